Context: an optimization exercise on an open-source flow, tuned for small area. The choices shown serve that exercise and are no tape-out recipe. RTL that was checked went through simulation tests only; none was proved equivalent to the original. Order is by start time. A run may have started before the one above it ended, and the first run may already hold edits. Some runs may be left out. An edit can pass the tests and still lose a function that they never use. Only the layout flow was run in runs 2 to 4, 14 and 22; the RTL was not checked for function there. The flow treats the clock pin as an ideal source. Dropping or thinning the clock tree relies on that and would not hold on a real chip. Power figures rest on the tool's default switching activity, not on a simulated workload.

$ cat design.v
module recursive_ma_fir(
	input logic clk, input logic reset_n,
	input  logic signed [15:0] d,
	output logic signed [15:0] q_8tap,
	output logic signed [15:0] q_rma
	);
	logic signed [15:0] del [7:0];
	integer i;
	always_ff@(posedge clk) begin
		del[0] <= d;
		for (i = 1; i <= 7; i = i+1)
			del[i] <= del[i-1];
	end
	logic [2:0] cnt;
	logic       v7;
	always_ff@(posedge clk)
		if (reset_n == 1'b0) begin
			cnt <= 3'd0;
			v7  <= 1'b0;
		end else begin
			if (cnt != 3'd7) cnt <= cnt + 3'd1;
			v7 <= (cnt == 3'd7);
		end
	logic signed [15:0] x6, x7;
	assign x6 = (cnt == 3'd7) ? del[6] : 16'sd0;
	assign x7 = v7 ? del[7] : 16'sd0;
	logic signed [18:0] sum;
	logic signed [15:0] y;
	logic signed [16:0] diff6;
	assign diff6 = d - x6;
	always_ff@(posedge clk)
		if (reset_n == 1'b0) begin
			sum <= 19'sd0;
			y   <= 16'sd0;
		end else begin
			sum <= sum + d - x7;
			y   <= y + 16'($signed(diff6[16:3]));
		end
	assign q_8tap = sum[18:3];
	assign q_rma  = y;
endmodule
$ cat run.sh
#!/bin/bash
# synth_recipe.tcl (not shown) runs the flow's synth.tcl, then flattens the netlist and writes it again
# the make line also repeats each setting of config.mk as NAME=value (left out here)
make -C /OpenROAD-flow-scripts/flow DESIGN_CONFIG=/design/flow/config.mk WORK_HOME=/design/flow/orfs CLKGATE_MAP_FILE= SYNTH_SCRIPT=/design/flow/synth_recipe.tcl finish
$ cat config.mk
export PLATFORM = sky130hd
export DESIGN_NAME = recursive_ma_fir
export DESIGN_NICKNAME = recursive_ma_fir
export VERILOG_FILES = /design/flow/design.v
export SDC_FILE = /design/flow/constraint.sdc
export NUM_CORES = 4
export LEC_CHECK = 0
export CAP_MARGIN = 20
export CORE_MARGIN = 2
export CORE_UTILIZATION = 40
export SLEW_MARGIN = 20
$ cat constraint.sdc
create_clock -name core_clock -period 7.0 [get_ports {clk}]
set_input_delay 1.4000 -clock core_clock [delete_from_list [all_inputs] [get_ports {clk}]]
set_output_delay 1.4000 -clock core_clock [all_outputs]
set_load 0.01 [all_outputs]
==> results.py, run 1 <==
metrics = {
    "outcome": {
        "status": "no timing/DRC/antenna violations",
    },
    "synth": {
        "syn_inst": 659,
        "synth_ff_type": "dfxtp_1",
        "synth_edf_count": 0,
        "async_flop_share_pct": 0,
        "ys_seq_area_share_pct": 49.3,
        "synthesis.area_mm2": 0.00678,
        "synth.ff_latch_count": 167,
        "yosysUniqueCellTypes": 52,
        "syn_avg_cell_area_um2": 10.3,
        "ys_warn_count": 2,
    },
    "setup_path": {
        "crit_arrival_ns": 4.85,
        "cp-end-kind": "register",
        "path_class": "input port to register",
        "crit_cells": 15,
        "crit_buf_inv": 1,
        "path_delay_family": "compound AO/OA/AOI/OAI gates",
        "cp_cell_sequence": "clkdlybuf4s50_1 > ha_1 > a21oi_1 > o211ai_1 > and2_1 > a21o_1 > a21oi_1 > xnor2_1 > ha_1 > or2_2 > a31oi_1 > a21oi_1 > a31oi_1 > xor2_1 > nor2_1",
        "cpMaxStageDelayCell": "clkdlybuf4s50_1",
        "path_max_fanout": 4,
        "reg2reg_slack_ns": 2.64,
        "r2r-start": "cnt[0]",
        "startpoint_type": "input port",
        "crit_top_cell": "a21oi_1",
        "r2r-end": "y[13]",
        "r2r_cells": 17,
        "crit_path_max_incr_delay_ns": 0.47,
        "cp.required_ns": 7.29,
    },
    "power_and_ir_drop": {
        "power_frac_seq_pct": 34.8,
        "irDropWorstVdd_v": 0.000190,
        "p_sw_share_pct": 33.7,
        "clkPwrFrac_pct": 28.5,
        "p_per_area_mw_per_mm2": 411,
        "p_total_w": 0.00328,
        "p_comb_share_pct": 36.7,
        "p_switching_w": 0.00111,
        "leakagePower_nw": 3.53,
        "internal_power_w": 0.00218,
    },
    "timing": {
        "fin_tns_setup_ns": 0,
        "period_minus_slack_ns": 4.55,
        "rsz0062_at_grt": "false",
        "fin_crit_sh_pct": 65.1,
        "worst_pin_slew_ns": 0.724,
        "slew_headroom_pct": 51.7,
        "finalClockSkew_ns": 0.00744,
        "clock.fmax_mhz": 220,
        "drv_slew": 0,
        "hold_viol": 0,
        "fin_hold_ws_ns": 0.323,
        "finalSetupViolCount": 0,
    },
    "layout": {
        "area_delta_synth_final_pct": 17.9,
        "nets": 795,
        "n_fill_cell": 1549,
        "num_antenna_cells": 0,
        "multiInputGateArea_mm2": 0.00298,
        "layout-drive-gt1-share_pct": 7.11,
        "ff_latch_area_mm2": 0.00334,
    },
    "hold_path": {
        "hold_depth": 0,
        "hold_start": "del[1][9]",
        "hold_end": "del[2][9]",
        "min_path_type": "register to register",
    },
    "grt": {
        "track_usage_pct": 16.0,
        "grt_pass1_wl_um": 22300,
        "grt_pass1_vias": 4660,
        "antenna_found_initial": 0,
        "overflow": 0,
        "grt_max_degree": 34,
    },
    "floorplanning": {
        "num_rows": 47,
        "die_height_um": 134,
        "initial_core_util_pct": 40.9,
        "coreArea_mm2": 0.0166,
        "die_area_mm2": 0.0180,
        "chipWidth_um": 134,
        "ioPinCount": 50,
    },
    "cts": {
        "worstSkewPairLatency_ns": 0.43,
        "cts_setup_buffers": 0,
        "numCtsBuffers": 17,
        "clockBufferDepth": 2,
        "cts_tree": "built",
        "cts_sinks": 167,
        "htree_levels": 4,
        "postCtsHoldBufs": 0,
        "post_cts_resized": 0,
        "ctsRootBufferMaster": "clkbuf_16",
        "path_clk_slew_ns": 0.07,
    },
    "job": {
        "maxCapViolCount": 0,
    },
    "route": {
        "wirelength_um": 13300,
        "dr.pass1.iters": 5,
        "drtIter0Drc": 310,
        "drcViolationCount": 0,
        "drtAntennaViolNets": 0,
        "num_vias": 4543,
        "vias_per_cell": 4.85,
        "wl_per_cell_um": 14.2,
    },
    "placement": {
        "portBuffers": 49,
        "globalplace.congestion": 0.980,
        "dp_hpwl_um": 9860,
    },
}
[how the worst max path moves through the flow]
stage               from     to  slack [ns]
global placement    d[2]  y[13]        2.12
detailed placement  d[2]  y[13]        2.04
CTS                 d[2]  y[13]        2.49
global route        d[2]  y[15]        2.17
floorplan           d[2]  y[14]        2.92
finish              d[2]  y[13]        2.45
[power by group through the flow]
stage	Combinational, W	Sequential, W	Clock [W]
global route	0.00135	0.00116	0.00100
finish	0.00121	0.00114	0.000935
global placement	0.00117	0.00116	0
detailed placement	0.00120	0.00116	0
CTS	0.00121	0.00115	0.000958
floorplan	0.000896	0.00116	0
[worst register-to-register path: cells and delay by family (launching register included)]
kind	cells	cell delay [ns]
AOI/OAI and AO/OA	7	1.51
adders and majority gates	4	1.39
and+or+nand+nor	4	0.67
DFF	1	0.36
xor gates and xnor gates	2	0.31
[state kept, by name (all words and copies together) (netlist names)]
signal and cells:
cnt 3, del 128, sum 19, v7 1, y 16
[metal layers]
layer  share of wire, %  vias up  GRT usage, %
li1                   -     2253             -
met1                 47     2139          20.0
met2                 46      120          26.1
met3                4.8       31          4.65
met4                2.2        0          6.37
met5                  0        -             0
[placed cells by master, fill, tap and decap left out, drive strengths merged, types with 3 or more instances in the layout]
cell	instances
a211oi	9
a21boi	3
a21o	17
a21oi	45
a31oi	5
and2	22
and3	4
clkbuf	18
clkdlybuf4s50	49
clkinv	4
dfxtp	167
fa	19
ha	54
inv	88
nand2	39
nand2b	6
nand3	8
nor2	47
nor3	8
nor4	4
o211ai	8
o21a	4
o21ai	18
o21bai	6
o31ai	3
or2	4
xnor2	18
xor2	16
[kinds of logic after synthesis]
group           after synthesis  synth area share (%)
xor+xnor                     34                  4.40
buf+inv                     105                  6.70
flops                       167                  49.3
simple gates                149                  10.5
compound gates              128                  12.9
fa+ha+maj                    73                  15.6
mux                           3                 0.517
[stage by stage]
stage / cell area, µm² / setup slack [ns] / utilization [%] / instances
after global placement: 7390 / 2.12 / 44.6 / 905
after global routing: 7990 / 2.17 / 48.2 / 937
after floorplan: 6780 / 2.92 / - / 659
final: 7990 / 2.45 / 48.2 / 937
after CTS: 7990 / 2.49 / 48.2 / 937
after detailed placement: 7390 / 2.04 / 44.6 / 905
[cell usage after synthesis (all sizes together), types with 4 or more instances]
cell,n,area [µm²]
dfxtp,167,3340
o211ai,8,65.1
nand2,39,149
nor3,8,40.0
fa,19,380
o21a,4,30.0
clkbuf,6,22.5
and3,4,25.0
o21ai,18,93.8
nand3,8,40.0
or2,4,25.0
xor2,16,140
o21bai,6,45.0
a21oi,45,240
inv,82,308
nand2b,6,37.5
nor2,47,176
a21o,17,128
a31oi,5,31.3
buf,17,124
nor4,4,31.3
ha,54,676
xnor2,18,158
and2,22,138
a211oi,9,82.6
[cell type report]
class / instances / area share (%)
well taps: 220 / 3.45
repair buffers: 49 / 6.14
clock buffers: 18 / 5.37
multi-input cells: 387 / 37.3
flip-flops and latches: 167 / 41.9
inverters: 82 / 3.85
clock inverters: 14 / 2.05
==> inputs of run 2 (changes only) <==
==> design.v (replaced) <==
module recursive_ma_fir(
	input logic clk, input logic reset_n,
	input  logic signed [15:0] d,
	output logic signed [15:0] q_8tap,
	output logic signed [15:0] q_rma
	);
	logic signed [15:0] del [7:0];
	integer i;
	always_ff@(posedge clk)
		if(reset_n == 1'b0)
			for (i = 0; i <= 7; i = i+1) begin : clear_fir
				del[i] <= 0;
			end
		else
			for (i = 0; i <= 7; i = i+1) begin : shift
				if(i == 0)
					del[i] <= d;
				else
					del[i] <= del[i-1];
			end
	logic signed [18:0] sum; assign sum =  del[0] + del[1] + del[2] + del[3] + del[4] + del[5] + del[6] + del[7];
	assign q_8tap = $signed(sum[18:3]); 
	logic signed [15:0] y_n_1;
	logic signed [15:0] x_n;
	assign x_n = del[0];
	logic signed [15:0] x_n_N;
	assign x_n_N = del[7];
	logic signed [18:0] diff;
	assign diff = x_n - x_n_N;
	logic signed [15:0] Navg;
	assign Navg = $signed(diff[18:3]);
	assign q_rma = y_n_1 + Navg;
	always_ff@(posedge clk)
	if(reset_n == 1'b0)
		 y_n_1 <= 15'd0;
	else
       y_n_1 <= q_rma;	
endmodule 
==> run 2 against run 1 <==
Maximum frequency fell by 32%. Power decreased by 18%. Non-clock buffer count increased by 4. Sequential power down 22%. Sequential cell count fell by 23. First-iteration DRC count down 25%. Setup slack got worse by 2.2 ns. Worst hold slack improved by 0.13 ns. Sequential share of layout area down 14 points. Synthesized cell count grew 39%. Register-to-register slack gained 0.29 ns. Highest routed layer unchanged.
==> results.py, run 2 <==
metrics = {
    "outcome": {
        "status": "no timing/DRC/antenna violations",
    },
    "floorplanning": {
        "die_height_um": 152,
        "coreArea_mm2": 0.0216,
        "initial_core_util_pct": 40.4,
        "chipWidth_um": 152,
        "die_area_mm2": 0.0231,
        "ioPinCount": 50,
        "num_rows": 54,
    },
    "cts": {
        "path_clk_slew_ns": 0.06,
        "htree_levels": 4,
        "cts_tree": "built",
        "postCtsHoldBufs": 0,
        "numCtsBuffers": 17,
        "ctsRootBufferMaster": "clkbuf_16",
        "worstSkewPairLatency_ns": 0.42,
        "clockBufferDepth": 2,
        "cts_sinks": 144,
    },
    "setup_path": {
        "r2r-end": "y_n_1[15]",
        "path_class": "register to output port",
        "cp-end-kind": "output port",
        "crit_path_start": "del[0][3]",
        "r2r_cells": 16,
        "crit_arrival_ns": 5.32,
        "startpoint_type": "register",
        "crit_path_max_incr_delay_ns": 0.59,
        "cp.required_ns": 5.60,
        "reg2reg_slack_ns": 2.93,
        "cpMaxStageDelayCell": "clkdlybuf4s50_1",
        "cp_cell_sequence": "inv_1 > fa_1 > inv_1 > fa_1 > fa_1 > inv_1 > fa_1 > inv_1 > ha_1 > a31o_1 > a21o_1 > a221o_1 > a21o_1 > a21oi_1 > xnor2_1 > clkdlybuf4s50_1",
        "crit_path_end": "q_8tap[8]",
        "r2r-start": "del[7][2]",
        "path_max_fanout": 3,
    },
    "timing": {
        "hold_viol": 0,
        "fin_hold_ws_ns": 0.448,
        "worst_pin_slew_ns": 0.569,
        "fin_crit_sh_pct": 95.9,
        "clock.fmax_mhz": 149,
        "rsz0062_at_grt": "false",
        "drv_slew": 0,
        "fin_tns_setup_ns": 0,
        "finalSetupViolCount": 0,
        "finalClockSkew_ns": 0.00826,
        "period_minus_slack_ns": 6.72,
        "slew_headroom_pct": 61.1,
    },
    "power_and_ir_drop": {
        "clkPwrFrac_pct": 35.1,
        "p_per_area_mw_per_mm2": 265,
        "p_total_w": 0.00270,
        "irDropWorstVdd_v": 0.000220,
        "p_switching_w": 0.000822,
        "leakagePower_nw": 4.76,
        "internal_power_w": 0.00188,
        "p_comb_share_pct": 31.9,
        "p_sw_share_pct": 30.4,
        "power_frac_seq_pct": 33.0,
    },
    "layout": {
        "top_regs": "del x128, y_n_1 x16",
        "num_antenna_cells": 0,
        "top_register": "del",
        "largest_register_ffs": 128,
        "layout-drive-gt1-share_pct": 4.66,
        "n_fill_cell": 2091,
        "area_delta_synth_final_pct": 16.7,
        "mostFrequentLayoutCells": "250 x inv_1, 145 x and2_1, 144 x dfxtp_1",
        "utilization_pct": 47.2,
        "multiInputGateArea_mm2": 0.00488,
        "nets": 1139,
        "ff_latch_area_mm2": 0.00288,
        "final_common_cell": "inv_1",
    },
    "grt": {
        "overflow": 0,
        "grt_pass1_wl_um": 26200,
        "busiest_layer": "met2",
        "grt_pass1_vias": 5801,
        "grt_max_degree": 74,
        "grt_use_met1_pct": 18.7,
        "antenna_found_initial": 0,
        "track_usage_pct": 13.9,
        "gr-usage-met3_pct": 3.88,
        "grtUsageMet2_pct": 22.1,
    },
    "synth": {
        "synthTopCellsByArea": "dfxtp_1 33%, fa_1 23%, inv_1 11%",
        "async_flop_share_pct": 0,
        "yosysUniqueCellTypes": 46,
        "synthesis.area_mm2": 0.00874,
        "synth_ff_type": "dfxtp_1",
        "yosysTopAreaCellShare_pct": 33.0,
        "ys_warn_count": 2,
        "ys_seq_area_share_pct": 33.0,
        "syn_inst": 918,
        "syn_avg_cell_area_um2": 9.52,
        "synth.ff_latch_count": 144,
        "yosysTopAreaCell": "dfxtp_1",
        "yosys-top-cells-count": "250 x inv_1, 145 x and2_1, 144 x dfxtp_1",
        "synth_most_common_cell": "inv_1",
        "synth_edf_count": 0,
    },
    "placement": {
        "portBuffers": 49,
        "dp_hpwl_um": 11400,
        "globalplace.congestion": 0.777,
    },
    "route": {
        "num_vias": 5527,
        "dr.pass1.iters": 4,
        "wl_per_cell_um": 11.6,
        "wirelength_um": 14700,
        "vias_per_cell": 4.36,
        "drtAntennaViolNets": 0,
        "drtIter0Drc": 232,
        "drcViolationCount": 0,
    },
    "job": {
        "maxCapViolCount": 0,
    },
    "hold_path": {
        "min_path_type": "register to register",
    },
}
## run 2: cell types whose count changed in the layout (fill, tap and decap cells not counted), sizes merged, moves of 6 or more
| cell | change |
|---|---|
| dfxtp | -23 |
| fa | +80 |
| a21oi | -16 |
| clkdlybuf4s50 | -6 |
| o211ai | -6 |
| nor2 | -23 |
| inv | +167 |
| ha | -6 |
| and2 | +123 |
| xor2 | -8 |
| nand2 | -25 |
## run 2: area by class of cell
cell class / instances / share of cell area, %
clock buffers: 19 / 4.34
flip-flops and latches: 144 / 28.2
inverters: 250 / 9.20
clock inverters: 13 / 1.72
repair buffers: 53 / 5.20
well taps: 280 / 3.43
multi-input cells: 508 / 47.9
## run 2: power groups by stage
stage          Clock [W]  Sequential, W  Combinational (W)
2_1_floorplan          0       0.000904           0.000553
3_3_place_gp           0       0.000910           0.000864
3_5_place_dp           0       0.000910           0.000866
4_1_cts         0.000979       0.000892           0.000877
5_1_grt          0.00101       0.000897           0.000971
6_report        0.000950       0.000891           0.000862
## run 2: critical path, delay by kind of cell, from the launching register on
kind	cells	cell delay [ns]
flops	1	0.36
xor+xnor	1	0.13
fa+ha+maj	5	2.43
compound gates	5	1.14
buf+inv	5	0.85
## run 2: layer usage
metal,up-vias,part of all wire [%]
met2,73,44
met4,0,0.95
met5,-,0
li1,2864,-
met1,2579,51
met3,11,3.7
## run 2: worst min path at each step
stage               cells past startpoint         end  slack [ns]  startpoint
floorplan                               1  del[2][10]        0.43  del[1][10]
global placement                        1  del[3][10]        0.43  del[2][10]
detailed placement                      1   del[3][7]        0.44   del[2][7]
CTS                                     1   del[5][2]        0.45   del[4][2]
global route                            1   del[5][7]        0.46   del[4][7]
finish                                  1   del[5][2]        0.45   del[4][2]
## run 2: kinds of logic after synthesis
logic type,count (synthesis),synth area share (%)
AOI/OAI and AO/OA,107,8.16
xor gates and xnor gates,30,3.01
adders and majority gates,147,29.5
buffers and inverters,266,11.4
DFF,144,33.0
muxes,2,0.229
and+or+nand+nor,222,14.7
## run 2: per-stage QoR
stage	setup WS [ns]	std cells	instance area, µm²
after floorplan	1.23	918	8740
after global placement	0.438	1233	9530
after detailed placement	0.358	1233	9530
after CTS	0.0437	1265	10200
after global routing	0.0469	1267	10200
final	0.284	1267	10200
## run 2: repair_timing
action	4_1_cts	5_1_grt
setup endpoints to repair	3	4
buffers inserted	0	2
gates resized for setup	3	7
pin swaps	0	4
==> inputs of run 3 (changes only) <==
==> design.v (replaced) <==
module recursive_ma_fir(
	input logic clk, input logic reset_n,
	input  logic signed [15:0] d,
	output logic signed [15:0] q_8tap,
	output logic signed [15:0] q_rma
	);
	logic [15:0] del [6:0];
	logic [15:0] n7;     
	integer i;
	logic [2:0] cnt;
	always_ff@(posedge clk)
		if (reset_n == 1'b0)
			cnt <= 3'd0;
		else if (cnt != 3'd7)
			cnt <= cnt + 3'd1;
	logic m;
	assign m = reset_n & (cnt == 3'd7);
	logic [15:0] n6;     
	assign n6 = ~({16{m}} & del[6]);
	always_ff@(posedge clk) begin
		del[0] <= d;
		for (i = 1; i <= 6; i = i+1)
			del[i] <= del[i-1];
		n7 <= n6;
	end
	logic [18:0] sum;
	logic [15:0] y;
	genvar g;
	logic [18:0] sa, sb, sc, ss, sk, so;
	logic [19:0] sr;
	assign sa = sum;
	assign sb = {{3{d[15]}}, d};
	assign sc = {{3{n7[15]}}, n7};
	generate for (g = 0; g < 19; g = g + 1) begin : s_csa
		rma_fa u (.a(sa[g]), .b(sb[g]), .c(sc[g]), .s(ss[g]), .co(sk[g]));
	end endgenerate
	assign sr[0] = 1'b0;
	generate for (g = 0; g < 19; g = g + 1) begin : s_cpa
		logic p, q;
		assign p = ss[g];
		assign q = (g == 0) ? 1'b1 : sk[g-1];
		rma_fa u (.a(p), .b(q), .c(sr[g]), .s(so[g]), .co(sr[g+1]));
	end endgenerate
	logic [3:0] lc;
	assign lc[0] = 1'b1;
	generate for (g = 0; g < 3; g = g + 1) begin : y_low
		assign lc[g+1] = (d[g] & n6[g]) | (d[g] & lc[g]) | (n6[g] & lc[g]);
	end endgenerate
	logic [15:0] ya, yb, yc, ys, yk, yo;
	logic [16:0] yr;
	assign ya = y;
	assign yb = {{3{d[15]}}, d[15:3]};
	assign yc = {{3{n6[15]}}, n6[15:3]};
	generate for (g = 0; g < 16; g = g + 1) begin : y_csa
		rma_fa u (.a(ya[g]), .b(yb[g]), .c(yc[g]), .s(ys[g]), .co(yk[g]));
	end endgenerate
	assign yr[0] = 1'b0;
	generate for (g = 0; g < 16; g = g + 1) begin : y_cpa
		logic p, q;
		assign p = ys[g];
		assign q = (g == 0) ? lc[3] : yk[g-1];
		rma_fa u (.a(p), .b(q), .c(yr[g]), .s(yo[g]), .co(yr[g+1]));
	end endgenerate
	always_ff@(posedge clk)
		if (reset_n == 1'b0) begin
			sum <= 19'd0;
			y   <= 16'd0;
		end else begin
			sum <= so;
			y   <= yo;
		end
	assign q_8tap = sum[18:3];
	assign q_rma  = y;
endmodule
module rma_fa(input logic a, input logic b, input logic c, output logic s, output logic co);
	assign s  = a ^ b ^ c;
	assign co = (a & b) | (a & c) | (b & c);
endmodule
--- a/config.mk
+++ b/config.mk
@@ -9,3 +9,5 @@
 export CORE_MARGIN = 2
 export CORE_UTILIZATION = 40
 export SLEW_MARGIN = 20
+export SYNTH_HIERARCHICAL = 1
+export SYNTH_MINIMUM_KEEP_SIZE = 0
==> run 3 against run 2 <==
The layout now fails its checks (negative setup slack). Register-to-register slack lost 3.7 ns. Via count shrank 59%. Global-route usage fell by 1.1 points. Wire length is 49% lower. Setup slack got worse by 1.8 ns. Critical path depth increased by 6. Combinational power fell by 18%. Die area fell by 39%. First-iteration DRC count is 50% lower. Synthesized cell count down 65%. Critical path type is now input port to register.
==> results.py, run 3 <==
metrics = {
    "grt": {
        "track_usage_pct": 12.8,
        "antenna_found_initial": 0,
        "overflow": 0,
        "grt_pass1_wl_um": 13200,
        "grt_max_degree": 39,
        "grt_pass1_vias": 2666,
    },
    "synth": {
        "yosys-top-cells-count": "166 x dfxtp_1, 70 x fa_1, 37 x and2_1",
        "syn_avg_cell_area_um2": 16.3,
        "async_flop_share_pct": 0,
        "yosysTopAreaCell": "dfxtp_1",
        "yosysUniqueCellTypes": 19,
        "synth.ff_latch_count": 166,
        "synth_ff_type": "dfxtp_1",
        "synth_most_common_cell": "dfxtp_1",
        "yosysTopAreaCellShare_pct": 62.8,
        "ys_warn_count": 8,
        "synth_edf_count": 0,
        "ys_seq_area_share_pct": 62.8,
        "synthTopCellsByArea": "dfxtp_1 63%, fa_1 27%, and2_1 4.4%",
        "synthesis.area_mm2": 0.00529,
        "syn_inst": 325,
    },
    "power_and_ir_drop": {
        "p_per_area_mw_per_mm2": 419,
        "internal_power_w": 0.00201,
        "power_frac_seq_pct": 41.5,
        "clkPwrFrac_pct": 33.1,
        "irDropWorstVdd_v": 0.000266,
        "p_switching_w": 0.000761,
        "p_sw_share_pct": 27.5,
        "p_comb_share_pct": 25.4,
        "p_total_w": 0.00277,
        "leakagePower_nw": 2.52,
    },
    "floorplanning": {
        "ioPinCount": 50,
        "chipWidth_um": 119,
        "num_rows": 42,
        "coreArea_mm2": 0.0131,
        "die_height_um": 119,
        "initial_core_util_pct": 40.4,
        "die_area_mm2": 0.0142,
    },
    "timing": {
        "worst_pin_slew_ns": 0.613,
        "slew_headroom_pct": 59.0,
        "finalSetupViolCount": 8,
        "period_minus_slack_ns": 8.54,
        "hold_viol": 0,
        "setup_slack_ns": -1.54,
        "rsz0062_at_grt": "true",
        "fin_crit_sh_pct": 122,
        "drv_slew": 0,
        "finalClockSkew_ns": 0.00844,
        "clock.fmax_mhz": 117,
    },
    "setup_path": {
        "reg2reg_slack_ns": -0.81,
        "cp.required_ns": 7.31,
        "startpoint_type": "input port",
        "path_max_fanout": 2,
        "crit_arrival_ns": 8.86,
        "path_class": "input port to register",
        "cp-end-kind": "register",
        "r2r_cells": 21,
    },
    "outcome": {
        "violations": "negative setup slack",
        "status": "finished with violations",
    },
    "cts": {
        "ctsRootBufferMaster": "clkbuf_16",
        "htree_levels": 4,
        "clockBufferDepth": 2,
        "postCtsHoldBufs": 0,
        "numCtsBuffers": 17,
        "cts_tree": "built",
        "worstSkewPairLatency_ns": 0.42,
        "path_clk_slew_ns": 0.06,
        "cts_sinks": 166,
    },
    "layout": {
        "nets": 471,
        "num_antenna_cells": 0,
        "top_register": "del",
        "area_delta_synth_final_pct": 25.1,
        "design_area_mm2": 0.00662,
        "largest_register_ffs": 112,
        "top_regs": "del x112, sum x19",
        "layout-drive-gt1-share_pct": 21.3,
        "mostFrequentLayoutCells": "166 x dfxtp_1, 44 x clkdlybuf4s50_1, 37 x fa_1",
        "final_common_cell": "dfxtp_1",
        "utilization_pct": 50.6,
    },
    "route": {
        "drcViolationCount": 0,
        "dr.pass1.iters": 4,
        "wl_per_cell_um": 13.3,
        "drtAntennaViolNets": 0,
        "num_vias": 2281,
        "wirelength_um": 7570,
        "drtIter0Drc": 115,
        "vias_per_cell": 4.00,
    },
    "hold_path": {
        "min_path_type": "register to register",
        "hold_depth": 0,
    },
    "placement": {
        "place_area_mm2": 0.00599,
        "pre_cts_ws_ns": -2.39,
        "portBuffers": 49,
        "globalplace.congestion": 0.717,
        "dp_hpwl_um": 5360,
    },
    "job": {
        "maxCapViolCount": 0,
    },
}
==> run 3: cell count changes after synthesis, sizes merged, moves of 13 or more <==
cell / previous run / this run
fa: 99 / 70
xnor2: 22 / 1
and2: 145 / 37
nor2: 24 / 0
clkbuf: 16 / 3
buf: 0 / 19
o21ai: 19 / 0
a21o: 15 / 0
ha: 48 / 2
dfxtp: 144 / 166
inv: 250 / 1
a21oi: 29 / 0
==> run 3: cell families after synthesis <==
logic type,share of synthesized area (%)
simple gates,5.87
other cells,0.142
compound gates,0.473
flops,62.8
fa+ha+maj,27.0
xor+xnor,0.166
mux,0.379
buf+inv,3.15
==> run 3: path summary, 6_finish.rpt <==
path             start   endpoint
max               d[0]    sum[18]
min          del[3][6]  del[4][6]
max reg2reg     sum[0]    sum[18]
min reg2reg  del[3][6]  del[4][6]
==> run 3: metal layers <==
| layer | GRT usage [%] | routed length, µm |
|---|---|---|
| met5 | 0 | 0 |
| met4 | 6.92 | 187 |
| met3 | 4.79 | 317 |
| met2 | 19.5 | 3660 |
| met1 | 15.7 | 3400 |
==> run 3: modules after synthesis (local to each module, per instance) <==
module	cells	cell area (µm²)	flops+latches
recursive_ma_fir	255	3890	166
rma_fa	1	20.0	0
==> run 3: cell type report <==
class                      count  area (µm²)
sequential                   166        3320
clock buffer                  18         439
inverter                       1        3.75
timing repair buffer          58         558
fill                        1119        6470
tap                          176         220
multi-input combinational    137        1920
clock inverter                14         151
==> run 3: repair_timing <==
| item | CTS | global route |
|---|---|---|
| pin swaps | 6 | 6 |
| hold endpoints to repair | 0 | 0 |
| gates resized for setup | 17 | 5 |
| cloned | 0 | 0 |
| buffers inserted | 0 | 1 |
| endpoints found under the setup margin | 10 | 8 |
==> run 3: power groups by stage <==
stage	Combinational (W)	Clock (W)	Sequential [W]
after floorplan	0.000475	0	0.00117
after global placement	0.000684	0	0.00117
after detailed placement	0.000710	0	0.00117
after CTS	0.000720	0.000944	0.00116
after global routing	0.000828	0.000981	0.00117
final	0.000703	0.000919	0.00115
==> run 3: worst max-delay path, stage by stage <==
cell and delay (ns):
buf_6 0.10, fa_1 0.47, fa_2 0.36, fa_2 0.39, fa_2 0.35, fa_2 0.36, fa_2 0.35, fa_2 0.35
fa_2 0.35, fa_2 0.35, fa_2 0.34, fa_2 0.35, fa_2 0.34, fa_2 0.34, fa_2 0.35, fa_2 0.35
fa_2 0.35, fa_2 0.35, fa_2 0.35, fa_2 0.34, fa_1 0.42, and2_1 0.16
==> run 3: per-stage QoR <==
stage	hold WS, ns	TNS, ns	std cells
CTS	0.327	-5.83	569
detailed placement	0.312	-14.34	537
global placement	0.310	-13.80	537
finish	0.325	-5.37	570
floorplan	0.310	-4.10	326
global route	0.331	-6.57	570
==> inputs of run 4 (changes only) <==
==> design.v (replaced) <==
module recursive_ma_fir(
	input logic clk, input logic reset_n,
	input  logic signed [15:0] d,
	output logic signed [15:0] q_8tap,
	output logic signed [15:0] q_rma
	);
	localparam int SK = 14;
	logic [15:0] del [6:0];
	logic [15:0] n7;     
	integer i;
	logic [2:0] cnt;
	always_ff@(posedge clk)
		if (reset_n == 1'b0)
			cnt <= 3'd0;
		else if (cnt != 3'd7)
			cnt <= cnt + 3'd1;
	logic m;
	assign m = reset_n & (cnt == 3'd7);
	logic [15:0] n6;     
	assign n6 = ~({16{m}} & del[6]);
	always_ff@(posedge clk) begin
		del[0] <= d;
		for (i = 1; i <= 6; i = i+1)
			del[i] <= del[i-1];
		n7 <= n6;
	end
	genvar g;
	logic [SK-1:0]  s_lo;      
	logic [18:SK]   s_hi;      
	logic           s_c;       
	logic [18:0]    s;         
	logic [19:SK] ic;
	assign ic[SK] = s_c;
	generate for (g = SK; g < 18; g = g + 1) begin : s_inc
		rma_ha u (.a(s_hi[g]), .b(ic[g]), .s(s[g]), .co(ic[g+1]));
	end endgenerate
	assign s[18] = s_hi[18] ^ ic[18];
	assign s[SK-1:0] = s_lo;
	logic [15:0] db, nb;
	assign db = {~d[15], d[14:0]};
	assign nb = {~n7[15], n7[14:0]};
	logic [15:0] ss, sk;
	generate for (g = 0; g < 16; g = g + 1) begin : s_csa
		rma_fa u (.a(s[g]), .b(db[g]), .c(nb[g]), .s(ss[g]), .co(sk[g]));
	end endgenerate
	logic [SK:0]   lc;
	logic [SK-1:0] lo_n;
	assign lo_n[0] = ~ss[0];
	assign lc[1]   = ss[0];
	generate for (g = 1; g < SK; g = g + 1) begin : s_lo_cpa
		rma_fa u (.a(ss[g]), .b(sk[g-1]), .c(lc[g]), .s(lo_n[g]), .co(lc[g+1]));
	end endgenerate
	logic [16:SK]  hc;
	logic [18:SK]  hi_n;
	rma_ha h0 (.a(ss[SK]), .b(sk[SK-1]), .s(hi_n[SK]), .co(hc[SK+1]));
	generate for (g = SK + 1; g < 16; g = g + 1) begin : s_hi_cpa
		rma_fa u (.a(ss[g]), .b(sk[g-1]), .c(hc[g]), .s(hi_n[g]), .co(hc[g+1]));
	end endgenerate
	assign hi_n[18:16] = s[18:16] + {2'b00, sk[15]} + {2'b00, hc[16]} + 3'b111;
	always_ff@(posedge clk)
		if (reset_n == 1'b0) begin
			s_lo <= '0;
			s_hi <= '0;
			s_c  <= 1'b0;
		end else begin
			s_lo <= lo_n;
			s_hi <= hi_n;
			s_c  <= lc[SK];
		end
	assign q_8tap = s[18:3];
	logic [15:0] y;
	logic c1, c2, c3;
	assign c1 = d[0] | n6[0];
	assign c2 = (d[1] & n6[1]) | (d[1] & c1) | (n6[1] & c1);
	assign c3 = (d[2] & n6[2]) | (d[2] & c2) | (n6[2] & c2);
	logic [12:0] ya, yb, ys, yk;
	assign ya = {~d[15], d[14:3]};
	assign yb = {~n6[15], n6[14:3]};
	generate for (g = 0; g < 13; g = g + 1) begin : y_csa
		rma_fa u (.a(y[g]), .b(ya[g]), .c(yb[g]), .s(ys[g]), .co(yk[g]));
	end endgenerate
	logic [13:0] yc;
	logic [15:0] y_n;
	rma_ha y0 (.a(ys[0]), .b(c3), .s(y_n[0]), .co(yc[1]));
	generate for (g = 1; g < 13; g = g + 1) begin : y_cpa
		rma_fa u (.a(ys[g]), .b(yk[g-1]), .c(yc[g]), .s(y_n[g]), .co(yc[g+1]));
	end endgenerate
	assign y_n[15:13] = y[15:13] + {2'b00, yk[12]} + {2'b00, yc[13]} + 3'b111;
	always_ff@(posedge clk)
		if (reset_n == 1'b0)
			y <= '0;
		else
			y <= y_n;
	assign q_rma = y;
endmodule
module rma_fa(input logic a, input logic b, input logic c, output logic s, output logic co);
	assign s  = a ^ b ^ c;
	assign co = (a & b) | (a & c) | (b & c);
endmodule
module rma_ha(input logic a, input logic b, output logic s, output logic co);
	assign s  = a ^ b;
	assign co = a & b;
endmodule
==> run 4 against run 3 <==
The layout still fails its checks (negative setup slack). Via count is 4.0% higher. Worst hold slack hardly changed. Clock power shrank 5.0%. Power is 0.62% higher. Cell area is the same. Maximum frequency grew 15%. Sequential share of layout area is 0.30 points higher. Register-to-register slack improved by 0.78 ns.
==> results.py, run 4 <==
metrics = {
    "route": {
        "drcViolationCount": 0,
        "num_vias": 2372,
        "wl_per_cell_um": 13.1,
        "drtIter0Drc": 101,
        "wirelength_um": 7650,
        "vias_per_cell": 4.06,
        "dr.pass1.iters": 4,
        "drtAntennaViolNets": 0,
    },
    "cts": {
        "cts_sinks": 167,
        "htree_levels": 4,
        "ctsRootBufferMaster": "clkbuf_16",
        "numCtsBuffers": 17,
        "cts_tree": "built",
        "clockBufferDepth": 2,
        "worstSkewPairLatency_ns": 0.42,
        "path_clk_slew_ns": 0.06,
    },
    "placement": {
        "globalplace.congestion": 0.787,
        "portBuffers": 49,
        "dp_hpwl_um": 5300,
        "place_area_mm2": 0.00596,
    },
    "synth": {
        "synth_most_common_cell": "dfxtp_1",
        "yosys-top-cells-count": "167 x dfxtp_1, 57 x fa_1, 34 x and2_1",
        "yosysTopAreaCellShare_pct": 63.5,
        "syn_inst": 338,
        "async_flop_share_pct": 0,
        "synth_ff_type": "dfxtp_1",
        "synth.ff_latch_count": 167,
        "synthesis.area_mm2": 0.00526,
        "synthTopCellsByArea": "dfxtp_1 64%, fa_1 22%, and2_1 4.0%",
        "ys_warn_count": 8,
        "ys_seq_area_share_pct": 63.5,
        "syn_avg_cell_area_um2": 15.6,
        "yosysUniqueCellTypes": 20,
        "yosysTopAreaCell": "dfxtp_1",
        "synth_edf_count": 0,
    },
    "layout": {
        "layout-drive-gt1-share_pct": 21.8,
        "top_register": "del",
        "area_delta_synth_final_pct": 25.7,
        "n_fill_cell": 1107,
        "num_antenna_cells": 0,
        "design_area_mm2": 0.00662,
        "mostFrequentLayoutCells": "167 x dfxtp_1, 44 x clkdlybuf4s50_1, 33 x and2_1",
        "top_regs": "del x112, n7 x16, y x16",
        "largest_register_ffs": 112,
        "final_common_cell": "dfxtp_1",
        "nets": 487,
    },
    "grt": {
        "grt_pass1_vias": 2706,
        "grt_max_degree": 40,
        "grt_pass1_wl_um": 13300,
        "antenna_found_initial": 0,
        "grt_use_met1_pct": 16.5,
        "busiest_layer": "met2",
        "track_usage_pct": 12.7,
        "overflow": 0,
        "gr-usage-met3_pct": 4.73,
        "grtUsageMet2_pct": 18.9,
    },
    "timing": {
        "setup_slack_ns": -0.417,
        "finalSetupViolCount": 2,
        "fin_crit_sh_pct": 106,
        "slew_headroom_pct": 76.5,
        "drv_slew": 0,
        "finalClockSkew_ns": 0.00706,
        "clock.fmax_mhz": 135,
        "rsz0062_at_grt": "true",
        "fin_tns_setup_ns": -0.648,
        "period_minus_slack_ns": 7.42,
        "worst_pin_slew_ns": 0.353,
        "hold_viol": 0,
    },
    "setup_path": {
        "r2r-end": "y[15]",
        "cp-end-kind": "register",
        "crit_arrival_ns": 7.73,
        "crit_top_cell": "fa_2",
        "path_max_fanout": 3,
        "r2r_cells": 27,
        "startpoint_type": "input port",
        "path_class": "input port to register",
        "reg2reg_slack_ns": -0.03,
        "cp.required_ns": 7.31,
        "cpMaxStageDelayCell": "fa_1",
        "r2r-start": "cnt[0]",
        "crit_path_max_incr_delay_ns": 0.50,
    },
    "outcome": {
        "status": "finished with violations",
        "violations": "negative setup slack",
    },
    "floorplanning": {
        "die_area_mm2": 0.0141,
        "coreArea_mm2": 0.0127,
        "ioPinCount": 50,
        "initial_core_util_pct": 41.4,
        "die_height_um": 119,
        "chipWidth_um": 119,
        "num_rows": 41,
    },
    "power_and_ir_drop": {
        "p_per_area_mw_per_mm2": 422,
        "leakagePower_nw": 2.60,
        "irDropWorstVdd_v": 0.000196,
    },
    "hold_path": {
        "hold_end": "del[6][12]",
        "min_path_type": "register to register",
        "hold_depth": 0,
        "hold_start": "del[5][12]",
    },
    "job": {
        "maxCapViolCount": 0,
    },
}
## run 4: power by group
part           internal [W]  leakage [nW]  switching, W  total (W)
logic              0.000436         0.954      0.000332   0.000768
clock network      0.000500         0.250      0.000373   0.000873
registers           0.00107          1.40     0.0000750    0.00115
total               0.00201          2.60      0.000780    0.00279
## run 4: cells by family after synthesis
logic type	count (synthesis)	synth area share, %
flip-flops	167	63.5
XOR/XNOR	6	1.14
AND/OR/NAND/NOR	57	6.02
AO/OA/AOI/OAI	3	0.476
adder cells (fa/ha/maj)	69	24.5
buffers and inverters	34	3.90
multiplexers	2	0.381
## run 4: per-module statistics from Yosys (local to each module, per instance)
module            times used  cell area (µm²)  cells inside
recursive_ma_fir           1             4090           277
rma_fa                    55             20.0             1
rma_ha                     6             12.5             1
## run 4: cell type report
class                   count  area, µm²  share of cell area [%]
repair buffers             65        603                    9.12
well taps                 172        215                    3.25
clock inverters            13        125                    1.89
multi-input cells         137       1840                    27.8
flip-flops and latches    167       3340                    50.5
inverters                  12       47.5                   0.719
clock buffers              18        439                    6.64
## run 4: worst max path at each step
stage                     startpoint  slack (ns)  cells after the start     to
final                        reset_n       -0.42                     26  y[15]
after floorplan              reset_n       -0.73                     26  y[15]
after global placement       reset_n       -1.31                     26  y[15]
after global routing         reset_n       -0.57                     26  y[15]
after detailed placement     reset_n       -1.37                     26  y[15]
after CTS                    reset_n       -0.47                     26  y[15]
## run 4: what timing repair did
| item | CTS | global route |
|---|---|---|
| hold buffers | 0 | 0 |
| gates resized for setup | 24 | 11 |
| hold endpoints to repair | 0 | 0 |
| buffers inserted | 1 | 2 |
| endpoints found under the setup margin | 6 | 5 |
| pin swaps | 6 | 2 |
## run 4: through the flow
stage	setup WS [ns]	std cells	hold slack [ns]	power [W]	util, %
floorplan	-0.733	338	0.310	0.00167	-
global placement	-1.31	550	0.310	0.00188	46.8
detailed placement	-1.37	550	0.312	0.00192	46.8
CTS	-0.472	582	0.326	0.00282	51.7
global route	-0.569	584	0.329	0.00300	52.0
finish	-0.417	584	0.326	0.00279	52.0
## run 4: routing by layer
layer  share of wire, %  routed length (µm)
met1                 47                3610
met2                 47                3570
met3                4.4                 336
met4                1.7                 130
met5                  0                   0
## run 4: critical path: cells and delay by family
kind	cells	cell delay (ns)
adders and majority gates	17	5.49
and+or+nand+nor	3	0.34
xor gates and xnor gates	2	0.26
buffers and inverters	4	0.22
==> inputs of run 5 (changes only) <==
--- a/design.v
+++ b/design.v
@@ -5,6 +5,7 @@
 	output logic signed [15:0] q_rma
 	);
 	localparam int SK = 14;
+	localparam int YK = 11;
 	logic [15:0] del [6:0];
 	logic [15:0] n7;     
 	integer i;
@@ -68,7 +69,17 @@
 			s_c  <= lc[SK];
 		end
 	assign q_8tap = s[18:3];
-	logic [15:0] y;
+	logic [YK-1:0] y_lo;      
+	logic [15:YK]  y_hi;      
+	logic          y_c;       
+	logic [15:0]   y;         
+	logic [16:YK] jc;
+	assign jc[YK] = y_c;
+	generate for (g = YK; g < 15; g = g + 1) begin : y_inc
+		rma_ha u (.a(y_hi[g]), .b(jc[g]), .s(y[g]), .co(jc[g+1]));
+	end endgenerate
+	assign y[15] = y_hi[15] ^ jc[15];
+	assign y[YK-1:0] = y_lo;
 	logic c1, c2, c3;
 	assign c1 = d[0] | n6[0];
 	assign c2 = (d[1] & n6[1]) | (d[1] & c1) | (n6[1] & c1);
@@ -79,18 +90,29 @@
 	generate for (g = 0; g < 13; g = g + 1) begin : y_csa
 		rma_fa u (.a(y[g]), .b(ya[g]), .c(yb[g]), .s(ys[g]), .co(yk[g]));
 	end endgenerate
-	logic [13:0] yc;
-	logic [15:0] y_n;
-	rma_ha y0 (.a(ys[0]), .b(c3), .s(y_n[0]), .co(yc[1]));
-	generate for (g = 1; g < 13; g = g + 1) begin : y_cpa
-		rma_fa u (.a(ys[g]), .b(yk[g-1]), .c(yc[g]), .s(y_n[g]), .co(yc[g+1]));
+	logic [YK:1]   yc;
+	logic [YK-1:0] ylo_n;
+	rma_ha y0 (.a(ys[0]), .b(c3), .s(ylo_n[0]), .co(yc[1]));
+	generate for (g = 1; g < YK; g = g + 1) begin : y_lo_cpa
+		rma_fa u (.a(ys[g]), .b(yk[g-1]), .c(yc[g]), .s(ylo_n[g]), .co(yc[g+1]));
 	end endgenerate
-	assign y_n[15:13] = y[15:13] + {2'b00, yk[12]} + {2'b00, yc[13]} + 3'b111;
+	logic [13:YK]  yh;
+	logic [15:YK]  yhi_n;
+	rma_ha y1 (.a(ys[YK]), .b(yk[YK-1]), .s(yhi_n[YK]), .co(yh[YK+1]));
+	generate for (g = YK + 1; g < 13; g = g + 1) begin : y_hi_cpa
+		rma_fa u (.a(ys[g]), .b(yk[g-1]), .c(yh[g]), .s(yhi_n[g]), .co(yh[g+1]));
+	end endgenerate
+	assign yhi_n[15:13] = y[15:13] + {2'b00, yk[12]} + {2'b00, yh[13]} + 3'b111;
 	always_ff@(posedge clk)
-		if (reset_n == 1'b0)
-			y <= '0;
-		else
-			y <= y_n;
+		if (reset_n == 1'b0) begin
+			y_lo <= '0;
+			y_hi <= '0;
+			y_c  <= 1'b0;
+		end else begin
+			y_lo <= ylo_n;
+			y_hi <= yhi_n;
+			y_c  <= yc[YK];
+		end
 	assign q_rma = y;
 endmodule
 module rma_fa(input logic a, input logic b, input logic c, output logic s, output logic co);
==> run 5 against run 4 <==
The run now finishes clean. Wire length is 1.3% lower. Global-route usage down 0.51 points. Cell area down 0.83%. Cell count is 0.51% higher. Setup slack gained 0.55 ns. Clock-buffer cell count down 1. Sequential share of layout area rose by 0.73 points. First-iteration DRC count up 19%. Core utilization shrank 2.1 points. Non-clock buffer count fell by 9. Clock skew decreased by 0.00088 ns.
==> results.py, run 5 <==
metrics = {
    "layout": {
        "layout-drive-gt1-share_pct": 12.4,
        "top_regs": "del x112, n7 x16, s_lo x14",
        "mostFrequentLayoutCells": "168 x dfxtp_1, 48 x clkdlybuf4s50_1, 46 x fa_1",
        "final_common_cell": "dfxtp_1",
        "num_antenna_cells": 0,
        "largest_register_ffs": 112,
        "design_area_mm2": 0.00656,
        "n_fill_cell": 1128,
        "nets": 489,
        "top_register": "del",
        "area_delta_synth_final_pct": 22.8,
    },
    "setup_path": {
        "cp-end-kind": "register",
        "cp.required_ns": 7.31,
        "crit_top_cell": "fa_2",
        "crit_path_max_incr_delay_ns": 0.49,
        "crit_arrival_ns": 7.18,
        "cpMaxStageDelayCell": "clkdlybuf4s50_1",
        "cp_cell_sequence": "clkdlybuf4s50_1 > fa_1 > fa_2 > fa_2 > fa_2 > fa_2 > fa_2 > fa_2 > fa_1 > fa_1 > fa_2 > fa_2 > fa_2 > fa_2 > fa_1 > and2_1",
        "path_class": "input port to register",
        "startpoint_type": "input port",
        "path_max_fanout": 2,
    },
    "synth": {
        "synth_ff_type": "dfxtp_1",
        "async_flop_share_pct": 0,
        "synthesis.area_mm2": 0.00534,
        "syn_inst": 345,
        "synthTopCellsByArea": "dfxtp_1 63%, fa_1 21%, and2_1 4.0%",
        "synth_edf_count": 0,
        "ys_seq_area_share_pct": 62.9,
        "yosysUniqueCellTypes": 18,
        "syn_avg_cell_area_um2": 15.5,
        "yosysTopAreaCell": "dfxtp_1",
        "yosys-top-cells-count": "168 x dfxtp_1, 56 x fa_1, 34 x and2_1",
        "synth.ff_latch_count": 168,
        "synth_most_common_cell": "dfxtp_1",
        "ys_warn_count": 8,
        "yosysTopAreaCellShare_pct": 62.9,
    },
    "placement": {
        "dp_hpwl_um": 5330,
        "globalplace.congestion": 0.717,
        "portBuffers": 49,
        "pre_cts_ws_ns": -0.714,
        "place_area_mm2": 0.00596,
    },
    "route": {
        "dr.pass1.iters": 4,
        "num_vias": 2407,
        "wl_per_cell_um": 12.9,
        "drtIter0Drc": 120,
        "vias_per_cell": 4.10,
        "drcViolationCount": 0,
        "drtAntennaViolNets": 0,
        "wirelength_um": 7550,
    },
    "floorplanning": {
        "coreArea_mm2": 0.0131,
        "num_rows": 42,
        "ioPinCount": 50,
        "initial_core_util_pct": 40.7,
        "chipWidth_um": 120,
        "die_area_mm2": 0.0143,
        "die_height_um": 120,
    },
    "cts": {
        "numCtsBuffers": 17,
        "cts_sinks": 168,
        "ctsRootBufferMaster": "clkbuf_16",
        "worstSkewPairLatency_ns": 0.42,
        "cts_tree": "built",
        "clockBufferDepth": 2,
        "postCtsHoldBufs": 0,
        "path_clk_slew_ns": 0.07,
        "htree_levels": 4,
    },
    "timing": {
        "finalClockSkew_ns": 0.00618,
        "clock.fmax_mhz": 146,
        "slew_headroom_pct": 75.1,
        "rsz0062_at_grt": "false",
        "period_minus_slack_ns": 6.86,
        "hold_viol": 0,
        "worst_pin_slew_ns": 0.374,
        "setup_slack_ns": 0.137,
        "drv_slew": 0,
        "fin_crit_sh_pct": 98.0,
        "finalSetupViolCount": 0,
    },
    "power_and_ir_drop": {
        "irDropWorstVdd_v": 0.000208,
        "p_per_area_mw_per_mm2": 430,
        "leakagePower_nw": 2.65,
    },
    "job": {
        "maxCapViolCount": 0,
    },
    "grt": {
        "overflow": 0,
        "grt_pass1_wl_um": 12800,
        "antenna_found_initial": 0,
        "track_usage_pct": 12.1,
        "grt_max_degree": 41,
        "grt_pass1_vias": 2590,
    },
    "hold_path": {
        "min_path_type": "register to register",
    },
    "outcome": {
        "status": "no timing/DRC/antenna violations",
    },
}
-- run 5: metrics by stage --
step / hold slack, ns / TNS [ns] / util (%) / total power (W) / cells
CTS: 0.327 / 0 / 49.9 / 0.00287 / 587
global placement: 0.310 / -1.80 / 45.4 / 0.00191 / 555
detailed placement: 0.312 / -2.10 / 45.4 / 0.00194 / 555
finish: 0.325 / 0 / 49.9 / 0.00282 / 587
global route: 0.329 / 0 / 49.9 / 0.00302 / 587
floorplan: 0.310 / 0 / - / 0.00169 / 345
-- run 5: per-module statistics from Yosys (local to each module, per instance) --
module | cell area [µm²] | flops+latches | cells inside | copies in the design
rma_ha | 12.5 | 0 | 1 | 11
recursive_ma_fir | 4130 | 168 | 280 | 1
rma_fa | 20.0 | 0 | 1 | 54
-- run 5: worst paths after layout --
| check | endpoint | slack, ns | cells after the start | from |
|---|---|---|---|---|
| setup / recovery | s_lo[13] | 0.14 | 16 | d[1] |
| hold / removal | del[5][4] | 0.32 | 0 | del[4][4] |
| setup reg to reg | y_lo[10] | 1.04 | 17 | cnt[0] |
| hold reg to reg | del[5][4] | 0.32 | 0 | del[4][4] |
-- run 5: layer usage --
metal / global-route usage (%) / wire [µm]
met3: 4.33 / 332
met5: 0 / 0
met4: 7.35 / 181
met2: 17.5 / 3470
met1: 15.6 / 3570
-- run 5: what timing repair did --
item | in CTS | in global routing
pin swaps | 2 | 1
setup buffers | 0 | 0
gates resized for setup | 5 | 2
setup endpoints to repair | 2 | 2
-- run 5: logic make-up (layout without fill, tap and decap cells) --
logic type | count (synthesis) | in the layout | synth area share, %
flip-flops | 168 | 168 | 62.9
buffers and inverters | 34 | 100 | 3.79
multiplexers | 2 | 2 | 0.375
XOR/XNOR | 7 | 7 | 1.43
AND/OR/NAND/NOR | 58 | 58 | 6.04
AO/OA/AOI/OAI | 3 | 3 | 0.468
adder cells (fa/ha/maj) | 73 | 73 | 25.0
-- run 5: where the power goes --
group	internal, W	switching [W]	total (W)
clock	0.000506	0.000404	0.000910
combinational	0.000424	0.000332	0.000756
sequential	0.00108	0.0000712	0.00115
total	0.00201	0.000807	0.00282
-- run 5: worst max-delay path: cells and delay by family --
family	cells	cell delay, ns
buf+inv	1	0.49
simple gates	1	0.16
fa+ha+maj	14	5.13
-- run 5: cell type report --
cell class,instances,area [µm²],area share [%]
sequential,168,3360,51.3
multi-input combinational,143,1800,27.5
timing repair buffer,56,542,8.26
clock buffer,17,425,6.48
tap,176,220,3.36
clock inverter,15,161,2.46
inverter,12,45.0,0.687
==> inputs of run 6 (changes only) <==
==> flow/run.sh (new file) <==
#!/bin/bash
# The standard layout (standard.sh, standard synthesis unchanged) with
# two changes: the port buffers are buf_1 instead of the flow's default
# delay buffer, and clock tree synthesis inserts no dummy loads and uses a
# smaller clock buffer. The full make output goes to flow.log here.
set -euo pipefail
bash standard.sh \
  "BUFFER_PORTS_ARGS=-buffer_cell sky130_fd_sc_hd__buf_1" \
  "CTS_ARGS=-sink_clustering_enable -repair_clock_nets -dont_use_dummy_load -buf_list sky130_fd_sc_hd__clkbuf_8" \
  finish > flow.log 2>&1
==> standard.sh (new file) <==
#!/bin/bash
# synth_recipe.tcl (not shown) runs the flow's synth.tcl, then flattens the netlist and writes it again
# the make line also repeats each setting of config.mk as NAME=value (left out here)
make -C /OpenROAD-flow-scripts/flow DESIGN_CONFIG=/design/flow/config.mk WORK_HOME=/design/flow/orfs CLKGATE_MAP_FILE= SYNTH_SCRIPT=/design/flow/synth_recipe.tcl "${@:-finish}"
removed: run.sh
==> run 6 against run 5 <==
Wire length shrank 2.4%. Critical path depth did not move. Cell count shrank 2.9%. Clock power down 46%. First-iteration DRC count shrank 29%. Sequential power about the same. Clock skew grew 0.014 ns.
==> results.py, run 6 <==
metrics = {
    "timing": {
        "fin_crit_sh_pct": 97.5,
        "slew_headroom_pct": 76.2,
        "clock.fmax_mhz": 147,
        "fin_hold_ws_ns": 0.312,
        "worst_pin_slew_ns": 0.358,
        "drv_slew": 0,
        "hold_viol": 0,
        "period_minus_slack_ns": 6.82,
        "rsz0062_at_grt": "false",
        "finalClockSkew_ns": 0.0201,
        "finalSetupViolCount": 0,
        "setup_slack_ns": 0.177,
    },
    "cts": {
        "worstSkewPairLatency_ns": 0.44,
        "htree_levels": 4,
        "clockBufferDepth": 2,
        "path_clk_slew_ns": 0.07,
        "numCtsBuffers": 17,
        "cts_sinks": 168,
        "ctsRootBufferMaster": "clkbuf_8",
        "cts_tree": "built",
        "cts_setup_buffers": 0,
    },
    "synth": {
        "ys_seq_area_share_pct": 62.9,
        "synth_edf_count": 0,
        "synthTopCellsByArea": "dfxtp_1 63%, fa_1 21%, and2_1 4.0%",
        "yosysTopAreaCellShare_pct": 62.9,
        "synth_ff_type": "dfxtp_1",
        "synth_most_common_cell": "dfxtp_1",
        "synthesis.area_mm2": 0.00534,
        "async_flop_share_pct": 0,
        "yosysTopAreaCell": "dfxtp_1",
        "ys_warn_count": 8,
        "yosys-top-cells-count": "168 x dfxtp_1, 56 x fa_1, 34 x and2_1",
        "syn_inst": 345,
        "yosysUniqueCellTypes": 18,
        "synth.ff_latch_count": 168,
        "syn_avg_cell_area_um2": 15.5,
    },
    "floorplanning": {
        "initial_core_util_pct": 40.7,
        "die_height_um": 120,
        "coreArea_mm2": 0.0131,
        "ioPinCount": 50,
        "die_area_mm2": 0.0143,
        "num_rows": 42,
        "chipWidth_um": 120,
    },
    "grt": {
        "antenna_found_initial": 0,
        "grt_pass1_vias": 2636,
        "grt_max_degree": 41,
        "grt_pass1_wl_um": 13000,
        "track_usage_pct": 12.3,
        "overflow": 0,
    },
    "layout": {
        "final_common_cell": "dfxtp_1",
        "top_regs": "del x112, n7 x16, s_lo x14",
        "largest_register_ffs": 112,
        "nets": 487,
        "n_fill_cell": 1214,
        "top_register": "del",
        "num_antenna_cells": 0,
        "multiInputGateArea_mm2": 0.00179,
        "area_delta_synth_final_pct": 9.95,
        "layout-drive-gt1-share_pct": 7.61,
        "ff_latch_area_mm2": 0.00336,
        "mostFrequentLayoutCells": "168 x dfxtp_1, 51 x fa_1, 48 x buf_1",
        "design_area_mm2": 0.00588,
    },
    "setup_path": {
        "path_class": "input port to register",
        "r2r_cells": 15,
        "crit_arrival_ns": 7.14,
        "startpoint_type": "input port",
        "cp.required_ns": 7.32,
        "path_max_fanout": 2,
        "cp-end-kind": "register",
    },
    "placement": {
        "portBuffers": 49,
        "dp_hpwl_um": 5430,
        "place_area_mm2": 0.00564,
        "globalplace.congestion": 0.716,
        "pre_cts_ws_ns": -0.381,
    },
    "route": {
        "wl_per_cell_um": 12.9,
        "drtIter0Drc": 85,
        "dr.pass1.iters": 4,
        "wirelength_um": 7360,
        "num_vias": 2332,
        "drtAntennaViolNets": 0,
        "drcViolationCount": 0,
        "vias_per_cell": 4.09,
    },
    "power_and_ir_drop": {
        "leakagePower_nw": 2.35,
        "irDropWorstVdd_v": 0.000162,
        "p_per_area_mw_per_mm2": 390,
    },
    "job": {
        "maxCapViolCount": 0,
    },
    "hold_path": {
        "min_path_type": "register to register",
        "hold_depth": 0,
    },
    "outcome": {
        "status": "no timing/DRC/antenna violations",
    },
}
## run 6: cell types whose count changed in the layout (fill, tap and decap cells not counted), moves of 4 or more
cell / previous run / this run
inv_6: 4 / 0
clkbuf_8: 0 / 17
clkinv_4: 5 / 0
clkbuf_16: 17 / 0
fa_1: 46 / 51
clkdlybuf4s50_1: 48 / 0
fa_2: 10 / 5
buf_1: 0 / 48
inv_8: 4 / 0
## run 6: logic make-up after synthesis
logic type               Yosys count  share of synthesized area [%]
buffers and inverters             34                           3.79
multiplexers                       2                          0.375
flip-flops                       168                           62.9
AND/OR/NAND/NOR                   58                           6.04
adder cells (fa/ha/maj)           73                           25.0
AO/OA/AOI/OAI                      3                          0.468
XOR/XNOR                           7                           1.43
## run 6: modules after synthesis (local to each module, per instance)
module	copies in the design	flip-flops and latches	cells inside	area [µm²]
recursive_ma_fir	1	168	280	4130
rma_fa	54	0	1	20.0
rma_ha	11	0	1	12.5
## run 6: what timing repair did
action	4_1_cts	5_1_grt
gates resized for setup	0	2
hold buffers	0	0
setup endpoints to repair	0	1
## run 6: final cells by class
class | instances | share of cell area (%)
clock buffers | 17 | 3.98
inverters | 12 | 0.767
multi-input cells | 143 | 30.5
flip-flops and latches | 168 | 57.2
well taps | 176 | 3.75
repair buffers | 54 | 3.79
## run 6: per-layer routing
metal / track usage, % / routed length, µm / share of wire (%) / vias up
met5: 0 / 0 / 0 / -
met3: 5.18 / 408 / 5.5 / 12
met4: 5.96 / 157 / 2.1 / 0
met1: 14.9 / 3290 / 45 / 1146
met2: 18.9 / 3510 / 48 / 48
li1: - / - / - / 1126
## run 6: power breakdown
part / switching [W] / total [W] / internal [W]
combinational: 0.000332 / 0.000652 / 0.000320
clock: 0.000275 / 0.000489 / 0.000214
sequential: 0.0000709 / 0.00115 / 0.00108
total: 0.000678 / 0.00229 / 0.00161
## run 6: worst max-delay path, stage by stage
cell    delay [ns]
buf_1         0.10
fa_1          0.51
fa_2          0.41
fa_2          0.36
fa_1          0.39
fa_1          0.40
fa_1          0.40
fa_1          0.39
fa_1          0.39
fa_1          0.38
fa_1          0.39
fa_2          0.35
fa_2          0.34
fa_2          0.34
fa_1          0.43
and2_1        0.16
## run 6: final timing paths
path	from	endpoint	slack [ns]
worst max-delay path	d[1]	s_lo[13]	0.18
worst min-delay path	del[3][12]	del[4][12]	0.31
worst min register to register	del[3][12]	del[4][12]	0.31
worst max register to register	s_lo[1]	s_lo[13]	0.90
## run 6: per-stage QoR
| stage | TNS (ns) | util [%] | std cells | total power, W |
|---|---|---|---|---|
| global placement | -0.508 | 42.9 | 553 | 0.00181 |
| CTS | 0 | 44.7 | 570 | 0.00235 |
| global route | 0 | 44.7 | 570 | 0.00251 |
| floorplan | 0 | - | 345 | 0.00169 |
| detailed placement | -0.698 | 42.9 | 553 | 0.00185 |
| finish | 0 | 44.7 | 570 | 0.00229 |
==> inputs of run 7 (changes only) <==
--- a/flow/run.sh
+++ b/flow/run.sh
@@ -6,5 +6,5 @@
 set -euo pipefail
 bash standard.sh \
   "BUFFER_PORTS_ARGS=-buffer_cell sky130_fd_sc_hd__buf_1" \
-  "CTS_ARGS=-sink_clustering_enable -repair_clock_nets -dont_use_dummy_load -buf_list sky130_fd_sc_hd__clkbuf_8" \
+  "CTS_ARGS=-sink_clustering_enable -repair_clock_nets -dont_use_dummy_load -buf_list sky130_fd_sc_hd__clkbuf_8 -sink_clustering_size 40 -sink_clustering_max_diameter 150" \
   finish > flow.log 2>&1
--- a/config.mk
+++ b/config.mk
@@ -7,7 +7,8 @@
 export LEC_CHECK = 0
 export CAP_MARGIN = 20
 export CORE_MARGIN = 2
-export CORE_UTILIZATION = 40
+export CORE_UTILIZATION = 65
+export PLACE_DENSITY = 0.75
 export SLEW_MARGIN = 20
 export SYNTH_HIERARCHICAL = 1
 export SYNTH_MINIMUM_KEEP_SIZE = 0
==> run 7 against run 6 <==
First-iteration DRC count shrank 69%. Cell count shrank 13%. Clock-buffer cell count is the same. Critical path type unchanged. Highest routed layer unchanged.
==> results.py, run 7 <==
metrics = {
    "cts": {
        "cts_sinks": 168,
        "htree_levels": 4,
        "path_clk_slew_ns": 0.08,
        "ctsRootBufferMaster": "clkbuf_8",
        "numCtsBuffers": 17,
        "clockBufferDepth": 2,
        "worstSkewPairLatency_ns": 0.42,
        "cts_setup_buffers": 0,
        "cts_tree": "built",
    },
    "grt": {
        "grt_pass1_wl_um": 11900,
        "grt_max_degree": 41,
        "overflow": 0,
        "grt_pass1_vias": 2578,
        "antenna_found_initial": 0,
        "track_usage_pct": 18.3,
    },
    "timing": {
        "finalSetupViolCount": 0,
        "worst_pin_slew_ns": 0.352,
        "slew_headroom_pct": 76.6,
        "drv_slew": 0,
        "fin_crit_sh_pct": 97.4,
        "period_minus_slack_ns": 6.82,
        "hold_viol": 0,
        "finalClockSkew_ns": 0.0340,
        "rsz0062_at_grt": "false",
        "clock.fmax_mhz": 147,
    },
    "synth": {
        "synth_compound_gate_area_share_pct": 0.468,
        "ys_seq_area_share_pct": 62.9,
        "yosysTopAreaCell": "dfxtp_1",
        "synthMuxAreaShare_pct": 0.375,
        "synth_fa_ha_area_share_pct": 25.0,
        "synthTopCellsByArea": "dfxtp_1 63%, fa_1 21%, and2_1 4.0%",
        "syn_inst": 345,
        "yosysTopAreaCellShare_pct": 62.9,
        "yosysUniqueCellTypes": 18,
        "synth_edf_count": 0,
        "ys_warn_count": 8,
        "synth_top_family_by_area": "adder cells",
        "synth_most_common_cell": "dfxtp_1",
        "synth.ff_latch_count": 168,
        "synthXorXnorAreaFrac_pct": 1.43,
        "syn_avg_cell_area_um2": 15.5,
        "async_flop_share_pct": 0,
        "synth_ff_type": "dfxtp_1",
        "synth-simple-area-share_pct": 6.04,
        "yosys-top-cells-count": "168 x dfxtp_1, 56 x fa_1, 34 x and2_1",
        "synthesis.area_mm2": 0.00534,
    },
    "power_and_ir_drop": {
        "leakagePower_nw": 2.35,
        "irDropWorstVdd_v": 0.000332,
        "p_per_area_mw_per_mm2": 394,
    },
    "placement": {
        "dp_hpwl_um": 5220,
        "portBuffers": 49,
        "place_area_mm2": 0.00554,
        "post-place-cells": 481,
        "globalplace.congestion": 0.714,
    },
    "floorplanning": {
        "die_area_mm2": 0.00896,
        "num_rows": 33,
        "initial_core_util_pct": 66.0,
        "ioPinCount": 50,
        "coreArea_mm2": 0.00809,
        "chipWidth_um": 94.7,
        "die_height_um": 94.7,
    },
    "outcome": {
        "status": "no timing/DRC/antenna violations",
    },
    "route": {
        "dr.pass1.iters": 3,
        "drcViolationCount": 0,
        "drtIter0Drc": 26,
        "wl_per_cell_um": 13.9,
        "num_vias": 2328,
        "wirelength_um": 6920,
        "drtAntennaViolNets": 0,
        "vias_per_cell": 4.67,
    },
    "layout": {
        "area_delta_synth_final_pct": 8.10,
        "num_antenna_cells": 0,
        "top_register": "del",
        "n_fill_cell": 584,
        "design_area_mm2": 0.00578,
        "layout-drive-gt1-share_pct": 7.12,
        "largest_register_ffs": 112,
        "mostFrequentLayoutCells": "168 x dfxtp_1, 52 x fa_1, 48 x buf_1",
        "top_regs": "del x112, n7 x16, s_lo x14",
        "final_cells": 498,
        "final_common_cell": "dfxtp_1",
        "nets": 486,
    },
    "job": {
        "maxCapViolCount": 0,
    },
    "setup_path": {
        "path_class": "input port to register",
        "startpoint_type": "input port",
        "cp.required_ns": 7.29,
        "cp-end-kind": "register",
        "crit_arrival_ns": 7.11,
        "path_max_fanout": 3,
    },
    "hold_path": {
        "min_path_type": "register to register",
    },
}
[run 7: cell types whose count changed in the layout (fill, tap and decap cells not counted), sizes merged]
cell | previous run | this run
buf | 53 | 52
[run 7: Yosys stat by module, one instance, submodules excluded]
module / area (µm²) / cells
recursive_ma_fir: 4130 / 280
rma_fa: 20.0 / 1
rma_ha: 12.5 / 1
[run 7: final cells by class]
class	count	area [µm²]	area share, %
flip-flops and latches	168	3360	58.2
clock buffers	17	234	4.05
repair buffers	53	215	3.73
well taps	105	131	2.27
inverters	12	45.0	0.780
multi-input cells	143	1790	31.0
[run 7: per-layer routing]
layer	GRT usage (%)	wire, µm	vias to the layer above
li1	-	-	1124
met1	23.3	3090	1158
met4	6.16	64	0
met3	6.23	273	7
met5	0	0	-
met2	29.6	3490	39
[run 7: stage by stage]
step / utilization [%] / TNS [ns] / setup slack [ns] / total power [W] / hold slack (ns)
after floorplan: - / 0 / 0.00189 / 0.00169 / 0.310
after global placement: 68.5 / -0.429 / -0.251 / 0.00180 / 0.310
after detailed placement: 68.5 / -0.549 / -0.309 / 0.00184 / 0.312
after CTS: 71.4 / 0 / 0.136 / 0.00232 / 0.303
after global routing: 71.4 / 0 / 0.00426 / 0.00248 / 0.309
final: 71.4 / 0 / 0.181 / 0.00228 / 0.301
[run 7: cells by family after synthesis]
kind of cell | after synthesis
adders and majority gates | 73
and+or+nand+nor | 58
muxes | 2
DFF | 168
buffers and inverters | 34
AOI/OAI and AO/OA | 3
xor gates and xnor gates | 7
[run 7: worst max-delay path, stage by stage]
cell,delay (ns)
clkbuf_2,0.12
fa_1,0.50
fa_2,0.36
fa_1,0.39
fa_1,0.40
fa_1,0.40
fa_1,0.39
fa_1,0.39
fa_1,0.39
fa_1,0.38
fa_1,0.39
fa_2,0.35
fa_2,0.34
fa_2,0.34
fa_1,0.42
and2_1,0.15
[run 7: path summary, 6_finish.rpt]
kind	start	end	slack [ns]	cells past startpoint
setup reg to reg	s_lo[1]	s_lo[13]	0.91	15
hold reg to reg	del[0][6]	del[1][6]	0.30	0
hold / removal	del[0][6]	del[1][6]	0.30	0
setup / recovery	d[0]	s_lo[13]	0.18	16
[run 7: timing repair]
item,4_1_cts,5_1_grt
endpoints found under the hold margin,0,0
hold buffers,0,0
endpoints found under the setup margin,0,2
resized for setup,0,1
[run 7: report_power, final]
part           total, W  switching [W]  internal (W)
logic          0.000645       0.000326      0.000318
clock network  0.000481       0.000266      0.000215
registers       0.00115      0.0000693       0.00108
total           0.00228       0.000662       0.00161
==> inputs of run 8 (changes only) <==
--- a/flow/run.sh
+++ b/flow/run.sh
@@ -6,5 +6,5 @@
 set -euo pipefail
 bash standard.sh \
   "BUFFER_PORTS_ARGS=-buffer_cell sky130_fd_sc_hd__buf_1" \
-  "CTS_ARGS=-sink_clustering_enable -repair_clock_nets -dont_use_dummy_load -buf_list sky130_fd_sc_hd__clkbuf_8 -sink_clustering_size 40 -sink_clustering_max_diameter 150" \
+  "CTS_ARGS=-sink_clustering_enable -repair_clock_nets -dont_use_dummy_load -buf_list sky130_fd_sc_hd__clkbuf_8" \
   finish > flow.log 2>&1
==> run 8 against run 7 <==
Still clean on timing, DRC and antenna. Sequential cell count did not move. Die area stayed put. Power is the same. Critical path depth unchanged. Wire length did not move. Core utilization is the same. Area after synthesis did not move. Critical path type unchanged.
==> results.py, run 8 <==
metrics = {
    "outcome": {
        "status": "no timing/DRC/antenna violations",
    },
    "synth": {
        "ys_seq_area_share_pct": 62.9,
        "synth_ff_type": "dfxtp_1",
        "syn_inst": 345,
        "yosys-top-cells-count": "168 x dfxtp_1, 56 x fa_1, 34 x and2_1",
        "async_flop_share_pct": 0,
        "synth.ff_latch_count": 168,
        "yosysUniqueCellTypes": 18,
        "yosysTopAreaCell": "dfxtp_1",
        "yosysTopAreaCellShare_pct": 62.9,
        "synth_most_common_cell": "dfxtp_1",
        "synthesis.area_mm2": 0.00534,
        "ys_warn_count": 8,
        "syn_avg_cell_area_um2": 15.5,
        "synth_edf_count": 0,
        "synthTopCellsByArea": "dfxtp_1 63%, fa_1 21%, and2_1 4.0%",
    },
    "cts": {
        "numCtsBuffers": 17,
        "cts_tree": "built",
        "worstSkewPairLatency_ns": 0.42,
        "postCtsHoldBufs": 0,
        "path_clk_slew_ns": 0.08,
        "clockBufferDepth": 2,
        "htree_levels": 4,
        "cts_sinks": 168,
        "cts_setup_buffers": 0,
        "ctsRootBufferMaster": "clkbuf_8",
    },
    "setup_path": {
        "path_max_fanout": 3,
        "r2r-start": "s_lo[1]",
        "path_class": "input port to register",
        "cpMaxStageDelayCell": "fa_1",
        "crit_path_max_incr_delay_ns": 0.50,
        "r2r_cells": 15,
        "crit_arrival_ns": 7.11,
        "cp_cell_sequence": "clkbuf_2 > fa_1 > fa_2 > fa_1 > fa_1 > fa_1 > fa_1 > fa_1 > fa_1 > fa_1 > fa_1 > fa_2 > fa_2 > fa_2 > fa_1 > and2_1",
        "r2r-end": "s_lo[13]",
        "crit_path_end": "s_lo[13]",
        "crit_path_start": "d[0]",
        "reg2reg_slack_ns": 0.91,
        "crit_top_cell": "fa_1",
        "cp-end-kind": "register",
        "cp.required_ns": 7.29,
        "startpoint_type": "input port",
    },
    "timing": {
        "slew_headroom_pct": 76.6,
        "finalClockSkew_ns": 0.0340,
        "clock.fmax_mhz": 147,
        "rsz0062_at_grt": "false",
        "hold_viol": 0,
        "finalSetupViolCount": 0,
        "fin_crit_sh_pct": 97.4,
        "worst_pin_slew_ns": 0.352,
        "period_minus_slack_ns": 6.82,
        "drv_slew": 0,
        "setup_slack_ns": 0.181,
    },
    "floorplanning": {
        "die_area_mm2": 0.00896,
        "ioPinCount": 50,
        "chipWidth_um": 94.7,
        "initial_core_util_pct": 66.0,
        "num_rows": 33,
        "coreArea_mm2": 0.00809,
        "die_height_um": 94.7,
    },
    "job": {
        "maxCapViolCount": 0,
    },
    "hold_path": {
        "hold_start": "del[0][6]",
        "min_path_type": "register to register",
    },
    "layout": {
        "design_area_mm2": 0.00578,
        "top_regs": "del x112, n7 x16, s_lo x14",
        "mostFrequentLayoutCells": "168 x dfxtp_1, 52 x fa_1, 48 x buf_1",
        "final_common_cell": "dfxtp_1",
        "largest_register_ffs": 112,
        "nets": 486,
        "n_fill_cell": 584,
        "num_antenna_cells": 0,
        "final_cells": 498,
        "area_delta_synth_final_pct": 8.10,
        "multiInputGateArea_mm2": 0.00179,
        "layout-drive-gt1-share_pct": 7.12,
        "top_register": "del",
        "ff_latch_area_mm2": 0.00336,
    },
    "placement": {
        "portBuffers": 49,
        "post-place-cells": 481,
        "dp_hpwl_um": 5220,
        "globalplace.congestion": 0.714,
        "place_area_mm2": 0.00554,
        "pre_cts_ws_ns": -0.309,
    },
    "grt": {
        "track_usage_pct": 18.3,
        "overflow": 0,
        "grt_max_degree": 41,
        "grt_pass1_wl_um": 11900,
        "grt_pass1_vias": 2578,
        "antenna_found_initial": 0,
    },
    "route": {
        "vias_per_cell": 4.67,
        "drcViolationCount": 0,
        "wl_per_cell_um": 13.9,
        "num_vias": 2328,
        "drtAntennaViolNets": 0,
        "drtIter0Drc": 26,
        "dr.pass1.iters": 3,
        "wirelength_um": 6920,
    },
    "power_and_ir_drop": {
        "leakagePower_nw": 2.35,
        "p_per_area_mw_per_mm2": 394,
        "irDropWorstVdd_v": 0.000332,
    },
}
## run 8: cell counts after synthesis
Identical to the previous run, type by type.
## run 8: cell type report
type,instances,share of cell area (%)
Clock buffer,17,4.05
Sequential cell,168,58.2
Timing Repair Buffer,53,3.73
Tap cell,105,2.27
Inverter,12,0.780
Multi-Input combinational cell,143,31.0
## run 8: critical path: cells and delay by family
family	cells	cell delay [ns]
and+or+nand+nor	1	0.15
adders and majority gates	14	5.44
buffers and inverters	1	0.12
## run 8: routing by layer
layer	global-route usage [%]	wire [µm]	share of wire [%]	vias up
met4	6.16	64	0.92	0
met1	23.3	3090	45	1158
met2	29.6	3490	50	39
li1	-	-	-	1124
met5	0	0	0	-
met3	6.23	273	3.9	7
## run 8: worst min path at each step
stage            endpoint  slack [ns]  cells past startpoint
4_1_cts         del[1][6]        0.30                      0
3_3_place_gp   del[2][13]        0.31                      0
6_report        del[1][6]        0.30                      0
3_5_place_dp    del[1][6]        0.31                      0
2_1_floorplan   del[1][0]        0.31                      0
5_1_grt         del[1][6]        0.31                      0
## run 8: repair_timing
action                                  CTS  global route
endpoints found under the setup margin    0             2
endpoints found under the hold margin     0             0
resized for setup                         0             1
## run 8: kinds of logic (layout without fill, tap and decap cells)
family	Yosys count	in the layout	share of synthesized area [%]
DFF	168	168	62.9
and+or+nand+nor	58	58	6.04
AOI/OAI and AO/OA	3	3	0.468
xor gates and xnor gates	7	7	1.43
muxes	2	2	0.375
buffers and inverters	34	82	3.79
adders and majority gates	73	73	25.0
## run 8: where the power goes
| part | total, W | internal, W | switching, W |
|---|---|---|---|
| registers | 0.00115 | 0.00108 | 0.0000693 |
| clock network | 0.000481 | 0.000215 | 0.000266 |
| logic | 0.000645 | 0.000318 | 0.000326 |
## run 8: Yosys stat by module, one instance, submodules excluded
module | flops+latches | area, µm² | cells inside | copies in the design
recursive_ma_fir | 168 | 4130 | 280 | 1
rma_fa | 0 | 20.0 | 1 | 54
rma_ha | 0 | 12.5 | 1 | 11
## run 8: stage by stage
stage                     TNS, ns  power [W]  hold slack [ns]  utilization [%]
after floorplan                 0    0.00169            0.310                -
after global placement     -0.429    0.00180            0.310             68.5
after detailed placement   -0.549    0.00184            0.312             68.5
after CTS                       0    0.00232            0.303             71.4
after global routing            0    0.00248            0.309             71.4
final                           0    0.00228            0.301             71.4
==> inputs of run 9 (changes only) <==
--- a/flow/run.sh
+++ b/flow/run.sh
@@ -6,5 +6,5 @@
 set -euo pipefail
 bash standard.sh \
   "BUFFER_PORTS_ARGS=-buffer_cell sky130_fd_sc_hd__buf_1" \
-  "CTS_ARGS=-sink_clustering_enable -repair_clock_nets -dont_use_dummy_load -buf_list sky130_fd_sc_hd__clkbuf_8" \
+  "CTS_ARGS=-sink_clustering_enable -repair_clock_nets -dont_use_dummy_load -buf_list {sky130_fd_sc_hd__clkbuf_4 sky130_fd_sc_hd__clkbuf_8}" \
   finish > flow.log 2>&1
==> run 9 against run 8 <==
Clock power is essentially flat. Power unchanged. Critical path depth unchanged. Non-clock buffer count is the same. Setup slack stayed put. Critical path type unchanged. Largest power group unchanged.
==> results.py, run 9 <==
metrics = {
    "placement": {
        "globalplace.congestion": 0.714,
        "place_area_mm2": 0.00554,
        "portBuffers": 49,
        "pre_cts_ws_ns": -0.309,
        "dp_hpwl_um": 5220,
    },
    "setup_path": {
        "startpoint_type": "input port",
        "path_delay_family": "adder cells",
        "cp-end-kind": "register",
        "crit_arrival_ns": 7.11,
        "path_max_fanout": 3,
        "crit_buf_inv": 1,
        "r2r-end": "s_lo[13]",
        "cp_cell_sequence": "clkbuf_2 > fa_1 > fa_2 > fa_1 > fa_1 > fa_1 > fa_1 > fa_1 > fa_1 > fa_1 > fa_1 > fa_2 > fa_2 > fa_2 > fa_1 > and2_1",
        "r2r_cells": 15,
        "crit_path_max_incr_delay_ns": 0.50,
        "path_class": "input port to register",
        "crit_top_cell": "fa_1",
        "cpMaxStageDelayCell": "fa_1",
        "reg2reg_slack_ns": 0.91,
        "r2r-start": "s_lo[1]",
        "cp.required_ns": 7.29,
    },
    "layout": {
        "layout-drive-gt1-share_pct": 7.12,
        "top_regs": "del x112, n7 x16, s_lo x14",
        "final_common_cell": "dfxtp_1",
        "largest_register_ffs": 112,
        "area_delta_synth_final_pct": 8.10,
        "top_register": "del",
        "design_area_mm2": 0.00578,
        "mostFrequentLayoutCells": "168 x dfxtp_1, 52 x fa_1, 48 x buf_1",
        "nets": 486,
        "num_antenna_cells": 0,
    },
    "grt": {
        "grt_pass1_wl_um": 11900,
        "antenna_found_initial": 0,
        "grt_max_degree": 41,
        "track_usage_pct": 18.3,
        "overflow": 0,
        "grt_pass1_vias": 2578,
    },
    "timing": {
        "setup_slack_ns": 0.181,
        "period_minus_slack_ns": 6.82,
        "finalSetupViolCount": 0,
        "worst_pin_slew_ns": 0.352,
        "fin_crit_sh_pct": 97.4,
        "drv_slew": 0,
        "clock.fmax_mhz": 147,
        "hold_viol": 0,
        "rsz0062_at_grt": "false",
        "slew_headroom_pct": 76.6,
        "finalClockSkew_ns": 0.0340,
    },
    "cts": {
        "htree_levels": 4,
        "cts_sinks": 168,
        "clockBufferDepth": 2,
        "ctsRootBufferMaster": "clkbuf_8",
        "path_clk_slew_ns": 0.08,
        "postCtsHoldBufs": 0,
        "worstSkewPairLatency_ns": 0.42,
        "cts_tree": "built",
        "numCtsBuffers": 17,
    },
    "floorplanning": {
        "coreArea_mm2": 0.00809,
        "ioPinCount": 50,
        "die_area_mm2": 0.00896,
        "chipWidth_um": 94.7,
        "num_rows": 33,
        "die_height_um": 94.7,
        "initial_core_util_pct": 66.0,
    },
    "route": {
        "drcViolationCount": 0,
        "drtIter0Drc": 26,
        "dr.pass1.iters": 3,
        "drtAntennaViolNets": 0,
        "wirelength_um": 6920,
        "wl_per_cell_um": 13.9,
        "vias_per_cell": 4.67,
        "num_vias": 2328,
    },
    "power_and_ir_drop": {
        "p_per_area_mw_per_mm2": 394,
        "leakagePower_nw": 2.35,
        "irDropWorstVdd_v": 0.000332,
    },
    "synth": {
        "yosysTopAreaCell": "dfxtp_1",
        "synthTopCellsByArea": "dfxtp_1 63%, fa_1 21%, and2_1 4.0%",
        "syn_avg_cell_area_um2": 15.5,
        "yosysUniqueCellTypes": 18,
        "synth_edf_count": 0,
        "synth.ff_latch_count": 168,
        "ys_seq_area_share_pct": 62.9,
        "synth_ff_type": "dfxtp_1",
        "ys_warn_count": 8,
        "async_flop_share_pct": 0,
        "yosys-top-cells-count": "168 x dfxtp_1, 56 x fa_1, 34 x and2_1",
        "syn_inst": 345,
        "synth_most_common_cell": "dfxtp_1",
        "synthesis.area_mm2": 0.00534,
        "yosysTopAreaCellShare_pct": 62.9,
    },
    "hold_path": {
        "hold_start": "del[0][6]",
        "hold_depth": 0,
        "hold_end": "del[1][6]",
        "min_path_type": "register to register",
    },
    "job": {
        "maxCapViolCount": 0,
    },
    "outcome": {
        "status": "no timing/DRC/antenna violations",
    },
}
## run 9: worst max-delay path by stage
| stage | startpoint | end | slack [ns] | depth (start not counted) |
|---|---|---|---|---|
| final | d[0] | s_lo[13] | 0.18 | 16 |
| after floorplan | d[1] | s_lo[13] | 0.002 | 15 |
| after global placement | d[0] | s_lo[13] | -0.25 | 16 |
| after detailed placement | d[0] | s_lo[13] | -0.31 | 16 |
| after CTS | d[0] | s_lo[13] | 0.14 | 16 |
| after global routing | d[0] | s_lo[13] | 0.004 | 16 |
## run 9: modules after synthesis (local to each module, per instance)
| module | flip-flops and latches | times used | cell area [µm²] | cells inside |
|---|---|---|---|---|
| rma_ha | 0 | 11 | 12.5 | 1 |
| recursive_ma_fir | 168 | 1 | 4130 | 280 |
| rma_fa | 0 | 54 | 20.0 | 1 |
## run 9: logic make-up after synthesis
logic type                 synth area share, %
xor gates and xnor gates                  1.43
buffers and inverters                     3.79
muxes                                    0.375
AOI/OAI and AO/OA                        0.468
and+or+nand+nor                           6.04
adders and majority gates                 25.0
DFF                                       62.9
## run 9: cell type report
type / instances / area [µm²]
Inverter: 12 / 45.0
Multi-Input combinational cell: 143 / 1790
Sequential cell: 168 / 3360
Timing Repair Buffer: 53 / 215
Tap cell: 105 / 131
Clock buffer: 17 / 234
Fill cell: 584 / 2320
## run 9: where the power goes
part | total, W | internal [W] | switching, W | leakage [nW]
Sequential | 0.00115 | 0.00108 | 0.0000693 | 1.41
Clock | 0.000481 | 0.000215 | 0.000266 | 0.122
Combinational | 0.000645 | 0.000318 | 0.000326 | 0.818
## run 9: worst reg2reg max path, stage by stage, from the launching register on
cell and delay (ns):
dfxtp_1 0.32, fa_1 0.52, fa_2 0.41, fa_1 0.39, fa_1 0.40, fa_1 0.40
fa_1 0.39, fa_1 0.39, fa_1 0.39, fa_1 0.38, fa_1 0.39, fa_2 0.35
fa_2 0.34, fa_2 0.34, fa_1 0.42, and2_1 0.15
## run 9: repair_timing
item                       4_1_cts  5_1_grt
setup endpoints to repair        0        2
gates resized for setup          0        1
hold endpoints to repair         0        0
setup buffers                    0        0
## run 9: metrics by stage
| step | total power [W] | std cells | TNS, ns | hold slack, ns | util [%] |
|---|---|---|---|---|---|
| floorplan | 0.00169 | 345 | 0 | 0.310 | - |
| global placement | 0.00180 | 481 | -0.429 | 0.310 | 68.5 |
| detailed placement | 0.00184 | 481 | -0.549 | 0.312 | 68.5 |
| CTS | 0.00232 | 498 | 0 | 0.303 | 71.4 |
| global route | 0.00248 | 498 | 0 | 0.309 | 71.4 |
| finish | 0.00228 | 498 | 0 | 0.301 | 71.4 |
## run 9: routing by layer
metal	part of all wire (%)	GRT usage, %	vias to the layer above
li1	-	-	1124
met1	45	23.3	1158
met2	50	29.6	39
met3	3.9	6.23	7
met4	0.92	6.16	0
met5	0	0	-
==> inputs of run 10 (changes only) <==
--- a/flow/run.sh
+++ b/flow/run.sh
@@ -6,5 +6,5 @@
 set -euo pipefail
 bash standard.sh \
   "BUFFER_PORTS_ARGS=-buffer_cell sky130_fd_sc_hd__buf_1" \
-  "CTS_ARGS=-sink_clustering_enable -repair_clock_nets -dont_use_dummy_load -buf_list {sky130_fd_sc_hd__clkbuf_4 sky130_fd_sc_hd__clkbuf_8}" \
+  "CTS_ARGS=-sink_clustering_enable -repair_clock_nets -dont_use_dummy_load -buf_list sky130_fd_sc_hd__clkbuf_8 -sink_clustering_levels 1 -sink_clustering_size 30 -sink_clustering_max_diameter 300" \
   finish > flow.log 2>&1
==> run 10 against run 9 <==
Sequential power is essentially flat. Power did not move. Largest cell class unchanged. Register-to-register slack about the same. Critical path type unchanged. Clock power is essentially flat. Clock-buffer cell count stayed put. Maximum frequency unchanged. Cell count unchanged.
==> results.py, run 10 <==
metrics = {
    "layout": {
        "num_antenna_cells": 0,
        "mostFrequentLayoutCells": "168 x dfxtp_1, 52 x fa_1, 48 x buf_1",
        "largest_register_ffs": 112,
        "n_fill_cell": 584,
        "top_regs": "del x112, n7 x16, s_lo x14",
        "final_cells": 498,
        "top_register": "del",
        "multiInputGateArea_mm2": 0.00179,
        "area_delta_synth_final_pct": 8.10,
        "layout-drive-gt1-share_pct": 7.12,
        "final_common_cell": "dfxtp_1",
        "nets": 486,
        "ff_latch_area_mm2": 0.00336,
    },
    "synth": {
        "yosysTopAreaCellShare_pct": 62.9,
        "yosys-top-cells-count": "168 x dfxtp_1, 56 x fa_1, 34 x and2_1",
        "synth_edf_count": 0,
        "synthesis.area_mm2": 0.00534,
        "syn_avg_cell_area_um2": 15.5,
        "ys_seq_area_share_pct": 62.9,
        "synth_compound_gate_area_share_pct": 0.468,
        "synth-simple-area-share_pct": 6.04,
        "synth_fa_ha_area_share_pct": 25.0,
        "synth_most_common_cell": "dfxtp_1",
        "syn_inst": 345,
        "synth_ff_type": "dfxtp_1",
        "synthMuxAreaShare_pct": 0.375,
        "async_flop_share_pct": 0,
        "synthTopCellsByArea": "dfxtp_1 63%, fa_1 21%, and2_1 4.0%",
        "synthXorXnorAreaFrac_pct": 1.43,
        "synth_top_family_by_area": "adder cells",
        "ys_warn_count": 8,
        "synth.ff_latch_count": 168,
        "yosysTopAreaCell": "dfxtp_1",
        "yosysUniqueCellTypes": 18,
    },
    "grt": {
        "track_usage_pct": 18.3,
        "overflow": 0,
        "busiest_layer": "met2",
        "grt_max_degree": 41,
        "grtUsageMet2_pct": 29.6,
        "gr-usage-met3_pct": 6.23,
        "grt_pass1_wl_um": 11900,
        "antenna_found_initial": 0,
        "grt_pass1_vias": 2578,
        "grt_use_met1_pct": 23.3,
    },
    "route": {
        "dr.pass1.iters": 3,
        "wirelength_um": 6920,
        "drtAntennaViolNets": 0,
        "vias_per_cell": 4.67,
        "drcViolationCount": 0,
        "num_vias": 2328,
        "wl_per_cell_um": 13.9,
        "drtIter0Drc": 26,
    },
    "cts": {
        "cts_sinks": 168,
        "ctsRootBufferMaster": "clkbuf_8",
        "numCtsBuffers": 17,
        "path_clk_slew_ns": 0.08,
        "clockBufferDepth": 2,
        "cts_tree": "built",
        "worstSkewPairLatency_ns": 0.42,
        "htree_levels": 4,
    },
    "setup_path": {
        "cpMaxStageDelayCell": "fa_1",
        "crit_path_max_incr_delay_ns": 0.50,
        "cp.required_ns": 7.29,
        "path_delay_family": "adder cells",
        "cp_cell_sequence": "clkbuf_2 > fa_1 > fa_2 > fa_1 > fa_1 > fa_1 > fa_1 > fa_1 > fa_1 > fa_1 > fa_1 > fa_2 > fa_2 > fa_2 > fa_1 > and2_1",
        "crit_buf_inv": 1,
        "crit_arrival_ns": 7.11,
        "crit_top_cell": "fa_1",
        "path_max_fanout": 3,
        "r2r_cells": 15,
        "r2r-start": "s_lo[1]",
        "startpoint_type": "input port",
        "cp-end-kind": "register",
        "path_class": "input port to register",
        "reg2reg_slack_ns": 0.91,
        "r2r-end": "s_lo[13]",
    },
    "hold_path": {
        "hold_start": "del[0][6]",
        "hold_end": "del[1][6]",
        "hold_depth": 0,
        "min_path_type": "register to register",
    },
    "placement": {
        "globalplace.congestion": 0.714,
        "post-place-cells": 481,
        "pre_cts_ws_ns": -0.309,
        "portBuffers": 49,
        "dp_hpwl_um": 5220,
    },
    "timing": {
        "finalSetupViolCount": 0,
        "clock.fmax_mhz": 147,
        "worst_pin_slew_ns": 0.352,
        "period_minus_slack_ns": 6.82,
        "setup_slack_ns": 0.181,
        "fin_hold_ws_ns": 0.301,
        "fin_crit_sh_pct": 97.4,
        "drv_slew": 0,
        "hold_viol": 0,
        "rsz0062_at_grt": "false",
        "finalClockSkew_ns": 0.0340,
        "slew_headroom_pct": 76.6,
        "fin_tns_setup_ns": 0,
    },
    "floorplanning": {
        "die_area_mm2": 0.00896,
        "num_rows": 33,
        "initial_core_util_pct": 66.0,
        "chipWidth_um": 94.7,
        "die_height_um": 94.7,
        "coreArea_mm2": 0.00809,
        "ioPinCount": 50,
    },
    "power_and_ir_drop": {
        "leakagePower_nw": 2.35,
        "irDropWorstVdd_v": 0.000332,
        "p_per_area_mw_per_mm2": 394,
    },
    "job": {
        "maxCapViolCount": 0,
    },
    "outcome": {
        "status": "no timing/DRC/antenna violations",
    },
}
-- run 10: cell counts after synthesis --
No cell type changed its count.
-- run 10: stage by stage --
stage	total power [W]	cell area, µm²	utilization (%)
global placement	0.00180	5540	68.5
detailed placement	0.00184	5540	68.5
CTS	0.00232	5780	71.4
floorplan	0.00169	5350	-
finish	0.00228	5780	71.4
global route	0.00248	5780	71.4
-- run 10: modules after synthesis, one instance, submodules excluded --
module            cells inside  area, µm²
recursive_ma_fir           280       4130
rma_fa                       1       20.0
rma_ha                       1       12.5
-- run 10: routing by layer --
| layer | wire, µm | vias up |
|---|---|---|
| met1 | 3090 | 1158 |
| met5 | 0 | - |
| li1 | - | 1124 |
| met2 | 3490 | 39 |
| met4 | 64 | 0 |
| met3 | 273 | 7 |
-- run 10: final cells by class --
cell class	count	share of cell area, %
flip-flops and latches	168	58.2
multi-input cells	143	31.0
clock buffers	17	4.05
repair buffers	53	3.73
well taps	105	2.27
inverters	12	0.780
-- run 10: cells by family after synthesis --
group,Yosys count
compound gates,3
xor+xnor,7
fa+ha+maj,73
buf+inv,34
flops,168
mux,2
simple gates,58
-- run 10: how the worst max path moves through the flow --
| stage | from | end | slack, ns | depth (start not counted) |
|---|---|---|---|---|
| CTS | d[0] | s_lo[13] | 0.14 | 16 |
| floorplan | d[1] | s_lo[13] | 0.002 | 15 |
| global placement | d[0] | s_lo[13] | -0.25 | 16 |
| detailed placement | d[0] | s_lo[13] | -0.31 | 16 |
| global route | d[0] | s_lo[13] | 0.004 | 16 |
| finish | d[0] | s_lo[13] | 0.18 | 16 |
-- run 10: timing repair --
item | 4_1_cts | 5_1_grt
hold buffers | 0 | 0
buffers inserted | 0 | 0
setup endpoints to repair | 0 | 2
endpoints found under the hold margin | 0 | 0
resized for setup | 0 | 1
-- run 10: power breakdown --
part,switching [W],total [W],internal [W]
combinational,0.000326,0.000645,0.000318
sequential,0.0000693,0.00115,0.00108
clock,0.000266,0.000481,0.000215
==> inputs of run 11 (changes only) <==
==> flow/run.sh (replaced) <==
#!/bin/bash
# The standard layout (standard.sh, with the standard synthesis unchanged)
# with three changes:
# * the port buffers are buf_1 instead of the flow's default delay buffer;
# * clock tree synthesis inserts no dummy loads and builds with clkbuf_8;
# * after CTS, flow/clock_trim.tcl merges and downsizes leaf clock buffers
#   while every flip-flop clock pin keeps its slew well under the limit.
# The full make output goes to flow.log in the work folder; ORFS keeps each
# step's own log under orfs/logs.
set -euo pipefail
here=$(pwd)
bash standard.sh \
  "BUFFER_PORTS_ARGS=-buffer_cell sky130_fd_sc_hd__buf_1" \
  "CTS_ARGS=-sink_clustering_enable -repair_clock_nets -dont_use_dummy_load -buf_list sky130_fd_sc_hd__clkbuf_8" \
  "POST_CTS_TCL=$here/flow/clock_trim.tcl" \
  finish > flow.log 2>&1
==> flow/clock_trim.tcl (new file) <==
set block [ord::get_db_block]
set max_sinks 24
set slew_limit 0.110
if {[info exists ::env(CLK_MERGE_MAX_SINKS)]} { set max_sinks $::env(CLK_MERGE_MAX_SINKS) }
if {[info exists ::env(CLK_SLEW_LIMIT)]} { set slew_limit $::env(CLK_SLEW_LIMIT) }

proc leaf_sinks {inst} {
  set out {}
  foreach it [[[$inst findITerm X] getNet] getITerms] {
    if {[$it isInputSignal]} { lappend out $it }
  }
  return $out
}
proc sink_centre {sinks} {
  set x 0; set y 0
  foreach it $sinks {
    set b [[$it getInst] getBBox]
    set x [expr {$x + ([$b xMin] + [$b xMax]) / 2}]
    set y [expr {$y + ([$b yMin] + [$b yMax]) / 2}]
  }
  set n [llength $sinks]
  return [list [expr {$x / $n}] [expr {$y / $n}]]
}
proc worst_sink_slew {inst} {
  set w 0
  foreach it [leaf_sinks $inst] {
    set s [get_property [get_pins [[$it getInst] getName]/[[$it getMTerm] getName]] slew_max]
    if {$s > $w} { set w $s }
  }
  return $w
}
proc move_to_centre {inst} {
  lassign [sink_centre [leaf_sinks $inst]] cx cy
  $inst setLocation [expr {int($cx)}] [expr {int($cy)}]
  $inst setPlacementStatus PLACED
}

# leaf buffers: clock buffers that drive flip-flop clock pins
set leaves {}
foreach inst [$block getInsts] {
  if {![string match sky130_fd_sc_hd__clkbuf_* [[$inst getMaster] getName]]} { continue }
  set ff 0
  foreach it [leaf_sinks $inst] { if {[[$it getMTerm] getName] eq "CLK"} { set ff 1 } }
  if {$ff} { lappend leaves $inst }
}
puts "clock trim: [llength $leaves] leaf buffers"
estimate_parasitics -placement

# candidate pairs, nearest first
set pairs {}
foreach a $leaves {
  lassign [sink_centre [leaf_sinks $a]] ax ay
  foreach b $leaves {
    if {[$a getId] >= [$b getId]} { continue }
    lassign [sink_centre [leaf_sinks $b]] bx by
    lappend pairs [list [expr {abs($ax - $bx) + abs($ay - $by)}] $a $b]
  }
}
set pairs [lsort -real -index 0 $pairs]
set used {}
foreach p $pairs {
  lassign $p dd a b
  if {[lsearch -exact $used $a] >= 0 || [lsearch -exact $used $b] >= 0} { continue }
  set sa [leaf_sinks $a]
  set sb [leaf_sinks $b]
  if {[llength $sa] + [llength $sb] > $max_sinks} { continue }
  set anet [[$a findITerm X] getNet]
  set bnet [[$b findITerm X] getNet]
  set aloc [$a getLocation]
  foreach it $sb { $it disconnect; $it connect $anet }
  move_to_centre $a
  estimate_parasitics -placement
  set w [worst_sink_slew $a]
  if {$w > $slew_limit} {
    foreach it $sb { $it disconnect; $it connect $bnet }
    $a setLocation [lindex $aloc 0] [lindex $aloc 1]
    estimate_parasitics -placement
    continue
  }
  lappend used $a $b
  set bname [$b getName]
  [$b findITerm A] disconnect
  [$b findITerm X] disconnect
  odb::dbInst_destroy $b
  odb::dbNet_destroy $bnet
  puts "clock trim: merged $bname into [$a getName] ([llength [leaf_sinks $a]] sinks, slew $w)"
}
detailed_placement
estimate_parasitics -placement

foreach inst [$block getInsts] {
  if {![string match sky130_fd_sc_hd__clkbuf_* [[$inst getMaster] getName]]} { continue }
  set ff 0
  foreach it [leaf_sinks $inst] { if {[[$it getMTerm] getName] eq "CLK"} { set ff 1 } }
  if {!$ff} { continue }
  set keep [[$inst getMaster] getName]
  foreach cand {sky130_fd_sc_hd__clkbuf_4 sky130_fd_sc_hd__clkbuf_2} {
    replace_cell [$inst getName] $cand
    estimate_parasitics -placement
    if {[worst_sink_slew $inst] <= $slew_limit} { set keep $cand } else { break }
  }
  replace_cell [$inst getName] $keep
  estimate_parasitics -placement
  puts "clock trim: [$inst getName] $keep [llength [leaf_sinks $inst]] sinks, worst slew [worst_sink_slew $inst]"
}
detailed_placement
estimate_parasitics -placement
==> run 11 against run 10 <==
Cell area shrank 1.2%. Critical path depth is the same. Largest cell class unchanged. Clock skew shrank 0.0018 ns. Die area is the same. Cell count shrank 0.80%. Sequential power is essentially flat. Clock-buffer cell count shrank 4. Setup slack gained 0.012 ns. Synthesized cell count is the same. Critical endpoint unchanged. Area after synthesis is the same. Global-route usage shrank 0.23 points. Register-to-register slack gained 0.04 ns.
==> results.py, run 11 <==
metrics = {
    "floorplanning": {
        "die_area_mm2": 0.00896,
        "ioPinCount": 50,
        "initial_core_util_pct": 66.0,
        "num_rows": 33,
        "die_height_um": 94.7,
        "chipWidth_um": 94.7,
        "coreArea_mm2": 0.00809,
    },
    "setup_path": {
        "path_max_fanout": 3,
        "cp-end-kind": "register",
        "r2r_cells": 15,
        "crit_path_end": "s_lo[13]",
        "startpoint_type": "input port",
        "r2r-end": "s_lo[13]",
        "path_class": "input port to register",
        "r2r-start": "n7[1]",
        "crit_path_start": "d[0]",
        "crit_arrival_ns": 7.11,
        "reg2reg_slack_ns": 0.95,
        "cp.required_ns": 7.30,
    },
    "power_and_ir_drop": {
        "irDropWorstVdd_v": 0.000265,
        "p_per_area_mw_per_mm2": 387,
        "leakagePower_nw": 2.31,
    },
    "placement": {
        "globalplace.congestion": 0.714,
        "portBuffers": 49,
        "place_area_mm2": 0.00554,
        "pre_cts_ws_ns": -0.309,
        "dp_hpwl_um": 5220,
    },
    "route": {
        "wirelength_um": 6930,
        "dr.pass1.iters": 4,
        "drcViolationCount": 0,
        "num_vias": 2315,
        "wl_per_cell_um": 14.0,
        "drtAntennaViolNets": 0,
        "vias_per_cell": 4.69,
        "drtIter0Drc": 30,
    },
    "synth": {
        "synth_ff_type": "dfxtp_1",
        "synth_most_common_cell": "dfxtp_1",
        "syn_avg_cell_area_um2": 15.5,
        "synthesis.area_mm2": 0.00534,
        "yosysTopAreaCell": "dfxtp_1",
        "async_flop_share_pct": 0,
        "synth.ff_latch_count": 168,
        "yosysTopAreaCellShare_pct": 62.9,
        "synthTopCellsByArea": "dfxtp_1 63%, fa_1 21%, and2_1 4.0%",
        "yosys-top-cells-count": "168 x dfxtp_1, 56 x fa_1, 34 x and2_1",
        "ys_seq_area_share_pct": 62.9,
        "ys_warn_count": 8,
        "syn_inst": 345,
        "yosysUniqueCellTypes": 18,
        "synth_edf_count": 0,
    },
    "job": {
        "maxCapViolCount": 0,
    },
    "grt": {
        "grt_pass1_wl_um": 11800,
        "grt_max_degree": 41,
        "overflow": 0,
        "grt_pass1_vias": 2537,
        "track_usage_pct": 18.1,
        "antenna_found_initial": 0,
    },
    "layout": {
        "area_delta_synth_final_pct": 6.84,
        "top_regs": "del x112, n7 x16, s_lo x14",
        "nets": 482,
        "utilization_pct": 70.5,
        "largest_register_ffs": 112,
        "top_register": "del",
        "mostFrequentLayoutCells": "168 x dfxtp_1, 52 x fa_1, 48 x buf_1",
        "design_area_mm2": 0.00571,
        "num_antenna_cells": 0,
        "final_common_cell": "dfxtp_1",
        "layout-drive-gt1-share_pct": 6.17,
    },
    "timing": {
        "drv_slew": 0,
        "period_minus_slack_ns": 6.81,
        "rsz0062_at_grt": "false",
        "clock.fmax_mhz": 147,
        "finalSetupViolCount": 0,
        "worst_pin_slew_ns": 0.356,
        "hold_viol": 0,
        "finalClockSkew_ns": 0.0322,
        "fin_crit_sh_pct": 97.2,
        "setup_slack_ns": 0.193,
        "slew_headroom_pct": 76.3,
    },
    "cts": {
        "cts_sinks": 168,
        "path_clk_slew_ns": 0.11,
        "worstSkewPairLatency_ns": 0.39,
    },
    "hold_path": {
        "min_path_type": "register to register",
    },
    "outcome": {
        "status": "no timing/DRC/antenna violations",
    },
}
==> run 11: changes by cell type in the layout (fill, tap and decap cells not counted) <==
cell      before  now
clkbuf_8      17   11
clkbuf_4       0    2
==> run 11: critical path, cell delays in order <==
cell and delay, ns:
clkbuf_2 0.12, fa_1 0.50, fa_2 0.36, fa_1 0.39, fa_1 0.40, fa_1 0.40, fa_1 0.39, fa_1 0.39
fa_1 0.39, fa_1 0.38, fa_1 0.39, fa_2 0.35, fa_2 0.34, fa_2 0.34, fa_1 0.42, and2_1 0.16
==> run 11: cell type report <==
cell class / instances / area, µm²
clock buffer: 13 / 166
fill: 593 / 2380
inverter: 12 / 45.0
multi-input combinational: 143 / 1790
sequential: 168 / 3360
tap: 105 / 131
timing repair buffer: 53 / 215
==> run 11: cells by family (layout without fill, tap and decap cells) <==
kind of cell	count (synthesis)	count (layout)	share of synthesized area, %
fa+ha+maj	73	73	25.0
buf+inv	34	78	3.79
compound gates	3	3	0.468
mux	2	2	0.375
xor+xnor	7	7	1.43
flops	168	168	62.9
simple gates	58	58	6.04
==> run 11: per-module statistics from Yosys, one instance, submodules excluded <==
module / flip-flops and latches / times used
rma_fa: 0 / 54
recursive_ma_fir: 168 / 1
rma_ha: 0 / 11
==> run 11: worst min path at each step <==
stage,from,endpoint,slack (ns),cells past startpoint
global route,del[0][8],del[1][8],0.30,0
finish,del[4][0],del[5][0],0.30,0
floorplan,del[0][0],del[1][0],0.31,0
detailed placement,del[0][6],del[1][6],0.31,0
global placement,del[1][13],del[2][13],0.31,0
==> run 11: per-layer routing <==
metal | track usage [%] | routed length, µm | part of all wire [%] | vias up
li1 | - | - | - | 1118
met1 | 23.6 | 3150 | 45 | 1155
met2 | 29.1 | 3470 | 50 | 35
met3 | 5.99 | 258 | 3.7 | 7
met4 | 5.43 | 53 | 0.76 | 0
met5 | 0 | 0 | 0 | -
==> run 11: metrics by stage <==
step | std cells | power, W | hold WS (ns) | setup TNS, ns
after floorplan | 345 | 0.00169 | 0.310 | 0
after global placement | 481 | 0.00180 | 0.310 | -0.429
after detailed placement | 481 | 0.00184 | 0.312 | -0.549
after global routing | 494 | 0.00241 | 0.300 | 0
final | 494 | 0.00221 | 0.298 | 0
==> run 11: where the power goes <==
group          total, W  switching [W]  leakage [nW]  internal, W
logic          0.000646       0.000327         0.818     0.000319
clock network  0.000413       0.000258        0.0883     0.000155
registers       0.00115      0.0000689          1.41      0.00108
total           0.00221       0.000654          2.31      0.00155
==> inputs of run 12 (changes only) <==
--- a/design.v
+++ b/design.v
@@ -5,7 +5,7 @@
 	output logic signed [15:0] q_rma
 	);
 	localparam int SK = 14;
-	localparam int YK = 11;
+	localparam int YK = 12;
 	logic [15:0] del [6:0];
 	logic [15:0] n7;     
 	integer i;
==> run 12 against run 11 <==
Power is essentially flat. Clock-buffer cell count is the same. Setup slack lost 0.083 ns. Highest routed layer unchanged. Still clean on timing, DRC and antenna. Sequential power is essentially flat.
==> results.py, run 12 <==
metrics = {
    "timing": {
        "drv_slew": 0,
        "clock.fmax_mhz": 145,
        "hold_viol": 0,
        "finalSetupViolCount": 0,
        "period_minus_slack_ns": 6.89,
        "finalClockSkew_ns": 0.0323,
        "slew_headroom_pct": 76.2,
        "fin_crit_sh_pct": 98.4,
        "worst_pin_slew_ns": 0.357,
        "setup_slack_ns": 0.110,
        "fin_hold_ws_ns": 0.308,
        "rsz0062_at_grt": "false",
    },
    "setup_path": {
        "r2r-start": "cnt[0]",
        "path_class": "input port to register",
        "cpMaxStageDelayCell": "fa_1",
        "cp-end-kind": "register",
        "path_max_fanout": 4,
        "crit_path_max_incr_delay_ns": 0.47,
        "r2r_cells": 18,
        "r2r-end": "y_lo[11]",
        "cp_cell_sequence": "buf_1 > and2_1 > nand2_1 > fa_1 > ha_1 > fa_1 > fa_1 > fa_1 > fa_1 > fa_1 > fa_1 > fa_1 > fa_1 > fa_1 > fa_1 > fa_1 > and2_1",
        "startpoint_type": "input port",
        "crit_arrival_ns": 7.20,
        "cp.required_ns": 7.31,
        "crit_top_cell": "fa_1",
        "reg2reg_slack_ns": 0.40,
    },
    "layout": {
        "ff_latch_area_mm2": 0.00336,
        "design_area_mm2": 0.00570,
        "nets": 482,
        "n_fill_cell": 582,
        "top_regs": "del x112, n7 x16, s_lo x14",
        "mostFrequentLayoutCells": "168 x dfxtp_1, 52 x fa_1, 48 x buf_1",
        "num_antenna_cells": 0,
        "area_delta_synth_final_pct": 6.90,
        "multiInputGateArea_mm2": 0.00178,
        "top_register": "del",
        "largest_register_ffs": 112,
        "final_common_cell": "dfxtp_1",
        "layout-drive-gt1-share_pct": 6.67,
    },
    "placement": {
        "pre_cts_ws_ns": -0.324,
        "portBuffers": 49,
        "dp_hpwl_um": 5250,
        "place_area_mm2": 0.00554,
        "globalplace.congestion": 0.735,
    },
    "synth": {
        "synthesis.area_mm2": 0.00533,
        "async_flop_share_pct": 0,
        "syn_avg_cell_area_um2": 15.5,
        "synth.ff_latch_count": 168,
        "yosysUniqueCellTypes": 18,
        "synth_most_common_cell": "dfxtp_1",
        "synth_edf_count": 0,
        "ys_warn_count": 8,
        "syn_inst": 344,
        "synth_ff_type": "dfxtp_1",
        "yosysTopAreaCellShare_pct": 63.1,
        "yosysTopAreaCell": "dfxtp_1",
        "yosys-top-cells-count": "168 x dfxtp_1, 56 x fa_1, 34 x and2_1",
        "ys_seq_area_share_pct": 63.1,
        "synthTopCellsByArea": "dfxtp_1 63%, fa_1 21%, and2_1 4.0%",
    },
    "route": {
        "dr.pass1.iters": 4,
        "vias_per_cell": 4.76,
        "m1WireLength_um": 3270,
        "num_vias": 2355,
        "drcViolationCount": 0,
        "routed.top_layer": "met4",
        "wl_met2_um": 3290,
        "wirelength_um": 7130,
        "drtAntennaViolNets": 0,
        "wl_met3_um": 314,
        "wl_per_cell_um": 14.4,
        "drtIter0Drc": 49,
    },
    "floorplanning": {
        "die_area_mm2": 0.00894,
        "num_rows": 33,
        "initial_core_util_pct": 65.9,
        "coreArea_mm2": 0.00809,
        "die_height_um": 94.6,
        "ioPinCount": 50,
        "chipWidth_um": 94.6,
    },
    "hold_path": {
        "hold_start": "del[0][4]",
        "hold_end": "del[1][4]",
        "hold_depth": 0,
        "min_path_type": "register to register",
    },
    "job": {
        "maxCapViolCount": 0,
    },
    "power_and_ir_drop": {
        "irDropWorstVdd_v": 0.000225,
        "p_per_area_mw_per_mm2": 387,
        "leakagePower_nw": 2.30,
        "p_total_w": 0.00221,
    },
    "grt": {
        "track_usage_pct": 19.1,
        "overflow": 0,
        "grt_pass1_wl_um": 12200,
        "grt_pass1_vias": 2586,
        "grt_max_degree": 41,
        "antenna_found_initial": 0,
    },
    "outcome": {
        "status": "no timing/DRC/antenna violations",
    },
    "cts": {
        "worstSkewPairLatency_ns": 0.41,
        "cts_sinks": 168,
        "path_clk_slew_ns": 0.11,
    },
}
## run 12: cell count changes after synthesis, sizes merged
cell  before  now
ha        17   16
## run 12: cells by family (layout without fill, tap and decap cells)
family / Yosys count / count (layout) / synth area share, %
flip-flops: 168 / 168 / 63.1
adder cells (fa/ha/maj): 72 / 72 / 24.8
AND/OR/NAND/NOR: 58 / 58 / 6.05
buffers and inverters: 34 / 80 / 3.80
XOR/XNOR: 7 / 7 / 1.43
AO/OA/AOI/OAI: 3 / 3 / 0.469
multiplexers: 2 / 2 / 0.376
## run 12: metal layers
layer / up-vias / global-route usage [%]
li1: 1117 / -
met1: 1157 / 25.3
met2: 55 / 27.9
met3: 26 / 5.83
met4: 0 / 11.6
met5: - / 0
## run 12: area by class of cell
class | count | area share, %
Sequential cell | 168 | 59.0
Multi-Input combinational cell | 142 | 31.2
Timing Repair Buffer | 55 | 4.04
Inverter | 12 | 0.790
Tap cell | 105 | 2.31
Clock buffer | 13 | 2.70
## run 12: worst max-delay path, delay by kind of cell
family / cells / cell delay (ns)
adder cells (fa/ha/maj): 13 / 5.18
buffers and inverters: 1 / 0.10
AND/OR/NAND/NOR: 3 / 0.52
## run 12: how the worst max path moves through the flow
stage | from | to
2_1_floorplan | d[1] | s_lo[13]
3_3_place_gp | d[0] | s_lo[13]
3_5_place_dp | d[0] | s_lo[13]
5_1_grt | d[0] | s_lo[13]
6_report | reset_n | y_lo[11]
## run 12: metrics by stage
step                      utilization, %  setup TNS (ns)  cells
after global routing                70.4               0    495
after global placement              68.5          -0.516    482
after detailed placement            68.5           -1.11    482
after floorplan                        -               0    344
final                               70.4               0    495
## run 12: Yosys stat by module, one instance, submodules excluded
| module | copies in the design | cell area [µm²] |
|---|---|---|
| rma_ha | 10 | 12.5 |
| recursive_ma_fir | 1 | 4130 |
| rma_fa | 54 | 20.0 |
## run 12: power by group
group,switching [W],internal (W)
Sequential,0.0000714,0.00108
Clock,0.000261,0.000143
Combinational,0.000330,0.000321
Total,0.000662,0.00154
==> inputs of run 13 (changes only) <==
--- a/flow/clock_trim.tcl
+++ b/flow/clock_trim.tcl
@@ -1,6 +1,6 @@
 set block [ord::get_db_block]
 set max_sinks 24
-set slew_limit 0.110
+set slew_limit 0.115
 if {[info exists ::env(CLK_MERGE_MAX_SINKS)]} { set max_sinks $::env(CLK_MERGE_MAX_SINKS) }
 if {[info exists ::env(CLK_SLEW_LIMIT)]} { set slew_limit $::env(CLK_SLEW_LIMIT) }
 
@@ -46,44 +46,63 @@
 puts "clock trim: [llength $leaves] leaf buffers"
 estimate_parasitics -placement
 
-# candidate pairs, nearest first
-set pairs {}
-foreach a $leaves {
-  lassign [sink_centre [leaf_sinks $a]] ax ay
-  foreach b $leaves {
-    if {[$a getId] >= [$b getId]} { continue }
-    lassign [sink_centre [leaf_sinks $b]] bx by
-    lappend pairs [list [expr {abs($ax - $bx) + abs($ay - $by)}] $a $b]
+proc current_leaves {block} {
+  set out {}
+  foreach inst [$block getInsts] {
+    if {![string match sky130_fd_sc_hd__clkbuf_* [[$inst getMaster] getName]]} { continue }
+    set ff 0
+    foreach it [leaf_sinks $inst] { if {[[$it getMTerm] getName] eq "CLK"} { set ff 1 } }
+    if {$ff} { lappend out $inst }
   }
+  return $out
 }
-set pairs [lsort -real -index 0 $pairs]
-set used {}
-foreach p $pairs {
-  lassign $p dd a b
-  if {[lsearch -exact $used $a] >= 0 || [lsearch -exact $used $b] >= 0} { continue }
-  set sa [leaf_sinks $a]
-  set sb [leaf_sinks $b]
-  if {[llength $sa] + [llength $sb] > $max_sinks} { continue }
-  set anet [[$a findITerm X] getNet]
-  set bnet [[$b findITerm X] getNet]
-  set aloc [$a getLocation]
-  foreach it $sb { $it disconnect; $it connect $anet }
-  move_to_centre $a
-  estimate_parasitics -placement
-  set w [worst_sink_slew $a]
-  if {$w > $slew_limit} {
-    foreach it $sb { $it disconnect; $it connect $bnet }
-    $a setLocation [lindex $aloc 0] [lindex $aloc 1]
+
+# merge rounds: in each round, candidate pairs are tried nearest first
+set merged_any 1
+while {$merged_any} {
+  set merged_any 0
+  set leaves [current_leaves $block]
+  # candidate pairs, nearest first
+  set pairs {}
+  foreach a $leaves {
+    lassign [sink_centre [leaf_sinks $a]] ax ay
+    foreach b $leaves {
+      if {[$a getId] >= [$b getId]} { continue }
+      lassign [sink_centre [leaf_sinks $b]] bx by
+      lappend pairs [list [expr {abs($ax - $bx) + abs($ay - $by)}] $a $b]
+    }
+  }
+  set pairs [lsort -real -index 0 $pairs]
+  set used {}
+  foreach p $pairs {
+    lassign $p dd a b
+    if {[lsearch -exact $used $a] >= 0 || [lsearch -exact $used $b] >= 0} { continue }
+    set sa [leaf_sinks $a]
+    set sb [leaf_sinks $b]
+    if {[llength $sa] + [llength $sb] > $max_sinks} { continue }
+    set anet [[$a findITerm X] getNet]
+    set bnet [[$b findITerm X] getNet]
+    set aloc [$a getLocation]
+    foreach it $sb { $it disconnect; $it connect $anet }
+    move_to_centre $a
     estimate_parasitics -placement
-    continue
+    set w [worst_sink_slew $a]
+    if {$w > $slew_limit} {
+      foreach it $sb { $it disconnect; $it connect $bnet }
+      $a setLocation [lindex $aloc 0] [lindex $aloc 1]
+      estimate_parasitics -placement
+      continue
+    }
+    lappend used $a $b
+    set merged_any 1
+    set bname [$b getName]
+    [$b findITerm A] disconnect
+    [$b findITerm X] disconnect
+    odb::dbInst_destroy $b
+    odb::dbNet_destroy $bnet
+    puts "clock trim: merged $bname into [$a getName] ([llength [leaf_sinks $a]] sinks, slew $w)"
   }
-  lappend used $a $b
-  set bname [$b getName]
-  [$b findITerm A] disconnect
-  [$b findITerm X] disconnect
-  odb::dbInst_destroy $b
-  odb::dbNet_destroy $bnet
-  puts "clock trim: merged $bname into [$a getName] ([llength [leaf_sinks $a]] sinks, slew $w)"
+
 }
 detailed_placement
 estimate_parasitics -placement
==> run 13 against run 12 <==
Still clean. Setup slack worse by 0.0046 ns. Area after synthesis stayed put. Clock-buffer cell count shrank 1. Wire length up 0.15%. First-iteration DRC count decreased by 2.0%. Largest power group unchanged. Highest routed layer unchanged.
==> results.py, run 13 <==
metrics = {
    "placement": {
        "portBuffers": 49,
        "pre_cts_ws_ns": -0.324,
        "post-place-cells": 482,
        "dp_hpwl_um": 5250,
        "globalplace.congestion": 0.735,
        "place_area_mm2": 0.00554,
    },
    "floorplanning": {
        "chipWidth_um": 94.6,
        "num_rows": 33,
        "coreArea_mm2": 0.00809,
        "die_area_mm2": 0.00894,
        "initial_core_util_pct": 65.9,
        "ioPinCount": 50,
        "die_height_um": 94.6,
    },
    "synth": {
        "synth_most_common_cell": "dfxtp_1",
        "async_flop_share_pct": 0,
        "synthesis.area_mm2": 0.00533,
        "synthTopCellsByArea": "dfxtp_1 63%, fa_1 21%, and2_1 4.0%",
        "synth.ff_latch_count": 168,
        "syn_inst": 344,
        "synth_ff_type": "dfxtp_1",
        "yosysTopAreaCellShare_pct": 63.1,
        "ys_seq_area_share_pct": 63.1,
        "syn_avg_cell_area_um2": 15.5,
        "synth_edf_count": 0,
        "ys_warn_count": 8,
        "yosys-top-cells-count": "168 x dfxtp_1, 56 x fa_1, 34 x and2_1",
        "yosysUniqueCellTypes": 18,
        "yosysTopAreaCell": "dfxtp_1",
    },
    "grt": {
        "track_usage_pct": 19.0,
        "grt_pass1_wl_um": 12200,
        "antenna_found_initial": 0,
        "grt_max_degree": 41,
        "overflow": 0,
        "grt_pass1_vias": 2573,
    },
    "outcome": {
        "status": "no timing/DRC/antenna violations",
    },
    "layout": {
        "top_register": "del",
        "final_cells": 494,
        "final_common_cell": "dfxtp_1",
        "area_delta_synth_final_pct": 6.88,
        "largest_register_ffs": 112,
        "design_area_mm2": 0.00570,
        "num_antenna_cells": 0,
        "top_regs": "del x112, n7 x16, s_lo x14",
        "layout-drive-gt1-share_pct": 6.43,
        "mostFrequentLayoutCells": "168 x dfxtp_1, 52 x fa_1, 48 x buf_1",
        "nets": 481,
    },
    "power_and_ir_drop": {
        "leakagePower_nw": 2.30,
        "internal_power_w": 0.00154,
        "irDropWorstVdd_v": 0.000223,
        "p_total_w": 0.00220,
        "power_frac_seq_pct": 52.2,
        "clkPwrFrac_pct": 18.2,
        "p_per_area_mw_per_mm2": 387,
        "p_switching_w": 0.000660,
        "p_sw_share_pct": 30.0,
        "p_comb_share_pct": 29.6,
    },
    "timing": {
        "drv_slew": 0,
        "setup_slack_ns": 0.105,
        "hold_viol": 0,
        "fin_crit_sh_pct": 98.5,
        "slew_headroom_pct": 75.9,
        "period_minus_slack_ns": 6.89,
        "finalClockSkew_ns": 0.0352,
        "rsz0062_at_grt": "false",
        "finalSetupViolCount": 0,
        "clock.fmax_mhz": 145,
        "worst_pin_slew_ns": 0.361,
    },
    "cts": {
        "path_clk_slew_ns": 0.11,
        "worstSkewPairLatency_ns": 0.41,
        "cts_sinks": 168,
    },
    "setup_path": {
        "crit_path_max_incr_delay_ns": 0.48,
        "cpMaxStageDelayCell": "fa_1",
        "path_max_fanout": 4,
        "cp_cell_sequence": "buf_1 > and2_1 > nand2_1 > fa_1 > ha_1 > fa_1 > fa_1 > fa_1 > fa_1 > fa_1 > fa_1 > fa_1 > fa_1 > fa_1 > fa_1 > fa_1 > and2_1",
        "crit_arrival_ns": 7.20,
        "cp-end-kind": "register",
        "crit_top_cell": "fa_1",
        "path_class": "input port to register",
        "startpoint_type": "input port",
        "cp.required_ns": 7.31,
    },
    "route": {
        "vias_per_cell": 4.75,
        "wl_per_cell_um": 14.5,
        "wirelength_um": 7140,
        "drcViolationCount": 0,
        "drtIter0Drc": 48,
        "dr.pass1.iters": 4,
        "drtAntennaViolNets": 0,
        "num_vias": 2348,
    },
    "job": {
        "maxCapViolCount": 0,
    },
    "hold_path": {
        "min_path_type": "register to register",
    },
}
[run 13: area by class of cell]
type,count,area [µm²]
well taps,105,131
flip-flops and latches,168,3360
repair buffers,55,230
inverters,12,45.0
multi-input cells,142,1780
fillers,581,2390
clock buffers,12,153
[run 13: worst max-delay path: cells and delay by family]
kind	cells	cell delay, ns
fa+ha+maj	13	5.19
buf+inv	1	0.10
simple gates	3	0.52
[run 13: logic make-up (layout without fill, tap and decap cells)]
family / Yosys count / in the layout / share of synthesized area [%]
AND/OR/NAND/NOR: 58 / 58 / 6.05
multiplexers: 2 / 2 / 0.376
buffers and inverters: 34 / 79 / 3.80
adder cells (fa/ha/maj): 72 / 72 / 24.8
XOR/XNOR: 7 / 7 / 1.43
flip-flops: 168 / 168 / 63.1
AO/OA/AOI/OAI: 3 / 3 / 0.469
[run 13: Yosys stat by module (local to each module, per instance)]
| module | times used | flops+latches | cells inside | cell area (µm²) |
|---|---|---|---|---|
| recursive_ma_fir | 1 | 168 | 280 | 4130 |
| rma_ha | 10 | 0 | 1 | 12.5 |
| rma_fa | 54 | 0 | 1 | 20.0 |
[run 13: power by group through the flow]
stage / combinational (W) / clock [W] / sequential (W)
3_5_place_dp: 0.000666 / 0 / 0.00118
6_report: 0.000652 / 0.000401 / 0.00115
2_1_floorplan: 0.000521 / 0 / 0.00117
5_1_grt: 0.000778 / 0.000456 / 0.00117
3_3_place_gp: 0.000623 / 0 / 0.00117
[run 13: worst paths after layout]
check	from	to	slack [ns]	cells after the start
max	reset_n	y_lo[11]	0.11	17
max reg2reg	cnt[0]	y_lo[11]	0.40	18
min reg2reg	del[0][4]	del[1][4]	0.31	0
min	del[0][4]	del[1][4]	0.31	0
[run 13: stage by stage]
stage               utilization, %  TNS, ns  hold WS (ns)
floorplan                        -        0         0.310
global placement              68.5   -0.516         0.310
detailed placement            68.5    -1.11         0.312
global route                  70.4        0         0.314
finish                        70.4        0         0.305
[run 13: per-layer routing]
layer	vias up	wire length, µm	global-route usage, %
met1	1170	3250	25.3
met5	-	0	0
met2	45	3390	28.2
li1	1113	-	-
met3	20	280	5.35
met4	0	224	11.1
==> inputs of run 14 (changes only) <==
--- a/design.v
+++ b/design.v
@@ -9,14 +9,25 @@
 	logic [15:0] del [6:0];
 	logic [15:0] n7;     
 	integer i;
-	logic [2:0] cnt;
+	logic [2:0] st, st_n;
+	always_comb
+		case (st)
+			3'b000:  st_n = 3'b111;
+			3'b111:  st_n = 3'b001;
+			3'b001:  st_n = 3'b101;
+			3'b101:  st_n = 3'b100;
+			3'b100:  st_n = 3'b110;
+			3'b110:  st_n = 3'b010;
+			3'b010:  st_n = 3'b011;
+			default: st_n = 3'b011;
+		endcase
 	always_ff@(posedge clk)
 		if (reset_n == 1'b0)
-			cnt <= 3'd0;
-		else if (cnt != 3'd7)
-			cnt <= cnt + 3'd1;
+			st <= 3'd0;
+		else
+			st <= st_n;
 	logic m;
-	assign m = reset_n & (cnt == 3'd7);
+	assign m = reset_n & (st == 3'b011);
 	logic [15:0] n6;     
 	assign n6 = ~({16{m}} & del[6]);
 	always_ff@(posedge clk) begin
==> run 14 against run 13 <==
Still clean on timing, DRC and antenna. Non-clock buffer count stayed put. Global-route usage is 0.082 points higher. Synthesized cell count is 0.87% lower. Sequential cell count stayed put. Clock-buffer cell count stayed put. Register-to-register slack better by 0.55 ns. Largest cell class unchanged. Highest routed layer unchanged.
==> results.py, run 14 <==
metrics = {
    "setup_path": {
        "crit_path_max_incr_delay_ns": 0.50,
        "path_class": "input port to register",
        "cp.required_ns": 7.30,
        "cpMaxStageDelayCell": "fa_1",
        "crit_arrival_ns": 7.13,
        "cp_cell_sequence": "buf_1 > fa_1 > fa_2 > fa_1 > fa_2 > fa_1 > fa_1 > fa_1 > fa_1 > fa_1 > fa_1 > fa_2 > fa_2 > fa_2 > fa_1 > and2_1",
        "crit_top_cell": "fa_1",
        "path_delay_family": "adder cells",
        "startpoint_type": "input port",
        "path_max_fanout": 2,
        "cp-end-kind": "register",
        "crit_buf_inv": 1,
    },
    "route": {
        "num_vias": 2297,
        "wl_per_cell_um": 14.7,
        "vias_per_cell": 4.70,
        "dr.pass1.iters": 4,
        "drtAntennaViolNets": 0,
        "drcViolationCount": 0,
        "wirelength_um": 7200,
        "drtIter0Drc": 51,
    },
    "placement": {
        "portBuffers": 49,
        "pre_cts_ws_ns": -0.339,
        "place_area_mm2": 0.00552,
        "globalplace.congestion": 0.779,
        "dp_hpwl_um": 5280,
    },
    "layout": {
        "num_antenna_cells": 0,
        "design_area_mm2": 0.00567,
        "area_delta_synth_final_pct": 7.09,
        "nets": 477,
        "mostFrequentLayoutCells": "168 x dfxtp_1, 51 x fa_1, 49 x buf_1",
        "final_common_cell": "dfxtp_1",
        "top_register": "del",
        "largest_register_ffs": 112,
        "top_regs": "del x112, n7 x16, s_lo x14",
        "layout-drive-gt1-share_pct": 6.98,
    },
    "synth": {
        "syn_inst": 341,
        "ys_seq_area_share_pct": 63.5,
        "yosysTopAreaCellShare_pct": 63.5,
        "synthTopCellsByArea": "dfxtp_1 63%, fa_1 21%, and2_1 3.9%",
        "yosysUniqueCellTypes": 19,
        "synth.ff_latch_count": 168,
        "syn_avg_cell_area_um2": 15.5,
        "ys_warn_count": 8,
        "synthesis.area_mm2": 0.00530,
        "yosys-top-cells-count": "168 x dfxtp_1, 56 x fa_1, 33 x and2_1",
        "yosysTopAreaCell": "dfxtp_1",
        "async_flop_share_pct": 0,
        "synth_edf_count": 0,
        "synth_most_common_cell": "dfxtp_1",
        "synth_ff_type": "dfxtp_1",
    },
    "grt": {
        "busiest_layer": "met2",
        "grt_max_degree": 41,
        "gr-usage-met3_pct": 5.62,
        "grt_pass1_vias": 2538,
        "overflow": 0,
        "track_usage_pct": 19.1,
        "grt_pass1_wl_um": 12200,
        "grtUsageMet2_pct": 30.5,
        "grt_use_met1_pct": 25.5,
        "antenna_found_initial": 0,
    },
    "timing": {
        "hold_viol": 0,
        "setup_slack_ns": 0.169,
        "finalSetupViolCount": 0,
        "fin_hold_ws_ns": 0.307,
        "finalClockSkew_ns": 0.0262,
        "drv_slew": 0,
        "fin_crit_sh_pct": 97.6,
        "period_minus_slack_ns": 6.83,
        "rsz0062_at_grt": "false",
        "clock.fmax_mhz": 146,
        "worst_pin_slew_ns": 0.357,
        "slew_headroom_pct": 76.2,
    },
    "floorplanning": {
        "coreArea_mm2": 0.00781,
        "initial_core_util_pct": 67.9,
        "ioPinCount": 50,
        "die_area_mm2": 0.00889,
        "die_height_um": 94.3,
        "num_rows": 32,
        "chipWidth_um": 94.3,
    },
    "hold_path": {
        "min_path_type": "register to register",
    },
    "job": {
        "maxCapViolCount": 0,
    },
    "cts": {
        "path_clk_slew_ns": 0.11,
        "cts_sinks": 168,
        "worstSkewPairLatency_ns": 0.39,
    },
    "outcome": {
        "status": "no timing/DRC/antenna violations",
    },
    "power_and_ir_drop": {
        "p_per_area_mw_per_mm2": 396,
        "leakagePower_nw": 2.28,
        "irDropWorstVdd_v": 0.000291,
    },
}
-- run 14: cell count changes in the layout (fill, tap and decap cells not counted), sizes merged, moves of 2 or more --
| cell | before | now |
|---|---|---|
| nand2 | 16 | 18 |
| a21boi | 1 | 3 |
| mux2i | 2 | 0 |
| ha | 16 | 14 |
-- run 14: worst paths after layout --
check,startpoint,slack (ns),endpoint,cells past startpoint
setup / recovery,d[1],0.17,s_lo[13],16
hold / removal,del[1][14],0.31,del[2][14],0
setup reg to reg,s_lo[1],0.95,s_lo[13],15
hold reg to reg,del[1][14],0.31,del[2][14],0
-- run 14: area by class of cell --
type / count / area [µm²]
Clock buffer: 12 / 153
Fill cell: 534 / 2130
Inverter: 11 / 41.3
Multi-Input combinational cell: 141 / 1760
Sequential cell: 168 / 3360
Tap cell: 102 / 128
Timing Repair Buffer: 55 / 229
-- run 14: kinds of logic (layout without fill, tap and decap cells) --
logic type      after synthesis  after routing  share of synthesized area [%]
buf+inv                      32             78                           3.54
xor+xnor                      6              6                           1.28
fa+ha+maj                    70             70                           24.5
flops                       168            168                           63.5
compound gates                5              5                          0.756
simple gates                 60             60                           6.47
-- run 14: worst reg2reg max path, stage by stage (launching register included) --
cell     delay (ns)
dfxtp_1        0.33
fa_1           0.51
fa_2           0.41
fa_1           0.40
fa_2           0.36
fa_1           0.38
fa_1           0.38
fa_1           0.40
fa_1           0.40
fa_1           0.38
fa_1           0.39
fa_2           0.35
fa_2           0.34
fa_2           0.34
fa_1           0.43
and2_1         0.17
-- run 14: through the flow --
stage / util (%) / setup TNS [ns] / instances / power [W]
2_1_floorplan: - / 0 / 341 / 0.00171
3_3_place_gp: 70.7 / -0.634 / 477 / 0.00183
3_5_place_dp: 70.7 / -0.954 / 477 / 0.00187
5_1_grt: 72.7 / 0 / 489 / 0.00244
6_report: 72.7 / 0 / 489 / 0.00224
-- run 14: layer usage --
metal | share of wire (%) | wire, µm | vias to the layer above
met3 | 4.1 | 293 | 9
met5 | 0 | 0 | -
met2 | 49 | 3560 | 38
li1 | - | - | 1107
met1 | 45 | 3260 | 1143
met4 | 1.2 | 87 | 0
-- run 14: power by group --
part           switching (W)  total (W)  leakage (nW)  internal, W
clock               0.000257   0.000399        0.0811     0.000143
sequential         0.0000736    0.00116          1.41      0.00108
combinational       0.000350   0.000689         0.792     0.000339
-- run 14: modules after synthesis, one instance, submodules excluded --
module,cells inside,area (µm²),times used,flip-flops and latches
recursive_ma_fir,277,4090,1,168
rma_fa,1,20.0,54,0
rma_ha,1,12.5,10,0
==> inputs of run 15 (changes only) <==
--- a/design.v
+++ b/design.v
@@ -7,7 +7,7 @@
 	localparam int SK = 14;
 	localparam int YK = 12;
 	logic [15:0] del [6:0];
-	logic [15:0] n7;     
+	logic [15:0] nb7;    
 	integer i;
 	logic [2:0] st, st_n;
 	always_comb
@@ -29,12 +29,14 @@
 	logic m;
 	assign m = reset_n & (st == 3'b011);
 	logic [15:0] n6;     
-	assign n6 = ~({16{m}} & del[6]);
+	logic [15:0] nb6;    
+	assign n6  = ~({16{m}} & del[6]);
+	assign nb6 = {~n6[15], n6[14:0]};
 	always_ff@(posedge clk) begin
 		del[0] <= d;
 		for (i = 1; i <= 6; i = i+1)
 			del[i] <= del[i-1];
-		n7 <= n6;
+		nb7 <= nb6;
 	end
 	genvar g;
 	logic [SK-1:0]  s_lo;      
@@ -50,7 +52,7 @@
 	assign s[SK-1:0] = s_lo;
 	logic [15:0] db, nb;
 	assign db = {~d[15], d[14:0]};
-	assign nb = {~n7[15], n7[14:0]};
+	assign nb = nb7;
 	logic [15:0] ss, sk;
 	generate for (g = 0; g < 16; g = g + 1) begin : s_csa
 		rma_fa u (.a(s[g]), .b(db[g]), .c(nb[g]), .s(ss[g]), .co(sk[g]));
@@ -97,7 +99,7 @@
 	assign c3 = (d[2] & n6[2]) | (d[2] & c2) | (n6[2] & c2);
 	logic [12:0] ya, yb, ys, yk;
 	assign ya = {~d[15], d[14:3]};
-	assign yb = {~n6[15], n6[14:3]};
+	assign yb = nb6[15:3];
 	generate for (g = 0; g < 13; g = g + 1) begin : y_csa
 		rma_fa u (.a(y[g]), .b(ya[g]), .c(yb[g]), .s(ys[g]), .co(yk[g]));
 	end endgenerate
==> run 15 against run 14 <==
Still clean. Core utilization down 0.40 points. Register-to-register slack worse by 0.02 ns. Via count down 0.48%. Sequential share of layout area up 0.33 points. Critical path depth unchanged. Area after synthesis down 0.28%. Combinational power down 3.5%. Highest routed layer unchanged.
==> results.py, run 15 <==
metrics = {
    "route": {
        "wl_per_cell_um": 14.1,
        "dr.pass1.iters": 4,
        "wirelength_um": 6890,
        "num_vias": 2286,
        "drcViolationCount": 0,
        "vias_per_cell": 4.69,
        "drtIter0Drc": 57,
        "drtAntennaViolNets": 0,
    },
    "layout": {
        "area_delta_synth_final_pct": 6.80,
        "ff_latch_area_mm2": 0.00336,
        "final_common_cell": "dfxtp_1",
        "top_register": "del",
        "num_antenna_cells": 0,
        "largest_register_ffs": 112,
        "layout-drive-gt1-share_pct": 7.27,
        "n_fill_cell": 540,
        "nets": 475,
        "mostFrequentLayoutCells": "168 x dfxtp_1, 51 x fa_1, 47 x buf_1",
        "multiInputGateArea_mm2": 0.00175,
        "top_regs": "del x112, nb7 x16, s_lo x14",
    },
    "power_and_ir_drop": {
        "p_switching_w": 0.000665,
        "power_frac_seq_pct": 52.5,
        "clkPwrFrac_pct": 17.4,
        "leakagePower_nw": 2.27,
        "internal_power_w": 0.00154,
        "p_comb_share_pct": 30.1,
        "p_sw_share_pct": 30.1,
        "p_per_area_mw_per_mm2": 391,
        "irDropWorstVdd_v": 0.000228,
    },
    "floorplanning": {
        "coreArea_mm2": 0.00781,
        "ioPinCount": 50,
        "initial_core_util_pct": 67.7,
        "die_area_mm2": 0.00886,
        "die_height_um": 94.2,
        "num_rows": 32,
        "chipWidth_um": 94.2,
    },
    "synth": {
        "synth_edf_count": 0,
        "yosysTopAreaCell": "dfxtp_1",
        "synthesis.area_mm2": 0.00528,
        "yosys-top-cells-count": "168 x dfxtp_1, 56 x fa_1, 33 x and2_1",
        "synth.ff_latch_count": 168,
        "async_flop_share_pct": 0,
        "syn_inst": 339,
        "yosysTopAreaCellShare_pct": 63.7,
        "synthTopCellsByArea": "dfxtp_1 64%, fa_1 21%, and2_1 3.9%",
        "synth_ff_type": "dfxtp_1",
        "yosysUniqueCellTypes": 18,
        "synth_most_common_cell": "dfxtp_1",
        "syn_avg_cell_area_um2": 15.6,
        "ys_warn_count": 8,
        "ys_seq_area_share_pct": 63.7,
    },
    "timing": {
        "finalClockSkew_ns": 0.0314,
        "rsz0062_at_grt": "false",
        "fin_crit_sh_pct": 97.1,
        "slew_headroom_pct": 76.3,
        "worst_pin_slew_ns": 0.355,
        "fin_hold_ws_ns": 0.307,
        "finalSetupViolCount": 0,
        "drv_slew": 0,
        "clock.fmax_mhz": 147,
        "period_minus_slack_ns": 6.80,
        "fin_tns_setup_ns": 0,
        "hold_viol": 0,
    },
    "setup_path": {
        "cp-end-kind": "register",
        "cp.required_ns": 7.28,
        "reg2reg_slack_ns": 0.93,
        "r2r_cells": 15,
        "crit_arrival_ns": 7.08,
        "r2r-start": "s_lo[1]",
        "r2r-end": "s_lo[13]",
        "path_class": "input port to register",
        "path_max_fanout": 4,
        "startpoint_type": "input port",
    },
    "job": {
        "maxCapViolCount": 0,
    },
    "hold_path": {
        "hold_end": "del[6][10]",
        "min_path_type": "register to register",
        "hold_start": "del[5][10]",
        "hold_depth": 0,
    },
    "grt": {
        "overflow": 0,
        "track_usage_pct": 18.4,
        "grt_max_degree": 41,
        "grt_pass1_wl_um": 11900,
        "antenna_found_initial": 0,
        "grt_pass1_vias": 2549,
    },
    "cts": {
        "worstSkewPairLatency_ns": 0.40,
        "path_clk_slew_ns": 0.11,
        "cts_sinks": 168,
    },
    "placement": {
        "globalplace.congestion": 0.729,
        "portBuffers": 49,
        "dp_hpwl_um": 5160,
    },
    "outcome": {
        "status": "no timing/DRC/antenna violations",
    },
}
-- run 15: cell types whose count changed after synthesis --
| cell | previous run | this run |
|---|---|---|
| nand2b_1 | 1 | 2 |
| nand2b_4 | 1 | 0 |
| nand2_1 | 18 | 17 |
| inv_1 | 11 | 10 |
-- run 15: routing by layer --
metal,global-route usage [%],wire [µm],vias to the layer above
li1,-,-,1103
met1,24.6,3170,1138
met2,28.4,3350,36
met3,6.26,283,9
met4,6.28,74,0
met5,0,0,-
-- run 15: stage by stage --
step	power (W)	instance area, µm²	util (%)	setup WS [ns]	cells
3_5_place_dp	0.00186	5500	70.4	-0.326	474
6_report	0.00221	5640	72.3	0.200	487
5_1_grt	0.00240	5640	72.3	0.0315	487
2_1_floorplan	0.00171	5290	-	0.00189	339
3_3_place_gp	0.00182	5500	70.4	-0.239	474
-- run 15: worst max path at each step --
stage / end / start / slack (ns)
after global routing: s_lo[13] / d[1] / 0.03
after floorplan: s_lo[13] / d[1] / 0.002
final: s_lo[13] / d[1] / 0.20
after detailed placement: s_lo[13] / d[1] / -0.33
after global placement: s_lo[13] / d[1] / -0.24
-- run 15: cells by family (layout without fill, tap and decap cells) --
logic type / Yosys count / in the layout / share of synthesized area (%)
buf+inv: 31 / 77 / 3.48
fa+ha+maj: 70 / 70 / 24.5
xor+xnor: 6 / 6 / 1.28
compound gates: 5 / 5 / 0.758
flops: 168 / 168 / 63.7
simple gates: 59 / 59 / 6.28
-- run 15: power groups by stage --
stage / Clock [W] / Combinational (W) / Sequential, W
5_1_grt: 0.000425 / 0.000802 / 0.00118
3_3_place_gp: 0 / 0.000643 / 0.00118
2_1_floorplan: 0 / 0.000539 / 0.00117
3_5_place_dp: 0 / 0.000681 / 0.00118
6_report: 0.000384 / 0.000665 / 0.00116
-- run 15: modules after synthesis, one instance, submodules excluded --
module            cells inside  flip-flops and latches  cell area (µm²)  copies in the design
recursive_ma_fir           275                     168             4080                     1
rma_fa                       1                       0             20.0                    54
rma_ha                       1                       0             12.5                    10
-- run 15: layout make-up --
class	instances	area share [%]
flip-flops and latches	168	59.6
multi-input cells	140	31.0
repair buffers	54	3.97
clock buffers	13	2.51
well taps	102	2.26
inverters	10	0.665
-- run 15: critical path, stage by stage --
cell	delay (ns)
clkbuf_2	0.11
fa_1	0.48
fa_2	0.41
fa_1	0.38
fa_1	0.39
fa_2	0.35
fa_1	0.38
fa_1	0.39
fa_1	0.39
fa_1	0.38
fa_1	0.39
fa_2	0.35
fa_2	0.34
fa_2	0.34
fa_1	0.43
and2_1	0.16
==> inputs of run 16 (changes only) <==
--- a/config.mk
+++ b/config.mk
@@ -7,8 +7,8 @@
 export LEC_CHECK = 0
 export CAP_MARGIN = 20
 export CORE_MARGIN = 2
-export CORE_UTILIZATION = 65
-export PLACE_DENSITY = 0.75
+export CORE_UTILIZATION = 55
+export PLACE_DENSITY = 0.65
 export SLEW_MARGIN = 20
 export SYNTH_HIERARCHICAL = 1
 export SYNTH_MINIMUM_KEEP_SIZE = 0
==> run 16 against run 15 <==
Combinational power barely moved. Sequential power barely moved. Core utilization fell by 11 points. Power rose by 0.89%. Clock-buffer cell count did not move. Sequential cell count did not move. Clock power rose by 5.7%. Sequential share of layout area fell by 0.58 points. Setup slack got worse by 0.053 ns. First-iteration DRC count rose by 3.5%. Largest cell class unchanged.
==> results.py, run 16 <==
metrics = {
    "outcome": {
        "status": "no timing/DRC/antenna violations",
    },
    "layout": {
        "num_antenna_cells": 0,
        "top_register": "del",
        "final_common_cell": "dfxtp_1",
        "mostFrequentLayoutCells": "168 x dfxtp_1, 52 x fa_1, 49 x buf_1",
        "nets": 476,
        "area_delta_synth_final_pct": 7.84,
        "n_fill_cell": 767,
        "top_regs": "del x112, nb7 x16, s_lo x14",
        "largest_register_ffs": 112,
        "layout-drive-gt1-share_pct": 6.74,
    },
    "cts": {
        "worstSkewPairLatency_ns": 0.41,
        "cts_sinks": 168,
        "path_clk_slew_ns": 0.10,
    },
    "route": {
        "vias_per_cell": 4.43,
        "num_vias": 2283,
        "wl_per_cell_um": 13.4,
        "drtIter0Drc": 59,
        "drcViolationCount": 0,
        "wirelength_um": 6890,
        "drtAntennaViolNets": 0,
        "dr.pass1.iters": 4,
    },
    "setup_path": {
        "path_class": "input port to register",
        "crit_path_max_incr_delay_ns": 0.47,
        "crit_top_cell": "fa_1",
        "path_max_fanout": 4,
        "cp_cell_sequence": "buf_1 > fa_1 > fa_2 > fa_1 > fa_1 > fa_1 > fa_1 > fa_1 > fa_1 > fa_1 > fa_1 > fa_2 > fa_2 > fa_2 > fa_1 > and2_1",
        "cp-end-kind": "register",
        "cpMaxStageDelayCell": "fa_1",
        "startpoint_type": "input port",
        "cp.required_ns": 7.30,
        "crit_arrival_ns": 7.16,
    },
    "power_and_ir_drop": {
        "p_comb_share_pct": 29.9,
        "p_switching_w": 0.000666,
        "leakagePower_nw": 2.27,
        "power_frac_seq_pct": 51.9,
        "clkPwrFrac_pct": 18.2,
        "irDropWorstVdd_v": 0.000253,
        "p_sw_share_pct": 29.9,
        "p_per_area_mw_per_mm2": 391,
        "internal_power_w": 0.00156,
    },
    "synth": {
        "async_flop_share_pct": 0,
        "synthesis.area_mm2": 0.00528,
        "synth.ff_latch_count": 168,
        "synth_most_common_cell": "dfxtp_1",
        "ys_seq_area_share_pct": 63.7,
        "ys_warn_count": 8,
        "yosysTopAreaCellShare_pct": 63.7,
        "synth_ff_type": "dfxtp_1",
        "synth_edf_count": 0,
        "yosysTopAreaCell": "dfxtp_1",
        "syn_avg_cell_area_um2": 15.6,
        "yosysUniqueCellTypes": 18,
        "yosys-top-cells-count": "168 x dfxtp_1, 56 x fa_1, 33 x and2_1",
        "synthTopCellsByArea": "dfxtp_1 64%, fa_1 21%, and2_1 3.9%",
        "syn_inst": 339,
    },
    "placement": {
        "pre_cts_ws_ns": -0.317,
        "dp_hpwl_um": 5030,
        "globalplace.congestion": 0.795,
        "portBuffers": 49,
    },
    "floorplanning": {
        "die_area_mm2": 0.0104,
        "die_height_um": 102,
        "num_rows": 35,
        "chipWidth_um": 102,
        "initial_core_util_pct": 56.9,
        "ioPinCount": 50,
        "coreArea_mm2": 0.00928,
    },
    "timing": {
        "drv_slew": 0,
        "fin_hold_ws_ns": 0.302,
        "finalSetupViolCount": 0,
        "slew_headroom_pct": 76.7,
        "clock.fmax_mhz": 146,
        "period_minus_slack_ns": 6.85,
        "fin_crit_sh_pct": 97.9,
        "hold_viol": 0,
        "finalClockSkew_ns": 0.0344,
        "setup_slack_ns": 0.147,
        "worst_pin_slew_ns": 0.350,
        "rsz0062_at_grt": "false",
    },
    "grt": {
        "antenna_found_initial": 0,
        "grt_pass1_wl_um": 11800,
        "grt_pass1_vias": 2440,
        "grt_max_degree": 41,
        "overflow": 0,
        "track_usage_pct": 15.7,
    },
    "job": {
        "maxCapViolCount": 0,
    },
    "hold_path": {
        "min_path_type": "register to register",
    },
}
==> run 16: cell counts after synthesis <==
Identical to the previous run, type by type.
==> run 16: kinds of logic (layout without fill, tap and decap cells) <==
logic type,Yosys count,after routing,share of synthesized area (%)
flip-flops,168,168,63.7
adder cells (fa/ha/maj),70,70,24.5
buffers and inverters,31,78,3.48
AND/OR/NAND/NOR,59,59,6.28
AO/OA/AOI/OAI,5,5,0.758
XOR/XNOR,6,6,1.28
==> run 16: metrics by stage <==
step                      instances  setup TNS [ns]  util [%]  power, W  instance area, µm²
after global routing            515               0      61.4   0.00243                5700
after floorplan                 339               0         -   0.00171                5290
after global placement          502          -0.616      59.6   0.00183                5540
final                           515               0      61.4   0.00223                5700
after detailed placement        502          -0.995      59.6   0.00186                5540
==> run 16: final cells by class <==
cell class                 count  area (µm²)  share of cell area (%)
sequential                   168        3360                    59.0
tap                          129         161                    2.83
clock buffer                  13         160                    2.81
multi-input combinational    140        1750                    30.6
timing repair buffer          55         229                    4.02
inverter                      10        37.5                   0.659
==> run 16: routing by layer <==
metal,track usage [%],routed length (µm),vias to the layer above
met2,23.2,3190,45
met1,20.7,3230,1118
met5,0,0,-
met4,6.56,128,0
met3,6.22,340,11
li1,-,-,1109
==> run 16: worst max-delay path, delay by kind of cell <==
kind          cells  cell delay (ns)
fa+ha+maj        14             5.43
buf+inv           1             0.17
simple gates      1             0.16
==> run 16: worst paths after layout <==
check        slack [ns]      start  depth (start not counted)        end
min reg2reg        0.30  del[0][1]                          0  del[1][1]
max                0.15       d[1]                         16   s_lo[13]
min                0.30  del[0][1]                          0  del[1][1]
max reg2reg        0.89      st[2]                         17   y_lo[11]
==> run 16: power by group through the flow <==
stage | sequential [W] | combinational, W | clock [W]
5_1_grt | 0.00117 | 0.000800 | 0.000461
3_3_place_gp | 0.00118 | 0.000649 | 0
6_report | 0.00115 | 0.000666 | 0.000406
3_5_place_dp | 0.00118 | 0.000682 | 0
2_1_floorplan | 0.00117 | 0.000539 | 0
==> run 16: per-module statistics from Yosys (local to each module, per instance) <==
module,cells,copies in the design
rma_fa,1,54
recursive_ma_fir,275,1
rma_ha,1,10
==> inputs of run 17 (changes only) <==
--- a/config.mk
+++ b/config.mk
@@ -7,8 +7,9 @@
 export LEC_CHECK = 0
 export CAP_MARGIN = 20
 export CORE_MARGIN = 2
-export CORE_UTILIZATION = 55
-export PLACE_DENSITY = 0.65
+export CORE_UTILIZATION = 65
+export GPL_TIMING_DRIVEN = 0
+export PLACE_DENSITY = 0.75
 export SLEW_MARGIN = 20
 export SYNTH_HIERARCHICAL = 1
 export SYNTH_MINIMUM_KEEP_SIZE = 0
==> run 17 against run 16 <==
Still clean. First-iteration DRC count is 8.5% lower. Power rose by 3.3%. Sequential share of layout area decreased by 0.86 points. Maximum frequency fell by 0.33%. Cell area increased by 1.5%. Critical path depth is the same. Global-route usage up 4.0 points. Area after synthesis unchanged. Clock skew decreased by 0.0052 ns. Setup slack got worse by 0.023 ns. Die area fell by 15%. Sequential cell count did not move.
==> results.py, run 17 <==
metrics = {
    "synth": {
        "synth_ff_type": "dfxtp_1",
        "synth_edf_count": 0,
        "ys_seq_area_share_pct": 63.7,
        "async_flop_share_pct": 0,
        "synth_most_common_cell": "dfxtp_1",
        "yosysUniqueCellTypes": 18,
        "yosys-top-cells-count": "168 x dfxtp_1, 56 x fa_1, 33 x and2_1",
        "synthesis.area_mm2": 0.00528,
        "syn_avg_cell_area_um2": 15.6,
        "yosysTopAreaCell": "dfxtp_1",
        "synth.ff_latch_count": 168,
        "syn_inst": 339,
        "yosysTopAreaCellShare_pct": 63.7,
        "ys_warn_count": 8,
        "synthTopCellsByArea": "dfxtp_1 64%, fa_1 21%, and2_1 3.9%",
    },
    "grt": {
        "overflow": 0,
        "grt_max_degree": 22,
        "grt_pass1_wl_um": 12600,
        "antenna_found_initial": 0,
        "grt_pass1_vias": 2668,
        "track_usage_pct": 19.6,
    },
    "job": {
        "maxCapViolCount": 0,
    },
    "floorplanning": {
        "chipWidth_um": 94.2,
        "coreArea_mm2": 0.00781,
        "ioPinCount": 50,
        "die_height_um": 94.2,
        "num_rows": 32,
        "die_area_mm2": 0.00886,
        "initial_core_util_pct": 67.7,
    },
    "layout": {
        "largest_register_ffs": 112,
        "final_common_cell": "dfxtp_1",
        "nets": 492,
        "area_delta_synth_final_pct": 9.43,
        "top_register": "del",
        "mostFrequentLayoutCells": "168 x dfxtp_1, 50 x fa_1, 46 x buf_1",
        "num_antenna_cells": 0,
        "final_cells": 504,
        "layout-drive-gt1-share_pct": 10.7,
        "top_regs": "del x112, nb7 x16, s_lo x14",
    },
    "setup_path": {
        "cp_cell_sequence": "clkbuf_2 > fa_1 > fa_2 > fa_1 > fa_2 > fa_1 > fa_2 > fa_1 > fa_1 > fa_1 > fa_1 > fa_2 > fa_2 > fa_2 > fa_1 > and2_1",
        "crit_path_max_incr_delay_ns": 0.50,
        "path_class": "input port to register",
        "r2r_cells": 17,
        "cpMaxStageDelayCell": "fa_1",
        "path_max_fanout": 4,
        "cp.required_ns": 7.30,
        "cp-end-kind": "register",
        "crit_buf_inv": 1,
        "crit_top_cell": "fa_1",
        "reg2reg_slack_ns": 0.88,
        "crit_arrival_ns": 7.18,
        "r2r-end": "y_lo[11]",
        "startpoint_type": "input port",
        "r2r-start": "st[2]",
        "path_delay_family": "adder cells",
    },
    "route": {
        "num_vias": 2389,
        "dr.pass1.iters": 4,
        "wl_per_cell_um": 14.6,
        "wirelength_um": 7340,
        "drtIter0Drc": 54,
        "drtAntennaViolNets": 0,
        "vias_per_cell": 4.74,
        "drcViolationCount": 0,
    },
    "power_and_ir_drop": {
        "p_per_area_mw_per_mm2": 398,
        "irDropWorstVdd_v": 0.000220,
        "leakagePower_nw": 2.35,
        "p_total_w": 0.00230,
    },
    "placement": {
        "portBuffers": 49,
        "globalplace.congestion": 0.741,
        "post-place-cells": 490,
        "dp_hpwl_um": 5190,
    },
    "cts": {
        "worstSkewPairLatency_ns": 0.39,
        "cts_sinks": 168,
        "path_clk_slew_ns": 0.11,
    },
    "timing": {
        "worst_pin_slew_ns": 0.475,
        "rsz0062_at_grt": "false",
        "slew_headroom_pct": 68.3,
        "clock.fmax_mhz": 145,
        "finalSetupViolCount": 0,
        "fin_crit_sh_pct": 98.2,
        "finalClockSkew_ns": 0.0292,
        "hold_viol": 0,
        "period_minus_slack_ns": 6.88,
        "drv_slew": 0,
    },
    "hold_path": {
        "min_path_type": "register to register",
        "hold_start": "del[1][12]",
        "hold_depth": 0,
        "hold_end": "del[2][12]",
    },
    "outcome": {
        "status": "no timing/DRC/antenna violations",
    },
}
==> run 17: cell types whose count changed in the layout (fill, tap and decap cells not counted), sizes merged <==
cell,before,now
clkbuf,13,19
buf,55,65
==> run 17: how the worst max path moves through the flow <==
stage | slack, ns | startpoint | to | cells past startpoint
global route | 0.02 | reset_n | y_lo[11] | 18
finish | 0.12 | d[1] | s_lo[13] | 16
detailed placement | -0.43 | reset_n | y_lo[11] | 18
floorplan | 0.002 | d[1] | s_lo[13] | 15
global placement | -0.40 | d[1] | s_lo[13] | 16
==> run 17: kinds of logic (layout without fill, tap and decap cells) <==
kind of cell	Yosys count	in the layout	share of synthesized area (%)
adders and majority gates	70	70	24.5
AOI/OAI and AO/OA	5	5	0.758
xor gates and xnor gates	6	6	1.28
DFF	168	168	63.7
buffers and inverters	31	94	3.48
and+or+nand+nor	59	59	6.28
==> run 17: report_power, final <==
| part | switching [W] | internal, W | leakage, nW | total [W] |
|---|---|---|---|---|
| sequential | 0.0000702 | 0.00108 | 1.41 | 0.00115 |
| clock | 0.000254 | 0.000142 | 0.0811 | 0.000397 |
| combinational | 0.000365 | 0.000387 | 0.859 | 0.000751 |
| total | 0.000689 | 0.00161 | 2.35 | 0.00230 |
==> run 17: per-layer routing <==
| metal | routed length, µm | share of wire (%) | track usage (%) | vias up |
|---|---|---|---|---|
| li1 | - | - | - | 1137 |
| met3 | 245 | 3.3 | 5.86 | 15 |
| met4 | 163 | 2.2 | 9.18 | 0 |
| met2 | 3580 | 49 | 30.1 | 47 |
| met1 | 3360 | 46 | 25.9 | 1190 |
| met5 | 0 | 0 | 0 | - |
==> run 17: through the flow <==
stage                     instance area [µm²]  hold WS (ns)  TNS, ns  worst slack [ns]  util (%)
after floorplan                          5290         0.310        0           0.00189         -
after global placement                   5600         0.310    -1.41            -0.396      71.8
after detailed placement                 5600         0.312    -1.65            -0.425      71.8
after global routing                     5780         0.320        0            0.0241      74.0
final                                    5780         0.301        0             0.124      74.0
==> run 17: per-module statistics from Yosys, one instance, submodules excluded <==
| module | cell area (µm²) | flip-flops and latches | cells |
|---|---|---|---|
| rma_ha | 12.5 | 0 | 1 |
| rma_fa | 20.0 | 0 | 1 |
| recursive_ma_fir | 4080 | 168 | 275 |
==> run 17: layout make-up <==
| type | instances | area, µm² |
|---|---|---|
| Fill cell | 535 | 2030 |
| Buffer | 21 | 146 |
| Tap cell | 102 | 128 |
| Timing Repair Buffer | 51 | 203 |
| Inverter | 10 | 37.5 |
| Sequential cell | 168 | 3360 |
| Clock buffer | 12 | 153 |
| Multi-Input combinational cell | 140 | 1750 |
==> inputs of run 18 (changes only) <==
--- a/config.mk
+++ b/config.mk
@@ -7,9 +7,8 @@
 export LEC_CHECK = 0
 export CAP_MARGIN = 20
 export CORE_MARGIN = 2
-export CORE_UTILIZATION = 65
-export GPL_TIMING_DRIVEN = 0
-export PLACE_DENSITY = 0.75
+export CORE_UTILIZATION = 72
+export PLACE_DENSITY = 0.85
 export SLEW_MARGIN = 20
 export SYNTH_HIERARCHICAL = 1
 export SYNTH_MINIMUM_KEEP_SIZE = 0
==> run 18 against run 17 <==
Still clean. Power decreased by 1.9%. Cell area down 2.1%. Maximum frequency grew 1.1%. Die area is 9.3% lower. Combinational power decreased by 6.1%. Highest routed layer unchanged.
==> results.py, run 18 <==
metrics = {
    "layout": {
        "nets": 475,
        "ff_latch_area_mm2": 0.00336,
        "area_delta_synth_final_pct": 7.08,
        "final_cells": 484,
        "top_regs": "del x112, nb7 x16, s_lo x14",
        "design_area_mm2": 0.00566,
        "layout-drive-gt1-share_pct": 7.79,
        "mostFrequentLayoutCells": "168 x dfxtp_1, 49 x fa_1, 48 x buf_1",
        "top_register": "del",
        "largest_register_ffs": 112,
        "n_fill_cell": 445,
        "num_antenna_cells": 0,
        "multiInputGateArea_mm2": 0.00176,
        "final_common_cell": "dfxtp_1",
    },
    "timing": {
        "period_minus_slack_ns": 6.80,
        "finalClockSkew_ns": 0.0278,
        "finalSetupViolCount": 0,
        "setup_slack_ns": 0.199,
        "fin_hold_ws_ns": 0.314,
        "clock.fmax_mhz": 147,
        "slew_headroom_pct": 76.6,
        "fin_crit_sh_pct": 97.2,
        "fin_tns_setup_ns": 0,
        "worst_pin_slew_ns": 0.351,
        "drv_slew": 0,
        "hold_viol": 0,
    },
    "synth": {
        "yosysTopAreaCell": "dfxtp_1",
        "synth_most_common_cell": "dfxtp_1",
        "syn_avg_cell_area_um2": 15.6,
        "synth.ff_latch_count": 168,
        "yosysTopAreaCellShare_pct": 63.7,
        "synth_edf_count": 0,
        "async_flop_share_pct": 0,
        "yosys-top-cells-count": "168 x dfxtp_1, 56 x fa_1, 33 x and2_1",
        "yosysUniqueCellTypes": 18,
        "synthesis.area_mm2": 0.00528,
        "synth_ff_type": "dfxtp_1",
        "synthTopCellsByArea": "dfxtp_1 64%, fa_1 21%, and2_1 3.9%",
        "ys_seq_area_share_pct": 63.7,
        "ys_warn_count": 8,
        "syn_inst": 339,
    },
    "route": {
        "wl_per_cell_um": 15.6,
        "wirelength_um": 7540,
        "vias_per_cell": 4.79,
        "drcViolationCount": 0,
        "num_vias": 2317,
        "drtAntennaViolNets": 0,
        "drtIter0Drc": 51,
        "dr.pass1.iters": 4,
    },
    "grt": {
        "grt_max_degree": 41,
        "overflow": 0,
        "grt_pass1_vias": 2547,
        "track_usage_pct": 21.5,
        "grt_pass1_wl_um": 12100,
        "antenna_found_initial": 0,
    },
    "setup_path": {
        "path_max_fanout": 4,
        "crit_arrival_ns": 7.11,
        "r2r_cells": 17,
        "cp.required_ns": 7.31,
        "path_class": "input port to register",
        "reg2reg_slack_ns": 0.95,
        "r2r-start": "st[0]",
        "startpoint_type": "input port",
        "r2r-end": "y_lo[11]",
        "crit_path_start": "reset_n",
        "crit_path_end": "y_lo[11]",
        "cp-end-kind": "register",
    },
    "power_and_ir_drop": {
        "power_frac_seq_pct": 51.3,
        "clkPwrFrac_pct": 17.5,
        "leakagePower_nw": 2.27,
        "internal_power_w": 0.00156,
        "p_switching_w": 0.000695,
        "p_comb_share_pct": 31.2,
        "p_per_area_mw_per_mm2": 399,
        "irDropWorstVdd_v": 0.000200,
        "p_sw_share_pct": 30.8,
    },
    "cts": {
        "cts_sinks": 168,
        "path_clk_slew_ns": 0.11,
        "worstSkewPairLatency_ns": 0.41,
    },
    "placement": {
        "portBuffers": 49,
        "place_area_mm2": 0.00549,
        "globalplace.congestion": 0.770,
        "pre_cts_ws_ns": -0.342,
        "dp_hpwl_um": 5550,
        "post-place-cells": 471,
    },
    "hold_path": {
        "min_path_type": "register to register",
    },
    "outcome": {
        "status": "no timing/DRC/antenna violations",
    },
    "floorplanning": {
        "num_rows": 31,
        "chipWidth_um": 89.7,
        "die_height_um": 89.7,
        "ioPinCount": 50,
        "die_area_mm2": 0.00804,
        "initial_core_util_pct": 73.6,
        "coreArea_mm2": 0.00718,
    },
    "job": {
        "maxCapViolCount": 0,
    },
}
run 18: area by class of cell:
cell class | instances | share of cell area (%)
timing repair buffer | 55 | 4.07
clock buffer | 12 | 2.59
sequential | 168 | 59.5
tap | 99 | 2.19
inverter | 10 | 0.664
multi-input combinational | 140 | 31.0
run 18: worst max-delay path: stages:
cell	delay (ns)
buf_1	0.15
nand2_2	0.10
nor2_4	0.15
nand2_1	0.10
fa_1	0.46
ha_1	0.24
fa_1	0.40
fa_1	0.39
fa_1	0.40
fa_1	0.40
fa_1	0.39
fa_1	0.38
fa_1	0.39
fa_1	0.38
fa_1	0.40
fa_2	0.35
fa_1	0.44
and2_1	0.17
run 18: per-layer routing:
metal  part of all wire (%)  wire [µm]  global-route usage (%)  vias up
met2                     52       3930                    35.9       43
met3                    2.9        221                    4.57       14
met5                      0          0                       0        -
li1                       -          -                       -     1103
met4                    2.0        148                    9.36        0
met1                     43       3240                    27.4     1157
run 18: Yosys stat by module, one instance, submodules excluded:
module	flops+latches	cell area [µm²]
recursive_ma_fir	168	4080
rma_fa	0	20.0
rma_ha	0	12.5
run 18: power by group through the flow:
stage	Sequential (W)	Combinational, W	Clock, W
floorplan	0.00117	0.000539	0
global placement	0.00118	0.000639	0
detailed placement	0.00118	0.000714	0
global route	0.00117	0.000835	0.000435
finish	0.00116	0.000705	0.000395
run 18: through the flow:
stage          total power, W  util, %
5_1_grt               0.00244     78.8
6_report              0.00226     78.8
3_5_place_dp          0.00190     76.5
3_3_place_gp          0.00182     76.5
2_1_floorplan         0.00171        -
run 18: logic make-up after synthesis:
| kind of cell | synth area share (%) |
|---|---|
| xor gates and xnor gates | 1.28 |
| adders and majority gates | 24.5 |
| buffers and inverters | 3.48 |
| AOI/OAI and AO/OA | 0.758 |
| and+or+nand+nor | 6.28 |
| DFF | 63.7 |
run 18: worst min path at each step:
stage / slack, ns / to / cells past startpoint / startpoint
final: 0.31 / del[6][5] / 0 / del[5][5]
after global placement: 0.31 / del[1][13] / 0 / del[0][13]
after floorplan: 0.31 / del[1][0] / 0 / del[0][0]
after detailed placement: 0.31 / del[2][9] / 0 / del[1][9]
after global routing: 0.31 / del[6][9] / 0 / del[5][9]
==> inputs of run 19 (changes only) <==
--- a/flow/clock_trim.tcl
+++ b/flow/clock_trim.tcl
@@ -1,6 +1,6 @@
 set block [ord::get_db_block]
 set max_sinks 24
-set slew_limit 0.115
+set slew_limit 0.118
 if {[info exists ::env(CLK_MERGE_MAX_SINKS)]} { set max_sinks $::env(CLK_MERGE_MAX_SINKS) }
 if {[info exists ::env(CLK_SLEW_LIMIT)]} { set slew_limit $::env(CLK_SLEW_LIMIT) }
 
--- a/config.mk
+++ b/config.mk
@@ -7,8 +7,8 @@
 export LEC_CHECK = 0
 export CAP_MARGIN = 20
 export CORE_MARGIN = 2
-export CORE_UTILIZATION = 72
-export PLACE_DENSITY = 0.85
+export CORE_UTILIZATION = 65
+export PLACE_DENSITY = 0.75
 export SLEW_MARGIN = 20
 export SYNTH_HIERARCHICAL = 1
 export SYNTH_MINIMUM_KEEP_SIZE = 0
==> run 19 against run 18 <==
Critical path depth shrank 2. First-iteration DRC count up 5.9%. Largest cell class unchanged. Worst hold slack lost 0.0068 ns. Global-route usage is 3.0 points lower. Synthesized cell count unchanged. Sequential share of layout area grew 0.17 points. Clock-buffer cell count did not move. Register-to-register slack got worse by 0.02 ns. Clock power is 3% lower. Setup slack better by 0.0063 ns. Cell count rose by 0.41%. Still clean on timing, DRC and antenna.
==> results.py, run 19 <==
metrics = {
    "route": {
        "dr.pass1.iters": 4,
        "drcViolationCount": 0,
        "drtAntennaViolNets": 0,
        "drtIter0Drc": 54,
        "wirelength_um": 6890,
        "wl_per_cell_um": 14.2,
        "num_vias": 2269,
        "vias_per_cell": 4.67,
    },
    "floorplanning": {
        "num_rows": 32,
        "initial_core_util_pct": 67.7,
        "coreArea_mm2": 0.00781,
        "die_height_um": 94.2,
        "die_area_mm2": 0.00886,
        "ioPinCount": 50,
        "chipWidth_um": 94.2,
    },
    "cts": {
        "cts_sinks": 168,
        "worstSkewPairLatency_ns": 0.40,
        "path_clk_slew_ns": 0.11,
    },
    "timing": {
        "fin_tns_setup_ns": 0,
        "slew_headroom_pct": 76.1,
        "finalClockSkew_ns": 0.0323,
        "clock.fmax_mhz": 147,
        "fin_crit_sh_pct": 97.1,
        "finalSetupViolCount": 0,
        "rsz0062_at_grt": "false",
        "hold_viol": 0,
        "drv_slew": 0,
        "worst_pin_slew_ns": 0.359,
        "period_minus_slack_ns": 6.79,
    },
    "layout": {
        "largest_register_ffs": 112,
        "mostFrequentLayoutCells": "168 x dfxtp_1, 51 x fa_1, 47 x buf_1",
        "layout-drive-gt1-share_pct": 7.03,
        "nets": 474,
        "top_regs": "del x112, nb7 x16, s_lo x14",
        "num_antenna_cells": 0,
        "n_fill_cell": 541,
        "area_delta_synth_final_pct": 6.77,
        "top_register": "del",
        "final_common_cell": "dfxtp_1",
    },
    "synth": {
        "yosysTopAreaCellShare_pct": 63.7,
        "synthTopCellsByArea": "dfxtp_1 64%, fa_1 21%, and2_1 3.9%",
        "synth_edf_count": 0,
        "synthesis.area_mm2": 0.00528,
        "async_flop_share_pct": 0,
        "synth.ff_latch_count": 168,
        "ys_seq_area_share_pct": 63.7,
        "ys_warn_count": 8,
        "synth_ff_type": "dfxtp_1",
        "yosysUniqueCellTypes": 18,
        "syn_avg_cell_area_um2": 15.6,
        "yosys-top-cells-count": "168 x dfxtp_1, 56 x fa_1, 33 x and2_1",
        "yosysTopAreaCell": "dfxtp_1",
        "synth_most_common_cell": "dfxtp_1",
        "syn_inst": 339,
    },
    "power_and_ir_drop": {
        "leakagePower_nw": 2.26,
        "irDropWorstVdd_v": 0.000227,
        "p_per_area_mw_per_mm2": 391,
        "p_total_w": 0.00221,
    },
    "setup_path": {
        "crit_arrival_ns": 7.07,
        "startpoint_type": "input port",
        "crit_buf_inv": 1,
        "path_delay_family": "adder cells",
        "crit_top_cell": "fa_1",
        "path_max_fanout": 4,
        "crit_path_max_incr_delay_ns": 0.48,
        "cpMaxStageDelayCell": "fa_1",
        "cp.required_ns": 7.28,
        "path_class": "input port to register",
        "cp_cell_sequence": "clkbuf_2 > fa_1 > fa_2 > fa_1 > fa_1 > fa_2 > fa_1 > fa_1 > fa_1 > fa_1 > fa_1 > fa_2 > fa_2 > fa_2 > fa_1 > and2_1",
        "cp-end-kind": "register",
    },
    "hold_path": {
        "min_path_type": "register to register",
    },
    "placement": {
        "portBuffers": 49,
        "dp_hpwl_um": 5160,
        "globalplace.congestion": 0.729,
    },
    "grt": {
        "track_usage_pct": 18.5,
        "overflow": 0,
        "grt_max_degree": 41,
        "grt_pass1_wl_um": 11900,
        "grt_pass1_vias": 2527,
        "antenna_found_initial": 0,
    },
    "job": {
        "maxCapViolCount": 0,
    },
    "outcome": {
        "status": "no timing/DRC/antenna violations",
    },
}
## run 19: metal layers
| metal | global-route usage, % | wire length, µm | up-vias |
|---|---|---|---|
| li1 | - | - | 1100 |
| met1 | 24.6 | 3190 | 1126 |
| met2 | 28.3 | 3340 | 37 |
| met3 | 7.22 | 299 | 6 |
| met4 | 5.56 | 68 | 0 |
| met5 | 0 | 0 | - |
## run 19: final timing paths
kind                            startpoint    endpoint  slack, ns  depth (start not counted)
worst max-delay path                  d[1]    s_lo[13]       0.21                         16
worst min-delay path            del[5][10]  del[6][10]       0.31                          0
worst max register to register     s_lo[1]    s_lo[13]       0.93                         15
worst min register to register  del[5][10]  del[6][10]       0.31                          0
## run 19: stage by stage
stage	setup slack, ns	utilization, %	std cells	hold slack, ns	cell area (µm²)
2_1_floorplan	0.00189	-	339	0.310	5290
3_3_place_gp	-0.239	70.4	474	0.310	5500
3_5_place_dp	-0.326	70.4	474	0.312	5500
5_1_grt	0.0369	72.2	486	0.322	5640
6_report	0.205	72.2	486	0.307	5640
## run 19: cell families (layout without fill, tap and decap cells)
kind of cell	Yosys count	count (layout)	synth area share, %
flops	168	168	63.7
fa+ha+maj	70	70	24.5
simple gates	59	59	6.28
buf+inv	31	76	3.48
xor+xnor	6	6	1.28
compound gates	5	5	0.758
## run 19: layout make-up
type / instances / area (µm²) / area share, %
Clock buffer: 12 / 140 / 2.48
Sequential cell: 168 / 3360 / 59.6
Timing Repair Buffer: 54 / 224 / 3.97
Multi-Input combinational cell: 140 / 1750 / 31.0
Inverter: 10 / 37.5 / 0.665
Tap cell: 102 / 128 / 2.26
## run 19: worst reg2reg max path, cell delays in order, from the launching register on
cell	delay [ns]
dfxtp_1	0.34
fa_1	0.52
fa_2	0.41
fa_1	0.38
fa_1	0.39
fa_2	0.36
fa_1	0.38
fa_1	0.39
fa_1	0.39
fa_1	0.38
fa_1	0.39
fa_2	0.35
fa_2	0.34
fa_2	0.34
fa_1	0.43
and2_1	0.16
## run 19: modules after synthesis, one instance, submodules excluded
module | cell area [µm²] | cells | flip-flops and latches
recursive_ma_fir | 4080 | 275 | 168
rma_fa | 20.0 | 1 | 0
rma_ha | 12.5 | 1 | 0
## run 19: report_power, final
group,switching (W),total [W],internal [W]
Clock,0.000254,0.000384,0.000130
Sequential,0.0000748,0.00116,0.00108
Combinational,0.000336,0.000664,0.000328
==> inputs of run 20 (changes only) <==
--- a/flow/clock_trim.tcl
+++ b/flow/clock_trim.tcl
@@ -1,6 +1,6 @@
 set block [ord::get_db_block]
 set max_sinks 24
-set slew_limit 0.118
+set slew_limit 0.115
 if {[info exists ::env(CLK_MERGE_MAX_SINKS)]} { set max_sinks $::env(CLK_MERGE_MAX_SINKS) }
 if {[info exists ::env(CLK_SLEW_LIMIT)]} { set slew_limit $::env(CLK_SLEW_LIMIT) }
 
--- a/config.mk
+++ b/config.mk
@@ -5,10 +5,10 @@
 export SDC_FILE = /design/flow/constraint.sdc
 export NUM_CORES = 4
 export LEC_CHECK = 0
-export CAP_MARGIN = 20
+export CAP_MARGIN = 10
 export CORE_MARGIN = 2
 export CORE_UTILIZATION = 65
 export PLACE_DENSITY = 0.75
-export SLEW_MARGIN = 20
+export SLEW_MARGIN = 10
 export SYNTH_HIERARCHICAL = 1
 export SYNTH_MINIMUM_KEEP_SIZE = 0
==> run 20 against run 19 <==
Still clean on timing, DRC and antenna. Cell count is 0.21% higher. Setup slack worse by 0.0051 ns. First-iteration DRC count grew 5.6%. Core utilization about the same. Sequential share of layout area barely moved. Critical path type unchanged. Largest cell class unchanged. Largest power group unchanged. Highest routed layer unchanged.
==> results.py, run 20 <==
metrics = {
    "timing": {
        "period_minus_slack_ns": 6.80,
        "worst_pin_slew_ns": 0.355,
        "finalSetupViolCount": 0,
        "slew_headroom_pct": 76.3,
        "fin_crit_sh_pct": 97.1,
        "clock.fmax_mhz": 147,
        "drv_slew": 0,
        "hold_viol": 0,
        "fin_tns_setup_ns": 0,
        "finalClockSkew_ns": 0.0314,
        "rsz0062_at_grt": "false",
    },
    "synth": {
        "synthTopCellsByArea": "dfxtp_1 64%, fa_1 21%, and2_1 3.9%",
        "yosys-top-cells-count": "168 x dfxtp_1, 56 x fa_1, 33 x and2_1",
        "yosysTopAreaCellShare_pct": 63.7,
        "ys_seq_area_share_pct": 63.7,
        "syn_inst": 339,
        "async_flop_share_pct": 0,
        "syn_avg_cell_area_um2": 15.6,
        "synth_edf_count": 0,
        "ys_warn_count": 8,
        "yosysUniqueCellTypes": 18,
        "synth_ff_type": "dfxtp_1",
        "synth.ff_latch_count": 168,
        "yosysTopAreaCell": "dfxtp_1",
        "synthesis.area_mm2": 0.00528,
        "synth_most_common_cell": "dfxtp_1",
    },
    "route": {
        "drtIter0Drc": 57,
        "wirelength_um": 6890,
        "num_vias": 2286,
        "vias_per_cell": 4.69,
        "drcViolationCount": 0,
        "drtAntennaViolNets": 0,
        "dr.pass1.iters": 4,
        "wl_per_cell_um": 14.1,
    },
    "layout": {
        "num_antenna_cells": 0,
        "final_common_cell": "dfxtp_1",
        "largest_register_ffs": 112,
        "final_cells": 487,
        "area_delta_synth_final_pct": 6.80,
        "layout-drive-gt1-share_pct": 7.27,
        "nets": 475,
        "top_regs": "del x112, nb7 x16, s_lo x14",
        "design_area_mm2": 0.00564,
        "top_register": "del",
        "mostFrequentLayoutCells": "168 x dfxtp_1, 51 x fa_1, 47 x buf_1",
    },
    "floorplanning": {
        "num_rows": 32,
        "ioPinCount": 50,
        "coreArea_mm2": 0.00781,
        "die_height_um": 94.2,
        "chipWidth_um": 94.2,
        "die_area_mm2": 0.00886,
        "initial_core_util_pct": 67.7,
    },
    "grt": {
        "overflow": 0,
        "grt_pass1_wl_um": 11900,
        "antenna_found_initial": 0,
        "grt_pass1_vias": 2549,
        "track_usage_pct": 18.4,
        "grt_max_degree": 41,
    },
    "hold_path": {
        "min_path_type": "register to register",
    },
    "placement": {
        "post-place-cells": 474,
        "dp_hpwl_um": 5160,
        "globalplace.congestion": 0.729,
        "place_area_mm2": 0.00550,
        "portBuffers": 49,
    },
    "cts": {
        "path_clk_slew_ns": 0.11,
        "cts_sinks": 168,
        "worstSkewPairLatency_ns": 0.40,
    },
    "power_and_ir_drop": {
        "p_per_area_mw_per_mm2": 391,
        "leakagePower_nw": 2.27,
        "p_total_w": 0.00221,
        "irDropWorstVdd_v": 0.000228,
    },
    "setup_path": {
        "path_class": "input port to register",
        "cp-end-kind": "register",
        "cp.required_ns": 7.28,
        "path_max_fanout": 4,
        "crit_arrival_ns": 7.08,
        "startpoint_type": "input port",
    },
    "outcome": {
        "status": "no timing/DRC/antenna violations",
    },
    "job": {
        "maxCapViolCount": 0,
    },
}
run 20: path summary, 6_finish.rpt:
path	to	slack, ns	depth (start not counted)	startpoint
hold / removal	del[6][10]	0.31	0	del[5][10]
setup reg to reg	s_lo[13]	0.93	15	s_lo[1]
hold reg to reg	del[6][10]	0.31	0	del[5][10]
setup / recovery	s_lo[13]	0.20	16	d[1]
run 20: modules after synthesis, one instance, submodules excluded:
module,flops+latches,times used,cells inside
recursive_ma_fir,168,1,275
rma_fa,0,54,1
rma_ha,0,10,1
run 20: final cells by class:
cell class	instances	area (µm²)
Inverter	10	37.5
Timing Repair Buffer	54	224
Clock buffer	13	141
Multi-Input combinational cell	140	1750
Fill cell	540	2170
Sequential cell	168	3360
Tap cell	102	128
run 20: logic make-up after synthesis:
family / share of synthesized area, %
AO/OA/AOI/OAI: 0.758
buffers and inverters: 3.48
AND/OR/NAND/NOR: 6.28
flip-flops: 63.7
adder cells (fa/ha/maj): 24.5
XOR/XNOR: 1.28
run 20: report_power, final:
part / switching, W / internal [W]
Combinational: 0.000336 / 0.000328
Sequential: 0.0000751 / 0.00108
Clock: 0.000253 / 0.000131
run 20: worst max-delay path, stage by stage:
cell and delay, ns:
clkbuf_2 0.11, fa_1 0.48, fa_2 0.41, fa_1 0.38, fa_1 0.39, fa_2 0.35, fa_1 0.38, fa_1 0.39
fa_1 0.39, fa_1 0.38, fa_1 0.39, fa_2 0.35, fa_2 0.34, fa_2 0.34, fa_1 0.43, and2_1 0.16
run 20: per-stage QoR:
stage	worst slack [ns]	hold slack (ns)	util, %
2_1_floorplan	0.00189	0.310	-
3_3_place_gp	-0.239	0.310	70.4
3_5_place_dp	-0.326	0.312	70.4
5_1_grt	0.0315	0.322	72.3
6_report	0.200	0.307	72.3
run 20: metal layers:
| layer | share of wire, % | up-vias | global-route usage [%] | wire length [µm] |
|---|---|---|---|---|
| li1 | - | 1103 | - | - |
| met1 | 46 | 1138 | 24.6 | 3170 |
| met2 | 49 | 36 | 28.4 | 3350 |
| met3 | 4.1 | 9 | 6.26 | 283 |
| met4 | 1.1 | 0 | 6.28 | 74 |
| met5 | 0 | - | 0 | 0 |
==> inputs of run 21 (changes only) <==
--- a/config.mk
+++ b/config.mk
@@ -5,10 +5,11 @@
 export SDC_FILE = /design/flow/constraint.sdc
 export NUM_CORES = 4
 export LEC_CHECK = 0
-export CAP_MARGIN = 10
+export CAP_MARGIN = 20
 export CORE_MARGIN = 2
 export CORE_UTILIZATION = 65
 export PLACE_DENSITY = 0.75
-export SLEW_MARGIN = 10
+export SLEW_MARGIN = 20
 export SYNTH_HIERARCHICAL = 1
 export SYNTH_MINIMUM_KEEP_SIZE = 0
+export TNS_END_PERCENT = 0
==> run 21 against run 20 <==
Still clean on timing, DRC and antenna. Area after synthesis stayed put. Setup slack stayed put. Non-clock buffer count stayed put. Combinational power hardly changed. Via count stayed put. Critical endpoint unchanged. Highest routed layer unchanged.
==> results.py, run 21 <==
metrics = {
    "synth": {
        "yosysTopAreaCell": "dfxtp_1",
        "yosysTopAreaCellShare_pct": 63.7,
        "synthXorXnorAreaFrac_pct": 1.28,
        "synth_most_common_cell": "dfxtp_1",
        "synth_fa_ha_area_share_pct": 24.5,
        "yosysUniqueCellTypes": 18,
        "synthTopCellsByArea": "dfxtp_1 64%, fa_1 21%, and2_1 3.9%",
        "syn_inst": 339,
        "synth-simple-area-share_pct": 6.28,
        "yosys-top-cells-count": "168 x dfxtp_1, 56 x fa_1, 33 x and2_1",
        "synth_edf_count": 0,
        "synth_ff_type": "dfxtp_1",
        "syn_avg_cell_area_um2": 15.6,
        "async_flop_share_pct": 0,
        "synthesis.area_mm2": 0.00528,
        "synth_compound_gate_area_share_pct": 0.758,
        "ys_seq_area_share_pct": 63.7,
        "synth_top_family_by_area": "adder cells",
        "ys_warn_count": 8,
        "synthMuxAreaShare_pct": 0,
        "synth.ff_latch_count": 168,
    },
    "setup_path": {
        "crit_path_start": "d[1]",
        "path_class": "input port to register",
        "cp-end-kind": "register",
        "path_max_fanout": 4,
        "crit_arrival_ns": 7.08,
        "r2r-end": "s_lo[13]",
        "startpoint_type": "input port",
        "crit_path_end": "s_lo[13]",
        "r2r-start": "s_lo[1]",
        "r2r_cells": 15,
        "cp.required_ns": 7.28,
        "reg2reg_slack_ns": 0.93,
    },
    "placement": {
        "portBuffers": 49,
        "place_area_mm2": 0.00550,
        "globalplace.congestion": 0.729,
        "dp_hpwl_um": 5160,
    },
    "grt": {
        "overflow": 0,
        "antenna_found_initial": 0,
        "grt_max_degree": 41,
        "grt_pass1_vias": 2549,
        "track_usage_pct": 18.4,
        "grt_pass1_wl_um": 11900,
    },
    "hold_path": {
        "hold_start": "del[5][10]",
        "min_path_type": "register to register",
    },
    "floorplanning": {
        "coreArea_mm2": 0.00781,
        "chipWidth_um": 94.2,
        "die_area_mm2": 0.00886,
        "ioPinCount": 50,
        "die_height_um": 94.2,
        "initial_core_util_pct": 67.7,
        "num_rows": 32,
    },
    "cts": {
        "worstSkewPairLatency_ns": 0.40,
        "path_clk_slew_ns": 0.11,
        "cts_sinks": 168,
    },
    "power_and_ir_drop": {
        "irDropWorstVdd_v": 0.000228,
        "p_per_area_mw_per_mm2": 391,
        "leakagePower_nw": 2.27,
    },
    "timing": {
        "finalSetupViolCount": 0,
        "hold_viol": 0,
        "rsz0062_at_grt": "false",
        "drv_slew": 0,
        "worst_pin_slew_ns": 0.355,
        "clock.fmax_mhz": 147,
        "fin_tns_setup_ns": 0,
        "fin_crit_sh_pct": 97.1,
        "period_minus_slack_ns": 6.80,
        "finalClockSkew_ns": 0.0314,
        "fin_hold_ws_ns": 0.307,
        "slew_headroom_pct": 76.3,
    },
    "layout": {
        "top_regs": "del x112, nb7 x16, s_lo x14",
        "area_delta_synth_final_pct": 6.80,
        "design_area_mm2": 0.00564,
        "layout-drive-gt1-share_pct": 7.27,
        "largest_register_ffs": 112,
        "final_common_cell": "dfxtp_1",
        "nets": 475,
        "top_register": "del",
        "mostFrequentLayoutCells": "168 x dfxtp_1, 51 x fa_1, 47 x buf_1",
        "num_antenna_cells": 0,
    },
    "route": {
        "drtAntennaViolNets": 0,
        "drcViolationCount": 0,
        "wirelength_um": 6890,
        "drtIter0Drc": 57,
        "wl_per_cell_um": 14.1,
        "vias_per_cell": 4.69,
        "num_vias": 2286,
        "dr.pass1.iters": 4,
    },
    "outcome": {
        "status": "no timing/DRC/antenna violations",
    },
    "job": {
        "maxCapViolCount": 0,
    },
}
[run 21: power breakdown]
group	switching [W]	total, W	internal, W
Sequential	0.0000751	0.00116	0.00108
Clock	0.000253	0.000384	0.000131
Combinational	0.000336	0.000665	0.000328
[run 21: cells by family after synthesis]
logic type	count (synthesis)
buffers and inverters	31
AO/OA/AOI/OAI	5
AND/OR/NAND/NOR	59
XOR/XNOR	6
adder cells (fa/ha/maj)	70
flip-flops	168
[run 21: routing by layer]
layer / vias to the layer above / part of all wire [%] / global-route usage, %
met5: - / 0 / 0
met4: 0 / 1.1 / 6.28
met3: 9 / 4.1 / 6.26
met2: 36 / 49 / 28.4
met1: 1138 / 46 / 24.6
li1: 1103 / - / -
[run 21: Yosys stat by module (local to each module, per instance)]
| module | copies in the design | cells | flops+latches | area [µm²] |
|---|---|---|---|---|
| recursive_ma_fir | 1 | 275 | 168 | 4080 |
| rma_fa | 54 | 1 | 0 | 20.0 |
| rma_ha | 10 | 1 | 0 | 12.5 |
[run 21: cell type report]
class | instances | area (µm²)
timing repair buffer | 54 | 224
sequential | 168 | 3360
tap | 102 | 128
inverter | 10 | 37.5
clock buffer | 13 | 141
fill | 540 | 2170
multi-input combinational | 140 | 1750
[run 21: worst min-delay path by stage]
stage	to	cells after the start
after global placement	del[3][14]	0
after floorplan	del[1][0]	0
after detailed placement	del[1][13]	0
final	del[6][10]	0
after global routing	del[5][9]	0
[run 21: worst max-delay path, cell delays in order]
cell and delay (ns):
clkbuf_2 0.11, fa_1 0.48, fa_2 0.41, fa_1 0.38, fa_1 0.39, fa_2 0.35, fa_1 0.38, fa_1 0.39
fa_1 0.39, fa_1 0.38, fa_1 0.39, fa_2 0.35, fa_2 0.34, fa_2 0.34, fa_1 0.43, and2_1 0.16
[run 21: stage by stage]
stage	setup WS, ns	instances	util (%)	power (W)
detailed placement	-0.326	474	70.4	0.00186
global route	0.0315	487	72.3	0.00240
global placement	-0.239	474	70.4	0.00182
floorplan	0.00189	339	-	0.00171
finish	0.200	487	72.3	0.00221
==> inputs of run 22 (changes only) <==
--- a/design.v
+++ b/design.v
@@ -5,7 +5,6 @@
 	output logic signed [15:0] q_rma
 	);
 	localparam int SK = 14;
-	localparam int YK = 12;
 	logic [15:0] del [6:0];
 	logic [15:0] nb7;    
 	integer i;
@@ -82,17 +81,7 @@
 			s_c  <= lc[SK];
 		end
 	assign q_8tap = s[18:3];
-	logic [YK-1:0] y_lo;      
-	logic [15:YK]  y_hi;      
-	logic          y_c;       
-	logic [15:0]   y;         
-	logic [16:YK] jc;
-	assign jc[YK] = y_c;
-	generate for (g = YK; g < 15; g = g + 1) begin : y_inc
-		rma_ha u (.a(y_hi[g]), .b(jc[g]), .s(y[g]), .co(jc[g+1]));
-	end endgenerate
-	assign y[15] = y_hi[15] ^ jc[15];
-	assign y[YK-1:0] = y_lo;
+	logic [15:0] y;
 	logic c1, c2, c3;
 	assign c1 = d[0] | n6[0];
 	assign c2 = (d[1] & n6[1]) | (d[1] & c1) | (n6[1] & c1);
@@ -103,29 +92,18 @@
 	generate for (g = 0; g < 13; g = g + 1) begin : y_csa
 		rma_fa u (.a(y[g]), .b(ya[g]), .c(yb[g]), .s(ys[g]), .co(yk[g]));
 	end endgenerate
-	logic [YK:1]   yc;
-	logic [YK-1:0] ylo_n;
-	rma_ha y0 (.a(ys[0]), .b(c3), .s(ylo_n[0]), .co(yc[1]));
-	generate for (g = 1; g < YK; g = g + 1) begin : y_lo_cpa
-		rma_fa u (.a(ys[g]), .b(yk[g-1]), .c(yc[g]), .s(ylo_n[g]), .co(yc[g+1]));
+	logic [13:1] yc;
+	logic [15:0] y_n;
+	rma_ha y0 (.a(ys[0]), .b(c3), .s(y_n[0]), .co(yc[1]));
+	generate for (g = 1; g < 13; g = g + 1) begin : y_cpa
+		rma_fa u (.a(ys[g]), .b(yk[g-1]), .c(yc[g]), .s(y_n[g]), .co(yc[g+1]));
 	end endgenerate
-	logic [13:YK]  yh;
-	logic [15:YK]  yhi_n;
-	rma_ha y1 (.a(ys[YK]), .b(yk[YK-1]), .s(yhi_n[YK]), .co(yh[YK+1]));
-	generate for (g = YK + 1; g < 13; g = g + 1) begin : y_hi_cpa
-		rma_fa u (.a(ys[g]), .b(yk[g-1]), .c(yh[g]), .s(yhi_n[g]), .co(yh[g+1]));
-	end endgenerate
-	assign yhi_n[15:13] = y[15:13] + {2'b00, yk[12]} + {2'b00, yh[13]} + 3'b111;
+	assign y_n[15:13] = y[15:13] + {2'b00, yk[12]} + {2'b00, yc[13]} + 3'b111;
 	always_ff@(posedge clk)
-		if (reset_n == 1'b0) begin
-			y_lo <= '0;
-			y_hi <= '0;
-			y_c  <= 1'b0;
-		end else begin
-			y_lo <= ylo_n;
-			y_hi <= yhi_n;
-			y_c  <= yc[YK];
-		end
+		if (reset_n == 1'b0)
+			y <= '0;
+		else
+			y <= y_n;
 	assign q_rma = y;
 endmodule
 module rma_fa(input logic a, input logic b, input logic c, output logic s, output logic co);
--- a/config.mk
+++ b/config.mk
@@ -12,4 +12,3 @@
 export SLEW_MARGIN = 20
 export SYNTH_HIERARCHICAL = 1
 export SYNTH_MINIMUM_KEEP_SIZE = 0
-export TNS_END_PERCENT = 0
==> run 22 against run 21 <==
The layout now fails its checks (negative setup slack). Cell count fell by 0.41%. Highest routed layer unchanged. Register-to-register slack got worse by 0.56 ns. Area after synthesis fell by 1.3%. Wire length rose by 0.73%. Core utilization rose by 1.2 points. Critical path type unchanged. Clock skew rose by 0.0034 ns. Synthesized cell count fell by 1.8%. Die area fell by 1.3%. Non-clock buffer count rose by 5. Global-route usage rose by 0.067 points.
==> results.py, run 22 <==
metrics = {
    "placement": {
        "dp_hpwl_um": 5040,
        "globalplace.congestion": 0.726,
        "portBuffers": 49,
        "post-place-cells": 471,
        "pre_cts_ws_ns": -0.969,
    },
    "floorplanning": {
        "chipWidth_um": 93.6,
        "coreArea_mm2": 0.00777,
        "num_rows": 32,
        "die_height_um": 93.6,
        "ioPinCount": 50,
        "die_area_mm2": 0.00875,
        "initial_core_util_pct": 67.1,
    },
    "route": {
        "drtAntennaViolNets": 0,
        "wirelength_um": 6940,
        "wl_per_cell_um": 14.3,
        "num_vias": 2250,
        "drtIter0Drc": 45,
        "drcViolationCount": 0,
        "dr.pass1.iters": 4,
        "vias_per_cell": 4.64,
    },
    "cts": {
        "cts_sinks": 167,
        "path_clk_slew_ns": 0.11,
        "worstSkewPairLatency_ns": 0.40,
    },
    "layout": {
        "layout-drive-gt1-share_pct": 14.1,
        "nets": 470,
        "final_common_cell": "dfxtp_1",
        "utilization_pct": 73.4,
        "num_antenna_cells": 0,
        "top_regs": "del x112, nb7 x16, y x16",
        "final_cells": 485,
        "mostFrequentLayoutCells": "167 x dfxtp_1, 48 x buf_1, 37 x fa_1",
        "area_delta_synth_final_pct": 9.43,
        "top_register": "del",
        "largest_register_ffs": 112,
    },
    "grt": {
        "antenna_found_initial": 0,
        "grt_max_degree": 40,
        "grt_pass1_wl_um": 11800,
        "overflow": 0,
        "grt_pass1_vias": 2483,
        "track_usage_pct": 18.4,
    },
    "setup_path": {
        "path_delay_family": "adder cells",
        "r2r-start": "st[2]",
        "crit_path_start": "reset_n",
        "cp-end-kind": "register",
        "crit_buf_inv": 5,
        "path_max_fanout": 3,
        "crit_arrival_ns": 7.55,
        "crit_top_cell": "fa_2",
        "cpMaxStageDelayCell": "fa_1",
        "startpoint_type": "input port",
        "cp.required_ns": 7.31,
        "path_class": "input port to register",
        "crit_path_max_incr_delay_ns": 0.47,
    },
    "hold_path": {
        "hold_start": "del[5][12]",
        "min_path_type": "register to register",
    },
    "timing": {
        "worst_pin_slew_ns": 0.356,
        "fin_tns_setup_ns": -0.425,
        "finalClockSkew_ns": 0.0347,
        "clock.fmax_mhz": 138,
        "rsz0062_at_grt": "true",
        "fin_crit_sh_pct": 103,
        "period_minus_slack_ns": 7.24,
        "hold_viol": 0,
        "setup_slack_ns": -0.241,
        "slew_headroom_pct": 76.3,
        "finalSetupViolCount": 2,
        "drv_slew": 0,
    },
    "synth": {
        "yosys-top-cells-count": "167 x dfxtp_1, 57 x fa_1, 33 x and2_1",
        "ys_seq_area_share_pct": 64.1,
        "synth_most_common_cell": "dfxtp_1",
        "syn_inst": 333,
        "synthTopCellsByArea": "dfxtp_1 64%, fa_1 22%, and2_1 4.0%",
        "synth_edf_count": 0,
        "ys_warn_count": 8,
        "syn_avg_cell_area_um2": 15.7,
        "synthesis.area_mm2": 0.00521,
        "yosysUniqueCellTypes": 20,
        "yosysTopAreaCellShare_pct": 64.1,
        "async_flop_share_pct": 0,
        "yosysTopAreaCell": "dfxtp_1",
        "synth.ff_latch_count": 167,
        "synth_ff_type": "dfxtp_1",
    },
    "power_and_ir_drop": {
        "leakagePower_nw": 2.24,
        "irDropWorstVdd_v": 0.000240,
        "p_per_area_mw_per_mm2": 390,
        "p_total_w": 0.00222,
    },
    "outcome": {
        "status": "finished with violations",
        "violations": "negative setup slack",
    },
    "job": {
        "maxCapViolCount": 0,
    },
}
==> run 22: cell type report <==
| type | instances | area [µm²] |
|---|---|---|
| flip-flops and latches | 167 | 3340 |
| fillers | 545 | 2060 |
| multi-input cells | 135 | 1770 |
| repair buffers | 59 | 270 |
| clock buffers | 12 | 153 |
| well taps | 102 | 128 |
| inverters | 10 | 37.5 |
==> run 22: Yosys stat by module, one instance, submodules excluded <==
module | cells inside | area (µm²)
recursive_ma_fir | 272 | 4040
rma_fa | 1 | 20.0
rma_ha | 1 | 12.5
==> run 22: logic make-up (layout without fill, tap and decap cells) <==
| kind of cell | after synthesis | after routing | synth area share (%) |
|---|---|---|---|
| AOI/OAI and AO/OA | 5 | 5 | 0.768 |
| buffers and inverters | 31 | 81 | 3.58 |
| DFF | 167 | 167 | 64.1 |
| xor gates and xnor gates | 5 | 5 | 0.984 |
| adders and majority gates | 67 | 67 | 24.3 |
| and+or+nand+nor | 58 | 58 | 6.24 |
==> run 22: per-stage QoR <==
step	hold WS [ns]	area, µm²
floorplan	0.310	5270
global placement	0.310	5490
detailed placement	0.312	5490
global route	0.310	5700
finish	0.306	5700
==> run 22: where the power goes <==
group | switching, W | internal, W
combinational | 0.000334 | 0.000343
clock | 0.000254 | 0.000142
sequential | 0.0000768 | 0.00107
total | 0.000665 | 0.00156
==> run 22: path summary, 6_finish.rpt <==
kind         cells past startpoint  slack, ns          to
max                             26      -0.24       y[15]
min                              0       0.31  del[6][12]
max reg2reg                     25       0.37       y[15]
min reg2reg                      0       0.31  del[6][12]
==> run 22: routing by layer <==
layer | track usage, % | up-vias | share of wire, % | routed length (µm)
met5 | 0 | - | 0 | 0
met4 | 8.21 | 0 | 1.9 | 133
li1 | - | 1088 | - | -
met2 | 28.1 | 33 | 49 | 3360
met1 | 24.5 | 1117 | 46 | 3170
met3 | 5.96 | 12 | 3.8 | 266
==> inputs of run 23 (changes only) <==
--- a/design.v
+++ b/design.v
@@ -5,6 +5,7 @@
 	output logic signed [15:0] q_rma
 	);
 	localparam int SK = 14;
+	localparam int YK = 12;
 	logic [15:0] del [6:0];
 	logic [15:0] nb7;    
 	integer i;
@@ -81,7 +82,17 @@
 			s_c  <= lc[SK];
 		end
 	assign q_8tap = s[18:3];
-	logic [15:0] y;
+	logic [YK-1:0] y_lo;      
+	logic [15:YK]  y_hi;      
+	logic          y_c;       
+	logic [15:0]   y;         
+	logic [16:YK] jc;
+	assign jc[YK] = y_c;
+	generate for (g = YK; g < 15; g = g + 1) begin : y_inc
+		rma_ha u (.a(y_hi[g]), .b(jc[g]), .s(y[g]), .co(jc[g+1]));
+	end endgenerate
+	assign y[15] = y_hi[15] ^ jc[15];
+	assign y[YK-1:0] = y_lo;
 	logic c1, c2, c3;
 	assign c1 = d[0] | n6[0];
 	assign c2 = (d[1] & n6[1]) | (d[1] & c1) | (n6[1] & c1);
@@ -92,18 +103,29 @@
 	generate for (g = 0; g < 13; g = g + 1) begin : y_csa
 		rma_fa u (.a(y[g]), .b(ya[g]), .c(yb[g]), .s(ys[g]), .co(yk[g]));
 	end endgenerate
-	logic [13:1] yc;
-	logic [15:0] y_n;
-	rma_ha y0 (.a(ys[0]), .b(c3), .s(y_n[0]), .co(yc[1]));
-	generate for (g = 1; g < 13; g = g + 1) begin : y_cpa
-		rma_fa u (.a(ys[g]), .b(yk[g-1]), .c(yc[g]), .s(y_n[g]), .co(yc[g+1]));
+	logic [YK:1]   yc;
+	logic [YK-1:0] ylo_n;
+	rma_ha y0 (.a(ys[0]), .b(c3), .s(ylo_n[0]), .co(yc[1]));
+	generate for (g = 1; g < YK; g = g + 1) begin : y_lo_cpa
+		rma_fa u (.a(ys[g]), .b(yk[g-1]), .c(yc[g]), .s(ylo_n[g]), .co(yc[g+1]));
 	end endgenerate
-	assign y_n[15:13] = y[15:13] + {2'b00, yk[12]} + {2'b00, yc[13]} + 3'b111;
+	logic [13:YK]  yh;
+	logic [15:YK]  yhi_n;
+	rma_ha y1 (.a(ys[YK]), .b(yk[YK-1]), .s(yhi_n[YK]), .co(yh[YK+1]));
+	generate for (g = YK + 1; g < 13; g = g + 1) begin : y_hi_cpa
+		rma_fa u (.a(ys[g]), .b(yk[g-1]), .c(yh[g]), .s(yhi_n[g]), .co(yh[g+1]));
+	end endgenerate
+	assign yhi_n[15:13] = y[15:13] + {2'b00, yk[12]} + {2'b00, yh[13]} + 3'b111;
 	always_ff@(posedge clk)
-		if (reset_n == 1'b0)
-			y <= '0;
-		else
-			y <= y_n;
+		if (reset_n == 1'b0) begin
+			y_lo <= '0;
+			y_hi <= '0;
+			y_c  <= 1'b0;
+		end else begin
+			y_lo <= ylo_n;
+			y_hi <= yhi_n;
+			y_c  <= yc[YK];
+		end
 	assign q_rma = y;
 endmodule
 module rma_fa(input logic a, input logic b, input logic c, output logic s, output logic co);
==> run 23 against run 22 <==
The run now finishes clean. Core utilization shrank 1.2 points. Maximum frequency up 6.5%. Sequential share of layout area up 1.0 points. Setup slack better by 0.44 ns. Largest cell class unchanged. Largest power group unchanged. Highest routed layer unchanged.
==> results.py, run 23 <==
metrics = {
    "outcome": {
        "status": "no timing/DRC/antenna violations",
    },
    "synth": {
        "ys_warn_count": 8,
        "yosysTopAreaCellShare_pct": 63.7,
        "syn_avg_cell_area_um2": 15.6,
        "synth_most_common_cell": "dfxtp_1",
        "yosysUniqueCellTypes": 18,
        "ys_seq_area_share_pct": 63.7,
        "async_flop_share_pct": 0,
        "syn_inst": 339,
        "synthTopCellsByArea": "dfxtp_1 64%, fa_1 21%, and2_1 3.9%",
        "synth.ff_latch_count": 168,
        "synth_ff_type": "dfxtp_1",
        "yosysTopAreaCell": "dfxtp_1",
        "synth_edf_count": 0,
        "yosys-top-cells-count": "168 x dfxtp_1, 56 x fa_1, 33 x and2_1",
        "synthesis.area_mm2": 0.00528,
    },
    "timing": {
        "slew_headroom_pct": 76.3,
        "finalSetupViolCount": 0,
        "fin_crit_sh_pct": 97.1,
        "setup_slack_ns": 0.200,
        "rsz0062_at_grt": "false",
        "clock.fmax_mhz": 147,
        "fin_tns_setup_ns": 0,
        "worst_pin_slew_ns": 0.355,
        "finalClockSkew_ns": 0.0314,
        "drv_slew": 0,
        "hold_viol": 0,
        "period_minus_slack_ns": 6.80,
    },
    "grt": {
        "overflow": 0,
        "grt_max_degree": 41,
        "grt_pass1_vias": 2549,
        "track_usage_pct": 18.4,
        "grt_pass1_wl_um": 11900,
        "antenna_found_initial": 0,
    },
    "layout": {
        "num_antenna_cells": 0,
        "top_register": "del",
        "nets": 475,
        "final_common_cell": "dfxtp_1",
        "mostFrequentLayoutCells": "168 x dfxtp_1, 51 x fa_1, 47 x buf_1",
        "layout-drive-gt1-share_pct": 7.27,
        "top_regs": "del x112, nb7 x16, s_lo x14",
        "largest_register_ffs": 112,
        "n_fill_cell": 540,
        "area_delta_synth_final_pct": 6.80,
        "design_area_mm2": 0.00564,
        "utilization_pct": 72.3,
    },
    "setup_path": {
        "crit_buf_inv": 1,
        "cp-end-kind": "register",
        "startpoint_type": "input port",
        "path_class": "input port to register",
        "cp_cell_sequence": "clkbuf_2 > fa_1 > fa_2 > fa_1 > fa_1 > fa_2 > fa_1 > fa_1 > fa_1 > fa_1 > fa_1 > fa_2 > fa_2 > fa_2 > fa_1 > and2_1",
        "crit_top_cell": "fa_1",
        "cpMaxStageDelayCell": "fa_1",
        "path_delay_family": "adder cells",
        "path_max_fanout": 4,
        "crit_path_max_incr_delay_ns": 0.48,
        "cp.required_ns": 7.28,
        "crit_arrival_ns": 7.08,
    },
    "route": {
        "routed.top_layer": "met4",
        "drtAntennaViolNets": 0,
        "drtIter0Drc": 57,
        "num_vias": 2286,
        "drcViolationCount": 0,
        "wl_met3_um": 283,
        "m1WireLength_um": 3170,
        "vias_per_cell": 4.69,
        "wirelength_um": 6890,
        "dr.pass1.iters": 4,
        "wl_per_cell_um": 14.1,
        "wl_met2_um": 3350,
    },
    "placement": {
        "globalplace.congestion": 0.729,
        "dp_hpwl_um": 5160,
        "place_area_mm2": 0.00550,
        "pre_cts_ws_ns": -0.326,
        "portBuffers": 49,
    },
    "job": {
        "maxCapViolCount": 0,
    },
    "floorplanning": {
        "coreArea_mm2": 0.00781,
        "ioPinCount": 50,
        "die_height_um": 94.2,
        "initial_core_util_pct": 67.7,
        "num_rows": 32,
        "die_area_mm2": 0.00886,
        "chipWidth_um": 94.2,
    },
    "power_and_ir_drop": {
        "irDropWorstVdd_v": 0.000228,
        "leakagePower_nw": 2.27,
        "p_per_area_mw_per_mm2": 391,
    },
    "cts": {
        "path_clk_slew_ns": 0.11,
        "worstSkewPairLatency_ns": 0.40,
        "cts_sinks": 168,
    },
    "hold_path": {
        "min_path_type": "register to register",
    },
}
-- run 23: cell types whose count changed after synthesis, sizes merged --
cell / before / now
buf: 18 / 17
clkbuf: 3 / 4
dfxtp: 167 / 168
fa: 57 / 56
ha: 10 / 14
nor2b: 5 / 6
xnor2: 3 / 2
xor2: 2 / 4
-- run 23: kinds of logic (layout without fill, tap and decap cells) --
| logic type | after synthesis | count (layout) | synth area share [%] |
|---|---|---|---|
| flops | 168 | 168 | 63.7 |
| buf+inv | 31 | 77 | 3.48 |
| simple gates | 59 | 59 | 6.28 |
| xor+xnor | 6 | 6 | 1.28 |
| compound gates | 5 | 5 | 0.758 |
| fa+ha+maj | 70 | 70 | 24.5 |
-- run 23: routing by layer --
layer	track usage (%)	vias up
met5	0	-
met4	6.28	0
met3	6.26	9
met2	28.4	36
met1	24.6	1138
li1	-	1103
-- run 23: area by class of cell --
| type | instances | area [µm²] | share of cell area [%] |
|---|---|---|---|
| clock buffer | 13 | 141 | 2.51 |
| inverter | 10 | 37.5 | 0.665 |
| multi-input combinational | 140 | 1750 | 31.0 |
| sequential | 168 | 3360 | 59.6 |
| tap | 102 | 128 | 2.26 |
| timing repair buffer | 54 | 224 | 3.97 |
-- run 23: worst paths after layout --
| kind | startpoint | to | slack, ns | cells past startpoint |
|---|---|---|---|---|
| setup / recovery | d[1] | s_lo[13] | 0.20 | 16 |
| hold / removal | del[5][10] | del[6][10] | 0.31 | 0 |
| setup reg to reg | s_lo[1] | s_lo[13] | 0.93 | 15 |
| hold reg to reg | del[5][10] | del[6][10] | 0.31 | 0 |
-- run 23: power breakdown --
group	total (W)	internal, W	switching (W)	leakage [nW]
clock	0.000384	0.000131	0.000253	0.0779
sequential	0.00116	0.00108	0.0000751	1.41
combinational	0.000665	0.000328	0.000336	0.779
total	0.00221	0.00154	0.000665	2.27
-- run 23: Yosys stat by module, one instance, submodules excluded --
module | copies in the design | cells inside | area (µm²)
recursive_ma_fir | 1 | 275 | 4080
rma_fa | 54 | 1 | 20.0
rma_ha | 10 | 1 | 12.5
-- run 23: stage by stage --
step / std cells / power, W / hold WS, ns
global placement: 474 / 0.00182 / 0.310
finish: 487 / 0.00221 / 0.307
floorplan: 339 / 0.00171 / 0.310
detailed placement: 474 / 0.00186 / 0.312
global route: 487 / 0.00240 / 0.322
==> inputs of run 24 (changes only) <==
--- a/flow/run.sh
+++ b/flow/run.sh
@@ -13,4 +13,5 @@
   "BUFFER_PORTS_ARGS=-buffer_cell sky130_fd_sc_hd__buf_1" \
   "CTS_ARGS=-sink_clustering_enable -repair_clock_nets -dont_use_dummy_load -buf_list sky130_fd_sc_hd__clkbuf_8" \
   "POST_CTS_TCL=$here/flow/clock_trim.tcl" \
+  "GPL_KEEP_OVERFLOW=0" \
   finish > flow.log 2>&1
==> run 24 against run 23 <==
Maximum frequency is 0.56% lower. Area after synthesis unchanged. Synthesized cell count did not move. Critical path depth did not move. Clock-buffer cell count fell by 2. Still clean on timing, DRC and antenna. Largest cell class unchanged.
==> results.py, run 24 <==
metrics = {
    "grt": {
        "grt_pass1_vias": 2461,
        "busiest_layer": "met2",
        "grtUsageMet2_pct": 30.0,
        "grt_max_degree": 42,
        "grt_pass1_wl_um": 12200,
        "gr-usage-met3_pct": 5.86,
        "overflow": 0,
        "antenna_found_initial": 0,
        "track_usage_pct": 18.9,
        "grt_use_met1_pct": 25.6,
    },
    "route": {
        "num_vias": 2276,
        "drtAntennaViolNets": 0,
        "drcViolationCount": 0,
        "wirelength_um": 6970,
        "drtIter0Drc": 53,
        "wl_per_cell_um": 14.4,
        "dr.pass1.iters": 4,
        "vias_per_cell": 4.69,
    },
    "synth": {
        "synth_top_family_by_area": "adder cells",
        "synth_fa_ha_area_share_pct": 24.5,
        "synthTopCellsByArea": "dfxtp_1 64%, fa_1 21%, and2_1 3.9%",
        "yosysUniqueCellTypes": 18,
        "yosys-top-cells-count": "168 x dfxtp_1, 56 x fa_1, 33 x and2_1",
        "synth_most_common_cell": "dfxtp_1",
        "async_flop_share_pct": 0,
        "synth_edf_count": 0,
        "synthMuxAreaShare_pct": 0,
        "yosysTopAreaCell": "dfxtp_1",
        "synth.ff_latch_count": 168,
        "ys_warn_count": 8,
        "yosysTopAreaCellShare_pct": 63.7,
        "syn_avg_cell_area_um2": 15.6,
        "synth-simple-area-share_pct": 6.28,
        "synth_ff_type": "dfxtp_1",
        "synthXorXnorAreaFrac_pct": 1.28,
        "syn_inst": 339,
        "synthesis.area_mm2": 0.00528,
        "synth_compound_gate_area_share_pct": 0.758,
        "ys_seq_area_share_pct": 63.7,
    },
    "setup_path": {
        "crit_arrival_ns": 7.13,
        "path_max_fanout": 4,
        "startpoint_type": "input port",
        "cp-end-kind": "register",
        "cp.required_ns": 7.29,
        "crit_top_cell": "fa_1",
        "cp_cell_sequence": "clkbuf_2 > fa_1 > fa_2 > fa_1 > fa_1 > fa_1 > fa_1 > fa_1 > fa_1 > fa_1 > fa_1 > fa_2 > fa_2 > fa_2 > fa_1 > and2_1",
        "r2r_cells": 15,
        "path_class": "input port to register",
        "crit_path_max_incr_delay_ns": 0.48,
        "cpMaxStageDelayCell": "fa_1",
    },
    "outcome": {
        "status": "no timing/DRC/antenna violations",
    },
    "floorplanning": {
        "initial_core_util_pct": 67.7,
        "num_rows": 32,
        "coreArea_mm2": 0.00781,
        "chipWidth_um": 94.2,
        "die_area_mm2": 0.00886,
        "ioPinCount": 50,
        "die_height_um": 94.2,
    },
    "layout": {
        "final_common_cell": "dfxtp_1",
        "mostFrequentLayoutCells": "168 x dfxtp_1, 50 x fa_1, 47 x buf_1",
        "n_fill_cell": 545,
        "utilization_pct": 72.6,
        "nets": 473,
        "largest_register_ffs": 112,
        "num_antenna_cells": 0,
        "area_delta_synth_final_pct": 7.34,
        "layout-drive-gt1-share_pct": 7.05,
        "final_cells": 485,
        "top_regs": "del x112, nb7 x16, s_lo x14",
        "top_register": "del",
    },
    "timing": {
        "slew_headroom_pct": 82.1,
        "finalSetupViolCount": 0,
        "period_minus_slack_ns": 6.84,
        "hold_viol": 0,
        "rsz0062_at_grt": "false",
        "worst_pin_slew_ns": 0.269,
        "drv_slew": 0,
        "fin_crit_sh_pct": 97.7,
        "clock.fmax_mhz": 146,
        "finalClockSkew_ns": 0.0238,
    },
    "power_and_ir_drop": {
        "irDropWorstVdd_v": 0.000233,
        "p_per_area_mw_per_mm2": 392,
        "leakagePower_nw": 2.27,
    },
    "placement": {
        "globalplace.congestion": 0.719,
        "dp_hpwl_um": 5080,
        "post-place-cells": 469,
        "portBuffers": 49,
    },
    "hold_path": {
        "min_path_type": "register to register",
        "hold_depth": 0,
    },
    "cts": {
        "cts_sinks": 168,
        "path_clk_slew_ns": 0.11,
        "worstSkewPairLatency_ns": 0.39,
    },
    "job": {
        "maxCapViolCount": 0,
    },
}
==> run 24: cell counts after synthesis <==
No cell type changed its count.
==> run 24: path summary, 6_finish.rpt <==
check | startpoint | endpoint | slack, ns
setup / recovery | d[1] | s_lo[13] | 0.16
hold reg to reg | del[3][5] | del[4][5] | 0.31
hold / removal | del[3][5] | del[4][5] | 0.31
setup reg to reg | nb7[1] | s_lo[13] | 0.94
==> run 24: layout make-up <==
type	instances	area [µm²]	area share [%]
well taps	102	128	2.25
repair buffers	54	246	4.35
multi-input cells	140	1750	30.9
inverters	10	37.5	0.662
clock buffers	11	145	2.56
flip-flops and latches	168	3360	59.3
==> run 24: per-stage QoR <==
stage | hold WS (ns) | setup WS (ns) | cell area, µm² | setup TNS, ns | total power (W)
floorplan | 0.310 | 0.00189 | 5290 | 0 | 0.00171
global placement | 0.310 | -1.62 | 5460 | -6.22 | 0.00182
detailed placement | 0.312 | -1.10 | 5460 | -3.70 | 0.00187
global route | 0.322 | 0.00893 | 5670 | 0 | 0.00244
finish | 0.309 | 0.162 | 5670 | 0 | 0.00222
==> run 24: metal layers <==
| layer | routed length [µm] | up-vias |
|---|---|---|
| met1 | 3200 | 1131 |
| met5 | 0 | - |
| met4 | 72 | 0 |
| met3 | 262 | 7 |
| met2 | 3430 | 38 |
| li1 | - | 1100 |
==> run 24: worst max-delay path, delay by kind of cell <==
kind / cells / cell delay (ns)
adders and majority gates: 14 / 5.46
buffers and inverters: 1 / 0.12
and+or+nand+nor: 1 / 0.17
==> run 24: cell families after synthesis <==
logic type,Yosys count
buffers and inverters,31
AOI/OAI and AO/OA,5
and+or+nand+nor,59
adders and majority gates,70
xor gates and xnor gates,6
DFF,168
==> run 24: where the power goes <==
part	switching, W	total [W]	internal, W
clock network	0.000252	0.000388	0.000136
logic	0.000343	0.000678	0.000335
registers	0.0000748	0.00116	0.00108
==> run 24: modules after synthesis (local to each module, per instance) <==
| module | cells | flops+latches | cell area [µm²] |
|---|---|---|---|
| recursive_ma_fir | 275 | 168 | 4080 |
| rma_ha | 1 | 0 | 12.5 |
| rma_fa | 1 | 0 | 20.0 |

==> afterwards: timing with drivers on the ports <==
In the flow no input, the clock included, has a driving cell. The finished layouts below were timed again as built, in two steps.
Step 1 assumes that a clkbuf_16 drives the clock port and a buf_2 every other input.
Step 2 adds t to the input delays and takes it off the output delays; t is the mean of the earliest and latest rising clock arrival at the registers after step 1. Input paths then give back, and output paths get back, about the clock's delay inside the block.
Slacks: no drivers / after step 1 / after step 2; pairs: no drivers / after step 1.
run	shift t [ns]	setup slack, ns	hold slack, ns	latest minus earliest clock arrival (ns)	pins driven straight from the clock port
run 1	0.469	2.446 / 2.461 / 1.992	0.323 / 0.323 / 0.323	0.008 / 0.008	1
run 2	0.461	0.284 / 0.239 / 0.700	0.448 / 0.448 / 0.448	0.008 / 0.008	1
run 3	0.454	-1.543 / -1.538 / -1.991	0.325 / 0.325 / 0.325	0.008 / 0.009	1
run 4	0.452	-0.417 / -0.422 / -0.873	0.326 / 0.326 / 0.326	0.007 / 0.007	1
run 5	0.456	0.137 / 0.153 / -0.303	0.325 / 0.325 / 0.325	0.006 / 0.006	1
run 6	0.458	0.177 / 0.191 / -0.267	0.312 / 0.312 / 0.312	0.023 / 0.022	1
run 7	0.439	0.181 / 0.188 / -0.250	0.301 / 0.301 / 0.301	0.035 / 0.035	1
run 8	0.439	0.181 / 0.188 / -0.250	0.301 / 0.301 / 0.301	0.035 / 0.035	1
run 9	0.439	0.181 / 0.188 / -0.250	0.301 / 0.301 / 0.301	0.035 / 0.035	1
run 10	0.439	0.181 / 0.188 / -0.250	0.301 / 0.301 / 0.301	0.035 / 0.035	1
run 11	0.408	0.193 / 0.200 / -0.208	0.298 / 0.298 / 0.298	0.033 / 0.032	1
run 12	0.426	0.110 / 0.117 / -0.309	0.308 / 0.308 / 0.308	0.033 / 0.033	1
run 13	0.424	0.105 / 0.113 / -0.311	0.305 / 0.305 / 0.305	0.036 / 0.036	1
run 14	0.412	0.169 / 0.178 / -0.234	0.307 / 0.307 / 0.307	0.026 / 0.026	1
run 15	0.413	0.200 / 0.210 / -0.203	0.307 / 0.307 / 0.307	0.032 / 0.032	1
run 16	0.422	0.147 / 0.156 / -0.266	0.302 / 0.302 / 0.302	0.035 / 0.036	1
run 17	0.414	0.124 / 0.129 / -0.285	0.301 / 0.301 / 0.301	0.029 / 0.030	1
run 18	0.422	0.199 / 0.207 / -0.215	0.314 / 0.314 / 0.314	0.028 / 0.028	1
run 19	0.416	0.205 / 0.215 / -0.202	0.307 / 0.307 / 0.307	0.033 / 0.033	1
run 20	0.413	0.200 / 0.210 / -0.203	0.307 / 0.307 / 0.307	0.032 / 0.032	1
run 21	0.413	0.200 / 0.210 / -0.203	0.307 / 0.307 / 0.307	0.032 / 0.032	1
run 22	0.417	-0.241 / -0.261 / -0.679	0.306 / 0.306 / 0.306	0.035 / 0.035	1
run 23	0.413	0.200 / 0.210 / -0.203	0.307 / 0.307 / 0.307	0.032 / 0.032	1
run 24	0.409	0.162 / 0.172 / -0.237	0.309 / 0.309 / 0.309	0.025 / 0.026	1
Met with ideal ports but missed after step 2: setup timing in 19 of these runs. For run 4, which loses most, drivers alone change the setup slack by -0.005 ns; drivers and shift together by -0.456 ns.
